Context: an optimization exercise on an open-source flow, tuned for small area and a short achievable clock period. The choices shown serve that exercise and are no tape-out recipe. Where RTL was checked, it was by simulation tests only, not by an equivalence proof against the original. The runs stand in the order in which they began. Some may have run side by side, so a run need not build on the results above it, and the first need not be the original design. The series may have gaps, and a smaller design here may also do less where the tests do not look. Only the layout flow was run in runs 2, 3, 9 to 12, 22 and 23; the RTL was not checked for function there. Power figures rest on the tool's default switching activity, not on a simulated workload.

$ cat design.v
`timescale 1ns / 1ps
module counter(clk,rst,count);
input clk;
input rst;
output reg [1:0]count;
reg [2:0]temp;
always@(posedge clk)
if(rst)
    begin
    temp <= 1;
    count <= 0;
    end
else if(temp<4)
    begin
    temp <= temp+1;
    count <= temp-1;
    end
else
    begin
    temp <= 2;
    count <= 0;
    end
endmodule
`timescale 1ns / 1ps
module adder_fixed(in1,in2,addout);
input  [19:0] in1,in2;
output reg [19:0] addout;
always@(*)
begin
addout=in1+in2;
end
endmodule
`timescale 1ns / 1ps
module multiplier_fixed(in1,in2,mulout);
input  [19:0] in1,in2;
output reg [19:0]mulout;
reg [40:0]temp;
always@(*)
begin
temp=in1*in2;
mulout=temp[29:10];
end
endmodule
`timescale 1ns / 1ps
module delay_one(clk,rst,in,out);
input clk;
input rst;
input [19:0]in;
output reg [19:0]out;
always@(posedge clk)
if(rst)
begin
out <= 0;
end
else
begin
out <= in;
end
endmodule
`timescale 1ns / 1ps
module delay_three(clk,rst,in,out);
input clk;
input rst;
input [19:0]in;
output reg [19:0]out;
reg [19:0]t1,t2;
always@(posedge clk)
if(rst)
begin
t1 <= 0;
t2 <= 0;
out <= 0;
end
else
begin
t1 <= in;
t2 <= t1;
out <= t2;
end
endmodule
`timescale 1ns / 1ps
module delay_five(clk,rst,in,out);
input clk;
input rst;
input [19:0]in;
output reg [19:0]out;
reg [19:0]t1,t2,t3,t4;
always@(posedge clk)
if(rst)
begin
t1 <= 0;
t2 <= 0;
t3 <= 0;
t4 <= 0;
out <= 0;
end
else
begin
t1 <= in;
t2 <= t1;
t3 <= t2;
t4 <= t3;
out <= t4;
end
endmodule
`timescale 1ns / 1ps
module iir_filter_threefold(clk,rst,x,y);
input clk;
input rst;
input [19:0]x;
output reg [19:0]y;
wire [1:0]count;
reg [19:0]in1,in2,in3,in4;
wire [19:0]addout,mulout;
wire [19:0]f1,f2,f3,f4;
counter c1(clk,rst,count);
adder_fixed af1(in1,in2,addout);
multiplier_fixed mf1(in3,in4,mulout);
delay_five d1(clk,rst,addout,f1);
delay_five d2(clk,rst,f1,f2);
delay_three d3(clk,rst,mulout,f3);
delay_one d4(clk,rst,f3,f4);
always@(posedge clk)
begin
if(rst)
    begin
    in1<=0;
    in2<=0;
    in3<=0;
    in4<=0;
    y<=0;
    end
else if(count==0)
    begin
    in1<=mulout;
    in2<=addout;
    in3<=20'b00000_01000_00000_00000;    
    in4<=f2;
    end
else if(count==1)
    begin
    in1<=x;
    in2<=addout;
    in3<=20'b00000_00100_00000_00000;    
    in4<=f1;
    end
else
    begin
    in1<=f3;
    in2<=f4;
    in3<=20'b00000_00010_00000_00000;    
    in4<=addout;
    y<=addout;
    end
end
endmodule
$ cat run.sh
#!/bin/bash
# synth_recipe.tcl (not shown) runs the flow's synth.tcl, then flattens the netlist and writes it again
# the make line also repeats each setting of config.mk as NAME=value (left out here)
make -C /OpenROAD-flow-scripts/flow DESIGN_CONFIG=/design/flow/config.mk WORK_HOME=/design/flow/orfs CLKGATE_MAP_FILE= SYNTH_SCRIPT=/design/flow/synth_recipe.tcl finish
$ cat config.mk
export PLATFORM = sky130hd
export DESIGN_NAME = iir_filter_threefold
export DESIGN_NICKNAME = iir_filter_threefold
export VERILOG_FILES = /design/flow/design.v
export SDC_FILE = /design/flow/constraint.sdc
export NUM_CORES = 4
export LEC_CHECK = 0
export CAP_MARGIN = 20
export CORE_MARGIN = 2
export CORE_UTILIZATION = 40
export SLEW_MARGIN = 20
$ cat constraint.sdc
create_clock -name core_clock -period 6.0 [get_ports {clk}]
set_input_delay 1.2000 -clock core_clock [delete_from_list [all_inputs] [get_ports {clk}]]
set_output_delay 1.2000 -clock core_clock [all_outputs]
set_load 0.01 [all_outputs]
==> summary.md, run 1 <==
| Metric | Value |
|---|---|
| Outcome | `finished clean` |
| Min-delay src | `d4.out[19]` |
| Non-Filler Instances | `1836` |
| Detail Route Antenna Nets | `0` |
| Core ar. | `33700 µm²` |
| Crit Path Max Fanout | `19` |
| Avg Inst Size Synth | `10.3 µm²` |
| Max Fclk | `193 MHz` |
| Area Overhead vs Synth | `15.0%` |
| Met2 wire len | `12600 µm` |
| Nets | `1513` |
| Clock Skew | `0.0166 ns` |
| Num Clock Sinks | `353` |
| R2r endpoint | `d3.t1[17]` |
| CP max stage cell | `dfxtp_1` |
| Final setup violation count | `0` |
| Crit end category | `flop` |
| Dominant synthesized flop cell | `dfxtp_1` |
| Maximum VDD drop | `0.258 mV` |
| CTS Buf Count | `39` |
| Hold-fix buffers, CTS | `0` |
| Cell Area, Placed | `14600 µm²` |
| Mux share of post-synthesis cell area | `1.64%` |
| Clock root buffer | `clkbuf_16` |
| DRC Markers | `0` |
| EDFF count, synth | `0` |
| Vias in the first global route | `8772` |
| Register area share after synthesis | `51.3%` |
| Final wirelength | `27600 µm` |
| Worst-Margin Slew | `1.03 ns` |
| Fin crit share | `86.3%` |
| Top post-synthesis cells by area | `dfxtp_1 51%, nor2b_1 11%, ha_1 11%` |
| Syn nets | `1491` |
| Gr usage total | `16.0%` |
| Synth async-reset ratio | `0%` |
| Slowest Stage Delay on Critical Path | `0.66 ns` |
| Detailed-route wire length per cell | `15.0 µm` |
| HP Class | `flop to flop` |
| Max H-tree Level | `2` |
| First-pass GRT wire length | `45800 µm` |
| RSZ-0062 raised after global routing | `false` |
| PD cells | `332 nW/µm²` |
| Leak Pwr | `6.94 nW` |
| Hold WS | `0.430 ns` |
| Worst path most repeated cell | `ha_1` |
| First DRT Iteration DRCs | `420` |
| Post-CTS sizing | `0` |
| Crit path DAT | `5.63 ns` |
| Clk slew on worst S/H paths | `0.06 ns` |
| Final setup margin | `0.820 ns` |
| R2R setup slack | `0.82 ns` |
| CP Launch Type | `flop` |
| CTS tree | `yes` |
| Mapped Area | `13800 µm²` |
| Crit path kind | `flop to flop` |
| Final-report hold violation count | `0` |
| WL met3 | `1090 µm` |
| Largest family of logic cells by synthesized area | `simple AND/OR/NAND/NOR gates` |
| Minimum clock period | `5.18 ns` |
| IO Pins | `42` |
| Pre-antenna DRT Iters | `4` |
| Synth top area share | `51.3%` |
| DP Cell Count | `1768` |
| Crit path from | `in3[11]` |
| Hold path endpoint | `in2[19]` |
| Mapped Cells | `1339` |
| Max Cap Viol | `0` |
| Total Neg Setup Slack | `0 ns` |
| Die W | `190 µm` |
| Slew margin rel. | `31.3%` |
| Post-Synth XOR/XNOR Area | `2.23%` |
| Simple logic cell fraction of the synthesized area | `19.4%` |
| Design Area, Final | `15800 µm²` |
| Reg2reg start | `in3[11]` |
| Clk buf depth | `3` |
| Max Used Layer | `met4` |
| Pin count of the biggest net entering global routing | `213` |
| Grt ovf | `0` |
| Initial core utilization | `40.9%` |
| Largest area contributor in the netlist | `dfxtp_1` |
| Post-synthesis compound-gate area fraction | `9.97%` |
| WHS Path Cells | `2` |
| PortBufs | `41` |
| Power after layout | `5.25 mW` |
| Yosys warning total | `7` |
| Die Ht | `190 µm` |
| Crit path required time | `6.45 ns` |
| Post-synth cell types | `54` |
| Die area | `35900 µm²` |
| Vias per std cell | `4.83` |
| Adder-cell share of the synthesized area | `12.6%` |
| ANT cells | `0` |
| Final HPWL DP | `18500 µm` |
| Clock Latency Late Sink | `0.55 ns` |
| Initial antenna violation count | `1` |
| FF-to-FF path depth | `17` |
| Row count | `67` |
| DP Worst Slack | `0.829 ns` |
| Gpl congestion | `0.827` |
| DR vias | `8870` |
| Layout cells sized above 1 | `6.12%` |
| Crit-path cells | `nand2_1 > fa_1 > inv_1 > ha_1 > ha_1 > ha_1 > ha_1 > ha_1 > ha_1 > ha_1 > and2_1 > a221oi_1 > a21oi_1 > a31o_2 > o21a_1 > or3b_2 > a21oi_1` |
| Final Max Slew Viols | `0` |
| Postcts setup bufs | `0` |
| FF+latch count, synth | `353` |
| Post-Route Utilization | `47.0%` |
| DRT met1 WL | `13100 µm` |
-- worst max path at each step --
stage / to / depth (start not counted)
final: d3.t1[17] / 17
after global routing: in1[19] / 17
after CTS: d3.t1[17] / 17
after detailed placement: d3.t1[17] / 17
after global placement: d3.t1[17] / 17
after floorplan: d3.t1[17] / 18
-- report_power, final --
part	total, mW	internal (mW)	switching [mW]	leakage [nW]
logic	0.435	0.163	0.272	3.46
registers	2.48	2.43	0.0493	2.86
clock network	2.34	1.39	0.947	0.621
total	5.25	3.99	1.27	6.94
-- synth_stat cells, types with 5 or more instances --
| master | count |
|---|---|
| dfxtp_1 | 353 |
| nor2b_1 | 242 |
| ha_1 | 116 |
| nor2_1 | 102 |
| a21oi_1 | 59 |
| nand2_1 | 58 |
| clkbuf_1 | 53 |
| and2_1 | 51 |
| inv_1 | 39 |
| o21ai_0 | 28 |
| a211oi_1 | 24 |
| xnor2_1 | 20 |
| a21o_1 | 17 |
| mux2i_1 | 17 |
| xor2_1 | 15 |
| fa_1 | 14 |
| buf_1 | 12 |
| o21a_1 | 11 |
| nand3_1 | 8 |
| nor3_1 | 7 |
| o22ai_1 | 7 |
| o211a_1 | 6 |
| mux2_2 | 5 |
| nand2b_1 | 5 |
| o211ai_1 | 5 |
| o21bai_1 | 5 |
-- metal layers --
| layer | vias up | GRT usage, % |
|---|---|---|
| li1 | 4498 | - |
| met1 | 4197 | 21.1 |
| met2 | 116 | 26.1 |
| met3 | 59 | 3.04 |
| met4 | 0 | 5.52 |
| met5 | - | 0 |
-- layout by cell type (no fill, tap or decap), drive strengths merged, types with 5 or more instances in the layout --
| cell | count |
|---|---|
| a2111oi | 7 |
| clkinv | 6 |
| o21ai | 28 |
| inv | 41 |
| clkdlybuf4s50 | 40 |
| xnor2 | 20 |
| nor2b | 242 |
| a211oi | 24 |
| nor2 | 102 |
| o211ai | 5 |
| and2 | 52 |
| a21oi | 59 |
| nand2 | 58 |
| mux2 | 5 |
| nor3 | 7 |
| dfxtp | 353 |
| fa | 14 |
| buf | 6 |
| ha | 116 |
| mux2i | 17 |
| a21o | 17 |
| o21a | 11 |
| nand3 | 8 |
| nand2b | 5 |
| o211a | 6 |
| o21bai | 5 |
| o22ai | 7 |
| clkbuf | 56 |
| xor2 | 15 |
-- area by class of cell --
class | instances | area, µm²
timing repair buffer | 46 | 465
sequential | 353 | 7070
clock inverter | 12 | 156
inverter | 39 | 146
clock buffer | 56 | 1120
fill | 3245 | 17900
multi-input combinational | 882 | 6320
tap | 448 | 561
-- sequential cells by signal, indices dropped and copies added (netlist names), 3 cells and up --
name	flops
y	20
in3	3
in1	20
d3.out	19
in4	19
d2.out	19
d3.t2	19
d3.t1	19
d1.t1	19
d2.t2	19
d1.t3	19
d1.out	19
d2.t4	19
d4.out	19
d2.t3	19
d1.t4	19
c1.temp	3
d1.t2	19
d2.t1	19
in2	20
-- worst max-delay path, delay by kind of cell (launching register included) --
kind,cells,cell delay (ns)
AO/OA/AOI/OAI,5,1.05
adder cells (fa/ha/maj),8,2.55
buffers and inverters,1,0.04
flip-flops,1,0.66
AND/OR/NAND/NOR,3,0.80
-- kinds of logic (layout without fill, tap and decap cells) --
group,Yosys count,count (layout)
compound gates,202,202
xor+xnor,35,35
fa+ha+maj,130,130
buf+inv,104,153
flops,353,353
mux,22,22
simple gates,493,493
==> inputs of run 2 (changes only) <==
==> design.v (replaced) <==
module iir_filter_threefold(clk,rst,x,y);
input clk;
input rst;
input [19:0] x;
output reg [19:0] y;
reg pa, pb, pc;
reg [19:0] xr;           
reg [17:0] h2, h3, h4;   
reg [16:0] h5;           
reg [19:1] v;            
wire [19:0] opb = ({20{pa}} & {h4, 2'b00})
                | ({20{pb}} & {y[18:0], 1'b0})
                | ({20{pc}} & xr);
wire [19:0] sum = {v, 1'b0} + opb;
always @(posedge clk) begin
  xr <= x;
  if (rst) begin
    pa <= 1'b0; pb <= 1'b0; pc <= 1'b0;
    y  <= 20'd0;
    h2 <= 18'd0; h3 <= 18'd0; h4 <= 18'd0;
    h5 <= 17'd0;
    v  <= 19'd0;
  end else begin
    pa <= pc | ~(pa | pb | pc);
    pb <= pa;
    pc <= pb;
    if (pc) begin
      y  <= sum;
      h2 <= y[17:0];
      h3 <= h2;
      h4 <= h3;
      h5 <= h4[16:0];
      v  <= {h5, 2'b00};
    end else begin
      v  <= sum[19:1];
    end
  end
end
endmodule
--- a/config.mk
+++ b/config.mk
@@ -9,3 +9,6 @@
 export CORE_MARGIN = 2
 export CORE_UTILIZATION = 40
+export CTS_CLUSTER_DIAMETER = 100
+export CTS_CLUSTER_SIZE = 40
+export SETUP_SLACK_MARGIN = 3.8
 export SLEW_MARGIN = 20
==> summary.md, run 2 <==
| Metric | Value |
|---|---|
| Outcome | `finished clean` |
| WHS Path Cells | `2 (unchanged)` |
| Crit-path cells | `buf_6 > a222oi_1 > inv_1 > ha_4 > and3_4 > a221oi_4 > a211o_2 > a21oi_2 > or3_1 > a32o_1` |
| First DRT Iteration DRCs | `313 (-25%)` |
| Total Neg Setup Slack | `0 ns (unchanged)` |
| Die area | `14900 µm² (-59%)` |
| Final HPWL DP | `8100 µm (-56%)` |
| Minimum clock period | `2.75 ns (-2.43 ns)` |
| Avg Inst Size Synth | `9.81 µm² (-4.6%)` |
| Final-report hold violation count | `0 (unchanged)` |
| Detail Route Antenna Nets | `0 (unchanged)` |
| DRT met1 WL | `6220 µm (-53%)` |
| DP Worst Slack | `2.58 ns (+1.75 ns)` |
| Hold path endpoint | `y[0]` |
| Crit Path Max Fanout | `7 (-12)` |
| Gpl congestion | `0.848 (+2.6%)` |
| Clk buf depth | `2 (-1)` |
| Top post-synthesis cells by area | `dfxtp_1 48%, mux2i_1 14%, nor2_1 6.5%` |
| First-pass GRT wire length | `22700 µm (-50%)` |
| Max Cap Viol | `0 (unchanged)` |
| Crit end category | `flop` |
| Design Area, Final | `7520 µm² (-52%)` |
| Pre-antenna DRT Iters | `5 (+1)` |
| Core ar. | `13700 µm² (-59%)` |
| DP Cell Count | `754 (-57%)` |
| Final setup margin | `3.25 ns (+2.43 ns)` |
| Pin count of the biggest net entering global routing | `99 (-54%)` |
| Die W | `122 µm (-36%)` |
| Mapped Area | `5560 µm² (-60%)` |
| Fin crit share | `45.8% (-41 points)` |
| Met2 wire len | `7010 µm (-44%)` |
| Yosys warning total | `1 (-6)` |
| Biggest regs | `xr (20), y (20), v (19)` |
| Crit path required time | `6.31 ns (-0.14 ns)` |
| Most frequent cell after synthesis | `dfxtp_1` |
| Layout cells sized above 1 | `27.4% (+21 points)` |
| Clock Skew | `0.00705 ns (-0.00956 ns)` |
| Reg2reg start | `pb` |
| IO Pins | `42 (unchanged)` |
| Leak Pwr | `2.95 nW (-57%)` |
| Gr usage total | `19.9% (+4.0 points)` |
| CTS Buf Count | `17 (-56%)` |
| Initial core utilization | `40.6% (-0.31 points)` |
| Post-Route Utilization | `54.8% (+7.9 points)` |
| Nets | `678 (-55%)` |
| PD cells | `289 nW/µm² (-13%)` |
| Vias in the first global route | `4456 (-49%)` |
| FF-to-FF path depth | `10 (-7)` |
| CP max stage cell | `dfxtp_4` |
| Largest area contributor in the netlist | `dfxtp_1` |
| Final wirelength | `14100 µm (-49%)` |
| Detailed-route wire length per cell | `17.0 µm (+13%)` |
| Max Used Layer | `met4` |
| Clock root buffer | `clkbuf_16` |
| WL met3 | `640 µm (-41%)` |
| Hold-fix buffers, CTS | `0 (unchanged)` |
| FF+latch count, synth | `133 (-62%)` |
| Top Family by Delay on Critical Path | `compound AO/OA/AOI/OAI gates` |
| Min-delay src | `xr[0]` |
| PortBufs | `41 (unchanged)` |
| Slowest Stage Delay on Critical Path | `0.38 ns (-0.28 ns)` |
| Worst-Margin Slew | `1.03 ns (-0.000487 ns)` |
| Synth async-reset ratio | `0% (unchanged)` |
| Post-synth cell types | `53 (-1.9%)` |
| Initial antenna violation count | `0 (-1)` |
| DR vias | `4450 (-50%)` |
| Grt ovf | `0 (unchanged)` |
| Most common cell after layout, fill and taps aside | `dfxtp_1` |
| Slew margin rel. | `31.2% (-0.15 points)` |
| CTS tree | `yes` |
| Max Fclk | `364 MHz (+88%)` |
| Most frequent cells in the layout | `110 x dfxtp_1, 94 x nor2_1, 80 x mux2i_1` |
| Maximum VDD drop | `0.156 mV (-40%)` |
| Clock Latency Late Sink | `0.42 ns (-0.13 ns)` |
| Synth top cells by count | `133 x dfxtp_1, 96 x nor2_1, 80 x mux2i_1, 32 x nand2_1, 24 x a21oi_1` |
| HP Class | `flop to flop` |
| CP Launch Type | `flop` |
| Final Max Slew Viols | `0 (unchanged)` |
| Cell Area, Placed | `6070 µm² (-58%)` |
| Vias per std cell | `5.36 (+11%)` |
| Register area share after synthesis | `47.9% (-3.5 points)` |
| ANT cells | `0 (unchanged)` |
| Mapped Cells | `567 (-58%)` |
| Num Clock Sinks | `133 (-62%)` |
| Clk slew on worst S/H paths | `0.05 ns (about the same)` |
| Crit path kind | `flop to flop` |
| DRC Markers | `0 (unchanged)` |
| Syn nets | `608 (-59%)` |
| R2R setup slack | `3.25 ns (+2.43 ns)` |
| RSZ-0062 raised after global routing | `true` |
| Max H-tree Level | `4 (+2)` |
| R2r endpoint | `v[17]` |
| Crit path DAT | `3.06 ns (-2.57 ns)` |
| Non-Filler Instances | `830 (-55%)` |
| Area Overhead vs Synth | `35.2%` |
| Final setup violation count | `0 (unchanged)` |
| Row count | `43 (-36%)` |
| Die Ht | `122 µm (-36%)` |
| EDFF count, synth | `0 (unchanged)` |
| Synth top area share | `47.9% (-3.5 points)` |
| Dominant synthesized flop cell | `dfxtp_1` |
| CP bufs+invs | `2 (+1)` |
## run 2: cell count changes in the layout (fill, tap and decap cells not counted), moves of 44 or more
cell,previous run,this run
dfxtp_1,351,110
nor2b_1,242,3
ha_1,116,4
mux2i_1,17,80
and2_1,51,2
a21oi_1,59,15
## run 2: layout make-up
class / instances / area (µm²)
clock buffers: 24 / 503
clock inverters: 8 / 143
fillers: 1170 / 6190
inverters: 23 / 86.3
multi-input cells: 374 / 3020
flip-flops and latches: 133 / 2720
well taps: 180 / 225
repair buffers: 88 / 825
## run 2: per-stage QoR
stage / power, mW / hold slack [ns]
3_3_place_gp: 1.03 / 0.456
6_report: 2.17 / 0.471
2_1_floorplan: 1.00 / 0.424
3_5_place_dp: 1.04 / 0.463
4_1_cts: 2.18 / 0.473
5_1_grt: 2.24 / 0.489
## run 2: timing repair
item                       4_1_cts  5_1_grt
setup endpoints to repair       56       41
gates resized for setup        167       33
pin swaps                       31       15
cloned                           1        0
buffers inserted                37        6
## run 2: per-layer routing
metal | vias up | GRT usage (%)
li1 | 2154 | -
met1 | 2165 | 24.8
met2 | 109 | 32.6
met3 | 22 | 5.62
met4 | 0 | 7.76
met5 | - | 0
## run 2: worst register-to-register path: cells and delay by family (launching register included)
kind,cells,cell delay [ns]
AOI/OAI and AO/OA,5,1.19
adders and majority gates,1,0.24
buffers and inverters,2,0.28
DFF,1,0.38
and+or+nand+nor,2,0.55
## run 2: power by group
part           internal [mW]  switching, mW  total [mW]
Sequential             0.896         0.0124       0.908
Combinational         0.0664         0.0748       0.141
Clock                  0.751          0.371        1.12
Total                   1.71          0.459        2.17
## run 2: cells by family (layout without fill, tap and decap cells)
| logic type | count (synthesis) | count (layout) | synth area share [%] |
|---|---|---|---|
| muxes | 80 | 80 | 14.4 |
| buffers and inverters | 60 | 143 | 5.01 |
| adders and majority gates | 19 | 19 | 4.41 |
| xor gates and xnor gates | 11 | 11 | 1.73 |
| and+or+nand+nor | 165 | 165 | 12.9 |
| AOI/OAI and AO/OA | 99 | 99 | 13.7 |
| DFF | 133 | 133 | 47.9 |
## run 2: worst max path at each step
stage	startpoint	end	slack [ns]	depth (start not counted)
floorplan	pc	y[17]	3.13	12
global placement	pc	y[17]	2.64	10
detailed placement	pc	v[17]	2.58	10
CTS	pb	v[17]	3.29	10
global route	pb	v[17]	3.18	10
finish	pb	v[17]	3.25	10
==> inputs of run 3 (changes only) <==
--- a/config.mk
+++ b/config.mk
@@ -9,6 +9,4 @@
 export CORE_MARGIN = 2
 export CORE_UTILIZATION = 40
-export CTS_CLUSTER_DIAMETER = 100
-export CTS_CLUSTER_SIZE = 40
 export SETUP_SLACK_MARGIN = 3.8
 export SLEW_MARGIN = 20
==> summary.md, run 3 <==
| Metric | Value |
|---|---|
| IO Pins | `42 (unchanged)` |
| Leak Pwr | `2.95 nW (unchanged)` |
| CP Launch Type | `flop` |
| Max Cap Viol | `0 (unchanged)` |
| Clock root buffer | `clkbuf_16` |
| Grt ovf | `0 (unchanged)` |
| Minimum clock period | `2.75 ns (unchanged)` |
| Final Max Slew Viols | `0 (unchanged)` |
| DR vias | `4450 (unchanged)` |
| WHS Path Cells | `2 (unchanged)` |
| CTS Buf Count | `17 (unchanged)` |
| Slew margin rel. | `31.2% (unchanged)` |
| Die Ht | `122 µm (unchanged)` |
| Top Family by Delay on Critical Path | `compound AO/OA/AOI/OAI gates` |
| PD cells | `289 nW/µm² (unchanged)` |
| Clk buf depth | `2 (unchanged)` |
| Gr usage total | `19.9% (unchanged)` |
| FF+latch count, synth | `133 (unchanged)` |
| Pin count of the biggest net entering global routing | `99 (unchanged)` |
| First-pass GRT wire length | `22700 µm (unchanged)` |
| Syn nets | `608 (unchanged)` |
| FF-to-FF path depth | `10 (unchanged)` |
| Non-Filler Instances | `830 (unchanged)` |
| RSZ-0062 raised after global routing | `true` |
| Vias in the first global route | `4456 (unchanged)` |
| Crit-path cells | `buf_6 > a222oi_1 > inv_1 > ha_4 > and3_4 > a221oi_4 > a211o_2 > a21oi_2 > or3_1 > a32o_1` |
| Final setup violation count | `0 (unchanged)` |
| Hold-fix buffers, CTS | `0 (unchanged)` |
| Outcome | `finished clean` |
| Max Fclk | `364 MHz (unchanged)` |
| Pre-antenna DRT Iters | `5 (unchanged)` |
| Crit path kind | `flop to flop` |
| CP max stage cell | `dfxtp_4` |
| Nets | `678 (unchanged)` |
| Clk slew on worst S/H paths | `0.05 ns (about the same)` |
| Vias per std cell | `5.36 (unchanged)` |
| Slowest Stage Delay on Critical Path | `0.38 ns (about the same)` |
| Row count | `43 (unchanged)` |
| Worst-Margin Slew | `1.03 ns (unchanged)` |
| Final wirelength | `14100 µm (unchanged)` |
| Dominant synthesized flop cell | `dfxtp_1` |
| Final-report hold violation count | `0 (unchanged)` |
| Most common cell after layout, fill and taps aside | `dfxtp_1` |
| Detail Route Antenna Nets | `0 (unchanged)` |
| Number of cells on the critical path | `10 (unchanged)` |
| Filler cells | `1170 (unchanged)` |
| Synth top cells by count | `133 x dfxtp_1, 96 x nor2_1, 80 x mux2i_1, 32 x nand2_1, 24 x a21oi_1` |
| Most frequent cell after synthesis | `dfxtp_1` |
| First DRT Iteration DRCs | `313 (unchanged)` |
| CTS tree | `yes` |
| R2R setup slack | `3.25 ns (about the same)` |
| Fin crit share | `45.8% (unchanged)` |
| ANT cells | `0 (unchanged)` |
| Avg Inst Size Synth | `9.81 µm² (unchanged)` |
| Synth top area share | `47.9% (unchanged)` |
| Design Area, Final | `7520 µm² (unchanged)` |
| Crit Path Max Fanout | `7 (unchanged)` |
| Most frequent cells in the layout | `110 x dfxtp_1, 94 x nor2_1, 80 x mux2i_1` |
| Crit end category | `flop` |
| Yosys warning total | `1 (unchanged)` |
| Mapped Cells | `567 (unchanged)` |
| Detailed-route wire length per cell | `17.0 µm (unchanged)` |
| Max H-tree Level | `4 (unchanged)` |
| Layout cells sized above 1 | `27.4% (unchanged)` |
| Crit path DAT | `3.06 ns (about the same)` |
| PortBufs | `41 (unchanged)` |
| Top post-synthesis cells by area | `dfxtp_1 48%, mux2i_1 14%, nor2_1 6.5%` |
| Maximum VDD drop | `0.156 mV (unchanged)` |
| DRC Markers | `0 (unchanged)` |
| Post-synth cell types | `53 (unchanged)` |
| Initial antenna violation count | `0 (unchanged)` |
| Die area | `14900 µm² (unchanged)` |
| Synth async-reset ratio | `0% (unchanged)` |
| Mapped Area | `5560 µm² (unchanged)` |
| Cell Area, Placed | `6070 µm² (unchanged)` |
| Total Neg Setup Slack | `0 ns (unchanged)` |
| HP Class | `flop to flop` |
| Num Clock Sinks | `133 (unchanged)` |
| Final HPWL DP | `8100 µm (unchanged)` |
| Area Overhead vs Synth | `35.2% (unchanged)` |
| Die W | `122 µm (unchanged)` |
| Crit path required time | `6.31 ns (about the same)` |
| CP bufs+invs | `2 (unchanged)` |
| DP Cell Count | `754 (unchanged)` |
| Largest area contributor in the netlist | `dfxtp_1` |
| Biggest regs | `xr (20), y (20), v (19)` |
| EDFF count, synth | `0 (unchanged)` |
| Core ar. | `13700 µm² (unchanged)` |
| Initial core utilization | `40.6% (unchanged)` |
| Clock Latency Late Sink | `0.42 ns (about the same)` |
| Register area share after synthesis | `47.9% (unchanged)` |
| Clock Skew | `0.00705 ns (unchanged)` |
| Gpl congestion | `0.848 (unchanged)` |
[run 3: worst paths after layout]
path / startpoint / endpoint
hold / removal: xr[0] / y[0]
hold reg to reg: xr[0] / y[0]
setup / recovery: pb / v[17]
setup reg to reg: pb / v[17]
[run 3: kinds of logic after synthesis]
group / count (synthesis) / synth area share, %
mux: 80 / 14.4
compound gates: 99 / 13.7
flops: 133 / 47.9
xor+xnor: 11 / 1.73
buf+inv: 60 / 5.01
fa+ha+maj: 19 / 4.41
simple gates: 165 / 12.9
[run 3: layer usage]
metal | routed length, µm | GRT usage, %
met5 | 0 | 0
met4 | 266 | 7.76
met3 | 640 | 5.62
met2 | 7010 | 32.6
met1 | 6220 | 24.8
[run 3: layout make-up]
cell class,count,area [µm²],share of cell area [%]
Clock buffer,24,503,6.68
Multi-Input combinational cell,374,3020,40.2
Tap cell,180,225,2.99
Inverter,23,86.3,1.15
Clock inverter,8,143,1.90
Sequential cell,133,2720,36.2
Timing Repair Buffer,88,825,11.0
[run 3: report_power, final]
| part | total [mW] | internal (mW) | switching [mW] |
|---|---|---|---|
| registers | 0.908 | 0.896 | 0.0124 |
| clock network | 1.12 | 0.751 | 0.371 |
| logic | 0.141 | 0.0664 | 0.0748 |
[run 3: through the flow]
step,hold WS (ns),worst slack (ns),power [mW],util (%)
finish,0.471,3.25,2.17,54.8
global route,0.489,3.18,2.24,54.8
CTS,0.473,3.29,2.18,53.5
detailed placement,0.463,2.58,1.04,44.2
global placement,0.456,2.64,1.03,44.2
floorplan,0.424,3.13,1.00,-
[run 3: tightest hold or removal path, stage by stage, from the launching register on]
cell and delay (ns):
dfxtp_1 0.30, mux2i_1 0.06, nor2_1 0.08
[run 3: timing repair]
action                     CTS  global route
resized for setup          167            33
pin swaps                   31            15
cloned                       1             0
buffers inserted            37             6
setup endpoints to repair   56            41
==> inputs of run 4 (changes only) <==
==> design.v (replaced) <==
module iir_filter_threefold(clk,rst,x,y);
input clk;
input rst;
input [19:0] x;
output reg [19:0] y;
reg pa, pb, pc;
reg [19:0] ob;           
reg [19:1] v;            
reg [17:0] h2, h3, h4;   
reg [16:0] h5;           
wire [19:0] sum = {v, 1'b0} + ob;
always @(posedge clk) begin
  if (rst) begin
    pa <= 1'b0; pb <= 1'b0; pc <= 1'b0;
    ob <= 20'd0;
    v  <= 19'd0;
    y  <= 20'd0;
    h2 <= 18'd0; h3 <= 18'd0; h4 <= 18'd0;
    h5 <= 17'd0;
  end else begin
    pa <= pc | ~(pa | pb | pc);
    pb <= pa;
    pc <= pb;
    ob <= ({20{pc}} & {h3, 2'b00})
        | ({20{pa}} & {y[18:0], 1'b0})
        | ({20{pb}} & x);
    if (pc) begin
      y  <= sum;
      h2 <= y[17:0];
      h3 <= h2;
      h4 <= h3;
      h5 <= h4[16:0];
      v  <= {h5, 2'b00};
    end else begin
      v  <= sum[19:1];
    end
  end
end
endmodule
--- a/config.mk
+++ b/config.mk
@@ -9,4 +9,3 @@
 export CORE_MARGIN = 2
 export CORE_UTILIZATION = 40
-export SETUP_SLACK_MARGIN = 3.8
 export SLEW_MARGIN = 20
==> summary.md, run 4 <==
| Metric | Value |
|---|---|
| Pre-antenna DRT Iters | `8 (+3)` |
| Total Neg Setup Slack | `0 ns (unchanged)` |
| Num Clock Sinks | `132 (-0.75%)` |
| Detailed-route wire length per cell | `16.4 µm (-3.6%)` |
| EDFF count, synth | `0 (unchanged)` |
| Final setup violation count | `0 (unchanged)` |
| HP Class | `flop to flop` |
| Max Used Layer | `met4` |
| Final Max Slew Viols | `0 (unchanged)` |
| Leak Pwr | `2.52 nW (-15%)` |
| Register area share after synthesis | `45.5% (-2.3 points)` |
| Vias per std cell | `5.52 (+2.9%)` |
| Layout cells sized above 1 | `6.71% (-21 points)` |
| Fin crit share | `45.3% (-0.49 points)` |
| Grt ovf | `0 (unchanged)` |
| Seq. cell area | `2650 µm² (-2.8%)` |
| Mapped Area | `5800 µm² (+4.3%)` |
| Multi-input combinational cell area | `2900 µm² (-4.0%)` |
| First DRT Iteration DRCs | `369 (+18%)` |
| Initial antenna violation count | `0 (unchanged)` |
| Hold-fix buffers, CTS | `0 (unchanged)` |
| WL met3 | `584 µm (-8.8%)` |
| Die area | `15500 µm² (+4.2%)` |
| Max H-tree Level | `4 (unchanged)` |
| Gpl congestion | `0.886 (+4.5%)` |
| Synth top area share | `45.5% (-2.3 points)` |
| Crit path DAT | `2.98 ns (-0.08 ns)` |
| Final setup margin | `3.28 ns (+0.0294 ns)` |
| Pin count of the biggest net entering global routing | `78 (-21%)` |
| Clk buf depth | `2 (unchanged)` |
| Core ar. | `14400 µm² (+4.7%)` |
| CP Launch Type | `flop` |
| DR vias | `4553 (+2.3%)` |
| ANT cells | `0 (unchanged)` |
| Clock Latency Late Sink | `0.41 ns (about the same)` |
| Final-report hold violation count | `0 (unchanged)` |
| Detail Route Antenna Nets | `0 (unchanged)` |
| Top post-synthesis cells by area | `dfxtp_1 46%, mux2i_1 13%, nor2_1 6.9%` |
| FF+latch count, synth | `132 (-0.75%)` |
| Area Overhead vs Synth | `17.9%` |
| Crit path kind | `flop to flop` |
| Post-CTS sizing | `0 (-100%)` |
| Mapped Cells | `612 (+7.9%)` |
| Hold WS | `0.464 ns (-0.00648 ns)` |
| CTS tree | `yes` |
| Yosys warning total | `1 (unchanged)` |
| Nets | `669 (-1.3%)` |
| DRC Markers | `0 (unchanged)` |
| Minimum clock period | `2.72 ns (-0.0294 ns)` |
| Most frequent cells in the layout | `131 x dfxtp_1, 107 x nor2_1, 77 x mux2i_1` |
| Max Cap Viol | `0 (unchanged)` |
| Die Ht | `124 µm (+2.1%)` |
| Crit Path Max Fanout | `4 (-3)` |
| Maximum VDD drop | `0.155 mV (-0.61%)` |
| IO Pins | `42 (unchanged)` |
| PortBufs | `41 (unchanged)` |
| Syn nets | `653 (+7.4%)` |
| Max Fclk | `368 MHz (+1.1%)` |
| Gr usage total | `18.0% (-1.9 points)` |
| Die W | `124 µm (+2.1%)` |
| Outcome | `finished clean` |
| Postcts setup bufs | `0 (-100%)` |
| Final HPWL DP | `8960 µm (+11%)` |
| PD cells | `306 nW/µm² (+6.0%)` |
| Initial core utilization | `40.4% (-0.16 points)` |
| DRT met1 WL | `6740 µm (+8.4%)` |
| Crit path required time | `6.25 ns (-0.06 ns)` |
| Post-synth cell types | `57 (+7.5%)` |
| Largest area contributor in the netlist | `dfxtp_1` |
| CTS Buf Count | `17 (unchanged)` |
| Final wirelength | `13500 µm (-4.2%)` |
| Row count | `44 (+2.3%)` |
| Clock Skew | `0.00614 ns (-0.000914 ns)` |
| DP Worst Slack | `2.91 ns (+0.336 ns)` |
| Clock root buffer | `clkbuf_16` |
| First-pass GRT wire length | `22600 µm (-0.64%)` |
| Slew margin rel. | `29.4% (-1.8 points)` |
| Clk slew on worst S/H paths | `0.06 ns (about the same)` |
| DP Cell Count | `793 (+5.2%)` |
| Worst-Margin Slew | `1.06 ns (+0.0312 ns)` |
| Most frequent cell after synthesis | `dfxtp_1` |
| Synth top cells by count | `132 x dfxtp_1, 107 x nor2_1, 77 x mux2i_1, 35 x nand2_1, 25 x clkbuf_1` |
| RSZ-0062 raised after global routing | `false` |
| Dominant synthesized flop cell | `dfxtp_1` |
| Met2 wire len | `5990 µm (-15%)` |
| Filler cells | `1358 (+16%)` |
| Crit end category | `flop` |
| Avg Inst Size Synth | `9.48 µm² (-3.4%)` |
| Synth async-reset ratio | `0% (unchanged)` |
| Most common cell after layout, fill and taps aside | `dfxtp_1` |
| Biggest regs | `ob (20), y (20), v (19)` |
| Post-Route Utilization | `47.6% (-7.2 points)` |
| Non-Filler Instances | `825 (-0.60%)` |
| Vias in the first global route | `4422 (-0.76%)` |
==> run 4: cell types whose count changed in the layout (fill, tap and decap cells not counted), sizes merged, moves of 8 or more <==
| cell | delta |
|---|---|
| a21o | +8 |
| buf | -63 |
| clkdlybuf4s50 | +20 |
| inv | -18 |
| nand3 | +16 |
| nor2 | +11 |
| nor3 | +10 |
==> run 4: cell families (layout without fill, tap and decap cells) <==
| family | Yosys count | after routing | share of synthesized area, % |
|---|---|---|---|
| buffers and inverters | 53 | 82 | 4.51 |
| AOI/OAI and AO/OA | 107 | 107 | 14.2 |
| DFF | 132 | 132 | 45.5 |
| muxes | 78 | 78 | 13.5 |
| and+or+nand+nor | 215 | 215 | 16.8 |
| adders and majority gates | 19 | 19 | 4.23 |
| xor gates and xnor gates | 8 | 8 | 1.21 |
==> run 4: area by class of cell <==
| class | count | share of cell area, % |
|---|---|---|
| clock buffer | 23 | 6.69 |
| sequential | 132 | 38.7 |
| clock inverter | 9 | 2.25 |
| inverter | 6 | 0.329 |
| tap | 184 | 3.37 |
| timing repair buffer | 44 | 6.29 |
| multi-input combinational | 427 | 42.4 |
==> run 4: layer usage <==
metal	vias to the layer above	track usage, %
met2	115	26.6
met4	0	6.61
li1	2245	-
met1	2176	25.6
met5	-	0
met3	17	4.17
==> run 4: stage by stage <==
step	total power, mW	area [µm²]
after floorplan	1.00	5800
after global placement	1.03	6230
after detailed placement	1.04	6230
after CTS	2.11	6840
after global routing	2.17	6840
final	2.09	6840
==> run 4: worst paths after layout <==
| path | start | end | slack, ns | cells past startpoint |
|---|---|---|---|---|
| max | ob[1] | y[19] | 3.28 | 9 |
| min | h5[3] | v[6] | 0.46 | 2 |
| max reg2reg | ob[1] | y[19] | 3.28 | 9 |
| min reg2reg | h5[3] | v[6] | 0.46 | 2 |
==> run 4: where the power goes <==
part	leakage, nW	internal (mW)	switching, mW
logic	1.16	0.0471	0.0610
registers	1.07	0.889	0.0205
clock network	0.291	0.705	0.370
==> run 4: critical path, cell delays in order (launching register included) <==
cell and delay, ns:
dfxtp_1 0.33, ha_1 0.17, inv_1 0.06, fa_1 0.40, nor2b_1 0.18, o211ai_1 0.20
a2111oi_0 0.58, nor3_2 0.11, xnor2_1 0.39, a211oi_1 0.13
==> inputs of run 5 (changes only) <==
==> flow/run.sh (new file) <==
#!/bin/bash
# Own layout flow: the standard ORFS flow (standard synthesis unchanged),
# with plain buf_1 port buffers and resizing not tied to cell footprints.
set -euo pipefail
bash standard.sh \
  "BUFFER_PORTS_ARGS=-buffer_cell sky130_fd_sc_hd__buf_1" \
  "MATCH_CELL_FOOTPRINT=0" \
  finish > flow_make.log 2>&1
==> standard.sh (new file) <==
#!/bin/bash
# synth_recipe.tcl (not shown) runs the flow's synth.tcl, then flattens the netlist and writes it again
# the make line also repeats each setting of config.mk as NAME=value (left out here)
make -C /OpenROAD-flow-scripts/flow DESIGN_CONFIG=/design/flow/config.mk WORK_HOME=/design/flow/orfs CLKGATE_MAP_FILE= SYNTH_SCRIPT=/design/flow/synth_recipe.tcl "${@:-finish}"
--- a/config.mk
+++ b/config.mk
@@ -9,3 +9,4 @@
 export CORE_MARGIN = 2
 export CORE_UTILIZATION = 40
+export SETUP_SLACK_MARGIN = 3.7
 export SLEW_MARGIN = 20
removed: run.sh
==> summary.md, run 5 <==
| Metric | Value |
|---|---|
| Area Overhead vs Synth | `19.5%` |
| Yosys warning total | `1 (unchanged)` |
| PD cells | `307 nW/µm² (+0.30%)` |
| FF-to-FF path depth | `9 (unchanged)` |
| Largest area contributor in the netlist | `dfxtp_1` |
| Final-report hold violation count | `0 (unchanged)` |
| Final wirelength | `14100 µm (+4.3%)` |
| Final setup margin | `3.64 ns (+0.364 ns)` |
| Pin count of the biggest net entering global routing | `104 (+33%)` |
| Minimum clock period | `2.36 ns (-0.364 ns)` |
| Synth top area share | `45.5% (unchanged)` |
| Die W | `124 µm (unchanged)` |
| Crit path required time | `6.30 ns (+0.05 ns)` |
| Synth top cells by count | `132 x dfxtp_1, 107 x nor2_1, 77 x mux2i_1, 35 x nand2_1, 25 x clkbuf_1` |
| Clock Skew | `0.00545 ns (-0.000687 ns)` |
| Clock root buffer | `clkbuf_16` |
| Max H-tree Level | `4 (unchanged)` |
| Crit path kind | `flop to flop` |
| Slew margin rel. | `30.9% (+1.5 points)` |
| First-pass GRT wire length | `22700 µm (+0.49%)` |
| Outcome | `finished clean` |
| Die area | `15500 µm² (unchanged)` |
| First DRT Iteration DRCs | `333 (-9.8%)` |
| Hold-fix buffers, CTS | `0 (unchanged)` |
| Total Neg Setup Slack | `0 ns (unchanged)` |
| Gpl congestion | `0.846 (-4.6%)` |
| Biggest regs | `ob (20), y (20), v (19)` |
| Gr usage total | `18.0% (-0.027 points)` |
| CTS tree | `yes` |
| Most frequent cell after synthesis | `dfxtp_1` |
| Initial core utilization | `40.4% (unchanged)` |
| Power after layout | `2.13 mW (+1.7%)` |
| Die Ht | `124 µm (unchanged)` |
| Clk slew on worst S/H paths | `0.06 ns (about the same)` |
| Final setup violation count | `0 (unchanged)` |
| Initial antenna violation count | `0 (unchanged)` |
| Grt ovf | `0 (unchanged)` |
| Reg2reg start | `v[1]` |
| Crit path DAT | `2.66 ns (-0.32 ns)` |
| Final Max Slew Viols | `0 (unchanged)` |
| CTS Buf Count | `17 (unchanged)` |
| Post-synth cell types | `57 (unchanged)` |
| Core ar. | `14400 µm² (unchanged)` |
| ANT cells | `0 (unchanged)` |
| Critical Path Sink | `v[15]` |
| Syn nets | `653 (unchanged)` |
| Filler cells | `1323 (-2.6%)` |
| R2R setup slack | `3.64 ns (+0.36 ns)` |
| Maximum VDD drop | `0.166 mV (+7.5%)` |
| HP Class | `flop to flop` |
| DP Worst Slack | `2.51 ns (-0.401 ns)` |
| Mapped Area | `5800 µm² (unchanged)` |
| Clk buf depth | `2 (unchanged)` |
| RSZ-0062 raised after global routing | `true` |
| Max Fclk | `424 MHz (+15%)` |
| Detail Route Antenna Nets | `0 (unchanged)` |
| PortBufs | `41 (unchanged)` |
| DRC Markers | `0 (unchanged)` |
| DR vias | `4704 (+3.3%)` |
| Top post-synthesis cells by area | `dfxtp_1 46%, mux2i_1 13%, nor2_1 6.9%` |
| Num Clock Sinks | `132 (unchanged)` |
| Crit Path Max Fanout | `4 (unchanged)` |
| Nets | `688 (+2.8%)` |
| Pre-antenna DRT Iters | `6 (-2)` |
| Vias in the first global route | `4544 (+2.8%)` |
| Clock Latency Late Sink | `0.42 ns (about the same)` |
| Leak Pwr | `2.53 nW (+0.54%)` |
| Register area share after synthesis | `45.5% (unchanged)` |
| Crit end category | `flop` |
| Fin crit share | `39.3% (-6.1 points)` |
| Synth async-reset ratio | `0% (unchanged)` |
| Crit path from | `v[1]` |
| IO Pins | `42 (unchanged)` |
| Vias per std cell | `5.57 (+0.99%)` |
| R2r endpoint | `v[15]` |
| CP Launch Type | `flop` |
| Max Cap Viol | `0 (unchanged)` |
| Final HPWL DP | `8680 µm (-3.2%)` |
| Hold WS | `0.470 ns (+0.00558 ns)` |
| Worst-Margin Slew | `1.04 ns (-0.0243 ns)` |
| Layout cells sized above 1 | `13.9% (+7.2 points)` |
| Most common cell after layout, fill and taps aside | `dfxtp_1` |
| FF+latch count, synth | `132 (unchanged)` |
| Detailed-route wire length per cell | `16.7 µm (+1.9%)` |
| Mapped Cells | `612 (unchanged)` |
| Avg Inst Size Synth | `9.48 µm² (unchanged)` |
| Dominant synthesized flop cell | `dfxtp_1` |
| Row count | `44 (unchanged)` |
| Most frequent cells in the layout | `128 x dfxtp_1, 107 x nor2_1, 77 x mux2i_1` |
| EDFF count, synth | `0 (unchanged)` |
-- run 5: cell types whose count changed in the layout (fill, tap and decap cells not counted), moves of 3 or more --
cell and delta:
a211oi_1 -3, a211oi_2 +3, buf_1 +40, buf_4 +9
buf_6 +7, clkbuf_8 +3, clkdlybuf4s50_1 -40, dfxtp_1 -3
dfxtp_2 +3, ha_1 -5, ha_2 +3, o21ai_0 -3
-- run 5: worst min path at each step --
stage,endpoint,depth (start not counted),start,slack [ns]
finish,v[7],2,h5[4],0.47
global route,v[4],2,h5[1],0.50
CTS,v[7],2,h5[4],0.47
detailed placement,y[0],2,ob[0],0.47
global placement,y[0],2,ob[0],0.46
floorplan,v[3],2,h5[0],0.44
-- run 5: stage by stage --
step	instances	area [µm²]	utilization (%)
2_1_floorplan	612	5800	-
3_3_place_gp	794	5990	41.7
3_5_place_dp	794	5990	41.7
4_1_cts	842	6800	47.3
5_1_grt	844	6940	48.3
6_report	844	6940	48.3
-- run 5: what timing repair did --
| action | CTS | global route |
|---|---|---|
| resized for setup | 19 | 30 |
| setup buffers | 15 | 1 |
| cloned | 1 | 1 |
| pin swaps | 8 | 12 |
| setup endpoints to repair | 53 | 22 |
-- run 5: critical path, stage by stage (launching register included) --
cell      delay [ns]
dfxtp_2         0.34
ha_4            0.14
inv_2           0.04
fa_2            0.37
nor2b_2         0.14
o211ai_1        0.24
a21oi_2         0.32
a31oi_2         0.16
and4_1          0.24
a311o_1         0.26
-- run 5: power breakdown --
group          switching [mW]  internal (mW)  leakage (nW)
sequential             0.0198          0.889          1.07
combinational          0.0665         0.0416          1.15
clock                   0.372          0.739         0.310
-- run 5: metal layers --
metal	vias to the layer above	track usage [%]	share of wire, %
met5	-	0	0
met4	0	6.74	1.5
met3	19	3.78	4.9
met2	112	27.8	46
met1	2277	24.6	48
li1	2296	-	-
-- run 5: cell type report --
class / instances / area, µm² / area share (%)
Clock buffer: 24 / 492 / 7.09
Clock inverter: 8 / 146 / 2.11
Inverter: 6 / 30.0 / 0.433
Multi-Input combinational cell: 427 / 3030 / 43.7
Sequential cell: 132 / 2650 / 38.2
Tap cell: 184 / 230 / 3.32
Timing Repair Buffer: 61 / 347 / 5.00
Timing Repair inverter: 2 / 12.5 / 0.180
-- run 5: cells by family (layout without fill, tap and decap cells) --
family          after synthesis  count (layout)  synth area share, %
simple gates                215             215                 16.8
flops                       132             132                 45.5
compound gates              107             107                 14.2
mux                          78              78                 13.5
buf+inv                      53             101                 4.51
fa+ha+maj                    19              19                 4.23
xor+xnor                      8               8                 1.21
==> inputs of run 6 (changes only) <==
==> run.sh (new file) <==
#!/bin/bash
# synth_recipe.tcl (not shown) runs the flow's synth.tcl, then flattens the netlist and writes it again
# the make line also repeats each setting of config.mk as NAME=value (left out here)
make -C /OpenROAD-flow-scripts/flow DESIGN_CONFIG=/design/flow/config.mk WORK_HOME=/design/flow/orfs CLKGATE_MAP_FILE= SYNTH_SCRIPT=/design/flow/synth_recipe.tcl finish
removed: flow/run.sh
removed: standard.sh
==> summary.md, run 6 <==
| Metric | Value |
|---|---|
| Die area | `15500 µm² (unchanged)` |
| Multi-input combinational cell area | `3030 µm² (-0.12%)` |
| FF-to-FF path depth | `10 (+1)` |
| HP Class | `flop to flop` |
| Outcome | `finished clean` |
| Slew margin rel. | `31.1% (+0.25 points)` |
| Most frequent cell after synthesis | `dfxtp_1` |
| Grt ovf | `0 (unchanged)` |
| Max H-tree Level | `4 (unchanged)` |
| Die Ht | `124 µm (unchanged)` |
| Synth top area share | `45.5% (unchanged)` |
| Final Max Slew Viols | `0 (unchanged)` |
| Final-report hold violation count | `0 (unchanged)` |
| Fin crit share | `39.2% (-0.13 points)` |
| PortBufs | `41 (unchanged)` |
| Min-delay src | `h5[3]` |
| Worst-Margin Slew | `1.03 ns (-0.00374 ns)` |
| Max Fclk | `426 MHz (+0.34%)` |
| Clk buf depth | `2 (unchanged)` |
| Dominant synthesized flop cell | `dfxtp_1` |
| Mapped Cells | `612 (unchanged)` |
| EDFF count, synth | `0 (unchanged)` |
| FF+latch count, synth | `132 (unchanged)` |
| Maximum VDD drop | `0.157 mV (-5.8%)` |
| First-pass GRT wire length | `23300 µm (+2.9%)` |
| Initial antenna violation count | `0 (unchanged)` |
| Switch Pwr | `0.457 mW (-0.26%)` |
| DP Cell Count | `793 (-0.13%)` |
| Seq pwr share | `43.1% (+0.4 points)` |
| Top Family by Delay on Critical Path | `simple AND/OR/NAND/NOR gates` |
| Detailed-route wire length per cell | `17.1 µm (+2.2%)` |
| Area Overhead vs Synth | `23.2%` |
| DRC Markers | `0 (unchanged)` |
| Initial core utilization | `40.4% (unchanged)` |
| First DRT Iteration DRCs | `349 (+4.8%)` |
| RSZ-0062 raised after global routing | `true` |
| Hold path endpoint | `v[6]` |
| Biggest regs | `ob (20), y (20), v (19)` |
| Crit path DAT | `2.68 ns (+0.02 ns)` |
| Core ar. | `14400 µm² (unchanged)` |
| Final HPWL DP | `8960 µm (+3.3%)` |
| Nets | `686 (-0.29%)` |
| Gpl congestion | `0.886 (+4.8%)` |
| R2R setup slack | `3.65 ns (about the same)` |
| Cell Area, Placed | `6230 µm² (+4.1%)` |
| CTS tree | `yes` |
| Register area share after synthesis | `45.5% (unchanged)` |
| Detail Route Antenna Nets | `0 (unchanged)` |
| Clock group share of total power | `51.1% (-1.1 points)` |
| Final wirelength | `14400 µm (+2.0%)` |
| Mapped Area | `5800 µm² (unchanged)` |
| Seq. cell area | `2670 µm² (+0.76%)` |
| Most common cell after layout, fill and taps aside | `dfxtp_1` |
| ANT cells | `0 (unchanged)` |
| Vias in the first global route | `4543 (-0.022%)` |
| Clk slew on worst S/H paths | `0.06 ns (about the same)` |
| Reg2reg start | `ob[1]` |
| Slowest Stage Delay on Critical Path | `0.52 ns (+0.15 ns)` |
| CP bufs+invs | `2 (+1)` |
| Layout cells sized above 1 | `16.9% (+2.9 points)` |
| Non-Filler Instances | `842 (-0.24%)` |
| Total Neg Setup Slack | `0 ns (unchanged)` |
| Design Area, Final | `7150 µm² (+3.1%)` |
| Vias per std cell | `5.64 (+1.1%)` |
| Post-synth cell types | `57 (unchanged)` |
| Synth top cells by count | `132 x dfxtp_1, 107 x nor2_1, 77 x mux2i_1, 35 x nand2_1, 25 x clkbuf_1` |
| Leak Pwr | `2.65 nW (+4.5%)` |
| Top post-synthesis cells by area | `dfxtp_1 46%, mux2i_1 13%, nor2_1 6.9%` |
| PD cells | `294 nW/µm² (-4.1%)` |
| Yosys warning total | `1 (unchanged)` |
| Sw Ratio | `21.7% (+0.19 points)` |
| Hold-fix buffers, CTS | `0 (unchanged)` |
| Pint | `1.65 mW (-1.4%)` |
| Final setup violation count | `0 (unchanged)` |
| CTS Buf Count | `17 (unchanged)` |
| R2r endpoint | `v[17]` |
| Max Cap Viol | `0 (unchanged)` |
| CP max stage cell | `or4_1` |
| Comb power frac | `5.7% (+0.6 points)` |
| Num Clock Sinks | `132 (unchanged)` |
| Crit path kind | `flop to flop` |
| Synth async-reset ratio | `0% (unchanged)` |
| Pin count of the biggest net entering global routing | `78 (-25%)` |
| Clock Latency Late Sink | `0.41 ns (about the same)` |
| Most frequent cells in the layout | `112 x dfxtp_1, 106 x nor2_1, 77 x mux2i_1` |
| Clock Skew | `0.00653 ns (+0.00108 ns)` |
| Filler cells | `1314 (-0.68%)` |
| Crit-path cells | `ha_4 > inv_2 > fa_2 > nor2b_4 > o211ai_1 > buf_4 > a211oi_2 > a211oi_2 > or4_1 > o211ai_1` |
| WHS Path Cells | `2 (unchanged)` |
| Crit Path Max Fanout | `2 (-2)` |
| Syn nets | `653 (unchanged)` |
| Largest area contributor in the netlist | `dfxtp_1` |
| CP Launch Type | `flop` |
| Row count | `44 (unchanged)` |
| Die W | `124 µm (unchanged)` |
| DR vias | `4746 (+0.89%)` |
| Clock root buffer | `clkbuf_16` |
| Avg Inst Size Synth | `9.48 µm² (unchanged)` |
| Pre-antenna DRT Iters | `5 (-1)` |
| Crit path required time | `6.34 ns (+0.04 ns)` |
| Minimum clock period | `2.35 ns (-0.00796 ns)` |
| IO Pins | `42 (unchanged)` |
| Crit end category | `flop` |
| Gr usage total | `18.7% (+0.74 points)` |
==> run 6: cell counts after synthesis <==
No cell type changed its count.
==> run 6: cell families (layout without fill, tap and decap cells) <==
kind of cell,after synthesis,in the layout,share of synthesized area [%]
AOI/OAI and AO/OA,107,107,14.2
xor gates and xnor gates,8,8,1.21
adders and majority gates,19,19,4.23
buffers and inverters,53,99,4.51
DFF,132,132,45.5
muxes,78,78,13.5
and+or+nand+nor,215,215,16.8
==> run 6: cell type report <==
type	instances	share of cell area [%]
Multi-Input combinational cell	427	42.3
Sequential cell	132	37.3
Timing Repair Buffer	60	8.12
Clock buffer	23	6.40
Tap cell	184	3.22
Clock inverter	9	2.15
Inverter	6	0.385
Timing Repair inverter	1	0.105
==> run 6: power groups by stage <==
stage	clock (mW)	combinational [mW]	sequential, mW
finish	1.08	0.120	0.908
global route	1.14	0.131	0.909
CTS	1.09	0.111	0.910
detailed placement	0	0.107	0.928
global placement	0	0.105	0.928
floorplan	0	0.0885	0.913
==> run 6: through the flow <==
| stage | setup slack (ns) | hold slack [ns] | power, mW | utilization [%] |
|---|---|---|---|---|
| floorplan | 3.74 | 0.440 | 1.00 | - |
| global placement | 2.95 | 0.452 | 1.03 | 43.4 |
| global route | 3.60 | 0.487 | 2.18 | 49.8 |
| detailed placement | 2.91 | 0.460 | 1.04 | 43.4 |
| CTS | 3.64 | 0.470 | 2.11 | 49.1 |
| finish | 3.65 | 0.463 | 2.10 | 49.8 |
==> run 6: worst register-to-register path: stages (launching register included) <==
cell and delay [ns]:
dfxtp_2 0.35, ha_4 0.14, inv_2 0.04, fa_2 0.37, nor2b_4 0.14, o211ai_1 0.13, buf_4 0.19, a211oi_2 0.22
a211oi_2 0.08, or4_1 0.52, o211ai_1 0.09
==> run 6: worst max path at each step <==
stage,startpoint,to,cells past startpoint
global route,ob[1],v[17],10
detailed placement,rst,y[15],4
floorplan,rst,y[16],6
global placement,rst,v[15],4
finish,ob[1],v[17],10
CTS,ob[1],y[15],10
==> run 6: routing by layer <==
metal | global-route usage, % | wire length [µm] | vias up
li1 | - | - | 2282
met1 | 25.6 | 6800 | 2299
met2 | 28.1 | 6540 | 141
met3 | 4.64 | 740 | 24
met4 | 7.87 | 317 | 0
met5 | 0 | 0 | -
==> run 6: what timing repair did <==
item | 4_1_cts | 5_1_grt
setup buffers | 12 | 4
pin swaps | 16 | 14
resized for setup | 71 | 33
setup endpoints to repair | 113 | 35
gates cloned | 1 | 0
==> inputs of run 7 (changes only) <==
==> flow/run.sh (new file) <==
#!/bin/bash
# Own layout flow: the standard ORFS flow (standard synthesis unchanged),
# with plain buf_1 port buffers and resizing not tied to cell footprints.
set -euo pipefail
bash standard.sh \
  "BUFFER_PORTS_ARGS=-buffer_cell sky130_fd_sc_hd__buf_1" \
  "MATCH_CELL_FOOTPRINT=0" \
  finish > flow_make.log 2>&1
==> standard.sh (new file) <==
#!/bin/bash
# synth_recipe.tcl (not shown) runs the flow's synth.tcl, then flattens the netlist and writes it again
# the make line also repeats each setting of config.mk as NAME=value (left out here)
make -C /OpenROAD-flow-scripts/flow DESIGN_CONFIG=/design/flow/config.mk WORK_HOME=/design/flow/orfs CLKGATE_MAP_FILE= SYNTH_SCRIPT=/design/flow/synth_recipe.tcl "${@:-finish}"
--- a/config.mk
+++ b/config.mk
@@ -6,7 +6,8 @@
 export NUM_CORES = 4
 export LEC_CHECK = 0
+export ABC_AREA = 1
 export CAP_MARGIN = 20
 export CORE_MARGIN = 2
 export CORE_UTILIZATION = 40
-export SETUP_SLACK_MARGIN = 3.7
+export SETUP_SLACK_MARGIN = 3.8
 export SLEW_MARGIN = 20
removed: run.sh
==> summary.md, run 7 <==
| Metric | Value |
|---|---|
| CP max stage cell | `dfxtp_2` |
| CTS Buf Count | `17 (unchanged)` |
| Biggest regs | `ob (20), y (20), v (19)` |
| EDFF count, synth | `0 (unchanged)` |
| Clock Latency Late Sink | `0.41 ns (about the same)` |
| Synth async-reset ratio | `0% (unchanged)` |
| Most common cell after layout, fill and taps aside | `nand2_1` |
| GR Layer Usage met3 | `4.20% (-0.44 points)` |
| Num Clock Sinks | `132 (unchanged)` |
| Crit end category | `output port` |
| Max H-tree Level | `4 (unchanged)` |
| Slew margin rel. | `41.6% (+10 points)` |
| PortBufs | `41 (unchanged)` |
| Yosys warning total | `1 (unchanged)` |
| Filler cells | `1287 (-2.1%)` |
| Crit Path Max Fanout | `4 (+2)` |
| Row count | `42 (-4.5%)` |
| Outcome | `finished clean` |
| Die W | `121 µm (-2.9%)` |
| Pre-antenna DRT Iters | `6 (+1)` |
| Crit-path cells | `buf_1` |
| CP bufs+invs | `1 (-1)` |
| RSZ-0062 raised after global routing | `true` |
| Nets | `778 (+13%)` |
| Top post-synthesis cells by area | `dfxtp_1 48%, nand2_1 14%, inv_1 7.3%` |
| Pin count of the biggest net entering global routing | `66 (-15%)` |
| Maximum VDD drop | `0.180 mV (+15%)` |
| IO Pins | `42 (unchanged)` |
| DRC Markers | `0 (unchanged)` |
| HP Class | `flop to flop` |
| Synth top cells by count | `197 x nand2_1, 132 x dfxtp_1, 106 x inv_1, 49 x o22ai_1, 37 x nand3_1` |
| Max Fclk | `462 MHz (+8.5%)` |
| Initial core utilization | `41.0% (+0.65 points)` |
| Met1 Use GR | `27.7% (+2.1 points)` |
| CTS tree | `yes` |
| Final wirelength | `13400 µm (-6.9%)` |
| Largest area contributor in the netlist | `dfxtp_1` |
| Vias in the first global route | `4405 (-3.0%)` |
| CP Launch Type | `flop` |
| First-pass GRT wire length | `22200 µm (-4.8%)` |
| Dominant synthesized flop cell | `dfxtp_1` |
| Fin crit share | `36.1% (-3.1 points)` |
| Worst-Margin Slew | `0.875 ns (-0.157 ns)` |
| Grt ovf | `0 (unchanged)` |
| Gr usage total | `19.5% (+0.78 points)` |
| Max Cap Viol | `0 (unchanged)` |
| Die area | `14600 µm² (-5.8%)` |
| Crit path required time | `4.80 ns (-1.54 ns)` |
| Most frequent cell after synthesis | `nand2_1` |
| First DRT Iteration DRCs | `273 (-22%)` |
| Vias per std cell | `4.99 (-11%)` |
| Hold-fix buffers, CTS | `0 (unchanged)` |
| Minimum clock period | `2.17 ns (-0.183 ns)` |
| Detailed-route wire length per cell | `14.5 µm (-15%)` |
| Final Max Slew Viols | `0 (unchanged)` |
| Most frequent cells in the layout | `196 x nand2_1, 126 x dfxtp_1, 104 x inv_1` |
| Register area share after synthesis | `48.4% (+2.9 points)` |
| Gpl congestion | `1.02 (+15%)` |
| Final HPWL DP | `9120 µm (+1.8%)` |
| Initial antenna violation count | `0 (unchanged)` |
| Cell Area, Placed | `5660 µm² (-9.1%)` |
| Avg Inst Size Synth | `7.75 µm² (-18%)` |
| ANT cells | `0 (unchanged)` |
| Clk slew on worst S/H paths | `0.06 ns (about the same)` |
| Clock Skew | `0.00783 ns (+0.00131 ns)` |
| Leak Pwr | `2.68 nW (+1.4%)` |
| Core ar. | `13300 µm² (-7.5%)` |
| Synth top area share | `48.4% (+2.9 points)` |
| Post-synth cell types | `28 (-51%)` |
| Total Neg Setup Slack | `0 ns (unchanged)` |
| GR Util met2 | `28.8% (+0.69 points)` |
| Area Overhead vs Synth | `17.7%` |
| PD cells | `346 nW/µm² (+18%)` |
| Slowest Stage Delay on Critical Path | `0.39 ns (-0.13 ns)` |
| Clock root buffer | `clkbuf_16` |
| DR vias | `4622 (-2.6%)` |
| Syn nets | `745 (+14%)` |
| Crit path DAT | `0.97 ns (-1.71 ns)` |
| Crit path kind | `flop to output port` |
| Detail Route Antenna Nets | `0 (unchanged)` |
| Mapped Area | `5460 µm² (-6.0%)` |
| Design Area, Final | `6420 µm² (-10%)` |
| Layout cells sized above 1 | `7.87% (-9.0 points)` |
| Busiest grt layer | `met2` |
| Top Family by Delay on Critical Path | `flip-flops` |
| Final-report hold violation count | `0 (unchanged)` |
| Mapped Cells | `704 (+15%)` |
| FF+latch count, synth | `132 (unchanged)` |
| Final setup violation count | `0 (unchanged)` |
| Clk buf depth | `2 (unchanged)` |
| Die Ht | `121 µm (-2.9%)` |
[run 7: cell types whose count changed in the layout (fill, tap and decap cells not counted), sizes merged, moves of 33 or more]
cell   delta
o21ai    +33
nor2     -80
mux2i    -77
nand2   +166
o22ai    +47
inv     +106
[run 7: cell type report]
class                      instances  area [µm²]  area share, %
inverter                         109         423           6.59
timing repair buffer              44         189           2.94
sequential                       132        2650           41.3
multi-input combinational        433        2230           34.8
tap                              176         220           3.43
clock buffer                      20         457           7.11
clock inverter                    12         248           3.86
[run 7: where the power goes]
part / switching (mW) / internal, mW / leakage, nW
Clock: 0.382 / 0.846 / 0.337
Sequential: 0.0124 / 0.889 / 1.07
Combinational: 0.0630 / 0.0275 / 1.28
Total: 0.457 / 1.76 / 2.68
[run 7: repair_timing]
item                                    CTS  global route
endpoints found under the hold margin     0             0
endpoints found under the setup margin  134            96
buffers inserted                          0             1
gates resized for setup                  13            11
[run 7: through the flow]
stage / utilization (%) / power (mW) / hold WS (ns) / setup slack (ns) / cells
floorplan: - / 0.984 / 0.406 / 4.16 / 704
global placement: 42.6 / 1.01 / 0.429 / 2.64 / 893
detailed placement: 42.6 / 1.01 / 0.445 / 2.59 / 893
CTS: 48.0 / 2.23 / 0.455 / 3.80 / 925
global route: 48.3 / 2.29 / 0.471 / 3.80 / 926
finish: 48.3 / 2.22 / 0.452 / 3.83 / 926
[run 7: final timing paths]
check	start	end	slack (ns)	cells past startpoint
min reg2reg	h5[14]	v[17]	0.45	2
max reg2reg	ob[1]	y[13]	4.00	13
max	y[15]	y[15]	3.83	1
min	h5[14]	v[17]	0.45	2
[run 7: kinds of logic after synthesis]
logic type / Yosys count / share of synthesized area (%)
and+or+nand+nor: 283 / 21.8
buffers and inverters: 139 / 11.0
DFF: 132 / 48.4
AOI/OAI and AO/OA: 125 / 13.3
adders and majority gates: 19 / 4.49
xor gates and xnor gates: 6 / 0.963
[run 7: metal layers]
metal  vias to the layer above  wire, µm
met2                       130      5900
met3                        20       576
met4                         0       233
li1                       2339         -
met5                         -         0
met1                      2133      6700
[run 7: tightest hold or removal path: stages, from the launching register on]
cell,delay [ns]
dfxtp_1,0.31
nand2_1,0.06
nand2_1,0.04
==> inputs of run 8 (changes only) <==
--- a/design.v
+++ b/design.v
@@ -9,5 +9,26 @@
 reg [17:0] h2, h3, h4;   
 reg [16:0] h5;           
-wire [19:0] sum = {v, 1'b0} + ob;
+wire [19:1] pa0 = v ^ ob[19:1];
+wire [19:1] ga0 = v & ob[19:1];
+wire [19:1] gl [0:5];
+wire [19:1] pl [0:5];
+assign gl[0] = ga0;
+assign pl[0] = pa0;
+genvar gi, gk;
+generate
+  for (gk = 0; gk < 5; gk = gk + 1) begin : lvl
+    for (gi = 1; gi <= 19; gi = gi + 1) begin : bitn
+      if (gi - (1 << gk) >= 1) begin : comb
+        assign gl[gk+1][gi] = gl[gk][gi] | (pl[gk][gi] & gl[gk][gi - (1 << gk)]);
+        assign pl[gk+1][gi] = pl[gk][gi] & pl[gk][gi - (1 << gk)];
+      end else begin : pass
+        assign gl[gk+1][gi] = gl[gk][gi];
+        assign pl[gk+1][gi] = pl[gk][gi];
+      end
+    end
+  end
+endgenerate
+wire [19:1] cin = {gl[5][18:1], 1'b0};
+wire [19:0] sum = {pa0 ^ cin, ob[0]};
 always @(posedge clk) begin
   if (rst) begin
==> summary.md, run 8 <==
| Metric | Value |
|---|---|
| Crit-path cells | `buf_1` |
| Minimum clock period | `2.16 ns (-0.0106 ns)` |
| Top post-synthesis cells by area | `dfxtp_1 48%, nand2_1 13%, inv_1 6.8%` |
| HP Class | `flop to flop` |
| Crit path required time | `4.80 ns (about the same)` |
| Row count | `43 (+2.4%)` |
| First-pass GRT wire length | `22100 µm (-0.65%)` |
| Synth top cells by count | `186 x nand2_1, 132 x dfxtp_1, 101 x inv_1, 42 x o22ai_1, 40 x o21ai_0` |
| Final Max Slew Viols | `0 (unchanged)` |
| Most frequent cells in the layout | `186 x nand2_1, 126 x dfxtp_1, 101 x inv_1` |
| Hold-fix buffers, CTS | `0 (unchanged)` |
| Slew margin rel. | `50.3% (+8.7 points)` |
| Crit Path Max Fanout | `4 (unchanged)` |
| Die Ht | `122 µm (+0.89%)` |
| Worst-Margin Slew | `0.745 ns (-0.130 ns)` |
| Die area | `14900 µm² (+1.8%)` |
| PD cells | `301 nW/µm² (-13%)` |
| RSZ-0062 raised after global routing | `true` |
| Initial antenna violation count | `1 (+1)` |
| Most common cell after layout, fill and taps aside | `nand2_1` |
| Post-synth cell types | `35 (+25%)` |
| Synth async-reset ratio | `0% (unchanged)` |
| Die W | `122 µm (+0.89%)` |
| CP max stage cell | `dfxtp_2` |
| Outcome | `finished clean` |
| Area Overhead vs Synth | `14.5%` |
| Vias in the first global route | `4505 (+2.3%)` |
| Grt ovf | `0 (unchanged)` |
| Slowest Stage Delay on Critical Path | `0.39 ns (about the same)` |
| Max Fclk | `464 MHz (+0.49%)` |
| Detail Route Antenna Nets | `0 (unchanged)` |
| Fin crit share | `35.9% (-0.18 points)` |
| Detailed-route wire length per cell | `14.7 µm (+1.6%)` |
| Layout cells sized above 1 | `10.8% (+3.0 points)` |
| Mapped Area | `5560 µm² (+1.9%)` |
| Max H-tree Level | `4 (unchanged)` |
| Mapped Cells | `699 (-0.71%)` |
| Crit end category | `output port` |
| Clock Skew | `0.0101 ns (+0.00222 ns)` |
| Maximum VDD drop | `0.193 mV (+6.8%)` |
| Most frequent cell after synthesis | `nand2_1` |
| IO Pins | `42 (unchanged)` |
| Crit path kind | `flop to output port` |
| PortBufs | `41 (unchanged)` |
| Final wirelength | `13700 µm (+1.8%)` |
| Post-Route Utilization | `46.4% (-1.9 points)` |
| Gr usage total | `19.1% (-0.42 points)` |
| Synth top area share | `47.5% (-0.88 points)` |
| Avg Inst Size Synth | `7.95 µm² (+2.6%)` |
| Final-report hold violation count | `0 (unchanged)` |
| Crit path DAT | `0.96 ns (about the same)` |
| Clk slew on worst S/H paths | `0.06 ns (about the same)` |
| Vias per std cell | `4.92 (-1.4%)` |
| Clock root buffer | `clkbuf_16` |
| Final setup violation count | `0 (unchanged)` |
| Pre-antenna DRT Iters | `4 (-2)` |
| Max Cap Viol | `0 (unchanged)` |
| Pin count of the biggest net entering global routing | `70 (+6.1%)` |
| Largest area contributor in the netlist | `dfxtp_1` |
| CTS Buf Count | `17 (unchanged)` |
| Clk buf depth | `2 (unchanged)` |
| Top Family by Delay on Critical Path | `flip-flops` |
| Total Neg Setup Slack | `0 ns (unchanged)` |
| Dominant synthesized flop cell | `dfxtp_1` |
| Initial core utilization | `40.5% (-0.53 points)` |
| CP bufs+invs | `1 (unchanged)` |
| Nets | `778 (unchanged)` |
| Final HPWL DP | `9120 µm (about the same)` |
| DR vias | `4567 (-1.2%)` |
| CTS tree | `yes` |
| Filler cells | `1355 (+5.3%)` |
| Biggest regs | `ob (20), y (20), v (19)` |
| FF+latch count, synth | `132 (unchanged)` |
| Register area share after synthesis | `47.5% (-0.88 points)` |
| EDFF count, synth | `0 (unchanged)` |
| CP Launch Type | `flop` |
| DRC Markers | `0 (unchanged)` |
| Num Clock Sinks | `132 (unchanged)` |
| First DRT Iteration DRCs | `276 (+1.1%)` |
| Gpl congestion | `0.784 (-23%)` |
| Clock Latency Late Sink | `0.40 ns (about the same)` |
| Core ar. | `13700 µm² (+3.2%)` |
| Leak Pwr | `2.63 nW (-2.0%)` |
| Syn nets | `740 (-0.67%)` |
| Yosys warning total | `1 (unchanged)` |
[run 8: power by group]
group	total, mW	switching [mW]	internal, mW
Clock	0.915	0.345	0.570
Sequential	0.900	0.0107	0.890
Combinational	0.0971	0.0690	0.0281
Total	1.91	0.425	1.49
[run 8: area by class of cell]
cell class / instances / area [µm²] / share of cell area [%]
antenna: 1 / 2.50 / 0.0393
clock buffer: 23 / 458 / 7.20
clock inverter: 6 / 57.6 / 0.905
inverter: 107 / 412 / 6.47
multi-input combinational: 433 / 2360 / 37.1
sequential: 132 / 2650 / 41.7
tap: 180 / 225 / 3.54
timing repair buffer: 46 / 194 / 3.05
[run 8: logic make-up after synthesis]
group / share of synthesized area [%]
adder cells (fa/ha/maj): 4.41
XOR/XNOR: 0.946
AO/OA/AOI/OAI: 14.3
flip-flops: 47.5
AND/OR/NAND/NOR: 22.2
buffers and inverters: 10.6
[run 8: final timing paths]
kind	start	endpoint	slack (ns)	cells after the start
max	y[12]	y[12]	3.84	1
min	y[19]	y[19]	0.45	2
max reg2reg	ob[1]	y[9]	3.94	9
min reg2reg	y[19]	y[19]	0.45	2
[run 8: repair_timing]
| action | CTS | global route |
|---|---|---|
| endpoints found under the setup margin | 117 | 79 |
| pin swaps | 2 | 2 |
| resized for setup | 10 | 5 |
| endpoints found under the hold margin | 0 | 0 |
| setup buffers | 0 | 3 |
| cloned | 2 | 1 |
[run 8: stage by stage]
stage | hold WS [ns] | instances | power, mW | worst slack [ns] | area (µm²)
after floorplan | 0.406 | 699 | 0.985 | 4.16 | 5560
after global placement | 0.438 | 892 | 1.01 | 2.34 | 5770
after detailed placement | 0.444 | 892 | 1.01 | 1.79 | 5770
after CTS | 0.456 | 923 | 1.93 | 3.81 | 6320
after global routing | 0.474 | 927 | 1.98 | 3.77 | 6360
final | 0.454 | 928 | 1.91 | 3.84 | 6360
[run 8: routing by layer]
layer	wire [µm]	vias up	global-route usage, %
li1	-	2333	-
met1	6680	2145	26.2
met2	6360	80	30.0
met3	495	9	3.65
met4	111	0	6.54
met5	0	-	0
==> inputs of run 9 (changes only) <==
--- a/design.v
+++ b/design.v
@@ -4,4 +4,5 @@
 input [19:0] x;
 output reg [19:0] y;
+reg rr;
 reg pa, pb, pc;
 reg [19:0] ob;           
@@ -32,13 +33,17 @@
 wire [19:0] sum = {pa0 ^ cin, ob[0]};
 always @(posedge clk) begin
-  if (rst) begin
-    pa <= 1'b0; pb <= 1'b0; pc <= 1'b0;
+  rr <= rst;
+  if (rst)
+    y <= 20'd0;
+  else if (pc & ~rr)
+    y <= sum;
+  if (rr) begin
+    pa <= 1'b1; pb <= 1'b0; pc <= 1'b0;
     ob <= 20'd0;
     v  <= 19'd0;
-    y  <= 20'd0;
     h2 <= 18'd0; h3 <= 18'd0; h4 <= 18'd0;
     h5 <= 17'd0;
   end else begin
-    pa <= pc | ~(pa | pb | pc);
+    pa <= pc;
     pb <= pa;
     pc <= pb;
@@ -47,5 +52,4 @@
         | ({20{pb}} & x);
     if (pc) begin
-      y  <= sum;
       h2 <= y[17:0];
       h3 <= h2;
--- a/config.mk
+++ b/config.mk
@@ -10,4 +10,4 @@
 export CORE_MARGIN = 2
 export CORE_UTILIZATION = 40
-export SETUP_SLACK_MARGIN = 3.8
+export SETUP_SLACK_MARGIN = 3.9
 export SLEW_MARGIN = 20
==> summary.md, run 9 <==
| Metric | Value |
|---|---|
| Outcome | `finished clean` |
| EDFF count, synth | `0 (unchanged)` |
| CTS tree | `yes` |
| DR vias | `4855 (+6.3%)` |
| R2R setup slack | `4.03 ns (+0.09 ns)` |
| Most frequent cell after synthesis | `nand2_1` |
| IO Pins | `42 (unchanged)` |
| Crit end category | `output port` |
| Clk slew on worst S/H paths | `0.05 ns (about the same)` |
| Mapped Cells | `745 (+6.6%)` |
| Final setup violation count | `0 (unchanged)` |
| Final wirelength | `14100 µm (+3.5%)` |
| Post-Synth XOR/XNOR Area | `1.23% (+0.29 points)` |
| Minimum clock period | `2.07 ns (-0.0855 ns)` |
| Synth top area share | `46.9% (-0.65 points)` |
| Clock Skew | `0.0105 ns (+0.000408 ns)` |
| Final Max Slew Viols | `0 (unchanged)` |
| Mux share of post-synthesis cell area | `0% (unchanged)` |
| PortBufs | `41 (unchanged)` |
| Crit path DAT | `0.87 ns (-0.09 ns)` |
| Layout cells sized above 1 | `14.1% (+3.3 points)` |
| Most common cell after layout, fill and taps aside | `nand2_1` |
| Vias per std cell | `4.96 (+0.77%)` |
| Vias in the first global route | `4626 (+2.7%)` |
| Crit path kind | `flop to output port` |
| Pin count of the biggest net entering global routing | `61 (-13%)` |
| Synth top cells by count | `177 x nand2_1, 141 x inv_1, 133 x dfxtp_1, 53 x o22ai_1, 40 x o21ai_0` |
| Largest family of logic cells by synthesized area | `simple AND/OR/NAND/NOR gates` |
| Detailed-route wire length per cell | `14.4 µm (-1.9%)` |
| Initial antenna violation count | `0 (-1)` |
| Crit path required time | `4.80 ns (about the same)` |
| Yosys warning total | `1 (unchanged)` |
| First DRT Iteration DRCs | `348 (+26%)` |
| Pre-antenna DRT Iters | `7 (+3)` |
| PD cells | `313 nW/µm² (+4.2%)` |
| Syn nets | `786 (+6.2%)` |
| Area Overhead vs Synth | `17.7%` |
| CP Launch Type | `flop` |
| Die Ht | `123 µm (+1.0%)` |
| Leak Pwr | `2.98 nW (+13%)` |
| Gpl congestion | `0.893 (+14%)` |
| Nets | `827 (+6.3%)` |
| Slowest Stage Delay on Critical Path | `0.36 ns (-0.03 ns)` |
| Register area share after synthesis | `46.9% (-0.65 points)` |
| CTS Buf Count | `17 (unchanged)` |
| Max Fclk | `483 MHz (+4.1%)` |
| DRC Markers | `0 (unchanged)` |
| Avg Inst Size Synth | `7.62 µm² (-4.1%)` |
| CP bufs+invs | `1 (unchanged)` |
| Core ar. | `13900 µm² (+1.2%)` |
| Grt ovf | `0 (unchanged)` |
| Dominant synthesized flop cell | `dfxtp_1` |
| Mapped Area | `5680 µm² (+2.2%)` |
| HP Class | `flop to flop` |
| Final HPWL DP | `10000 µm (+9.8%)` |
| Adder-cell share of the synthesized area | `4.32% (-0.093 points)` |
| Gr usage total | `19.8% (+0.76 points)` |
| Final-report hold violation count | `0 (unchanged)` |
| Die W | `123 µm (+1.0%)` |
| Top post-synthesis cells by area | `dfxtp_1 47%, nand2_1 12%, inv_1 9.3%` |
| Max H-tree Level | `4 (unchanged)` |
| Hold WS | `0.458 ns (+0.00401 ns)` |
| Initial core utilization | `40.9% (+0.39 points)` |
| Detail Route Antenna Nets | `0 (unchanged)` |
| RSZ-0062 raised after global routing | `true` |
| Synth async-reset ratio | `0% (unchanged)` |
| First-pass GRT wire length | `23100 µm (+4.6%)` |
| CP max stage cell | `dfxtp_2` |
| Clk buf depth | `2 (unchanged)` |
| Worst-Margin Slew | `1.07 ns (+0.325 ns)` |
| Total Neg Setup Slack | `0 ns (unchanged)` |
| Row count | `43 (unchanged)` |
| Crit Path Max Fanout | `2 (-2)` |
| Post-synth cell types | `33 (-5.7%)` |
| Top Family by Delay on Critical Path | `flip-flops` |
| Crit-path cells | `buf_6` |
| Power after layout | `2.09 mW (+9.4%)` |
| Max Cap Viol | `0 (unchanged)` |
| Num Clock Sinks | `133 (+0.76%)` |
| Biggest regs | `ob (20), y (20), v (19)` |
| ANT cells | `0 (-1)` |
| Clock Latency Late Sink | `0.40 ns (about the same)` |
| Slew margin rel. | `28.5% (-22 points)` |
| Fin crit share | `34.5% (-1.4 points)` |
| Clock root buffer | `clkbuf_16` |
| Simple logic cell fraction of the synthesized area | `20.1% (-2.1 points)` |
| Die area | `15200 µm² (+2.1%)` |
| FF+latch count, synth | `133 (+0.76%)` |
| Post-synthesis compound-gate area fraction | `15.4% (+1.1 points)` |
| Largest area contributor in the netlist | `dfxtp_1` |
| Most frequent cells in the layout | `177 x nand2_1, 141 x inv_1, 114 x dfxtp_1` |
| Maximum VDD drop | `0.167 mV (-13%)` |
## run 9: repair_timing
action | in CTS | in global routing
gates resized for setup | 29 | 35
gates cloned | 1 | 0
buffers inserted | 6 | 0
endpoints found under the setup margin | 95 | 69
hold buffers | 0 | 0
pin swaps | 1 | 0
## run 9: path summary, 6_finish.rpt
| kind | cells past startpoint | from | endpoint |
|---|---|---|---|
| setup / recovery | 1 | y[10] | y[10] |
| hold / removal | 2 | h3[1] | h3[1] |
| setup reg to reg | 12 | ob[1] | y[13] |
| hold reg to reg | 2 | h3[1] | h3[1] |
## run 9: where the power goes
| group | switching, mW | internal (mW) | total (mW) | leakage [nW] |
|---|---|---|---|---|
| combinational | 0.0971 | 0.0476 | 0.145 | 1.61 |
| sequential | 0.0173 | 0.906 | 0.923 | 1.09 |
| clock | 0.374 | 0.652 | 1.03 | 0.283 |
| total | 0.488 | 1.60 | 2.09 | 2.98 |
## run 9: stage by stage
stage	utilization (%)	worst slack, ns	area [µm²]	cells
2_1_floorplan	-	4.20	5680	745
3_3_place_gp	42.8	3.48	5940	940
3_5_place_dp	42.8	3.39	5940	940
4_1_cts	47.8	3.90	6630	979
5_1_grt	48.1	3.90	6680	979
6_report	48.1	3.93	6680	979
## run 9: layer usage
layer / track usage [%] / vias up / part of all wire, %
met5: 0 / - / 0
met4: 5.89 / 0 / 1.2
met3: 3.14 / 11 / 3.9
met2: 31.1 / 119 / 46
met1: 28.1 / 2270 / 49
li1: - / 2455 / -
## run 9: logic make-up after synthesis
logic type | after synthesis
simple gates | 262
xor+xnor | 8
fa+ha+maj | 19
buf+inv | 174
flops | 133
compound gates | 149
## run 9: worst min-delay path: stages, from the launching register on
cell and delay [ns]:
dfxtp_1 0.32, nand2_1 0.05, o21ai_0 0.06
## run 9: area by class of cell
type	count	area [µm²]
repair buffers	50	275
clock buffers	19	433
multi-input cells	439	2350
clock inverters	13	159
well taps	180	225
fillers	1398	7200
inverters	145	547
flip-flops and latches	133	2690
==> inputs of run 10 (changes only) <==
==> flow/run.sh (replaced) <==
#!/bin/bash
# Own layout flow: the standard ORFS flow (standard synthesis unchanged), with
#  - plain buf_1 port buffers (resized later as timing needs),
#  - resizing not tied to cell footprints,
#  - a clock tree of clkbuf_4 leaf buffers under a clkbuf_16 root, without dummy loads.
set -euo pipefail
bash standard.sh \
  "BUFFER_PORTS_ARGS=-buffer_cell sky130_fd_sc_hd__buf_1" \
  "MATCH_CELL_FOOTPRINT=0" \
  "CTS_ARGS=-sink_clustering_enable -repair_clock_nets -dont_use_dummy_load -buf_list sky130_fd_sc_hd__clkbuf_4 -root_buf sky130_fd_sc_hd__clkbuf_16" \
  finish > flow_make.log 2>&1
--- a/config.mk
+++ b/config.mk
@@ -10,4 +10,4 @@
 export CORE_MARGIN = 2
 export CORE_UTILIZATION = 40
-export SETUP_SLACK_MARGIN = 3.9
+export SETUP_SLACK_MARGIN = 4.0
 export SLEW_MARGIN = 20
==> summary.md, run 10 <==
| Metric | Value |
|---|---|
| Layout cells sized above 1 | `14.4% (+0.31 points)` |
| CP Launch Type | `flop` |
| ANT cells | `0 (unchanged)` |
| Max H-tree Level | `4 (unchanged)` |
| First-pass GRT wire length | `22800 µm (-1.2%)` |
| Sw Ratio | `24.8% (+1.5 points)` |
| Final Max Slew Viols | `0 (unchanged)` |
| Reg2reg start | `ob[1]` |
| Pin count of the biggest net entering global routing | `61 (unchanged)` |
| Power after layout | `1.48 mW (-29%)` |
| Switch Pwr | `0.368 mW (-25%)` |
| CP max stage cell | `dfxtp_4` |
| Crit path required time | `4.80 ns (about the same)` |
| Most frequent cells in the layout | `177 x nand2_1, 140 x inv_1, 109 x dfxtp_1` |
| Comb power frac | `10.2% (+3.3 points)` |
| Clock Latency Late Sink | `0.35 ns (-0.05 ns)` |
| Seq. cell area | `2700 µm² (+0.14%)` |
| Yosys warning total | `1 (unchanged)` |
| Register area share after synthesis | `46.9% (unchanged)` |
| Total Neg Setup Slack | `0 ns (unchanged)` |
| Clock Skew | `0.0343 ns (+0.0238 ns)` |
| Most common cell after layout, fill and taps aside | `nand2_1` |
| HP Class | `flop to flop` |
| Outcome | `finished clean` |
| Detailed-route wire length per cell | `14.3 µm (-0.91%)` |
| Leak Pwr | `2.83 nW (-5.2%)` |
| FF-to-FF path depth | `12 (unchanged)` |
| Detail Route Antenna Nets | `0 (unchanged)` |
| Min-delay src | `h5[14]` |
| EDFF count, synth | `0 (unchanged)` |
| Clock group share of total power | `27.5% (-21 points)` |
| DRC Markers | `0 (unchanged)` |
| DR vias | `4793 (-1.3%)` |
| Hold path endpoint | `v[17]` |
| FF+latch count, synth | `133 (unchanged)` |
| Top Family by Delay on Critical Path | `flip-flops` |
| Crit path kind | `flop to output port` |
| Row count | `43 (unchanged)` |
| Biggest regs | `ob (20), y (20), v (19)` |
| RSZ-0062 raised after global routing | `true` |
| Final HPWL DP | `10000 µm (unchanged)` |
| CTS tree | `yes` |
| Clk buf depth | `2 (unchanged)` |
| Max Fclk | `491 MHz (+1.5%)` |
| Clock root buffer | `clkbuf_16` |
| DP Cell Count | `940 (unchanged)` |
| Initial core utilization | `40.9% (unchanged)` |
| Die area | `15200 µm² (unchanged)` |
| CP bufs+invs | `1 (unchanged)` |
| Crit end category | `output port` |
| PD cells | `231 nW/µm² (-26%)` |
| Largest area contributor in the netlist | `dfxtp_1` |
| Post-synth cell types | `33 (unchanged)` |
| Core ar. | `13900 µm² (unchanged)` |
| Top post-synthesis cells by area | `dfxtp_1 47%, nand2_1 12%, inv_1 9.3%` |
| Synth top cells by count | `177 x nand2_1, 141 x inv_1, 133 x dfxtp_1, 53 x o22ai_1, 40 x o21ai_0` |
| Initial antenna violation count | `0 (unchanged)` |
| Most frequent cell after synthesis | `nand2_1` |
| Worst-Margin Slew | `0.757 ns (-0.313 ns)` |
| R2r endpoint | `y[13]` |
| Vias per std cell | `4.95 (-0.26%)` |
| Gr usage total | `19.6% (-0.21 points)` |
| Dominant synthesized flop cell | `dfxtp_1` |
| Mapped Cells | `745 (unchanged)` |
| Filler cells | `1428 (+2.1%)` |
| Hold-fix buffers, CTS | `0 (unchanged)` |
| Vias in the first global route | `4565 (-1.3%)` |
| Minimum clock period | `2.04 ns (-0.0308 ns)` |
| Grt ovf | `0 (unchanged)` |
| CTS Buf Count | `17 (unchanged)` |
| Die Ht | `123 µm (unchanged)` |
| Crit-path cells | `buf_6` |
| Pint | `1.11 mW (-31%)` |
| Slowest Stage Delay on Critical Path | `0.37 ns (about the same)` |
| WHS Path Cells | `2 (unchanged)` |
| DP Worst Slack | `3.39 ns (unchanged)` |
| Non-Filler Instances | `969 (-1.0%)` |
| Maximum VDD drop | `0.120 mV (-28%)` |
| Area Overhead vs Synth | `12.7%` |
| First DRT Iteration DRCs | `306 (-12%)` |
| Seq pwr share | `62.3% (+18 points)` |
| Fin crit share | `34.0% (-0.51 points)` |
| Synth top area share | `46.9% (unchanged)` |
| Syn nets | `786 (unchanged)` |
| Synth async-reset ratio | `0% (unchanged)` |
| IO Pins | `42 (unchanged)` |
| Final setup violation count | `0 (unchanged)` |
| Multi-input combinational cell area | `2370 µm² (+0.90%)` |
| R2R setup slack | `4.10 ns (+0.07 ns)` |
| Clk slew on worst S/H paths | `0.11 ns (+0.06 ns)` |
| Slew margin rel. | `49.4% (+21 points)` |
| Num Clock Sinks | `133 (unchanged)` |
| Gpl congestion | `0.893 (unchanged)` |
| Pre-antenna DRT Iters | `6 (-1)` |
| Mapped Area | `5680 µm² (unchanged)` |
| Die W | `123 µm (unchanged)` |
| Final wirelength | `13900 µm (-1.9%)` |
| Avg Inst Size Synth | `7.62 µm² (unchanged)` |
| Final-report hold violation count | `0 (unchanged)` |
| Crit Path Max Fanout | `2 (unchanged)` |
| Post-Route Utilization | `46.1% (-2.0 points)` |
| Final setup margin | `3.96 ns (+0.0308 ns)` |
| Nets | `832 (+0.60%)` |
| PortBufs | `41 (unchanged)` |
| Max Cap Viol | `0 (unchanged)` |
| Crit path DAT | `0.84 ns (-0.03 ns)` |
[run 10: cell counts after synthesis]
Identical to the previous run, type by type.
[run 10: logic make-up (layout without fill, tap and decap cells)]
| logic type | count (synthesis) | in the layout | share of synthesized area [%] |
|---|---|---|---|
| AND/OR/NAND/NOR | 262 | 263 | 20.1 |
| XOR/XNOR | 8 | 8 | 1.23 |
| buffers and inverters | 174 | 217 | 12.1 |
| flip-flops | 133 | 133 | 46.9 |
| adder cells (fa/ha/maj) | 19 | 19 | 4.32 |
| AO/OA/AOI/OAI | 149 | 149 | 15.4 |
[run 10: worst max-delay path by stage]
stage | startpoint | to | slack, ns | cells after the start
3_3_place_gp | rr | y[11] | 3.48 | 6
4_1_cts | y[18] | y[18] | 3.95 | 1
2_1_floorplan | rst | y[10] | 4.20 | 4
5_1_grt | y[18] | y[18] | 3.91 | 1
3_5_place_dp | pc | y[11] | 3.39 | 7
6_report | y[18] | y[18] | 3.96 | 1
[run 10: power groups by stage]
stage | registers, mW | logic, mW | clock network, mW
after floorplan | 0.935 | 0.0985 | 0
after global placement | 0.941 | 0.133 | 0
after detailed placement | 0.942 | 0.134 | 0
after CTS | 0.923 | 0.149 | 0.423
after global routing | 0.926 | 0.169 | 0.460
final | 0.923 | 0.151 | 0.407
[run 10: metrics by stage]
step                      cell area, µm²  hold slack, ns
after detailed placement            5940           0.451
after CTS                           6360           0.460
after global routing                6400           0.461
after global placement              5940           0.444
final                               6400           0.454
after floorplan                     5680           0.429
[run 10: tightest hold or removal path: stages (launching register included)]
cell and delay (ns):
dfxtp_1 0.30, inv_1 0.06, o21ai_1 0.06
[run 10: area by class of cell]
cell class | count | area share (%)
clock buffer | 17 | 2.27
inverter | 145 | 8.58
multi-input combinational | 439 | 37.1
sequential | 133 | 42.1
tap | 180 | 3.52
timing repair buffer | 55 | 6.45
[run 10: layer usage]
| layer | vias up | track usage (%) | wire length [µm] |
|---|---|---|---|
| li1 | 2454 | - | - |
| met1 | 2209 | 27.8 | 6840 |
| met2 | 113 | 30.5 | 6190 |
| met3 | 17 | 3.18 | 582 |
| met4 | 0 | 6.25 | 240 |
| met5 | - | 0 | 0 |
[run 10: what timing repair did]
| item | CTS | global route |
|---|---|---|
| endpoints found under the setup margin | 118 | 66 |
| cloned | 1 | 0 |
| setup buffers | 10 | 1 |
| pin swaps | 2 | 2 |
| gates resized for setup | 86 | 12 |
==> inputs of run 11 (changes only) <==
--- a/config.mk
+++ b/config.mk
@@ -10,4 +10,4 @@
 export CORE_MARGIN = 2
 export CORE_UTILIZATION = 40
-export SETUP_SLACK_MARGIN = 4.0
+export SETUP_SLACK_MARGIN = 3.9
 export SLEW_MARGIN = 20
==> summary.md, run 11 <==
| Metric | Value |
|---|---|
| Hold-fix buffers, CTS | `0 (unchanged)` |
| Most frequent cell after synthesis | `nand2_1` |
| Max Cap Viol | `0 (unchanged)` |
| Outcome | `finished clean` |
| Initial antenna violation count | `0 (unchanged)` |
| CTS tree | `yes` |
| Cell Area, Placed | `5940 µm² (unchanged)` |
| Pin count of the biggest net entering global routing | `61 (unchanged)` |
| Most common cell after layout, fill and taps aside | `nand2_1` |
| Final-report hold violation count | `0 (unchanged)` |
| Post-Synth XOR/XNOR Area | `1.23% (unchanged)` |
| Clock root buffer | `clkbuf_16` |
| Maximum VDD drop | `0.134 mV (+12%)` |
| Power after layout | `1.47 mW (-0.56%)` |
| Clk slew on worst S/H paths | `0.11 ns (about the same)` |
| IO Pins | `42 (unchanged)` |
| Yosys warning total | `1 (unchanged)` |
| Mapped Cells | `745 (unchanged)` |
| FF+latch count, synth | `133 (unchanged)` |
| Core ar. | `13900 µm² (unchanged)` |
| Seq. cell area | `2680 µm² (-0.42%)` |
| Adder-cell share of the synthesized area | `4.32% (unchanged)` |
| Dominant synthesized flop cell | `dfxtp_1` |
| PortBufs | `41 (unchanged)` |
| CP bufs+invs | `1 (unchanged)` |
| Final setup margin | `3.94 ns (-0.0261 ns)` |
| Mapped Area | `5680 µm² (unchanged)` |
| Row count | `43 (unchanged)` |
| Detail Route Antenna Nets | `0 (unchanged)` |
| Non-Filler Instances | `963 (-0.62%)` |
| Final Max Slew Viols | `0 (unchanged)` |
| Detailed-route wire length per cell | `14.2 µm (-0.57%)` |
| Die Ht | `123 µm (unchanged)` |
| Gpl congestion | `0.893 (unchanged)` |
| Die area | `15200 µm² (unchanged)` |
| Clock Latency Late Sink | `0.35 ns (about the same)` |
| Nets | `826 (-0.72%)` |
| DP Worst Slack | `3.39 ns (unchanged)` |
| Final wirelength | `13700 µm (-1.2%)` |
| CTS Buf Count | `17 (unchanged)` |
| Final HPWL DP | `10000 µm (unchanged)` |
| Synth async-reset ratio | `0% (unchanged)` |
| Crit path kind | `flop to output port` |
| Minimum clock period | `2.06 ns (+0.0261 ns)` |
| CP Launch Type | `flop` |
| Layout cells sized above 1 | `10.6% (-3.8 points)` |
| Avg Inst Size Synth | `7.62 µm² (unchanged)` |
| Fin crit share | `34.4% (+0.44 points)` |
| PD cells | `238 nW/µm² (+2.7%)` |
| Syn nets | `786 (unchanged)` |
| Post-Route Utilization | `44.6% (-1.5 points)` |
| Clk buf depth | `2 (unchanged)` |
| Area Overhead vs Synth | `9.12%` |
| Biggest regs | `ob (20), y (20), v (19)` |
| Most frequent cells in the layout | `177 x nand2_1, 141 x inv_1, 122 x dfxtp_1` |
| Slowest Stage Delay on Critical Path | `0.38 ns (about the same)` |
| Filler cells | `1445 (+1.2%)` |
| Top post-synthesis cells by area | `dfxtp_1 47%, nand2_1 12%, inv_1 9.3%` |
| Post-synthesis compound-gate area fraction | `15.4% (unchanged)` |
| DR vias | `4765 (-0.58%)` |
| Total Neg Setup Slack | `0 ns (unchanged)` |
| Gr usage total | `19.3% (-0.28 points)` |
| Crit Path Max Fanout | `4 (+2)` |
| Simple logic cell fraction of the synthesized area | `20.1% (unchanged)` |
| Leak Pwr | `2.73 nW (-3.3%)` |
| Worst-Margin Slew | `1.07 ns (+0.310 ns)` |
| Hold WS | `0.456 ns (+0.00244 ns)` |
| Clock Skew | `0.0352 ns (+0.000873 ns)` |
| CP max stage cell | `dfxtp_2` |
| Synth top area share | `46.9% (unchanged)` |
| Num Clock Sinks | `133 (unchanged)` |
| Vias in the first global route | `4519 (-1.0%)` |
| Multi-input combinational cell area | `2350 µm² (-1.0%)` |
| Crit path required time | `4.80 ns (about the same)` |
| Synth top cells by count | `177 x nand2_1, 141 x inv_1, 133 x dfxtp_1, 53 x o22ai_1, 40 x o21ai_0` |
| First-pass GRT wire length | `22600 µm (-1.2%)` |
| Post-synth cell types | `33 (unchanged)` |
| DRC Markers | `0 (unchanged)` |
| RSZ-0062 raised after global routing | `false` |
| First DRT Iteration DRCs | `258 (-16%)` |
| Largest area contributor in the netlist | `dfxtp_1` |
| Crit end category | `output port` |
| Slew margin rel. | `28.8% (-21 points)` |
| EDFF count, synth | `0 (unchanged)` |
| Grt ovf | `0 (unchanged)` |
| Vias per std cell | `4.95 (about the same)` |
| Max H-tree Level | `4 (unchanged)` |
| Crit path DAT | `0.86 ns (+0.02 ns)` |
| Die W | `123 µm (unchanged)` |
| Final setup violation count | `0 (unchanged)` |
| Crit-path cells | `clkbuf_2` |
| ANT cells | `0 (unchanged)` |
| Mux share of post-synthesis cell area | `0% (unchanged)` |
| Initial core utilization | `40.9% (unchanged)` |
| Top Family by Delay on Critical Path | `flip-flops` |
| Design Area, Final | `6200 µm² (-3.2%)` |
| Pre-antenna DRT Iters | `5 (-1)` |
| HP Class | `flop to flop` |
| Max Fclk | `484 MHz (-1.3%)` |
| DP Cell Count | `940 (unchanged)` |
| Largest family of logic cells by synthesized area | `simple AND/OR/NAND/NOR gates` |
| Register area share after synthesis | `46.9% (unchanged)` |
## run 11: path summary, 6_finish.rpt
| kind | startpoint | end | slack [ns] | cells after the start |
|---|---|---|---|---|
| max | y[5] | y[5] | 3.94 | 1 |
| min | h5[14] | v[17] | 0.46 | 2 |
| max reg2reg | ob[1] | y[15] | 4.08 | 12 |
| min reg2reg | h5[14] | v[17] | 0.46 | 2 |
## run 11: worst register-to-register path: cells and delay by family (launching register included)
kind / cells / cell delay (ns)
AND/OR/NAND/NOR: 9 / 0.86
adder cells (fa/ha/maj): 2 / 0.61
buffers and inverters: 1 / 0.04
flip-flops: 1 / 0.32
## run 11: layout make-up
| class | instances | share of cell area, % |
|---|---|---|
| clock buffer | 17 | 2.34 |
| inverter | 145 | 8.82 |
| multi-input combinational | 439 | 37.9 |
| sequential | 133 | 43.3 |
| tap | 180 | 3.63 |
| timing repair buffer | 49 | 3.96 |
## run 11: power breakdown
| part | internal, mW | total [mW] | switching [mW] |
|---|---|---|---|
| registers | 0.904 | 0.921 | 0.0177 |
| clock network | 0.155 | 0.411 | 0.257 |
| logic | 0.0455 | 0.140 | 0.0946 |
## run 11: kinds of logic after synthesis
family | count (synthesis)
buffers and inverters | 174
flip-flops | 133
AND/OR/NAND/NOR | 262
adder cells (fa/ha/maj) | 19
AO/OA/AOI/OAI | 149
XOR/XNOR | 8
## run 11: per-layer routing
metal	vias to the layer above	track usage [%]	part of all wire, %
met5	-	0	0
met4	0	6.96	2.2
met3	20	3.60	5.1
met2	119	29.8	44
met1	2186	27.0	48
li1	2440	-	-
## run 11: repair_timing
item | in CTS | in global routing
pin swaps | 1 | 1
cloned | 1 | 0
resized for setup | 14 | 23
buffers inserted | 1 | 4
endpoints found under the setup margin | 86 | 64
==> inputs of run 12 (changes only) <==
==> design.v (replaced) <==
module iir_filter_threefold(clk,rst,x,y);
input clk;
input rst;
input [19:0] x;
output reg [19:0] y;
reg rr;
reg pa, pb, pc;
reg [19:0] ob;           
reg [19:1] v;            
reg [17:0] h2, h3n, h4;  
reg [16:0] h5n;          
wire [18:0] ap = v;
wire [18:0] bp = ob[19:1];
wire [18:0] p0 = ap ^ bp;
wire [18:0] g0 = ap & bp;
wire gg1 = g0[1] | (p0[1] & g0[0]);
wire gg2 = g0[3] | (p0[3] & g0[2]);
wire pp2 = p0[3] & p0[2];
wire gg3 = g0[5] | (p0[5] & g0[4]);
wire pp3 = p0[5] & p0[4];
wire gg4 = g0[7] | (p0[7] & g0[6]);
wire pp4 = p0[7] & p0[6];
wire gg5 = g0[9] | (p0[9] & g0[8]);
wire pp5 = p0[9] & p0[8];
wire gg6 = g0[11] | (p0[11] & g0[10]);
wire pp6 = p0[11] & p0[10];
wire gg7 = g0[13] | (p0[13] & g0[12]);
wire pp7 = p0[13] & p0[12];
wire gg8 = g0[15] | (p0[15] & g0[14]);
wire pp8 = p0[15] & p0[14];
wire gg9 = g0[17] | (p0[17] & g0[16]);
wire pp9 = p0[17] & p0[16];
wire gg10 = gg2 | (pp2 & gg1);
wire gg11 = gg3 | (pp3 & gg2);
wire pp11 = pp3 & pp2;
wire gg12 = gg4 | (pp4 & gg3);
wire pp12 = pp4 & pp3;
wire gg13 = gg5 | (pp5 & gg4);
wire pp13 = pp5 & pp4;
wire gg14 = gg6 | (pp6 & gg5);
wire pp14 = pp6 & pp5;
wire gg15 = gg7 | (pp7 & gg6);
wire pp15 = pp7 & pp6;
wire gg16 = gg8 | (pp8 & gg7);
wire pp16 = pp8 & pp7;
wire gg17 = gg9 | (pp9 & gg8);
wire pp17 = pp9 & pp8;
wire gg18 = gg11 | (pp11 & gg1);
wire gg19 = gg12 | (pp12 & gg10);
wire gg20 = gg13 | (pp13 & gg11);
wire pp20 = pp13 & pp11;
wire gg21 = gg14 | (pp14 & gg12);
wire pp21 = pp14 & pp12;
wire gg22 = gg15 | (pp15 & gg13);
wire pp22 = pp15 & pp13;
wire gg23 = gg16 | (pp16 & gg14);
wire pp23 = pp16 & pp14;
wire gg24 = gg17 | (pp17 & gg15);
wire pp24 = pp17 & pp15;
wire gg25 = gg20 | (pp20 & gg1);
wire gg26 = gg21 | (pp21 & gg10);
wire gg27 = gg22 | (pp22 & gg18);
wire gg28 = gg23 | (pp23 & gg19);
wire gg29 = gg24 | (pp24 & gg20);
wire pp29 = pp24 & pp20;
wire gg30 = gg29 | (pp29 & gg1);
wire gg31 = g0[2] | (p0[2] & gg1);
wire gg32 = g0[4] | (p0[4] & gg10);
wire gg33 = g0[6] | (p0[6] & gg18);
wire gg34 = g0[8] | (p0[8] & gg19);
wire gg35 = g0[10] | (p0[10] & gg25);
wire gg36 = g0[12] | (p0[12] & gg26);
wire gg37 = g0[14] | (p0[14] & gg27);
wire gg38 = g0[16] | (p0[16] & gg28);
wire gg39 = g0[18] | (p0[18] & gg30);
wire [18:0] cg = {gg39, gg30, gg38, gg28, gg37, gg27, gg36, gg26, gg35, gg25, gg34, gg19, gg33, gg18, gg32, gg10, gg31, gg1, g0[0]};
wire [19:0] sum = {p0 ^ {cg[17:0], 1'b0}, ob[0]};
always @(posedge clk) begin
  rr <= rst;
  if (rst)
    y <= 20'd0;
  else if (pc & ~rr)
    y <= sum;
  if (rr) begin
    pa <= 1'b1; pb <= 1'b0; pc <= 1'b0;
    ob <= 20'd0;
    v  <= 19'd0;
    h2 <= 18'd0; h3n <= 18'h3ffff; h4 <= 18'd0;
    h5n <= 17'h1ffff;
  end else begin
    pa <= pc;
    pb <= pa;
    pc <= pb;
    ob <= ({20{pc}} & {~h3n, 2'b00})
        | ({20{pa}} & {y[18:0], 1'b0})
        | ({20{pb}} & x);
    if (pc) begin
      h2 <= y[17:0];
      h3n <= ~h2;
      h4 <= ~h3n;
      h5n <= ~h4[16:0];
      v  <= {~h5n, 2'b00};
    end else begin
      v  <= sum[19:1];
    end
  end
end
endmodule
==> flow/run.sh (replaced) <==
#!/bin/bash
# Own layout flow: the standard ORFS flow (standard synthesis unchanged), with
#  - plain buf_1 port buffers (resized later as timing needs),
#  - resizing not tied to cell footprints,
#  - a clock tree of clkbuf_8 leaf buffers under a clkbuf_16 root, without dummy loads.
set -euo pipefail
bash standard.sh \
  "BUFFER_PORTS_ARGS=-buffer_cell sky130_fd_sc_hd__buf_1" \
  "MATCH_CELL_FOOTPRINT=0" \
  "CTS_ARGS=-sink_clustering_enable -repair_clock_nets -dont_use_dummy_load -buf_list sky130_fd_sc_hd__clkbuf_8 -root_buf sky130_fd_sc_hd__clkbuf_16" \
  finish > flow_make.log 2>&1
==> summary.md, run 12 <==
| Metric | Value |
|---|---|
| Register area share after synthesis | `52.8% (+5.9 points)` |
| Comb power frac | `7.7% (-1.8 points)` |
| Top post-synthesis cells by area | `dfxtp_1 53%, nand2_1 7.0%, a21oi_1 5.6%` |
| PD cells | `271 nW/µm² (+14%)` |
| Sw Ratio | `23.9% (-1.2 points)` |
| R2R setup slack | `3.79 ns (-0.29 ns)` |
| Clk slew on worst S/H paths | `0.07 ns (-0.04 ns)` |
| Syn nets | `628 (-20%)` |
| Switch Pwr | `0.382 mW (+3.5%)` |
| Die Ht | `116 µm (-5.5%)` |
| Gr usage total | `19.0% (-0.34 points)` |
| Largest area contributor in the netlist | `dfxtp_1` |
| Fin crit share | `36.8% (+2.3 points)` |
| First DRT Iteration DRCs | `279 (+8.1%)` |
| Final HPWL DP | `7580 µm (-24%)` |
| Total Neg Setup Slack | `0 ns (unchanged)` |
| Core ar. | `12500 µm² (-10%)` |
| WL met3 | `459 µm (-35%)` |
| IO Pins | `42 (unchanged)` |
| First-pass GRT wire length | `19700 µm (-13%)` |
| Crit end category | `flop` |
| HP Class | `flop to flop` |
| Final setup violation count | `0 (unchanged)` |
| Maximum VDD drop | `0.148 mV (+10%)` |
| Pin count of the biggest net entering global routing | `50 (-18%)` |
| Filler cells | `1225 (-15%)` |
| DR vias | `3930 (-18%)` |
| Most frequent cell after synthesis | `dfxtp_1` |
| CTS Buf Count | `17 (unchanged)` |
| DRT met1 WL | `5910 µm (-11%)` |
| Layout cells sized above 1 | `17.8% (+7.2 points)` |
| Biggest regs | `ob (20), y (20), v (19)` |
| Most common cell after layout, fill and taps aside | `dfxtp_1` |
| Pre-antenna DRT Iters | `4 (-1)` |
| Max Cap Viol | `0 (unchanged)` |
| Initial core utilization | `40.5% (-0.43 points)` |
| Yosys warning total | `1 (unchanged)` |
| Multi-input combinational cell area | `2290 µm² (-2.4%)` |
| Crit Path Max Fanout | `3 (-1)` |
| Synth top area share | `52.8% (+5.9 points)` |
| Synth top cells by count | `133 x dfxtp_1, 94 x nand2_1, 65 x nor2_1, 56 x a21oi_1, 50 x inv_1` |
| Clock Skew | `0.0177 ns (-0.0175 ns)` |
| Post-synth cell types | `30 (-9.1%)` |
| Vias per std cell | `4.97 (+0.54%)` |
| Crit path DAT | `2.44 ns (+1.58 ns)` |
| Clock group share of total power | `34.2% (+6.3 points)` |
| Mapped Area | `5050 µm² (-11%)` |
| Synth async-reset ratio | `0% (unchanged)` |
| Max Fclk | `453 MHz (-6.4%)` |
| Met2 wire len | `5630 µm (-7.2%)` |
| Crit path kind | `flop to flop` |
| Final Max Slew Viols | `0 (unchanged)` |
| Gpl congestion | `0.800 (-10%)` |
| Crit path required time | `6.23 ns (+1.43 ns)` |
| RSZ-0062 raised after global routing | `true` |
| Minimum clock period | `2.21 ns (+0.140 ns)` |
| Seq. cell area | `2710 µm² (+0.84%)` |
| ANT cells | `0 (unchanged)` |
| Avg Inst Size Synth | `8.70 µm² (+14%)` |
| Detailed-route wire length per cell | `15.3 µm (+7.6%)` |
| FF+latch count, synth | `133 (unchanged)` |
| Mapped Cells | `580 (-22%)` |
| Max Used Layer | `met4` |
| EDFF count, synth | `0 (unchanged)` |
| Nets | `668 (-19%)` |
| Hold-fix buffers, CTS | `0 (unchanged)` |
| PortBufs | `41 (unchanged)` |
| Dominant synthesized flop cell | `dfxtp_1` |
| Clk buf depth | `2 (unchanged)` |
| Slew margin rel. | `36.2% (+7.4 points)` |
| Detail Route Antenna Nets | `0 (unchanged)` |
| Row count | `41 (-4.7%)` |
| Clock Latency Late Sink | `0.36 ns (about the same)` |
| Most frequent cells in the layout | `110 x dfxtp_1, 85 x nand2_1, 65 x nor2_1` |
| Worst-Margin Slew | `0.956 ns (-0.111 ns)` |
| Die area | `13500 µm² (-11%)` |
| Initial antenna violation count | `0 (unchanged)` |
| CTS tree | `yes` |
| Outcome | `finished clean` |
| Clock root buffer | `clkbuf_16` |
| Grt ovf | `0 (unchanged)` |
| Die W | `116 µm (-5.5%)` |
| Final wirelength | `12100 µm (-12%)` |
| Area Overhead vs Synth | `16.9%` |
| Num Clock Sinks | `133 (unchanged)` |
| Seq pwr share | `58.1% (-4.5 points)` |
| Final setup margin | `3.79 ns (-0.140 ns)` |
| Final-report hold violation count | `0 (unchanged)` |
| DRC Markers | `0 (unchanged)` |
| Max H-tree Level | `4 (unchanged)` |
| CP Launch Type | `flop` |
| Pint | `1.22 mW (+10%)` |
| Leak Pwr | `2.38 nW (-13%)` |
| Vias in the first global route | `3790 (-16%)` |
| DP Worst Slack | `3.30 ns (-0.0918 ns)` |
## run 12: power by group through the flow
stage,Clock [mW],Sequential [mW],Combinational [mW]
floorplan,0,0.938,0.0759
global placement,0,0.946,0.103
detailed placement,0,0.946,0.104
CTS,0.563,0.929,0.117
global route,0.601,0.931,0.137
finish,0.548,0.929,0.123
## run 12: final cells by class
| type | count | area share, % |
|---|---|---|
| clock buffers | 17 | 4.16 |
| inverters | 55 | 3.54 |
| multi-input cells | 365 | 38.9 |
| repair buffers | 48 | 3.92 |
| flip-flops and latches | 133 | 45.9 |
| well taps | 172 | 3.65 |
## run 12: what timing repair did
item | 4_1_cts | 5_1_grt
gates resized for setup | 56 | 37
cloned | 2 | 0
buffers inserted | 4 | 1
pin swaps | 18 | 14
setup endpoints to repair | 89 | 43
## run 12: per-stage QoR
stage                     hold slack [ns]  area (µm²)  util (%)  total power [mW]  std cells
after floorplan                     0.406        5050         -              1.01        580
after global placement              0.413        5300      42.5              1.05        766
after detailed placement            0.417        5300      42.5              1.05        766
after CTS                           0.423        5780      46.4              1.61        789
after global routing                0.432        5900      47.3              1.67        790
final                               0.417        5900      47.3              1.60        790
## run 12: final timing paths
check | from | to | cells past startpoint
max | ob[1] | y[17] | 11
min | h2[6] | h3n[6] | 1
max reg2reg | ob[1] | y[17] | 11
min reg2reg | h2[6] | h3n[6] | 1
## run 12: kinds of logic after synthesis
family / after synthesis / synth area share, %
XOR/XNOR: 9 / 1.56
AO/OA/AOI/OAI: 141 / 16.3
flip-flops: 133 / 52.8
adder cells (fa/ha/maj): 26 / 7.79
buffers and inverters: 84 / 6.65
AND/OR/NAND/NOR: 187 / 15.0
## run 12: metal layers
layer | track usage [%] | vias to the layer above
li1 | - | 1974
met1 | 26.1 | 1868
met2 | 30.3 | 82
met3 | 4.26 | 6
met4 | 5.24 | 0
met5 | 0 | -
## run 12: critical path: stages, from the launching register on
cell and delay, ns:
dfxtp_2 0.34, ha_4 0.13, inv_2 0.03, fa_2 0.37, inv_2 0.10, a21oi_2 0.06
o21bai_1 0.19, nand2_1 0.13, o311ai_4 0.09, fa_2 0.50, nor2_1 0.10, nor2_1 0.04
==> inputs of run 13 (changes only) <==
==> design.v (replaced) <==
module iir_filter_threefold(clk,rst,x,y);
input clk;
input rst;
input [19:0] x;
output reg [19:0] y;
reg rr;
reg pa, pb, pc;
reg [19:0] ob;           
reg [19:1] v;            
reg [17:0] h2, h3n, h4;  
reg [16:0] h5n;          
wire [19:1] pa0 = v ^ ob[19:1];
wire [19:1] ga0 = v & ob[19:1];
wire [19:1] gl [0:5];
wire [19:1] pl [0:5];
assign gl[0] = ga0;
assign pl[0] = pa0;
genvar gi, gk;
generate
  for (gk = 0; gk < 5; gk = gk + 1) begin : lvl
    for (gi = 1; gi <= 19; gi = gi + 1) begin : bitn
      if (gi - (1 << gk) >= 1) begin : comb
        assign gl[gk+1][gi] = gl[gk][gi] | (pl[gk][gi] & gl[gk][gi - (1 << gk)]);
        assign pl[gk+1][gi] = pl[gk][gi] & pl[gk][gi - (1 << gk)];
      end else begin : pass
        assign gl[gk+1][gi] = gl[gk][gi];
        assign pl[gk+1][gi] = pl[gk][gi];
      end
    end
  end
endgenerate
wire [19:1] cin = {gl[5][18:1], 1'b0};
wire [19:0] sum = {pa0 ^ cin, ob[0]};
always @(posedge clk) begin
  rr <= rst;
  if (rst)
    y <= 20'd0;
  else if (pc & ~rr)
    y <= sum;
  if (rr) begin
    pa <= 1'b1; pb <= 1'b0; pc <= 1'b0;
    ob <= 20'd0;
    v  <= 19'd0;
    h2 <= 18'd0; h3n <= 18'h3ffff; h4 <= 18'd0;
    h5n <= 17'h1ffff;
  end else begin
    pa <= pc;
    pb <= pa;
    pc <= pb;
    ob <= ({20{pc}} & {~h3n, 2'b00})
        | ({20{pa}} & {y[18:0], 1'b0})
        | ({20{pb}} & x);
    if (pc) begin
      h2 <= y[17:0];
      h3n <= ~h2;
      h4 <= ~h3n;
      h5n <= ~h4[16:0];
      v  <= {~h5n, 2'b00};
    end else begin
      v  <= sum[19:1];
    end
  end
end
endmodule
==> summary.md, run 13 <==
| Metric | Value |
|---|---|
| Max Fclk | `485 MHz (+6.9%)` |
| Final setup violation count | `0 (unchanged)` |
| Area Overhead vs Synth | `10.6%` |
| Slew margin rel. | `40.7% (+4.5 points)` |
| Fin crit share | `34.4% (-2.4 points)` |
| EDFF count, synth | `0 (unchanged)` |
| Die W | `122 µm (+4.5%)` |
| Clk buf depth | `2 (unchanged)` |
| Maximum VDD drop | `0.171 mV (+16%)` |
| First DRT Iteration DRCs | `241 (-14%)` |
| Crit path required time | `4.80 ns (-1.43 ns)` |
| Final-report hold violation count | `0 (unchanged)` |
| Pre-antenna DRT Iters | `5 (+1)` |
| Die Ht | `122 µm (+4.5%)` |
| FF-to-FF path depth | `6 (-5)` |
| Post-synth cell types | `28 (-6.7%)` |
| Row count | `42 (+2.4%)` |
| Reg2reg start | `pc` |
| Mapped Cells | `748 (+29%)` |
| Synth top cells by count | `186 x nand2_1, 133 x dfxtp_1, 97 x inv_1, 72 x nor2_1, 67 x a21oi_1` |
| CP bufs+invs | `1 (-1)` |
| Final wirelength | `13600 µm (+13%)` |
| Layout cells sized above 1 | `8.19% (-9.6 points)` |
| Crit path DAT | `0.86 ns (-1.58 ns)` |
| Gpl congestion | `0.869 (+8.6%)` |
| CTS tree | `yes` |
| Total Neg Setup Slack | `0 ns (unchanged)` |
| Top post-synthesis cells by area | `dfxtp_1 48%, nand2_1 13%, inv_1 6.6%` |
| DRC Markers | `0 (unchanged)` |
| R2R setup slack | `4.05 ns (+0.26 ns)` |
| Yosys warning total | `1 (unchanged)` |
| FF+latch count, synth | `133 (unchanged)` |
| Crit path from | `y[5]` |
| Num Clock Sinks | `133 (unchanged)` |
| RSZ-0062 raised after global routing | `false` |
| Clock Latency Late Sink | `0.36 ns (about the same)` |
| DR vias | `4752 (+21%)` |
| Max H-tree Level | `4 (unchanged)` |
| Hold WS | `0.417 ns (+0.000604 ns)` |
| Hold-fix buffers, CTS | `0 (unchanged)` |
| PortBufs | `41 (unchanged)` |
| Slowest Stage Delay on Critical Path | `0.38 ns (-0.12 ns)` |
| Mapped Area | `5530 µm² (+9.6%)` |
| ANT cells | `0 (unchanged)` |
| PD cells | `262 nW/µm² (-3.5%)` |
| Pin count of the biggest net entering global routing | `61 (+22%)` |
| Max Cap Viol | `0 (unchanged)` |
| Most frequent cells in the layout | `185 x nand2_1, 123 x dfxtp_1, 97 x inv_1` |
| Avg Inst Size Synth | `7.39 µm² (-15%)` |
| Clk slew on worst S/H paths | `0.08 ns (about the same)` |
| Largest area contributor in the netlist | `dfxtp_1` |
| Clock root buffer | `clkbuf_16` |
| Top Family by Delay on Critical Path | `flip-flops` |
| Minimum clock period | `2.06 ns (-0.143 ns)` |
| Initial core utilization | `41.4% (+0.94 points)` |
| CP Launch Type | `flop` |
| CP max stage cell | `dfxtp_2` |
| Worst-Margin Slew | `0.887 ns (-0.0683 ns)` |
| Critical Path Sink | `y[5]` |
| Dominant synthesized flop cell | `dfxtp_1` |
| First-pass GRT wire length | `22600 µm (+15%)` |
| Grt ovf | `0 (unchanged)` |
| Initial antenna violation count | `0 (unchanged)` |
| Postcts setup bufs | `0 (-4)` |
| Crit path kind | `flop to output port` |
| IO Pins | `42 (unchanged)` |
| Synth top area share | `48.2% (-4.6 points)` |
| Filler cells | `1398 (+14%)` |
| Vias in the first global route | `4655 (+23%)` |
| Biggest regs | `ob (20), y (20), v (19)` |
| R2r endpoint | `y[19]` |
| Crit-path cells | `clkbuf_2` |
| Final HPWL DP | `9720 µm (+28%)` |
| Die area | `14800 µm² (+9.2%)` |
| Most frequent cell after synthesis | `nand2_1` |
| Vias per std cell | `4.97 (-0.18%)` |
| Most common cell after layout, fill and taps aside | `nand2_1` |
| Core ar. | `13300 µm² (+7.1%)` |
| Number of cells on the critical path | `1 (-10)` |
| Syn nets | `789 (+26%)` |
| Gr usage total | `19.6% (+0.60 points)` |
| Register area share after synthesis | `48.2% (-4.6 points)` |
| Detailed-route wire length per cell | `14.2 µm (-6.9%)` |
| Clock Skew | `0.0317 ns (+0.0140 ns)` |
| Synth async-reset ratio | `0% (unchanged)` |
| Outcome | `finished clean` |
| Crit end category | `output port` |
| HP Class | `flop to flop` |
| Leak Pwr | `2.78 nW (+17%)` |
| Detail Route Antenna Nets | `0 (unchanged)` |
| Final Max Slew Viols | `0 (unchanged)` |
| Nets | `824 (+23%)` |
| Crit Path Max Fanout | `4 (+1)` |
| CTS Buf Count | `17 (unchanged)` |
run 13: cells by family (layout without fill, tap and decap cells):
| logic type | Yosys count | in the layout | share of synthesized area [%] |
|---|---|---|---|
| XOR/XNOR | 8 | 8 | 1.27 |
| AND/OR/NAND/NOR | 313 | 313 | 23.1 |
| flip-flops | 133 | 133 | 48.2 |
| adder cells (fa/ha/maj) | 19 | 19 | 4.44 |
| buffers and inverters | 128 | 161 | 8.89 |
| AO/OA/AOI/OAI | 147 | 147 | 14.1 |
run 13: per-layer routing:
layer | global-route usage (%) | up-vias | share of wire [%]
li1 | - | 2433 | -
met2 | 30.8 | 87 | 45
met3 | 3.89 | 15 | 3.5
met1 | 27.4 | 2217 | 50
met5 | 0 | - | 0
met4 | 5.75 | 0 | 1.2
run 13: worst min-delay path by stage:
stage | slack (ns) | depth (start not counted) | end | startpoint
2_1_floorplan | 0.41 | 1 | h3n[0] | h2[0]
3_3_place_gp | 0.41 | 1 | h3n[4] | h2[4]
3_5_place_dp | 0.42 | 1 | h5n[10] | h4[10]
4_1_cts | 0.42 | 1 | h5n[1] | h4[1]
5_1_grt | 0.43 | 1 | h5n[13] | h4[13]
6_report | 0.42 | 1 | h5n[1] | h4[1]
run 13: timing repair:
item                       in CTS  in global routing
pin swaps                       0                  1
setup endpoints to repair      44                 30
gates resized for setup         8                 25
run 13: layout make-up:
type                    instances  area (µm²)  area share [%]
multi-input cells             487        2400            39.2
flip-flops and latches        133        2680            43.8
clock buffers                  17         245            4.01
inverters                      99         372            6.07
repair buffers                 45         205            3.35
well taps                     176         220            3.60
run 13: power by group:
part           total [mW]  switching (mW)  internal (mW)
Clock               0.543           0.277          0.266
Combinational       0.135          0.0927         0.0425
Sequential          0.922          0.0169          0.905
Total                1.60           0.386           1.21
run 13: per-stage QoR:
stage / power [mW] / setup slack (ns) / area (µm²) / instances / util [%]
6_report: 1.60 / 3.94 / 6120 / 957 / 45.8
5_1_grt: 1.67 / 3.90 / 6120 / 957 / 45.8
3_5_place_dp: 1.07 / 3.59 / 5820 / 940 / 43.6
3_3_place_gp: 1.07 / 3.66 / 5820 / 940 / 43.6
4_1_cts: 1.61 / 3.90 / 6080 / 957 / 45.5
2_1_floorplan: 1.03 / 4.22 / 5530 / 748 / -
==> inputs of run 14 (changes only) <==
==> design.v (replaced) <==
module iir_filter_threefold(clk,rst,x,y);
input clk;
input rst;
input [19:0] x;
output reg [19:0] y;
reg rr;
reg pa, pb, pc;
reg [19:0] ob;           
reg [19:1] v;            
reg [17:0] h2, h3n, h4;  
reg [16:0] h5n;          
wire [18:0] ap = v;
wire [18:0] bp = ob[19:1];
wire [18:0] p0 = ap ^ bp;
wire [18:0] g0 = ap & bp;
wire gg1 = g0[1] | (p0[1] & g0[0]);
wire gg2 = g0[3] | (p0[3] & g0[2]);
wire pp2 = p0[3] & p0[2];
wire gg3 = g0[5] | (p0[5] & g0[4]);
wire pp3 = p0[5] & p0[4];
wire gg4 = g0[7] | (p0[7] & g0[6]);
wire pp4 = p0[7] & p0[6];
wire gg5 = g0[9] | (p0[9] & g0[8]);
wire pp5 = p0[9] & p0[8];
wire gg6 = g0[11] | (p0[11] & g0[10]);
wire pp6 = p0[11] & p0[10];
wire gg7 = g0[13] | (p0[13] & g0[12]);
wire pp7 = p0[13] & p0[12];
wire gg8 = g0[15] | (p0[15] & g0[14]);
wire pp8 = p0[15] & p0[14];
wire gg9 = g0[17] | (p0[17] & g0[16]);
wire pp9 = p0[17] & p0[16];
wire gg10 = g0[2] | (p0[2] & gg1);
wire gg11 = gg2 | (pp2 & gg1);
wire gg12 = g0[6] | (p0[6] & gg3);
wire pp12 = p0[6] & pp3;
wire gg13 = gg4 | (pp4 & gg3);
wire pp13 = pp4 & pp3;
wire gg14 = g0[10] | (p0[10] & gg5);
wire pp14 = p0[10] & pp5;
wire gg15 = gg6 | (pp6 & gg5);
wire pp15 = pp6 & pp5;
wire gg16 = g0[14] | (p0[14] & gg7);
wire pp16 = p0[14] & pp7;
wire gg17 = gg8 | (pp8 & gg7);
wire pp17 = pp8 & pp7;
wire gg18 = g0[18] | (p0[18] & gg9);
wire pp18 = p0[18] & pp9;
wire gg19 = g0[4] | (p0[4] & gg11);
wire gg20 = gg3 | (pp3 & gg11);
wire gg21 = gg12 | (pp12 & gg11);
wire gg22 = gg13 | (pp13 & gg11);
wire gg23 = g0[12] | (p0[12] & gg15);
wire pp23 = p0[12] & pp15;
wire gg24 = gg7 | (pp7 & gg15);
wire pp24 = pp7 & pp15;
wire gg25 = gg16 | (pp16 & gg15);
wire pp25 = pp16 & pp15;
wire gg26 = gg17 | (pp17 & gg15);
wire pp26 = pp17 & pp15;
wire gg27 = g0[8] | (p0[8] & gg22);
wire gg28 = gg5 | (pp5 & gg22);
wire gg29 = gg14 | (pp14 & gg22);
wire gg30 = gg15 | (pp15 & gg22);
wire gg31 = gg23 | (pp23 & gg22);
wire gg32 = gg24 | (pp24 & gg22);
wire gg33 = gg25 | (pp25 & gg22);
wire gg34 = gg26 | (pp26 & gg22);
wire gg35 = g0[16] | (p0[16] & gg34);
wire gg36 = gg9 | (pp9 & gg34);
wire gg37 = gg18 | (pp18 & gg34);
wire [18:0] cg = {gg37, gg36, gg35, gg34, gg33, gg32, gg31, gg30, gg29, gg28, gg27, gg22, gg21, gg20, gg19, gg11, gg10, gg1, g0[0]};
wire [19:0] sum = {p0 ^ {cg[17:0], 1'b0}, ob[0]};
always @(posedge clk) begin
  rr <= rst;
  if (rst)
    y <= 20'd0;
  else if (pc & ~rr)
    y <= sum;
  if (rr) begin
    pa <= 1'b1; pb <= 1'b0; pc <= 1'b0;
    ob <= 20'd0;
    v  <= 19'd0;
    h2 <= 18'd0; h3n <= 18'h3ffff; h4 <= 18'd0;
    h5n <= 17'h1ffff;
  end else begin
    pa <= pc;
    pb <= pa;
    pc <= pb;
    ob <= ({20{pc}} & {~h3n, 2'b00})
        | ({20{pa}} & {y[18:0], 1'b0})
        | ({20{pb}} & x);
    if (pc) begin
      h2 <= y[17:0];
      h3n <= ~h2;
      h4 <= ~h3n;
      h5n <= ~h4[16:0];
      v  <= {~h5n, 2'b00};
    end else begin
      v  <= sum[19:1];
    end
  end
end
endmodule
--- a/config.mk
+++ b/config.mk
@@ -10,4 +10,4 @@
 export CORE_MARGIN = 2
 export CORE_UTILIZATION = 40
-export SETUP_SLACK_MARGIN = 3.9
+export SETUP_SLACK_MARGIN = 4.0
 export SLEW_MARGIN = 20
==> summary.md, run 14 <==
| Metric | Value |
|---|---|
| Outcome | `finished clean` |
| Hold-fix buffers, CTS | `0 (unchanged)` |
| First-pass GRT wire length | `19900 µm (-12%)` |
| Area Overhead vs Synth | `20.5%` |
| PortBufs | `41 (unchanged)` |
| Power after layout | `1.60 mW (+0.11%)` |
| Vias in the first global route | `4146 (-11%)` |
| Core ar. | `12500 µm² (-6.2%)` |
| Pre-antenna DRT Iters | `5 (unchanged)` |
| Crit path DAT | `2.34 ns (+1.48 ns)` |
| Clock group share of total power | `33.7% (-0.2 points)` |
| Maximum VDD drop | `0.0973 mV (-43%)` |
| Cell Area, Placed | `5360 µm² (-7.8%)` |
| Pint | `1.22 mW (+0.82%)` |
| First DRT Iteration DRCs | `232 (-3.7%)` |
| Clk buf depth | `2 (unchanged)` |
| Total Neg Setup Slack | `0 ns (unchanged)` |
| Vias per std cell | `4.95 (-0.39%)` |
| Detailed-route wire length per cell | `15.0 µm (+5.1%)` |
| Fin crit share | `34.2% (-0.20 points)` |
| Nets | `690 (-16%)` |
| Min-delay src | `h4[14]` |
| Worst path most repeated cell | `nand2_4` |
| PD cells | `260 nW/µm² (-0.48%)` |
| IO Pins | `42 (unchanged)` |
| Max Fclk | `488 MHz (+0.60%)` |
| Yosys warning total | `1 (unchanged)` |
| Slew margin rel. | `31.7% (-9.0 points)` |
| Grt ovf | `0 (unchanged)` |
| Clock Skew | `0.0240 ns (-0.00769 ns)` |
| GR Layer Usage met3 | `4.84% (+0.95 points)` |
| Leak Pwr | `2.58 nW (-7.3%)` |
| Max H-tree Level | `4 (unchanged)` |
| Die W | `117 µm (-3.8%)` |
| FF+latch count, synth | `133 (unchanged)` |
| Initial core utilization | `40.8% (-0.62 points)` |
| Worst-Margin Slew | `1.02 ns (+0.135 ns)` |
| Crit path required time | `6.29 ns (+1.49 ns)` |
| Crit Path Max Fanout | `3 (-1)` |
| DRC Markers | `0 (unchanged)` |
| CP bufs+invs | `1 (unchanged)` |
| Design Area, Final | `6150 µm² (+0.59%)` |
| Reg2reg start | `v[1]` |
| Avg Inst Size Synth | `8.56 µm² (+16%)` |
| Synth top cells by count | `133 x dfxtp_1, 116 x nand2_1, 59 x a21oi_1, 52 x inv_1` |
| CP max stage cell | `fa_2` |
| Dominant synthesized flop cell | `dfxtp_1` |
| Top Family by Delay on Critical Path | `adder cells` |
| Synth async-reset ratio | `0% (unchanged)` |
| Slowest Stage Delay on Critical Path | `0.53 ns (+0.15 ns)` |
| Busiest grt layer | `met2` |
| Pin count of the biggest net entering global routing | `70 (+15%)` |
| Clock Latency Late Sink | `0.36 ns (about the same)` |
| Biggest regs | `ob (20), y (20), v (19)` |
| Most frequent cells in the layout | `111 x dfxtp_1, 106 x nand2_1, 58 x a21oi_1` |
| Post-synth cell types | `33 (+18%)` |
| Crit path kind | `flop to flop` |
| Most frequent cell after synthesis | `dfxtp_1` |
| Clk slew on worst S/H paths | `0.08 ns (about the same)` |
| Crit-path cells | `ha_4 > fa_2 > nand2_2 > nand2_2 > nand3_2 > nand2_4 > nand2_4 > nand2_4 > fa_2 > inv_2 > o22ai_2` |
| Mapped Cells | `597 (-20%)` |
| Detail Route Antenna Nets | `0 (unchanged)` |
| EDFF count, synth | `0 (unchanged)` |
| Clock root buffer | `clkbuf_16` |
| GR Util met2 | `31.7% (+0.85 points)` |
| Comb power frac | `8.6% (+0.2 points)` |
| Gpl congestion | `0.796 (-8.4%)` |
| Layout cells sized above 1 | `21.0% (+13 points)` |
| Switch Pwr | `0.378 mW (-2.1%)` |
| Minimum clock period | `2.05 ns (-0.0122 ns)` |
| DR vias | `4036 (-15%)` |
| Crit end category | `flop` |
| CTS Buf Count | `17 (unchanged)` |
| Largest area contributor in the netlist | `dfxtp_1` |
| Final wirelength | `12200 µm (-10%)` |
| Synth top area share | `52.1% (+4.0 points)` |
| Die Ht | `117 µm (-3.8%)` |
| Num Clock Sinks | `133 (unchanged)` |
| Final setup violation count | `0 (unchanged)` |
| Final-report hold violation count | `0 (unchanged)` |
| Syn nets | `641 (-19%)` |
| HP Class | `flop to flop` |
| Max Cap Viol | `0 (unchanged)` |
| Register area share after synthesis | `52.1% (+4.0 points)` |
| Seq pwr share | `57.7% (about the same)` |
| Crit path from | `v[1]` |
| Final Max Slew Viols | `0 (unchanged)` |
| Top post-synthesis cells by area | `dfxtp_1 52%, nand2_1 8.5%, a21oi_1 5.8%` |
| Most common cell after layout, fill and taps aside | `dfxtp_1` |
| Initial antenna violation count | `0 (unchanged)` |
| Mapped Area | `5110 µm² (-7.6%)` |
| Gr usage total | `19.0% (-0.59 points)` |
| Final HPWL DP | `7040 µm (-28%)` |
| Die area | `13700 µm² (-7.4%)` |
| ANT cells | `0 (unchanged)` |
| Met1 Use GR | `24.0% (-3.4 points)` |
| Sw Ratio | `23.6% (-0.54 points)` |
| CP Launch Type | `flop` |
| CTS tree | `yes` |
| Row count | `41 (-2.4%)` |
| RSZ-0062 raised after global routing | `true` |
## run 14: final timing paths
check	to	slack (ns)	cells after the start
setup / recovery	v[17]	3.95	11
hold / removal	h5n[14]	0.41	1
hold reg to reg	h5n[14]	0.41	1
setup reg to reg	v[17]	3.95	11
## run 14: per-stage QoR
stage | std cells | util, % | worst slack [ns] | hold WS (ns)
2_1_floorplan | 597 | - | 4.03 | 0.406
3_3_place_gp | 782 | 42.9 | 3.64 | 0.412
3_5_place_dp | 782 | 42.9 | 3.51 | 0.417
4_1_cts | 814 | 47.9 | 3.86 | 0.418
5_1_grt | 816 | 49.2 | 3.86 | 0.430
6_report | 816 | 49.2 | 3.95 | 0.415
## run 14: kinds of logic (layout without fill, tap and decap cells)
group,after synthesis,count (layout),share of synthesized area [%]
flops,133,133,52.1
buf+inv,87,132,6.96
simple gates,193,195,15.9
fa+ha+maj,22,22,6.12
compound gates,154,154,17.5
xor+xnor,8,8,1.37
## run 14: area by class of cell
class	instances	area, µm²
Inverter	56	213
Fill cell	1234	6360
Clock buffer	17	245
Tap cell	172	215
Multi-Input combinational cell	379	2320
Timing Repair Buffer	59	448
Sequential cell	133	2710
## run 14: metal layers
layer  share of wire [%]  vias to the layer above
li1                    -                     2050
met1                  46                     1895
met5                   0                        -
met2                  48                       81
met3                 4.6                       10
met4                 1.1                        0
## run 14: power groups by stage
stage	clock network, mW	logic, mW	registers, mW
after floorplan	0	0.0807	0.937
after global placement	0	0.109	0.942
after detailed placement	0	0.111	0.943
after CTS	0.556	0.131	0.923
after global routing	0.594	0.153	0.926
final	0.540	0.138	0.924
## run 14: repair_timing
action,CTS,global route
pin swaps,14,14
gates cloned,2,0
buffers inserted,13,2
resized for setup,108,35
endpoints found under the setup margin,91,77
==> inputs of run 15 (changes only) <==
--- a/config.mk
+++ b/config.mk
@@ -10,4 +10,4 @@
 export CORE_MARGIN = 2
 export CORE_UTILIZATION = 40
-export SETUP_SLACK_MARGIN = 4.0
+export SETUP_SLACK_MARGIN = 3.9
 export SLEW_MARGIN = 20
==> summary.md, run 15 <==
| Metric | Value |
|---|---|
| PD cells | `275 nW/µm² (+5.6%)` |
| Nets | `678 (-1.7%)` |
| R2R setup slack | `3.94 ns (about the same)` |
| Final setup margin | `3.94 ns (-0.0124 ns)` |
| Most frequent cells in the layout | `115 x dfxtp_1, 110 x nand2_1, 59 x a21oi_1` |
| Clock Skew | `0.0290 ns (+0.00505 ns)` |
| PortBufs | `41 (unchanged)` |
| Final-report hold violation count | `0 (unchanged)` |
| Num Clock Sinks | `133 (unchanged)` |
| Vias in the first global route | `3947 (-4.8%)` |
| Slew margin rel. | `37.4% (+5.7 points)` |
| RSZ-0062 raised after global routing | `true` |
| First-pass GRT wire length | `19300 µm (-2.8%)` |
| Core ar. | `12500 µm² (unchanged)` |
| Area Overhead vs Synth | `12.8%` |
| Most common cell after layout, fill and taps aside | `dfxtp_1` |
| Fin crit share | `34.4% (+0.21 points)` |
| Crit end category | `flop` |
| Post-synth cell types | `33 (unchanged)` |
| Detailed-route wire length per cell | `14.7 µm (-1.8%)` |
| Top post-synthesis cells by area | `dfxtp_1 52%, nand2_1 8.5%, a21oi_1 5.8%` |
| Crit path kind | `flop to flop` |
| Initial antenna violation count | `0 (unchanged)` |
| CP max stage cell | `fa_2` |
| R2r endpoint | `v[17]` |
| Non-Filler Instances | `804 (-1.5%)` |
| Syn nets | `641 (unchanged)` |
| Synth top area share | `52.1% (unchanged)` |
| Clk slew on worst S/H paths | `0.07 ns (about the same)` |
| Crit path required time | `6.27 ns (-0.02 ns)` |
| CTS Buf Count | `17 (unchanged)` |
| Die area | `13700 µm² (unchanged)` |
| Clk buf depth | `2 (unchanged)` |
| ANT cells | `0 (unchanged)` |
| Top Family by Delay on Critical Path | `adder cells` |
| CP bufs+invs | `1 (unchanged)` |
| Clock root buffer | `clkbuf_16` |
| DRC Markers | `0 (unchanged)` |
| Reg2reg start | `ob[1]` |
| Yosys warning total | `1 (unchanged)` |
| Final setup violation count | `0 (unchanged)` |
| Hold path endpoint | `h5n[15]` |
| Avg Inst Size Synth | `8.56 µm² (unchanged)` |
| Gr usage total | `18.6% (-0.43 points)` |
| Max Cap Viol | `0 (unchanged)` |
| Final Max Slew Viols | `0 (unchanged)` |
| Die Ht | `117 µm (unchanged)` |
| Maximum VDD drop | `0.123 mV (+27%)` |
| Min-delay src | `h4[15]` |
| Synth top cells by count | `133 x dfxtp_1, 116 x nand2_1, 59 x a21oi_1, 52 x inv_1` |
| Max H-tree Level | `4 (unchanged)` |
| Final wirelength | `11800 µm (-3.3%)` |
| Mapped Area | `5110 µm² (unchanged)` |
| Cell Area, Placed | `5370 µm² (about the same)` |
| IO Pins | `42 (unchanged)` |
| Die W | `117 µm (unchanged)` |
| Crit-path cells | `ha_2 > fa_2 > nand2_2 > nand2_2 > nand3_2 > nand2_4 > nand2_2 > nand2_2 > fa_2 > inv_1 > o22ai_1` |
| Design Area, Final | `5760 µm² (-6.4%)` |
| Hold-fix buffers, CTS | `0 (unchanged)` |
| Slowest Stage Delay on Critical Path | `0.52 ns (about the same)` |
| Register area share after synthesis | `52.1% (unchanged)` |
| Row count | `41 (unchanged)` |
| Minimum clock period | `2.06 ns (+0.0124 ns)` |
| Mapped Cells | `597 (unchanged)` |
| CTS tree | `yes` |
| DP Worst Slack | `3.46 ns (-0.0498 ns)` |
| Grt ovf | `0 (unchanged)` |
| Leak Pwr | `2.43 nW (-6.0%)` |
| First DRT Iteration DRCs | `233 (+0.43%)` |
| CP Launch Type | `flop` |
| FF+latch count, synth | `133 (unchanged)` |
| Synth async-reset ratio | `0% (unchanged)` |
| Pin count of the biggest net entering global routing | `48 (-31%)` |
| Layout cells sized above 1 | `15.7% (-5.3 points)` |
| Dominant synthesized flop cell | `dfxtp_1` |
| WHS Path Cells | `1 (unchanged)` |
| Gpl congestion | `0.745 (-6.4%)` |
| Clock Latency Late Sink | `0.36 ns (about the same)` |
| Hold WS | `0.407 ns (-0.00835 ns)` |
| Worst path most repeated cell | `nand2_2` |
| Biggest regs | `ob (20), y (20), v (19)` |
| Total Neg Setup Slack | `0 ns (unchanged)` |
| Most frequent cell after synthesis | `dfxtp_1` |
| Initial core utilization | `40.8% (unchanged)` |
| HP Class | `flop to flop` |
| Pre-antenna DRT Iters | `6 (+1)` |
| Crit Path Max Fanout | `3 (unchanged)` |
| Largest area contributor in the netlist | `dfxtp_1` |
| FF-to-FF path depth | `11 (unchanged)` |
| Detail Route Antenna Nets | `0 (unchanged)` |
| Vias per std cell | `4.95 (about the same)` |
| Crit path DAT | `2.33 ns (about the same)` |
| Max Fclk | `485 MHz (-0.60%)` |
| Worst-Margin Slew | `0.937 ns (-0.0851 ns)` |
| Final HPWL DP | `7170 µm (+1.8%)` |
| DP Cell Count | `783 (+0.13%)` |
| DR vias | `3978 (-1.4%)` |
| Outcome | `finished clean` |
| EDFF count, synth | `0 (unchanged)` |
==> run 15: cell count changes in the layout (fill, tap and decap cells not counted), moves of 3 or more <==
cell      previous run  this run
o21ai_0             43        47
dfxtp_1            111       115
dfxtp_2             13        17
ha_4                 3         0
clkbuf_2             1        20
nand2_4              8         3
buf_4               16         6
nand2_1            106       110
buf_6               22         0
dfxtp_4              9         1
==> run 15: how the worst max path moves through the flow <==
stage / start / end / slack, ns / depth (start not counted)
final: ob[1] / v[17] / 3.94 / 11
after global routing: ob[1] / v[17] / 3.87 / 11
after CTS: rr / v[4] / 3.89 / 4
after detailed placement: pc / y[5] / 3.46 / 6
after global placement: pc / y[8] / 3.56 / 6
after floorplan: v[1] / y[18] / 3.97 / 11
==> run 15: layout make-up <==
class / instances / area (µm²)
fill: 1288 / 6760
sequential: 133 / 2690
multi-input combinational: 379 / 2170
clock buffer: 17 / 245
timing repair buffer: 47 / 224
inverter: 56 / 215
tap: 172 / 215
==> run 15: kinds of logic (layout without fill, tap and decap cells) <==
group                    Yosys count  after routing  synth area share [%]
buffers and inverters             87            120                  6.96
flip-flops                       133            133                  52.1
adder cells (fa/ha/maj)           22             22                  6.12
AO/OA/AOI/OAI                    154            154                  17.5
XOR/XNOR                           8              8                  1.37
AND/OR/NAND/NOR                  193            195                  15.9
==> run 15: where the power goes <==
group / internal, mW / total (mW) / leakage [nW] / switching, mW
combinational: 0.0398 / 0.119 / 1.21 / 0.0795
sequential: 0.906 / 0.924 / 1.09 / 0.0180
clock: 0.266 / 0.540 / 0.127 / 0.274
==> run 15: per-stage QoR <==
stage	utilization, %	total power [mW]
after floorplan	-	1.02
after global placement	42.9	1.05
after detailed placement	42.9	1.05
after CTS	45.5	1.60
after global routing	46.0	1.66
final	46.0	1.58
==> run 15: layer usage <==
layer  up-vias  GRT usage [%]  wire length, µm
met1      1854           24.0             5410
met2        89           30.5             5730
li1       2031              -                -
met3         4           4.07              596
met5         -              0                0
met4         0           7.29               76
==> run 15: what timing repair did <==
item | 4_1_cts | 5_1_grt
gates resized for setup | 23 | 36
cloned | 2 | 0
setup buffers | 2 | 0
pin swaps | 6 | 3
endpoints found under the setup margin | 65 | 73
==> inputs of run 16 (changes only) <==
--- a/config.mk
+++ b/config.mk
@@ -9,5 +9,5 @@
 export CAP_MARGIN = 20
 export CORE_MARGIN = 2
-export CORE_UTILIZATION = 40
+export CORE_UTILIZATION = 55
 export SETUP_SLACK_MARGIN = 3.9
 export SLEW_MARGIN = 20
==> summary.md, run 16 <==
| Metric | Value |
|---|---|
| Final setup violation count | `0 (unchanged)` |
| Crit end category | `flop` |
| Largest area contributor in the netlist | `dfxtp_1` |
| First-pass GRT wire length | `18700 µm (-3.5%)` |
| GR Util met2 | `37.4% (+6.9 points)` |
| GR Layer Usage met3 | `5.08% (+1.0 points)` |
| Top post-synthesis cells by area | `dfxtp_1 52%, nand2_1 8.5%, a21oi_1 5.8%` |
| Grt ovf | `0 (unchanged)` |
| CP Launch Type | `flop` |
| Mapped Area | `5110 µm² (unchanged)` |
| Die W | `100 µm (-14%)` |
| Biggest regs | `ob (20), y (20), v (19)` |
| Outcome | `finished clean` |
| Layout cells sized above 1 | `15.0% (-0.66 points)` |
| Core ar. | `9110 µm² (-27%)` |
| Detail Route Antenna Nets | `0 (unchanged)` |
| RSZ-0062 raised after global routing | `true` |
| Clk slew on worst S/H paths | `0.08 ns (about the same)` |
| Cell Area, Placed | `5290 µm² (-1.6%)` |
| Post-synthesis compound-gate area fraction | `17.5% (unchanged)` |
| HP Class | `flop to flop` |
| Minimum clock period | `2.08 ns (+0.0181 ns)` |
| Crit path required time | `6.27 ns (about the same)` |
| Pre-antenna DRT Iters | `4 (-2)` |
| Largest family of logic cells by synthesized area | `compound AO/OA/AOI/OAI gates` |
| Post-synth cell types | `33 (unchanged)` |
| Met1 Use GR | `33.0% (+9.0 points)` |
| Maximum VDD drop | `0.160 mV (+30%)` |
| CTS tree | `yes` |
| DP Cell Count | `721 (-7.9%)` |
| Final wirelength | `11300 µm (-4.3%)` |
| Max H-tree Level | `4 (unchanged)` |
| Detailed-route wire length per cell | `15.2 µm (+3.5%)` |
| Initial antenna violation count | `0 (unchanged)` |
| Synth top area share | `52.1% (unchanged)` |
| Crit Path Max Fanout | `3 (unchanged)` |
| Post-Synth XOR/XNOR Area | `1.37% (unchanged)` |
| CTS Buf Count | `17 (unchanged)` |
| Reg2reg start | `v[1]` |
| Leak Pwr | `2.43 nW (about the same)` |
| Initial core utilization | `56.1% (+15 points)` |
| ANT cells | `0 (unchanged)` |
| Gpl congestion | `0.786 (+5.5%)` |
| Final-report hold violation count | `0 (unchanged)` |
| Most frequent cell after synthesis | `dfxtp_1` |
| Clock Latency Late Sink | `0.36 ns (about the same)` |
| Crit path DAT | `2.35 ns (+0.02 ns)` |
| DR vias | `3998 (+0.50%)` |
| Gr usage total | `23.9% (+5.3 points)` |
| Die area | `10100 µm² (-26%)` |
| Fin crit share | `34.7% (+0.30 points)` |
| Vias in the first global route | `3775 (-4.4%)` |
| Max Cap Viol | `0 (unchanged)` |
| Clock Skew | `0.0301 ns (+0.00109 ns)` |
| Crit path kind | `flop to flop` |
| First DRT Iteration DRCs | `116 (-50%)` |
| Max Fclk | `481 MHz (-0.87%)` |
| Die Ht | `100 µm (-14%)` |
| Mux share of post-synthesis cell area | `0% (unchanged)` |
| Yosys warning total | `1 (unchanged)` |
| Syn nets | `641 (unchanged)` |
| Final HPWL DP | `6750 µm (-5.9%)` |
| Register area share after synthesis | `52.1% (unchanged)` |
| Worst-Margin Slew | `1.04 ns (+0.101 ns)` |
| Most frequent cells in the layout | `122 x dfxtp_1, 113 x nand2_1, 57 x a21oi_1` |
| Synth async-reset ratio | `0% (unchanged)` |
| Synth top cells by count | `133 x dfxtp_1, 116 x nand2_1, 59 x a21oi_1, 52 x inv_1` |
| Mapped Cells | `597 (unchanged)` |
| Design Area, Final | `5720 µm² (-0.74%)` |
| Num Clock Sinks | `133 (unchanged)` |
| Slew margin rel. | `30.7% (-6.7 points)` |
| Avg Inst Size Synth | `8.56 µm² (unchanged)` |
| Busiest grt layer | `met2` |
| Vias per std cell | `5.37 (+8.6%)` |
| Final Max Slew Viols | `0 (unchanged)` |
| Crit path from | `v[1]` |
| Clk buf depth | `2 (unchanged)` |
| Adder-cell share of the synthesized area | `6.12% (unchanged)` |
| EDFF count, synth | `0 (unchanged)` |
| DRC Markers | `0 (unchanged)` |
| Min-delay src | `h2[7]` |
| Dominant synthesized flop cell | `dfxtp_1` |
| IO Pins | `42 (unchanged)` |
| PortBufs | `41 (unchanged)` |
| Non-Filler Instances | `744 (-7.5%)` |
| Hold WS | `0.426 ns (+0.0196 ns)` |
| PD cells | `277 nW/µm² (+0.84%)` |
| Simple logic cell fraction of the synthesized area | `15.9% (unchanged)` |
| Pin count of the biggest net entering global routing | `64 (+33%)` |
| Total Neg Setup Slack | `0 ns (unchanged)` |
| Clock root buffer | `clkbuf_16` |
| Nets | `679 (+0.15%)` |
| Most common cell after layout, fill and taps aside | `dfxtp_1` |
| Row count | `35 (-15%)` |
| Area Overhead vs Synth | `11.9%` |
| FF+latch count, synth | `133 (unchanged)` |
run 16: stage by stage:
step           setup slack [ns]  power (mW)  utilization (%)
4_1_cts                    3.87        1.60             61.4
2_1_floorplan              3.97        1.02                -
3_5_place_dp               3.54        1.05             58.0
6_report                   3.92        1.59             62.8
5_1_grt                    3.87        1.66             62.8
3_3_place_gp               3.56        1.05             58.0
run 16: where the power goes:
| part | total, mW | switching [mW] | leakage (nW) | internal [mW] |
|---|---|---|---|---|
| registers | 0.925 | 0.0184 | 1.08 | 0.906 |
| clock network | 0.541 | 0.275 | 0.127 | 0.266 |
| logic | 0.119 | 0.0776 | 1.21 | 0.0416 |
run 16: area by class of cell:
type / count / area [µm²]
clock buffers: 17 / 245
fillers: 828 / 3390
repair buffers: 48 / 234
multi-input cells: 379 / 2210
well taps: 111 / 139
flip-flops and latches: 133 / 2680
inverters: 56 / 210
run 16: metal layers:
layer / wire (µm) / part of all wire (%)
met4: 121 / 1.1
met2: 5320 / 47
met3: 356 / 3.1
met1: 5510 / 49
met5: 0 / 0
run 16: critical path, cell delays in order (launching register included):
cell	delay, ns
dfxtp_2	0.33
ha_4	0.15
fa_2	0.36
nand2_2	0.08
nand2_2	0.07
nand3_2	0.08
nand2_4	0.09
nand2_4	0.08
nand2_4	0.05
fa_2	0.53
inv_2	0.04
o22ai_1	0.13
run 16: repair_timing:
| item | in CTS | in global routing |
|---|---|---|
| hold buffers | 0 | 0 |
| hold endpoints to repair | 0 | 0 |
| gates resized for setup | 22 | 28 |
| setup buffers | 1 | 3 |
| cloned | 1 | 1 |
| endpoints found under the setup margin | 72 | 68 |
| pin swaps | 12 | 8 |
run 16: kinds of logic (layout without fill, tap and decap cells):
kind of cell               Yosys count  after routing
DFF                                133            133
xor gates and xnor gates             8              8
and+or+nand+nor                    193            195
buffers and inverters               87            121
adders and majority gates           22             22
AOI/OAI and AO/OA                  154            154
run 16: path summary, 6_finish.rpt:
check	endpoint	slack, ns	depth (start not counted)
worst min-delay path	h3n[7]	0.43	1
worst min register to register	h3n[7]	0.43	1
worst max register to register	v[17]	3.92	11
worst max-delay path	v[17]	3.92	11
==> inputs of run 17 (changes only) <==
--- a/config.mk
+++ b/config.mk
@@ -9,5 +9,5 @@
 export CAP_MARGIN = 20
 export CORE_MARGIN = 2
-export CORE_UTILIZATION = 55
-export SETUP_SLACK_MARGIN = 3.9
+export CORE_UTILIZATION = 40
+export SETUP_SLACK_MARGIN = 3.8
 export SLEW_MARGIN = 20
==> summary.md, run 17 <==
| Metric | Value |
|---|---|
| Minimum clock period | `2.13 ns (+0.0459 ns)` |
| Num Clock Sinks | `133 (unchanged)` |
| Cell Area, Placed | `5370 µm² (+1.6%)` |
| Most common cell after layout, fill and taps aside | `dfxtp_1` |
| Filler cells | `1290 (+56%)` |
| DR vias | `3990 (-0.20%)` |
| Die Ht | `117 µm (+17%)` |
| Die area | `13700 µm² (+36%)` |
| Layout cells sized above 1 | `8.54% (-6.5 points)` |
| Pre-antenna DRT Iters | `6 (+2)` |
| Crit path required time | `6.26 ns (about the same)` |
| Max H-tree Level | `4 (unchanged)` |
| Row count | `41 (+17%)` |
| HP Class | `flop to flop` |
| Dominant synthesized flop cell | `dfxtp_1` |
| Crit path DAT | `2.39 ns (+0.04 ns)` |
| Clock root buffer | `clkbuf_16` |
| Clk slew on worst S/H paths | `0.07 ns (about the same)` |
| Area Overhead vs Synth | `11.1%` |
| Outcome | `finished clean` |
| Max Cap Viol | `0 (unchanged)` |
| Vias in the first global route | `3941 (+4.4%)` |
| Yosys warning total | `1 (unchanged)` |
| Avg Inst Size Synth | `8.56 µm² (unchanged)` |
| Detail Route Antenna Nets | `0 (unchanged)` |
| PD cells | `279 nW/µm² (+0.57%)` |
| DRC Markers | `0 (unchanged)` |
| Grt ovf | `0 (unchanged)` |
| Pin count of the biggest net entering global routing | `48 (-25%)` |
| Final setup violation count | `0 (unchanged)` |
| CTS tree | `yes` |
| First DRT Iteration DRCs | `214 (+84%)` |
| Final HPWL DP | `7170 µm (+6.3%)` |
| Vias per std cell | `4.96 (-7.6%)` |
| First-pass GRT wire length | `19300 µm (+3.4%)` |
| Syn nets | `641 (unchanged)` |
| PortBufs | `41 (unchanged)` |
| Final-report hold violation count | `0 (unchanged)` |
| Worst-Margin Slew | `0.960 ns (-0.0785 ns)` |
| DP Worst Slack | `3.46 ns (-0.0803 ns)` |
| Final setup margin | `3.87 ns (-0.0459 ns)` |
| Hold-fix buffers, CTS | `0 (unchanged)` |
| RSZ-0062 raised after global routing | `false` |
| Top post-synthesis cells by area | `dfxtp_1 52%, nand2_1 8.5%, a21oi_1 5.8%` |
| Nets | `678 (-0.15%)` |
| Register area share after synthesis | `52.1% (unchanged)` |
| Crit Path Max Fanout | `6 (+3)` |
| Die W | `117 µm (+17%)` |
| CP Launch Type | `flop` |
| FF+latch count, synth | `133 (unchanged)` |
| Most frequent cells in the layout | `133 x dfxtp_1, 115 x nand2_1, 59 x a21oi_1` |
| IO Pins | `42 (unchanged)` |
| Detailed-route wire length per cell | `14.7 µm (-3.3%)` |
| Maximum VDD drop | `0.125 mV (-22%)` |
| Clock Latency Late Sink | `0.36 ns (about the same)` |
| Most frequent cell after synthesis | `dfxtp_1` |
| Mapped Area | `5110 µm² (unchanged)` |
| ANT cells | `0 (unchanged)` |
| Design Area, Final | `5670 µm² (-0.77%)` |
| Initial antenna violation count | `0 (unchanged)` |
| Synth async-reset ratio | `0% (unchanged)` |
| Synth top cells by count | `133 x dfxtp_1, 116 x nand2_1, 59 x a21oi_1, 52 x inv_1` |
| Final Max Slew Viols | `0 (unchanged)` |
| Initial core utilization | `40.8% (-15 points)` |
| Slew margin rel. | `35.9% (+5.2 points)` |
| EDFF count, synth | `0 (unchanged)` |
| Largest area contributor in the netlist | `dfxtp_1` |
| Total Neg Setup Slack | `0 ns (unchanged)` |
| Gr usage total | `18.5% (-5.4 points)` |
| Leak Pwr | `2.33 nW (-3.8%)` |
| Clock Skew | `0.0307 ns (+0.000550 ns)` |
| Crit path kind | `flop to flop` |
| Core ar. | `12500 µm² (+37%)` |
| Clk buf depth | `2 (unchanged)` |
| Post-synth cell types | `33 (unchanged)` |
| Biggest regs | `ob (20), y (20), v (19)` |
| Mapped Cells | `597 (unchanged)` |
| Synth top area share | `52.1% (unchanged)` |
| Crit end category | `flop` |
| Max Fclk | `470 MHz (-2.2%)` |
| Fin crit share | `35.4% (+0.76 points)` |
| Final wirelength | `11800 µm (+4.5%)` |
| Gpl congestion | `0.745 (-5.2%)` |
| CTS Buf Count | `17 (unchanged)` |
run 17: cell count changes in the layout (fill, tap and decap cells not counted), moves of 3 or more:
cell,previous run,this run
buf_1,22,41
clkbuf_2,19,0
ha_4,3,0
dfxtp_1,122,133
inv_2,5,2
dfxtp_2,11,0
run 17: worst max-delay path: stages (launching register included):
cell and delay (ns):
dfxtp_1 0.31, ha_2 0.18, fa_2 0.34, nand2_1 0.07
nand2_1 0.07, nand3_2 0.10, nand2_4 0.10, nand2_2 0.08
nand2_2 0.06, fa_2 0.51, inv_1 0.07, o22ai_1 0.16
run 17: power by group:
group	leakage [nW]	internal (mW)	total, mW	switching, mW
Combinational	1.13	0.0376	0.116	0.0782
Sequential	1.08	0.906	0.924	0.0180
Clock	0.127	0.266	0.543	0.277
Total	2.33	1.21	1.58	0.373
run 17: worst paths after layout:
kind | start | endpoint | slack, ns | depth (start not counted)
worst min-delay path | h4[15] | h5n[15] | 0.41 | 1
worst max-delay path | ob[1] | v[17] | 3.87 | 11
worst min register to register | h4[15] | h5n[15] | 0.41 | 1
worst max register to register | ob[1] | v[17] | 3.87 | 11
run 17: logic make-up after synthesis:
family          Yosys count  synth area share (%)
simple gates            193                  15.9
compound gates          154                  17.5
flops                   133                  52.1
buf+inv                  87                  6.96
fa+ha+maj                22                  6.12
xor+xnor                  8                  1.37
run 17: what timing repair did:
item | CTS | global route
pin swaps | 1 | 2
gates resized for setup | 2 | 7
buffers inserted | 0 | 2
endpoints found under the setup margin | 38 | 38
gates cloned | 2 | 0
run 17: cell type report:
| class | count | area (µm²) | area share (%) |
|---|---|---|---|
| tap | 172 | 215 | 3.79 |
| inverter | 56 | 214 | 3.77 |
| sequential | 133 | 2660 | 46.9 |
| timing repair buffer | 47 | 199 | 3.51 |
| multi-input combinational | 379 | 2140 | 37.7 |
| clock buffer | 17 | 245 | 4.32 |
run 17: per-stage QoR:
stage	cells	power, mW	hold slack [ns]	utilization [%]
detailed placement	783	1.05	0.417	42.9
CTS	802	1.60	0.413	45.1
global route	804	1.66	0.427	45.3
floorplan	597	1.02	0.406	-
finish	804	1.58	0.407	45.3
global placement	783	1.05	0.413	42.9
run 17: layer usage:
layer  vias up  part of all wire [%]  track usage (%)
li1       2036                     -                -
met1      1869                    46             23.7
met2        71                    49             30.5
met3        14                   3.8             4.07
met4         0                   1.3             7.29
met5         -                     0                0
==> inputs of run 18 (changes only) <==
--- a/config.mk
+++ b/config.mk
@@ -9,5 +9,5 @@
 export CAP_MARGIN = 20
 export CORE_MARGIN = 2
-export CORE_UTILIZATION = 40
-export SETUP_SLACK_MARGIN = 3.8
+export CORE_UTILIZATION = 50
+export SETUP_SLACK_MARGIN = 3.9
 export SLEW_MARGIN = 20
==> summary.md, run 18 <==
| Metric | Value |
|---|---|
| Outcome | `finished clean` |
| CTS Buf Count | `17 (unchanged)` |
| Synth top area share | `52.1% (unchanged)` |
| Most frequent cell after synthesis | `dfxtp_1` |
| Most common cell after layout, fill and taps aside | `dfxtp_1` |
| Slew margin rel. | `29.4% (-6.5 points)` |
| Die Ht | `105 µm (-10%)` |
| Row count | `36 (-12%)` |
| Crit path kind | `flop to flop` |
| Vias per std cell | `5.24 (+5.7%)` |
| Pin count of the biggest net entering global routing | `64 (+33%)` |
| Die W | `105 µm (-10%)` |
| Worst-Margin Slew | `1.06 ns (+0.0973 ns)` |
| FF-to-FF path depth | `11 (unchanged)` |
| DRC Markers | `0 (unchanged)` |
| DRT met1 WL | `5530 µm (+1.4%)` |
| Max Used Layer | `met4` |
| Post-synth cell types | `33 (unchanged)` |
| Syn nets | `641 (unchanged)` |
| Clk slew on worst S/H paths | `0.07 ns (about the same)` |
| Core ar. | `9860 µm² (-21%)` |
| Crit path DAT | `2.38 ns (about the same)` |
| First DRT Iteration DRCs | `215 (+0.47%)` |
| Grt ovf | `0 (unchanged)` |
| Dominant synthesized flop cell | `dfxtp_1` |
| Synth top cells by count | `133 x dfxtp_1, 116 x nand2_1, 59 x a21oi_1, 52 x inv_1` |
| Die area | `11000 µm² (-19%)` |
| Detail Route Antenna Nets | `0 (unchanged)` |
| RSZ-0062 raised after global routing | `true` |
| Register area share after synthesis | `52.1% (unchanged)` |
| Nets | `678 (unchanged)` |
| Hold WS | `0.414 ns (+0.00767 ns)` |
| WHS Path Cells | `1 (unchanged)` |
| DR vias | `4011 (+0.53%)` |
| Crit end category | `flop` |
| Minimum clock period | `2.11 ns (-0.0139 ns)` |
| Final HPWL DP | `6880 µm (-4.0%)` |
| Total Neg Setup Slack | `0 ns (unchanged)` |
| Max H-tree Level | `4 (unchanged)` |
| Gr usage total | `21.6% (+3.1 points)` |
| Max Fclk | `473 MHz (+0.66%)` |
| Detailed-route wire length per cell | `15.3 µm (+4.3%)` |
| Leak Pwr | `2.46 nW (+5.2%)` |
| Max Cap Viol | `0 (unchanged)` |
| Final wirelength | `11700 µm (-0.72%)` |
| Met2 wire len | `5570 µm (-3.3%)` |
| Yosys warning total | `1 (unchanged)` |
| Filler cells | `926 (-28%)` |
| Mapped Area | `5110 µm² (unchanged)` |
| FF+latch count, synth | `133 (unchanged)` |
| Most frequent cells in the layout | `121 x dfxtp_1, 109 x nand2_1, 58 x a21oi_1` |
| Clock Skew | `0.0193 ns (-0.0114 ns)` |
| Maximum VDD drop | `0.204 mV (+63%)` |
| ANT cells | `0 (unchanged)` |
| WL met3 | `550 µm (+23%)` |
| Vias in the first global route | `3684 (-6.5%)` |
| HP Class | `flop to flop` |
| PD cells | `276 nW/µm² (-1.2%)` |
| Fin crit share | `35.2% (-0.23 points)` |
| Gpl congestion | `0.734 (-1.5%)` |
| CP Launch Type | `flop` |
| Clk buf depth | `2 (unchanged)` |
| Final Max Slew Viols | `0 (unchanged)` |
| Largest area contributor in the netlist | `dfxtp_1` |
| Avg Inst Size Synth | `8.56 µm² (unchanged)` |
| Initial antenna violation count | `0 (unchanged)` |
| Final setup violation count | `0 (unchanged)` |
| Crit path required time | `6.27 ns (about the same)` |
| PortBufs | `41 (unchanged)` |
| Clock Latency Late Sink | `0.36 ns (about the same)` |
| Crit Path Max Fanout | `3 (-3)` |
| Clock root buffer | `clkbuf_16` |
| Num Clock Sinks | `133 (unchanged)` |
| Synth async-reset ratio | `0% (unchanged)` |
| EDFF count, synth | `0 (unchanged)` |
| CTS tree | `yes` |
| IO Pins | `42 (unchanged)` |
| Layout cells sized above 1 | `15.8% (+7.3 points)` |
| Area Overhead vs Synth | `13.1%` |
| Biggest regs | `ob (20), y (20), v (19)` |
| Initial core utilization | `51.8% (+11 points)` |
| Final-report hold violation count | `0 (unchanged)` |
| Power after layout | `1.59 mW (+0.58%)` |
| Pre-antenna DRT Iters | `6 (unchanged)` |
| Top post-synthesis cells by area | `dfxtp_1 52%, nand2_1 8.5%, a21oi_1 5.8%` |
| Mapped Cells | `597 (unchanged)` |
| First-pass GRT wire length | `18600 µm (-3.5%)` |
## run 18: cell counts after synthesis
No cell type changed its count.
## run 18: area by class of cell
| class | count | area (µm²) | area share [%] |
|---|---|---|---|
| timing repair buffer | 47 | 226 | 3.92 |
| clock buffer | 17 | 245 | 4.25 |
| sequential | 133 | 2680 | 46.4 |
| tap | 133 | 166 | 2.88 |
| multi-input combinational | 379 | 2240 | 38.9 |
| inverter | 56 | 210 | 3.64 |
## run 18: repair_timing
item / in CTS / in global routing
setup endpoints to repair: 72 / 71
setup buffers: 2 / 1
resized for setup: 20 / 45
pin swaps: 6 / 15
hold buffers: 0 / 0
gates cloned: 1 / 1
## run 18: worst max-delay path, cell delays in order, from the launching register on
cell and delay, ns:
dfxtp_1 0.30, ha_2 0.19, fa_2 0.37, nand2_2 0.08, nand2_2 0.06, nand3_2 0.08, nand2_4 0.09, nand2_4 0.09
nand2_4 0.06, fa_2 0.54, inv_2 0.05, o22ai_2 0.12
## run 18: final timing paths
check,startpoint,end,slack [ns]
hold reg to reg,h4[14],h5n[14],0.41
hold / removal,h4[14],h5n[14],0.41
setup reg to reg,ob[1],v[17],3.89
setup / recovery,ob[1],v[17],3.89
## run 18: logic make-up after synthesis
kind of cell    after synthesis  synth area share [%]
simple gates                193                  15.9
compound gates              154                  17.5
flops                       133                  52.1
buf+inv                      87                  6.96
fa+ha+maj                    22                  6.12
xor+xnor                      8                  1.37
## run 18: through the flow
| step | worst slack [ns] | cell area, µm² | utilization [%] | instances |
|---|---|---|---|---|
| 3_3_place_gp | 3.57 | 5310 | 53.9 | 743 |
| 6_report | 3.89 | 5780 | 58.5 | 765 |
| 2_1_floorplan | 3.97 | 5110 | - | 597 |
| 5_1_grt | 3.81 | 5780 | 58.5 | 765 |
| 4_1_cts | 3.88 | 5630 | 57.1 | 763 |
| 3_5_place_dp | 3.50 | 5310 | 53.9 | 743 |
## run 18: report_power, final
| group | leakage [nW] | internal, mW | switching (mW) |
|---|---|---|---|
| logic | 1.24 | 0.0407 | 0.0799 |
| clock network | 0.127 | 0.267 | 0.281 |
| registers | 1.09 | 0.906 | 0.0177 |
## run 18: per-layer routing
layer | vias up | GRT usage, %
li1 | 2030 | -
met1 | 1898 | 29.1
met2 | 73 | 34.7
met3 | 10 | 4.93
met4 | 0 | 6.29
met5 | - | 0
==> inputs of run 19 (changes only) <==
==> flow/run.sh (replaced) <==
#!/bin/bash
# Own layout flow: the standard ORFS flow (standard synthesis unchanged), with
#  - plain buf_1 port buffers (resized later as timing needs),
#  - resizing not tied to cell footprints,
#  - a clock tree of clkbuf_4 or clkbuf_8 leaf buffers under a clkbuf_16 root, without dummy loads.
set -euo pipefail
bash standard.sh \
  "BUFFER_PORTS_ARGS=-buffer_cell sky130_fd_sc_hd__buf_1" \
  "MATCH_CELL_FOOTPRINT=0" \
  "CTS_ARGS=-sink_clustering_enable -repair_clock_nets -dont_use_dummy_load -buf_list {sky130_fd_sc_hd__clkbuf_4 sky130_fd_sc_hd__clkbuf_8} -root_buf sky130_fd_sc_hd__clkbuf_16" \
  finish > flow_make.log 2>&1
--- a/config.mk
+++ b/config.mk
@@ -9,5 +9,5 @@
 export CAP_MARGIN = 20
 export CORE_MARGIN = 2
-export CORE_UTILIZATION = 50
+export CORE_UTILIZATION = 40
 export SETUP_SLACK_MARGIN = 3.9
 export SLEW_MARGIN = 20
==> summary.md, run 19 <==
| Metric | Value |
|---|---|
| Outcome | `finished clean` |
| Crit path from | `ob[1]` |
| Detail Route Antenna Nets | `0 (unchanged)` |
| Post-synth cell types | `33 (unchanged)` |
| Slew margin rel. | `37.4% (+8.0 points)` |
| Gr usage total | `18.6% (-3.0 points)` |
| Max Fclk | `485 MHz (+2.4%)` |
| Initial core utilization | `40.8% (-11 points)` |
| FF+latch count, synth | `133 (unchanged)` |
| Minimum clock period | `2.06 ns (-0.0501 ns)` |
| ANT cells | `0 (unchanged)` |
| Register area share after synthesis | `52.1% (unchanged)` |
| Synth async-reset ratio | `0% (unchanged)` |
| CP Launch Type | `flop` |
| Initial antenna violation count | `0 (unchanged)` |
| Hold WS | `0.407 ns (-0.00775 ns)` |
| Max Cap Viol | `0 (unchanged)` |
| First-pass GRT wire length | `19300 µm (+3.9%)` |
| First DRT Iteration DRCs | `233 (+8.4%)` |
| Final wirelength | `11800 µm (+0.71%)` |
| Layout cells sized above 1 | `15.7% (-0.16 points)` |
| IO Pins | `42 (unchanged)` |
| DRC Markers | `0 (unchanged)` |
| Filler cells | `1288 (+39%)` |
| Final setup violation count | `0 (unchanged)` |
| Slowest Stage Delay on Critical Path | `0.52 ns (-0.02 ns)` |
| Biggest regs | `ob (20), y (20), v (19)` |
| Final Max Slew Viols | `0 (unchanged)` |
| Crit Path Max Fanout | `3 (unchanged)` |
| Core ar. | `12500 µm² (+27%)` |
| Fin crit share | `34.4% (-0.84 points)` |
| Num Clock Sinks | `133 (unchanged)` |
| Gpl congestion | `0.745 (+1.6%)` |
| Most common cell after layout, fill and taps aside | `dfxtp_1` |
| DR vias | `3978 (-0.82%)` |
| Clock root buffer | `clkbuf_16` |
| HP Class | `flop to flop` |
| Die W | `117 µm (+11%)` |
| Clk slew on worst S/H paths | `0.07 ns (about the same)` |
| Crit path required time | `6.27 ns (about the same)` |
| Top post-synthesis cells by area | `dfxtp_1 52%, nand2_1 8.5%, a21oi_1 5.8%` |
| Detailed-route wire length per cell | `14.7 µm (-4.2%)` |
| DP Cell Count | `783 (+5.4%)` |
| Dominant synthesized flop cell | `dfxtp_1` |
| Post-Route Utilization | `46.0% (-13 points)` |
| Power after layout | `1.58 mW (-0.47%)` |
| EDFF count, synth | `0 (unchanged)` |
| CP max stage cell | `fa_2` |
| WHS Path Cells | `1 (unchanged)` |
| Vias in the first global route | `3947 (+7.1%)` |
| Maximum VDD drop | `0.123 mV (-40%)` |
| Most frequent cell after synthesis | `dfxtp_1` |
| Most frequent cells in the layout | `115 x dfxtp_1, 110 x nand2_1, 59 x a21oi_1` |
| Clk buf depth | `2 (unchanged)` |
| Worst path most repeated cell | `nand2_2` |
| Number of cells on the critical path | `11 (unchanged)` |
| PortBufs | `41 (unchanged)` |
| Total Neg Setup Slack | `0 ns (unchanged)` |
| Syn nets | `641 (unchanged)` |
| CP bufs+invs | `1 (unchanged)` |
| Die area | `13700 µm² (+24%)` |
| RSZ-0062 raised after global routing | `true` |
| FF-to-FF path depth | `11 (unchanged)` |
| Pin count of the biggest net entering global routing | `48 (-25%)` |
| Crit path DAT | `2.33 ns (-0.05 ns)` |
| Nets | `678 (unchanged)` |
| Mapped Cells | `597 (unchanged)` |
| Max H-tree Level | `4 (unchanged)` |
| Crit end category | `flop` |
| Pre-antenna DRT Iters | `6 (unchanged)` |
| Leak Pwr | `2.43 nW (-1.2%)` |
| Non-Filler Instances | `804 (+5.1%)` |
| Clock Latency Late Sink | `0.36 ns (about the same)` |
| Mapped Area | `5110 µm² (unchanged)` |
| Die Ht | `117 µm (+11%)` |
| CTS tree | `yes` |
| PD cells | `275 nW/µm² (-0.19%)` |
| Avg Inst Size Synth | `8.56 µm² (unchanged)` |
| Reg2reg start | `ob[1]` |
| Row count | `41 (+14%)` |
| Clock Skew | `0.0290 ns (+0.00978 ns)` |
| Min-delay src | `h4[15]` |
| Top Family by Delay on Critical Path | `adder cells` |
| Largest area contributor in the netlist | `dfxtp_1` |
| Area Overhead vs Synth | `12.8%` |
| Yosys warning total | `1 (unchanged)` |
| Crit path kind | `flop to flop` |
| Synth top cells by count | `133 x dfxtp_1, 116 x nand2_1, 59 x a21oi_1, 52 x inv_1` |
| Synth top area share | `52.1% (unchanged)` |
| Grt ovf | `0 (unchanged)` |
| Worst-Margin Slew | `0.937 ns (-0.120 ns)` |
| CTS Buf Count | `17 (unchanged)` |
| Vias per std cell | `4.95 (-5.6%)` |
| Crit-path cells | `ha_2 > fa_2 > nand2_2 > nand2_2 > nand3_2 > nand2_4 > nand2_2 > nand2_2 > fa_2 > inv_1 > o22ai_1` |
| Final-report hold violation count | `0 (unchanged)` |
| Hold-fix buffers, CTS | `0 (unchanged)` |
| Final HPWL DP | `7170 µm (+4.1%)` |
-- run 19: cell counts after synthesis --
No cell type changed its count.
-- run 19: worst paths after layout --
| kind | to | slack (ns) |
|---|---|---|
| worst min register to register | h5n[15] | 0.41 |
| worst min-delay path | h5n[15] | 0.41 |
| worst max register to register | v[17] | 3.94 |
| worst max-delay path | v[17] | 3.94 |
-- run 19: metal layers --
metal | track usage, % | wire length [µm] | vias to the layer above
met5 | 0 | 0 | -
met4 | 7.29 | 76 | 0
met3 | 4.07 | 596 | 4
met2 | 30.5 | 5730 | 89
met1 | 24.0 | 5410 | 1854
li1 | - | - | 2031
-- run 19: cell type report --
class	instances	area (µm²)	area share, %
clock buffer	17	245	4.26
sequential	133	2690	46.7
inverter	56	215	3.74
tap	172	215	3.74
timing repair buffer	47	224	3.89
multi-input combinational	379	2170	37.7
-- run 19: through the flow --
stage / worst slack [ns] / area [µm²]
6_report: 3.94 / 5760
5_1_grt: 3.87 / 5760
4_1_cts: 3.89 / 5690
3_5_place_dp: 3.46 / 5370
3_3_place_gp: 3.56 / 5370
2_1_floorplan: 3.97 / 5110
-- run 19: power by group --
| group | switching, mW | internal [mW] | leakage (nW) |
|---|---|---|---|
| clock | 0.274 | 0.266 | 0.127 |
| sequential | 0.0180 | 0.906 | 1.09 |
| combinational | 0.0795 | 0.0398 | 1.21 |
-- run 19: cell families (layout without fill, tap and decap cells) --
group / Yosys count / after routing / share of synthesized area [%]
simple gates: 193 / 195 / 15.9
compound gates: 154 / 154 / 17.5
flops: 133 / 133 / 52.1
buf+inv: 87 / 120 / 6.96
fa+ha+maj: 22 / 22 / 6.12
xor+xnor: 8 / 8 / 1.37
-- run 19: timing repair --
item                                    4_1_cts  5_1_grt
endpoints found under the setup margin       65       73
pin swaps                                     6        3
endpoints found under the hold margin         0        0
setup buffers                                 2        0
gates cloned                                  2        0
resized for setup                            23       36
==> inputs of run 20 (changes only) <==
==> flow/run.sh (replaced) <==
#!/bin/bash
# Own layout flow: the standard ORFS flow (standard synthesis unchanged), with
#  - plain buf_1 port buffers (resized later as timing needs),
#  - resizing not tied to cell footprints,
#  - a clock tree of clkbuf_8 leaf buffers under a clkbuf_16 root, without dummy loads.
set -euo pipefail
bash standard.sh \
  "BUFFER_PORTS_ARGS=-buffer_cell sky130_fd_sc_hd__buf_1" \
  "MATCH_CELL_FOOTPRINT=0" \
  "CTS_ARGS=-sink_clustering_enable -repair_clock_nets -dont_use_dummy_load -buf_list sky130_fd_sc_hd__clkbuf_8 -root_buf sky130_fd_sc_hd__clkbuf_16" \
  finish > flow_make.log 2>&1
--- a/config.mk
+++ b/config.mk
@@ -9,5 +9,5 @@
 export CAP_MARGIN = 20
 export CORE_MARGIN = 2
-export CORE_UTILIZATION = 40
+export CORE_UTILIZATION = 35
 export SETUP_SLACK_MARGIN = 3.9
 export SLEW_MARGIN = 20
==> summary.md, run 20 <==
| Metric | Value |
|---|---|
| Outcome | `finished clean` |
| Clock Skew | `0.0206 ns (-0.00846 ns)` |
| Most common cell after layout, fill and taps aside | `dfxtp_1` |
| Clock root buffer | `clkbuf_16` |
| Synth async-reset ratio | `0% (unchanged)` |
| Dominant synthesized flop cell | `dfxtp_1` |
| Leak Pwr | `2.42 nW (-0.32%)` |
| Final setup margin | `3.93 ns (-0.0122 ns)` |
| Mapped Area | `5110 µm² (unchanged)` |
| R2r endpoint | `v[18]` |
| Worst-Margin Slew | `0.958 ns (+0.0212 ns)` |
| RSZ-0062 raised after global routing | `true` |
| Pre-antenna DRT Iters | `4 (-2)` |
| CP Launch Type | `flop` |
| Gpl congestion | `0.757 (+1.6%)` |
| Reg2reg start | `ob[1]` |
| Max Cap Viol | `0 (unchanged)` |
| Most frequent cell after synthesis | `dfxtp_1` |
| CTS tree | `yes` |
| ANT cells | `0 (unchanged)` |
| DR vias | `4055 (+1.9%)` |
| FF+latch count, synth | `133 (unchanged)` |
| DP Worst Slack | `3.52 ns (+0.0571 ns)` |
| Register area share after synthesis | `52.1% (unchanged)` |
| Adder-cell share of the synthesized area | `6.12% (unchanged)` |
| Initial antenna violation count | `0 (unchanged)` |
| Layout cells sized above 1 | `15.7% (+0.025 points)` |
| Core ar. | `14400 µm² (+15%)` |
| Slew margin rel. | `36.0% (-1.4 points)` |
| PD cells | `274 nW/µm² (-0.19%)` |
| Post-Route Utilization | `40.5% (-5.5 points)` |
| Post-Synth XOR/XNOR Area | `1.37% (unchanged)` |
| Final wirelength | `12100 µm (+2.5%)` |
| Design Area, Final | `5810 µm² (+0.96%)` |
| Final Max Slew Viols | `0 (unchanged)` |
| Die area | `15600 µm² (+14%)` |
| Clk buf depth | `2 (unchanged)` |
| Largest area contributor in the netlist | `dfxtp_1` |
| Hold path endpoint | `h5n[2]` |
| Crit path required time | `6.21 ns (-0.06 ns)` |
| Crit path DAT | `2.29 ns (-0.04 ns)` |
| FF-to-FF path depth | `11 (unchanged)` |
| Biggest regs | `ob (20), y (20), v (19)` |
| Nets | `677 (-0.15%)` |
| HP Class | `flop to flop` |
| First DRT Iteration DRCs | `219 (-6.0%)` |
| Final setup violation count | `0 (unchanged)` |
| Min-delay src | `h4[2]` |
| Final HPWL DP | `7290 µm (+1.7%)` |
| Post-synthesis compound-gate area fraction | `17.5% (unchanged)` |
| Power after layout | `1.60 mW (+0.77%)` |
| Num Clock Sinks | `133 (unchanged)` |
| Maximum VDD drop | `0.150 mV (+21%)` |
| IO Pins | `42 (unchanged)` |
| Grt ovf | `0 (unchanged)` |
| Most frequent cells in the layout | `114 x dfxtp_1, 113 x nand2_1, 59 x a21oi_1` |
| First-pass GRT wire length | `19900 µm (+2.9%)` |
| Clock Latency Late Sink | `0.36 ns (about the same)` |
| Simple logic cell fraction of the synthesized area | `15.9% (unchanged)` |
| Detail Route Antenna Nets | `0 (unchanged)` |
| Non-Filler Instances | `815 (+1.4%)` |
| Avg Inst Size Synth | `8.56 µm² (unchanged)` |
| Crit path kind | `flop to flop` |
| EDFF count, synth | `0 (unchanged)` |
| Max Fclk | `482 MHz (-0.59%)` |
| Mux share of post-synthesis cell area | `0% (unchanged)` |
| Yosys warning total | `1 (unchanged)` |
| Synth top cells by count | `133 x dfxtp_1, 116 x nand2_1, 59 x a21oi_1, 52 x inv_1` |
| Clk slew on worst S/H paths | `0.07 ns (about the same)` |
| Vias per std cell | `4.98 (+0.56%)` |
| CTS Buf Count | `17 (unchanged)` |
| Die Ht | `125 µm (+6.7%)` |
| R2R setup slack | `3.93 ns (about the same)` |
| Crit Path Max Fanout | `3 (unchanged)` |
| Area Overhead vs Synth | `13.8%` |
| Initial core utilization | `35.5% (-5.3 points)` |
| Post-synth cell types | `33 (unchanged)` |
| Vias in the first global route | `3967 (+0.51%)` |
| Mapped Cells | `597 (unchanged)` |
| Syn nets | `641 (unchanged)` |
| Cell Area, Placed | `5380 µm² (+0.14%)` |
| Pin count of the biggest net entering global routing | `48 (unchanged)` |
| Crit end category | `flop` |
| Minimum clock period | `2.07 ns (+0.0122 ns)` |
| Total Neg Setup Slack | `0 ns (unchanged)` |
| Fin crit share | `34.6% (+0.20 points)` |
| DP Cell Count | `794 (+1.4%)` |
| Synth top area share | `52.1% (unchanged)` |
| Die W | `125 µm (+6.7%)` |
| Detailed-route wire length per cell | `14.8 µm (+1.1%)` |
| Filler cells | `1439 (+12%)` |
| Max H-tree Level | `4 (unchanged)` |
| DRC Markers | `0 (unchanged)` |
| WHS Path Cells | `1 (unchanged)` |
| PortBufs | `41 (unchanged)` |
| Hold WS | `0.418 ns (+0.0110 ns)` |
| Final-report hold violation count | `0 (unchanged)` |
| Row count | `44 (+7.3%)` |
| Largest family of logic cells by synthesized area | `compound AO/OA/AOI/OAI gates` |
| Gr usage total | `16.0% (-2.6 points)` |
| Top post-synthesis cells by area | `dfxtp_1 52%, nand2_1 8.5%, a21oi_1 5.8%` |
run 20: cell counts after synthesis:
Identical to the previous run, type by type.
run 20: how the worst max path moves through the flow:
stage                     depth (start not counted)     to  slack (ns)  startpoint
after detailed placement                          4  y[10]        3.52         rst
after CTS                                        11  v[17]        3.88       ob[1]
final                                            11  v[18]        3.93       ob[1]
after floorplan                                  11  y[18]        3.97        v[1]
after global placement                            6   y[9]        3.55          pc
after global routing                             11  v[18]        3.84       ob[1]
run 20: final cells by class:
cell class	count	area, µm²	area share, %
inverter	56	214	3.68
multi-input combinational	379	2210	38.0
timing repair buffer	46	216	3.72
clock buffer	17	245	4.22
sequential	133	2700	46.4
tap	184	230	3.96
run 20: power breakdown:
group	internal, mW	total [mW]	switching (mW)
Sequential	0.905	0.925	0.0197
Combinational	0.0414	0.120	0.0782
Clock	0.266	0.551	0.285
run 20: repair_timing:
item | in CTS | in global routing
resized for setup | 39 | 23
endpoints found under the setup margin | 65 | 52
pin swaps | 11 | 8
gates cloned | 2 | 0
hold buffers | 0 | 0
setup buffers | 2 | 0
run 20: critical path: stages (launching register included):
cell and delay (ns):
dfxtp_2 0.33, ha_4 0.15, fa_2 0.35, nand2_2 0.07, nand2_2 0.07, nand3_2 0.09
nand2_4 0.09, nand2_4 0.07, nand2_4 0.06, fa_2 0.36, xnor2_2 0.20, o22ai_1 0.08
run 20: routing by layer:
metal / GRT usage (%) / share of wire (%)
met5: 0 / 0
met4: 7.47 / 2.4
met3: 3.61 / 5.0
met2: 24.5 / 45
met1: 21.3 / 48
run 20: kinds of logic after synthesis:
kind of cell             count (synthesis)
XOR/XNOR                                 8
AND/OR/NAND/NOR                        193
flip-flops                             133
adder cells (fa/ha/maj)                 22
AO/OA/AOI/OAI                          154
buffers and inverters                   87
==> inputs of run 21 (changes only) <==
--- a/config.mk
+++ b/config.mk
@@ -9,5 +9,6 @@
 export CAP_MARGIN = 20
 export CORE_MARGIN = 2
-export CORE_UTILIZATION = 35
+export CORE_UTILIZATION = 40
+export GPL_TIMING_DRIVEN = 1
 export SETUP_SLACK_MARGIN = 3.9
 export SLEW_MARGIN = 20
==> summary.md, run 21 <==
| Metric | Value |
|---|---|
| Outcome | `finished clean` |
| Pin count of the biggest net entering global routing | `48 (unchanged)` |
| Final wirelength | `11800 µm (-2.4%)` |
| First DRT Iteration DRCs | `233 (+6.4%)` |
| CTS Buf Count | `17 (unchanged)` |
| Max H-tree Level | `4 (unchanged)` |
| PD cells | `275 nW/µm² (+0.19%)` |
| Final Max Slew Viols | `0 (unchanged)` |
| Initial core utilization | `40.8% (+5.3 points)` |
| Post-synth cell types | `33 (unchanged)` |
| Top post-synthesis cells by area | `dfxtp_1 52%, nand2_1 8.5%, a21oi_1 5.8%` |
| Final HPWL DP | `7170 µm (-1.7%)` |
| Leak Pwr | `2.43 nW (+0.32%)` |
| Maximum VDD drop | `0.123 mV (-18%)` |
| Num Clock Sinks | `133 (unchanged)` |
| First-pass GRT wire length | `19300 µm (-2.8%)` |
| DR vias | `3978 (-1.9%)` |
| Final-report hold violation count | `0 (unchanged)` |
| Pre-antenna DRT Iters | `6 (+2)` |
| Detail Route Antenna Nets | `0 (unchanged)` |
| Clk slew on worst S/H paths | `0.07 ns (about the same)` |
| Most frequent cell after synthesis | `dfxtp_1` |
| Synth top cells by count | `133 x dfxtp_1, 116 x nand2_1, 59 x a21oi_1, 52 x inv_1` |
| Hold-fix buffers, CTS | `0 (unchanged)` |
| Initial antenna violation count | `0 (unchanged)` |
| Syn nets | `641 (unchanged)` |
| Core ar. | `12500 µm² (-13%)` |
| Crit Path Max Fanout | `3 (unchanged)` |
| Max Cap Viol | `0 (unchanged)` |
| Total Neg Setup Slack | `0 ns (unchanged)` |
| Worst-Margin Slew | `0.937 ns (-0.0212 ns)` |
| Crit path kind | `flop to flop` |
| Mapped Area | `5110 µm² (unchanged)` |
| Dominant synthesized flop cell | `dfxtp_1` |
| Clock Skew | `0.0290 ns (+0.00846 ns)` |
| Die W | `117 µm (-6.3%)` |
| Register area share after synthesis | `52.1% (unchanged)` |
| Yosys warning total | `1 (unchanged)` |
| Nets | `678 (+0.15%)` |
| Max Fclk | `485 MHz (+0.59%)` |
| Final setup violation count | `0 (unchanged)` |
| R2R setup slack | `3.94 ns (about the same)` |
| Avg Inst Size Synth | `8.56 µm² (unchanged)` |
| Hold path endpoint | `h5n[15]` |
| WHS Path Cells | `1 (unchanged)` |
| Biggest regs | `ob (20), y (20), v (19)` |
| RSZ-0062 raised after global routing | `true` |
| Row count | `41 (-6.8%)` |
| Most frequent cells in the layout | `115 x dfxtp_1, 110 x nand2_1, 59 x a21oi_1` |
| Synth async-reset ratio | `0% (unchanged)` |
| Synth top area share | `52.1% (unchanged)` |
| Die area | `13700 µm² (-12%)` |
| Clk buf depth | `2 (unchanged)` |
| Vias per std cell | `4.95 (-0.56%)` |
| EDFF count, synth | `0 (unchanged)` |
| Gpl congestion | `0.745 (-1.6%)` |
| HP Class | `flop to flop` |
| PortBufs | `41 (unchanged)` |
| Gr usage total | `18.6% (+2.6 points)` |
| Min-delay src | `h4[15]` |
| R2r endpoint | `v[17]` |
| Reg2reg start | `ob[1]` |
| CP Launch Type | `flop` |
| FF-to-FF path depth | `11 (unchanged)` |
| Largest area contributor in the netlist | `dfxtp_1` |
| DRC Markers | `0 (unchanged)` |
| CTS tree | `yes` |
| Detailed-route wire length per cell | `14.7 µm (-1.1%)` |
| Die Ht | `117 µm (-6.3%)` |
| ANT cells | `0 (unchanged)` |
| Mapped Cells | `597 (unchanged)` |
| Slew margin rel. | `37.4% (+1.4 points)` |
| Crit path required time | `6.27 ns (+0.06 ns)` |
| Crit path DAT | `2.33 ns (+0.04 ns)` |
| Crit end category | `flop` |
| Vias in the first global route | `3947 (-0.50%)` |
| IO Pins | `42 (unchanged)` |
| Clock Latency Late Sink | `0.36 ns (about the same)` |
| Fin crit share | `34.4% (-0.20 points)` |
| Minimum clock period | `2.06 ns (-0.0122 ns)` |
| Grt ovf | `0 (unchanged)` |
| Filler cells | `1288 (-10%)` |
| Layout cells sized above 1 | `15.7% (-0.025 points)` |
| Area Overhead vs Synth | `12.8%` |
| Most common cell after layout, fill and taps aside | `dfxtp_1` |
| Clock root buffer | `clkbuf_16` |
| Power after layout | `1.58 mW (-0.76%)` |
| FF+latch count, synth | `133 (unchanged)` |
==> run 21: metrics by stage <==
step / std cells / hold WS [ns] / area, µm² / utilization (%) / setup WS (ns)
floorplan: 597 / 0.406 / 5110 / - / 3.97
global placement: 783 / 0.413 / 5370 / 42.9 / 3.56
detailed placement: 783 / 0.417 / 5370 / 42.9 / 3.46
CTS: 804 / 0.413 / 5690 / 45.5 / 3.89
global route: 804 / 0.427 / 5760 / 46.0 / 3.87
finish: 804 / 0.407 / 5760 / 46.0 / 3.94
==> run 21: cell families after synthesis <==
logic type,count (synthesis),synth area share (%)
flops,133,52.1
simple gates,193,15.9
fa+ha+maj,22,6.12
buf+inv,87,6.96
compound gates,154,17.5
xor+xnor,8,1.37
==> run 21: worst max-delay path, cell delays in order (launching register included) <==
cell     delay [ns]
dfxtp_1        0.31
ha_2           0.18
fa_2           0.35
nand2_2        0.07
nand2_2        0.06
nand3_2        0.08
nand2_4        0.08
nand2_2        0.07
nand2_2        0.06
fa_2           0.52
inv_1          0.07
o22ai_1        0.16
==> run 21: worst max path at each step <==
stage | from | to | cells after the start
final | ob[1] | v[17] | 11
after global routing | ob[1] | v[17] | 11
after CTS | rr | v[4] | 4
after detailed placement | pc | y[5] | 6
after global placement | pc | y[8] | 6
after floorplan | v[1] | y[18] | 11
==> run 21: where the power goes <==
group / internal (mW) / switching (mW)
sequential: 0.906 / 0.0180
clock: 0.266 / 0.274
combinational: 0.0398 / 0.0795
==> run 21: area by class of cell <==
type / count / area [µm²] / share of cell area, %
sequential: 133 / 2690 / 46.7
tap: 172 / 215 / 3.74
inverter: 56 / 215 / 3.74
timing repair buffer: 47 / 224 / 3.89
multi-input combinational: 379 / 2170 / 37.7
clock buffer: 17 / 245 / 4.26
==> run 21: what timing repair did <==
action                     CTS  global route
pin swaps                    6             3
buffers inserted             2             0
resized for setup           23            36
setup endpoints to repair   65            73
cloned                       2             0
==> run 21: per-layer routing <==
layer	part of all wire [%]	global-route usage [%]
met1	46	24.0
met2	48	30.5
met3	5.0	4.07
met4	0.64	7.29
met5	0	0
==> inputs of run 22 (changes only) <==
==> design.v (replaced) <==
module iir_filter_threefold(clk,rst,x,y);
input clk;
input rst;
input [19:0] x;
output reg [19:0] y;
reg pa, pb, pc;
reg [19:0] ob;           
reg [19:1] v;            
reg [17:0] h2, h3n, h4;  
reg [16:0] h5n;          
wire [18:0] ap = v;
wire [18:0] bp = ob[19:1];
wire [18:0] p0 = ap ^ bp;
wire [18:0] g0 = ap & bp;
wire gg1 = g0[1] | (p0[1] & g0[0]);
wire gg2 = g0[3] | (p0[3] & g0[2]);
wire pp2 = p0[3] & p0[2];
wire gg3 = g0[5] | (p0[5] & g0[4]);
wire pp3 = p0[5] & p0[4];
wire gg4 = g0[7] | (p0[7] & g0[6]);
wire pp4 = p0[7] & p0[6];
wire gg5 = g0[9] | (p0[9] & g0[8]);
wire pp5 = p0[9] & p0[8];
wire gg6 = g0[11] | (p0[11] & g0[10]);
wire pp6 = p0[11] & p0[10];
wire gg7 = g0[13] | (p0[13] & g0[12]);
wire pp7 = p0[13] & p0[12];
wire gg8 = g0[15] | (p0[15] & g0[14]);
wire pp8 = p0[15] & p0[14];
wire gg9 = g0[17] | (p0[17] & g0[16]);
wire pp9 = p0[17] & p0[16];
wire gg10 = gg2 | (pp2 & gg1);
wire gg11 = gg3 | (pp3 & gg2);
wire pp11 = pp3 & pp2;
wire gg12 = gg4 | (pp4 & gg3);
wire pp12 = pp4 & pp3;
wire gg13 = gg5 | (pp5 & gg4);
wire pp13 = pp5 & pp4;
wire gg14 = gg6 | (pp6 & gg5);
wire pp14 = pp6 & pp5;
wire gg15 = gg7 | (pp7 & gg6);
wire pp15 = pp7 & pp6;
wire gg16 = gg8 | (pp8 & gg7);
wire pp16 = pp8 & pp7;
wire gg17 = gg9 | (pp9 & gg8);
wire pp17 = pp9 & pp8;
wire gg18 = gg11 | (pp11 & gg1);
wire gg19 = gg12 | (pp12 & gg10);
wire gg20 = gg13 | (pp13 & gg11);
wire pp20 = pp13 & pp11;
wire gg21 = gg14 | (pp14 & gg12);
wire pp21 = pp14 & pp12;
wire gg22 = gg15 | (pp15 & gg13);
wire pp22 = pp15 & pp13;
wire gg23 = gg16 | (pp16 & gg14);
wire pp23 = pp16 & pp14;
wire gg24 = gg17 | (pp17 & gg15);
wire pp24 = pp17 & pp15;
wire gg25 = gg20 | (pp20 & gg1);
wire gg26 = gg21 | (pp21 & gg10);
wire gg27 = gg22 | (pp22 & gg18);
wire gg28 = gg23 | (pp23 & gg19);
wire gg29 = gg24 | (pp24 & gg20);
wire pp29 = pp24 & pp20;
wire gg30 = gg29 | (pp29 & gg1);
wire gg31 = g0[2] | (p0[2] & gg1);
wire gg32 = g0[4] | (p0[4] & gg10);
wire gg33 = g0[6] | (p0[6] & gg18);
wire gg34 = g0[8] | (p0[8] & gg19);
wire gg35 = g0[10] | (p0[10] & gg25);
wire gg36 = g0[12] | (p0[12] & gg26);
wire gg37 = g0[14] | (p0[14] & gg27);
wire gg38 = g0[16] | (p0[16] & gg28);
wire gg39 = g0[18] | (p0[18] & gg30);
wire [18:0] cg = {gg39, gg30, gg38, gg28, gg37, gg27, gg36, gg26, gg35, gg25, gg34, gg19, gg33, gg18, gg32, gg10, gg31, gg1, g0[0]};
wire [19:0] sum = {p0 ^ {cg[17:0], 1'b0}, ob[0]};
always @(posedge clk) begin
  if (rst) begin
    pa <= 1'b0; pb <= 1'b0; pc <= 1'b0;
    y  <= 20'd0;
    ob <= 20'd0;
    v  <= 19'd0;
    h2 <= 18'd0; h3n <= 18'h3ffff; h4 <= 18'd0;
    h5n <= 17'h1ffff;
  end else begin
    pa <= pc | ~(pa | pb | pc);
    pb <= pa;
    pc <= pb;
    ob <= ({20{pc}} & {~h3n, 2'b00})
        | ({20{pa}} & {y[18:0], 1'b0})
        | ({20{pb}} & x);
    if (pc) begin
      y  <= sum;
      h2 <= y[17:0];
      h3n <= ~h2;
      h4 <= ~h3n;
      h5n <= ~h4[16:0];
      v  <= {~h5n, 2'b00};
    end else begin
      v  <= sum[19:1];
    end
  end
end
endmodule
--- a/config.mk
+++ b/config.mk
@@ -10,5 +10,4 @@
 export CORE_MARGIN = 2
 export CORE_UTILIZATION = 40
-export GPL_TIMING_DRIVEN = 1
 export SETUP_SLACK_MARGIN = 3.9
 export SLEW_MARGIN = 20
==> summary.md, run 22 <==
| Metric | Value |
|---|---|
| Outcome | `finished clean` |
| Layout cells sized above 1 | `19.9% (+4.3 points)` |
| DP Cell Count | `760 (-2.9%)` |
| Initial core utilization | `41.4% (+0.57 points)` |
| Minimum clock period | `2.24 ns (+0.179 ns)` |
| Largest area contributor in the netlist | `dfxtp_1` |
| Detailed-route wire length per cell | `14.5 µm (-0.96%)` |
| Final HPWL DP | `6910 µm (-3.6%)` |
| Clk slew on worst S/H paths | `0.08 ns (about the same)` |
| Vias per std cell | `4.92 (-0.53%)` |
| Nets | `672 (-0.88%)` |
| Register area share after synthesis | `52.7% (+0.60 points)` |
| First-pass GRT wire length | `19000 µm (-1.6%)` |
| EDFF count, synth | `0 (unchanged)` |
| Avg Inst Size Synth | `8.62 µm² (+0.82%)` |
| Syn nets | `629 (-1.9%)` |
| Pin count of the biggest net entering global routing | `70 (+46%)` |
| Gpl congestion | `0.743 (-0.30%)` |
| Crit path kind | `flop to flop` |
| PD cells | `262 nW/µm² (-4.8%)` |
| Maximum VDD drop | `0.124 mV (+0.74%)` |
| Hold-fix buffers, CTS | `0 (unchanged)` |
| FF+latch count, synth | `132 (-0.75%)` |
| RSZ-0062 raised after global routing | `true` |
| Max Cap Viol | `0 (unchanged)` |
| Clock Latency Late Sink | `0.36 ns (about the same)` |
| CP Launch Type | `flop` |
| Leak Pwr | `2.22 nW (-8.4%)` |
| Filler cells | `1205 (-6.4%)` |
| Num Clock Sinks | `132 (-0.75%)` |
| Max Fclk | `446 MHz (-8.0%)` |
| Most common cell after layout, fill and taps aside | `dfxtp_1` |
| DR vias | `3888 (-2.3%)` |
| Hold path endpoint | `h5n[11]` |
| Clk buf depth | `2 (unchanged)` |
| Crit Path Max Fanout | `3 (unchanged)` |
| Core ar. | `12100 µm² (-3.2%)` |
| CTS tree | `yes` |
| Crit path DAT | `2.46 ns (+0.13 ns)` |
| Die Ht | `116 µm (-0.91%)` |
| Final setup violation count | `0 (unchanged)` |
| First DRT Iteration DRCs | `161 (-31%)` |
| Row count | `40 (-2.4%)` |
| Final-report hold violation count | `0 (unchanged)` |
| Most frequent cell after synthesis | `dfxtp_1` |
| Initial antenna violation count | `0 (unchanged)` |
| CTS Buf Count | `17 (unchanged)` |
| Crit end category | `flop` |
| Detail Route Antenna Nets | `0 (unchanged)` |
| Biggest regs | `ob (20), y (20), v (19)` |
| Synth async-reset ratio | `0% (unchanged)` |
| ANT cells | `0 (unchanged)` |
| Die area | `13400 µm² (-1.8%)` |
| Min-delay src | `h4[11]` |
| Most frequent cells in the layout | `113 x dfxtp_1, 90 x nand2_1, 64 x inv_1` |
| Vias in the first global route | `3835 (-2.8%)` |
| DRC Markers | `0 (unchanged)` |
| Top post-synthesis cells by area | `dfxtp_1 53%, nand2_1 7.1%, inv_1 5.2%` |
| Crit path required time | `6.22 ns (-0.05 ns)` |
| IO Pins | `42 (unchanged)` |
| Pre-antenna DRT Iters | `5 (-1)` |
| Area Overhead vs Synth | `17.3%` |
| Multi-input combinational cell area | `2190 µm² (+0.69%)` |
| R2r endpoint | `v[17]` |
| Seq. cell area | `2670 µm² (-0.79%)` |
| Yosys warning total | `1 (unchanged)` |
| Total Neg Setup Slack | `0 ns (unchanged)` |
| Reg2reg start | `v[1]` |
| Synth top area share | `52.7% (+0.60 points)` |
| Non-Filler Instances | `790 (-1.7%)` |
| R2R setup slack | `3.76 ns (-0.18 ns)` |
| Max H-tree Level | `4 (unchanged)` |
| Gr usage total | `18.3% (-0.27 points)` |
| Post-synth cell types | `28 (-15%)` |
| Clock root buffer | `clkbuf_16` |
| Mapped Cells | `581 (-2.7%)` |
| Mapped Area | `5010 µm² (-1.9%)` |
| PortBufs | `41 (unchanged)` |
| Grt ovf | `0 (unchanged)` |
| WHS Path Cells | `1 (unchanged)` |
| Dominant synthesized flop cell | `dfxtp_1` |
| Final Max Slew Viols | `0 (unchanged)` |
| Synth top cells by count | `132 x dfxtp_1, 95 x nand2_1, 70 x inv_1, 59 x nor2_1, 45 x a21oi_1` |
| Worst-Margin Slew | `0.956 ns (+0.0185 ns)` |
| Final wirelength | `11500 µm (-2.7%)` |
| Die W | `116 µm (-0.91%)` |
| Fin crit share | `37.4% (+3.0 points)` |
| FF-to-FF path depth | `11 (unchanged)` |
| Slew margin rel. | `36.2% (-1.2 points)` |
| HP Class | `flop to flop` |
| Clock Skew | `0.0217 ns (-0.00732 ns)` |
==> run 22: cell count changes after synthesis, sizes merged, moves of 17 or more <==
cell | before | now
a21oi | 62 | 45
inv | 56 | 79
nand2 | 127 | 95
o22ai | 6 | 37
o221ai | 17 | 0
o21ai | 57 | 39
==> run 22: cell families (layout without fill, tap and decap cells) <==
kind of cell / count (synthesis) / after routing / synth area share [%]
DFF: 132 / 132 / 52.7
xor gates and xnor gates: 9 / 9 / 1.57
and+or+nand+nor: 164 / 168 / 12.8
AOI/OAI and AO/OA: 141 / 141 / 16.3
adders and majority gates: 26 / 26 / 7.84
buffers and inverters: 109 / 146 / 8.71
==> run 22: report_power, final <==
part | total (mW) | internal, mW | switching, mW
clock network | 0.544 | 0.266 | 0.278
logic | 0.0869 | 0.0310 | 0.0559
registers | 0.907 | 0.889 | 0.0180
total | 1.54 | 1.19 | 0.352
==> run 22: worst max-delay path, cell delays in order, from the launching register on <==
cell and delay, ns:
dfxtp_2 0.35, ha_4 0.13, inv_2 0.03, fa_2 0.36, inv_2 0.09, nand3_2 0.09
nand3_4 0.17, a21oi_4 0.09, o21ai_4 0.17, fa_2 0.47, inv_2 0.08, o22ai_1 0.07
==> run 22: worst max-delay path by stage <==
stage,startpoint,to,slack (ns),cells past startpoint
after floorplan,v[1],v[17],3.92,11
after global placement,rst,h5n[6],2.11,5
after detailed placement,rst,v[7],2.06,4
after CTS,v[1],y[17],3.75,11
after global routing,v[1],v[17],3.69,11
final,v[1],v[17],3.76,11
==> run 22: cell type report <==
type,count,area share (%)
inverter,79,5.30
timing repair buffer,50,4.38
multi-input combinational,344,37.2
tap,168,3.58
clock buffer,17,4.17
sequential,132,45.4
==> run 22: metrics by stage <==
step	setup slack [ns]	power (mW)	hold WS [ns]	util (%)	instance area, µm²
after global placement	2.11	0.995	0.413	43.2	5240
after CTS	3.75	1.54	0.407	47.2	5720
after global routing	3.69	1.60	0.425	48.5	5880
final	3.76	1.54	0.412	48.5	5880
after floorplan	3.92	0.974	0.406	-	5010
after detailed placement	2.06	0.997	0.415	43.2	5240
==> run 22: timing repair <==
item,in CTS,in global routing
pin swaps,13,24
setup buffers,6,3
setup endpoints to repair,111,41
gates resized for setup,44,51
cloned,4,0
==> run 22: layer usage <==
metal	part of all wire (%)	routed length, µm	vias to the layer above	track usage [%]
li1	-	-	1967	-
met5	0	0	-	0
met2	46	5320	72	29.2
met4	1.5	176	0	5.40
met3	3.8	432	14	4.50
met1	48	5560	1835	24.8
==> inputs of run 23 (changes only) <==
==> design.v (replaced) <==
module iir_filter_threefold(clk,rst,x,y);
input clk;
input rst;
input [19:0] x;
output reg [19:0] y;
reg pa, pb, pc;
reg [19:0] ob;           
reg [19:1] v;            
reg [17:0] h2, h3n, h4;  
reg [16:0] h5n;          
wire [18:0] ap = v;
wire [18:0] bp = ob[19:1];
wire [18:0] p0 = ap ^ bp;
wire [18:0] g0 = ap & bp;
wire gg1 = g0[1] | (p0[1] & g0[0]);
wire gg2 = g0[3] | (p0[3] & g0[2]);
wire pp2 = p0[3] & p0[2];
wire gg3 = g0[5] | (p0[5] & g0[4]);
wire pp3 = p0[5] & p0[4];
wire gg4 = g0[7] | (p0[7] & g0[6]);
wire pp4 = p0[7] & p0[6];
wire gg5 = g0[9] | (p0[9] & g0[8]);
wire pp5 = p0[9] & p0[8];
wire gg6 = g0[11] | (p0[11] & g0[10]);
wire pp6 = p0[11] & p0[10];
wire gg7 = g0[13] | (p0[13] & g0[12]);
wire pp7 = p0[13] & p0[12];
wire gg8 = g0[15] | (p0[15] & g0[14]);
wire pp8 = p0[15] & p0[14];
wire gg9 = g0[17] | (p0[17] & g0[16]);
wire pp9 = p0[17] & p0[16];
wire gg10 = gg2 | (pp2 & gg1);
wire gg11 = gg4 | (pp4 & gg3);
wire pp11 = pp4 & pp3;
wire gg12 = gg6 | (pp6 & gg5);
wire pp12 = pp6 & pp5;
wire gg13 = gg8 | (pp8 & gg7);
wire pp13 = pp8 & pp7;
wire gg14 = gg11 | (pp11 & gg10);
wire gg15 = gg13 | (pp13 & gg12);
wire pp15 = pp13 & pp12;
wire gg16 = gg15 | (pp15 & gg14);
wire gg17 = gg12 | (pp12 & gg14);
wire gg18 = gg3 | (pp3 & gg10);
wire gg19 = gg5 | (pp5 & gg14);
wire gg20 = gg7 | (pp7 & gg17);
wire gg21 = gg9 | (pp9 & gg16);
wire gg22 = g0[2] | (p0[2] & gg1);
wire gg23 = g0[4] | (p0[4] & gg10);
wire gg24 = g0[6] | (p0[6] & gg18);
wire gg25 = g0[8] | (p0[8] & gg14);
wire gg26 = g0[10] | (p0[10] & gg19);
wire gg27 = g0[12] | (p0[12] & gg17);
wire gg28 = g0[14] | (p0[14] & gg20);
wire gg29 = g0[16] | (p0[16] & gg16);
wire gg30 = g0[18] | (p0[18] & gg21);
wire [18:0] cg = {gg30, gg21, gg29, gg16, gg28, gg20, gg27, gg17, gg26, gg19, gg25, gg14, gg24, gg18, gg23, gg10, gg22, gg1, g0[0]};
wire [19:0] sum = {p0 ^ {cg[17:0], 1'b0}, ob[0]};
always @(posedge clk) begin
  if (rst) begin
    pa <= 1'b0; pb <= 1'b0; pc <= 1'b0;
    y  <= 20'd0;
    ob <= 20'd0;
    v  <= 19'd0;
    h2 <= 18'd0; h3n <= 18'h3ffff; h4 <= 18'd0;
    h5n <= 17'h1ffff;
  end else begin
    pa <= pc | ~(pa | pb | pc);
    pb <= pa;
    pc <= pb;
    ob <= ({20{pc}} & {~h3n, 2'b00})
        | ({20{pa}} & {y[18:0], 1'b0})
        | ({20{pb}} & x);
    if (pc) begin
      y  <= sum;
      h2 <= y[17:0];
      h3n <= ~h2;
      h4 <= ~h3n;
      h5n <= ~h4[16:0];
      v  <= {~h5n, 2'b00};
    end else begin
      v  <= sum[19:1];
    end
  end
end
endmodule
==> summary.md, run 23 <==
| Metric | Value |
|---|---|
| Dominant synthesized flop cell | `dfxtp_1` |
| Crit Path Max Fanout | `4 (+1)` |
| Synth top area share | `53.6% (+0.88 points)` |
| Crit end category | `flop` |
| Core ar. | `12000 µm² (-0.83%)` |
| Detailed-route wire length per cell | `15.9 µm (+9.5%)` |
| Layout cells sized above 1 | `18.4% (-1.5 points)` |
| Slew margin rel. | `34.5% (-1.7 points)` |
| Crit path DAT | `2.46 ns (about the same)` |
| Clock root buffer | `clkbuf_16` |
| Area Overhead vs Synth | `16.8%` |
| Most frequent cell after synthesis | `dfxtp_1` |
| PortBufs | `41 (unchanged)` |
| HP Class | `flop to flop` |
| Crit path kind | `flop to flop` |
| Most frequent cells in the layout | `118 x dfxtp_1, 97 x nand2_1, 49 x inv_1` |
| Mapped Area | `4930 µm² (-1.6%)` |
| Yosys warning total | `1 (unchanged)` |
| Grt ovf | `0 (unchanged)` |
| Worst-Margin Slew | `0.981 ns (+0.0257 ns)` |
| EDFF count, synth | `0 (unchanged)` |
| Syn nets | `588 (-6.5%)` |
| Clk slew on worst S/H paths | `0.06 ns (-0.02 ns)` |
| Clock Latency Late Sink | `0.35 ns (about the same)` |
| Non-Filler Instances | `733 (-7.2%)` |
| R2r endpoint | `v[17]` |
| Final-report hold violation count | `0 (unchanged)` |
| Min-delay src | `h2[4]` |
| Register area share after synthesis | `53.6% (+0.88 points)` |
| CP Launch Type | `flop` |
| Reg2reg start | `ob[1]` |
| Gr usage total | `17.9% (-0.38 points)` |
| Crit path from | `ob[1]` |
| Max Cap Viol | `0 (unchanged)` |
| Initial antenna violation count | `0 (unchanged)` |
| CTS Buf Count | `17 (unchanged)` |
| Total Neg Setup Slack | `0 ns (unchanged)` |
| FF+latch count, synth | `132 (unchanged)` |
| DRC Markers | `0 (unchanged)` |
| DP Cell Count | `701 (-7.8%)` |
| First-pass GRT wire length | `18200 µm (-4.4%)` |
| Row count | `40 (unchanged)` |
| Final setup violation count | `0 (unchanged)` |
| Critical Path Sink | `v[17]` |
| Die Ht | `115 µm (-0.80%)` |
| Biggest regs | `ob (20), y (20), v (19)` |
| CTS tree | `yes` |
| Most common cell after layout, fill and taps aside | `dfxtp_1` |
| Crit path required time | `6.27 ns (+0.05 ns)` |
| Vias per std cell | `5.17 (+4.9%)` |
| DP Worst Slack | `2.84 ns (+0.779 ns)` |
| Clock Skew | `0.0233 ns (+0.00160 ns)` |
| Max Fclk | `456 MHz (+2.3%)` |
| Design Area, Final | `5760 µm² (-2.1%)` |
| Maximum VDD drop | `0.137 mV (+9.9%)` |
| Die W | `115 µm (-0.80%)` |
| Die area | `13200 µm² (-1.6%)` |
| Cell Area, Placed | `5130 µm² (-2.0%)` |
| First DRT Iteration DRCs | `171 (+6.2%)` |
| DR vias | `3786 (-2.6%)` |
| Final setup margin | `3.81 ns (+0.0499 ns)` |
| Clk buf depth | `2 (unchanged)` |
| Nets | `636 (-5.4%)` |
| Final Max Slew Viols | `0 (unchanged)` |
| Post-synth cell types | `31 (+11%)` |
| Hold-fix buffers, CTS | `0 (unchanged)` |
| ANT cells | `0 (unchanged)` |
| Num Clock Sinks | `132 (unchanged)` |
| FF-to-FF path depth | `12 (+1)` |
| Synth top cells by count | `132 x dfxtp_1, 99 x nand2_1, 50 x inv_1, 38 x a21oi_1, 38 x nor2_1` |
| RSZ-0062 raised after global routing | `true` |
| Largest area contributor in the netlist | `dfxtp_1` |
| Initial core utilization | `41.0% (-0.34 points)` |
| Synth async-reset ratio | `0% (unchanged)` |
| Mapped Cells | `540 (-7.1%)` |
| Avg Inst Size Synth | `9.13 µm² (+5.8%)` |
| IO Pins | `42 (unchanged)` |
| Top post-synthesis cells by area | `dfxtp_1 54%, nand2_1 7.5%, ha_1 4.3%` |
| Detail Route Antenna Nets | `0 (unchanged)` |
| R2R setup slack | `3.81 ns (+0.05 ns)` |
| Fin crit share | `36.5% (-0.83 points)` |
| Final HPWL DP | `6540 µm (-5.3%)` |
| Leak Pwr | `2.18 nW (-2.0%)` |
| Gpl congestion | `0.744 (about the same)` |
| Final wirelength | `11700 µm (+1.6%)` |
| PD cells | `266 nW/µm² (+1.8%)` |
| Vias in the first global route | `3685 (-3.9%)` |
| Pre-antenna DRT Iters | `5 (unchanged)` |
| Minimum clock period | `2.19 ns (-0.0499 ns)` |
| Outcome | `finished clean` |
| Pin count of the biggest net entering global routing | `88 (+26%)` |
| Max H-tree Level | `4 (unchanged)` |
[run 23: cell count changes in the layout (fill, tap and decap cells not counted), moves of 6 or more]
cell / change
o21ai_1: -24
a31o_1: -6
nand2_1: +7
nor2_1: -21
o22ai_1: -7
inv_2: -9
o221ai_1: +17
o21ai_0: +23
a31o_2: -7
inv_1: -15
[run 23: layout make-up]
cell class / count / area, µm²
fill: 1173 / 6260
sequential: 132 / 2660
multi-input combinational: 329 / 2110
timing repair buffer: 55 / 359
clock buffer: 17 / 245
inverter: 53 / 199
tap: 147 / 184
[run 23: cell families after synthesis]
logic type | Yosys count | synth area share, %
flip-flops | 132 | 53.6
AO/OA/AOI/OAI | 134 | 16.3
XOR/XNOR | 9 | 1.60
AND/OR/NAND/NOR | 156 | 13.1
buffers and inverters | 83 | 7.34
adder cells (fa/ha/maj) | 26 | 7.97
[run 23: worst min-delay path by stage]
| stage | cells past startpoint | slack [ns] | to |
|---|---|---|---|
| 2_1_floorplan | 2 | 0.41 | y[0] |
| 3_3_place_gp | 1 | 0.41 | h3n[1] |
| 3_5_place_dp | 1 | 0.42 | h3n[4] |
| 4_1_cts | 1 | 0.40 | h3n[4] |
| 5_1_grt | 1 | 0.43 | h3n[4] |
| 6_report | 1 | 0.40 | h3n[4] |
[run 23: report_power, final]
part	leakage, nW	internal (mW)	switching, mW
combinational	0.977	0.0331	0.0595
sequential	1.07	0.889	0.0140
clock	0.127	0.266	0.271
total	2.18	1.19	0.344
[run 23: metrics by stage]
step,total power [mW],hold WS [ns],util (%)
final,1.53,0.402,47.9
after global routing,1.60,0.425,47.9
after CTS,1.54,0.403,46.1
after detailed placement,0.994,0.416,42.7
after global placement,0.991,0.410,42.7
after floorplan,0.972,0.406,-
[run 23: worst max-delay path, cell delays in order (launching register included)]
cell and delay, ns:
dfxtp_1 0.32, ha_4 0.16, fa_2 0.36, nand2_2 0.07, nand2_2 0.07, nand3_2 0.09
nand2_4 0.09, buf_6 0.13, nand2_4 0.05, nand2_4 0.06, fa_2 0.53, inv_1 0.06
o22ai_2 0.13
[run 23: metal layers]
metal / vias to the layer above / global-route usage [%] / wire length (µm)
li1: 1875 / - / -
met2: 76 / 28.7 / 5720
met4: 0 / 7.39 / 199
met3: 12 / 4.90 / 525
met5: - / 0 / 0
met1: 1823 / 23.0 / 5230
[run 23: timing repair]
item / in CTS / in global routing
setup buffers: 3 / 6
gates resized for setup: 33 / 41
pin swaps: 16 / 9
cloned: 4 / 2
endpoints found under the setup margin: 135 / 139

re-timing with driven ports:
Ports are ideal in the flow. The routed layouts listed here were re-timed in OpenROAD.
Step 1 assumes that a clkbuf_16 drives the clock port and a buf_2 every other input.
Step 2 also shifts input and output timing later by t, the mid clock arrival at the registers, as if the neighbouring blocks saw the same clock.
a / b / c = no drivers / after step 1 / after step 2; a / b = the first two.
| run | shift t [ns] | setup WS [ns] | hold WS [ns] |
|---|---|---|---|
| run 1 | 0.588 | 0.820 / 0.820 / 0.820 | 0.430 / 0.430 / 0.430 |
| run 2 | 0.458 | 3.250 / 3.250 / 3.250 | 0.471 / 0.471 / 0.471 |
| run 3 | 0.458 | 3.250 / 3.250 / 3.250 | 0.471 / 0.471 / 0.471 |
| run 4 | 0.453 | 3.279 / 3.279 / 2.876 | 0.464 / 0.464 / 0.464 |
| run 5 | 0.452 | 3.643 / 3.643 / 3.353 | 0.470 / 0.470 / 0.470 |
| run 6 | 0.452 | 3.651 / 3.651 / 3.264 | 0.463 / 0.463 / 0.463 |
| run 7 | 0.448 | 3.834 / 3.792 / 3.452 | 0.452 / 0.452 / 0.452 |
| run 8 | 0.440 | 3.845 / 3.804 / 3.466 | 0.454 / 0.454 / 0.454 |
| run 9 | 0.439 | 3.930 / 3.890 / 3.947 | 0.458 / 0.458 / 0.458 |
| run 10 | 0.374 | 3.961 / 3.923 / 3.980 | 0.454 / 0.454 / 0.454 |
| run 11 | 0.373 | 3.935 / 3.898 / 3.965 | 0.456 / 0.456 / 0.456 |
| run 12 | 0.387 | 3.795 / 3.765 / 3.624 | 0.417 / 0.417 / 0.417 |
| run 13 | 0.387 | 3.938 / 3.898 / 3.951 | 0.417 / 0.417 / 0.417 |
| run 14 | 0.381 | 3.950 / 3.941 / 3.852 | 0.415 / 0.415 / 0.415 |
| run 15 | 0.379 | 3.938 / 3.912 / 3.762 | 0.407 / 0.407 / 0.407 |
| run 16 | 0.384 | 3.920 / 3.903 / 3.797 | 0.426 / 0.426 / 0.426 |
| run 17 | 0.383 | 3.874 / 3.838 / 3.776 | 0.407 / 0.407 / 0.407 |
| run 18 | 0.384 | 3.888 / 3.888 / 3.799 | 0.414 / 0.414 / 0.414 |
| run 19 | 0.379 | 3.938 / 3.912 / 3.762 | 0.407 / 0.407 / 0.407 |
| run 20 | 0.392 | 3.926 / 3.893 / 3.827 | 0.418 / 0.418 / 0.418 |
| run 21 | 0.379 | 3.938 / 3.912 / 3.762 | 0.407 / 0.407 / 0.407 |
| run 22 | 0.382 | 3.758 / 3.758 / 3.678 | 0.412 / 0.412 / 0.412 |
| run 23 | 0.378 | 3.808 / 3.808 / 3.588 | 0.402 / 0.402 / 0.402 |
After both steps every run listed still meets setup and hold. The setup slack of run 4, which loses most, moves by 0.000 ns with the drivers and by -0.403 ns with both steps.
